Context: an optimization exercise on an open-source flow, tuned for small area. The choices shown serve that exercise and are no tape-out recipe. RTL that was checked went through simulation tests only; none was proved equivalent to the original. Order is by start time. A run may have started before the one above it ended, and the first run may already hold edits. The series may have gaps, and a smaller design here may also do less where the tests do not look. The RTL of run 15 was laid out without a check of its function. No activity file was given, so power comes from the tool's default toggle rates.

### flow/run.sh
#!/bin/bash
# synth_recipe.tcl (not shown) runs the flow's synth.tcl, then flattens the netlist and writes it again
# the make line also repeats each setting of config.mk as NAME=value (left out here)
make -C /OpenROAD-flow-scripts/flow DESIGN_CONFIG=/design/flow/config.mk WORK_HOME=/design/flow/orfs CLKGATE_MAP_FILE= SYNTH_SCRIPT=/design/flow/synth_recipe.tcl finish
### flow/config.mk
export PLATFORM = sky130hd
export DESIGN_NAME = CombinedCode
export DESIGN_NICKNAME = CombinedCode
export VERILOG_FILES = /design/flow/design.v
export SDC_FILE = /design/flow/constraint.sdc
export NUM_CORES = 4
export LEC_CHECK = 0
export CAP_MARGIN = 20
export CORE_MARGIN = 2
export CORE_UTILIZATION = 40
export SLEW_MARGIN = 20
### flow/constraint.sdc
create_clock -name core_clock -period 8.0 [get_ports {clk}]
set_input_delay 1.6000 -clock core_clock [delete_from_list [all_inputs] [get_ports {clk}]]
set_output_delay 1.6000 -clock core_clock [all_outputs]
set_load 0.01 [all_outputs]
### flow/design.v
module CombinedCode(clk,rst,switch, btn1, btn2,keypad_col,keypad_row, dot_row, dot_col, seven_right, led1, led2);
input clk,rst;
input switch;
input btn1, btn2;
input [3:0] keypad_col;
output [3:0] keypad_row;
output reg [7:0] dot_row;
output reg [15:0] dot_col;
output wire [6:0] seven_right;
output wire led1, led2;
wire [15:0]col1;
wire [7:0]col2;
wire [7:0]row1;
wire[7:0]row2;
HeartDisease gm1(.game_mode(switch),.clk(clk),.rst(rst),.btn1(btn1),.btn2(btn2),
					.dot_row(row1),.dot_col(col1),.led1(led1),.led2(led2));
MoleBuster gm2(.game_mode(switch),.clk(clk),.rst(rst),.keypad_row(keypad_row),
					.keypad_col(keypad_col),.dot_row(row2),.dot_col(col2),.score(seven_right));
always@(*) begin
case(switch)
	1'd0:begin
		dot_col = col1;
		dot_row = row1;
	end
	1'd1:begin
		dot_col = {8'd0, col2};
		dot_row = row2;
	end
endcase
end
endmodule
module HeartDisease(    input game_mode,
								input clk,
                        input rst,
                        input btn1,
                        input btn2,
                        output wire [7:0] dot_row,
                        output wire [15:0] dot_col,
                        output wire led1,
                        output wire led2);
wire clk_seven, clk_dot;
wire tick_seven, tick_dot;
wire [3:0] number1, number2;
wire btn1push, btn2push;
ClockDividerSeven div_seven(clk, rst, clk_seven, tick_seven);
ClockDivDot div_dot(clk, rst, clk_dot, tick_dot);
ButtonControl button1(btn1, clk, rst, btn1push);
ButtonControl button2(btn2, clk, rst, btn2push);
StateMachineControl fsm(game_mode,clk, tick_seven, rst, btn1push, btn2push, number1, number2, led1, led2);
DotMatrixDisplay dot(game_mode, clk, tick_dot, number1, number2, rst, dot_row, dot_col);
endmodule
module StateMachineControl( input game_mode,
									 input clk,
									 input tick,
                            input rst,
                            input btn1push,
                            input btn2push,
                            output reg [3:0] number1,
                            output reg [3:0] number2,
                            output reg led1,
                            output reg led2);
reg [3:0] state, next;
reg [3:0] tmp1, tmp2;
parameter s0 = 4'd0, s1 = 4'd1, s2 = 4'd2;
always @(*) begin
	next = s0;
	led1 = 0;
	led2 = 0;
	if(!rst) begin
		next = s0;
   end
   else begin
		case (state)
			s0: begin
				if (btn1push) begin
					if (number1 == number2) begin
						next = s1;
					end
					else begin
						next = s2;
					end
				end
				else if (btn2push) begin
					if (number1 == number2) begin
						next = s2;
					end
					else begin
						next = s1;
					end
				end
				else 
					next = s0;
			end
			s1: begin
				next = s1;
			end
			s2: begin
				next = s2;
			end
			default: next = s0;
		endcase
		case (next)
			s0: begin
				led1 = 0;
				led2 = 0;
			end
			s1: begin
				led1 = 1;
				led2 = 0;
			end
			s2: begin
				led1 = 0;
				led2 = 1;
			end
			default: begin
				led1 = 0;
				led2 = 0;
			end
		endcase
	end
end
always @(posedge clk or negedge rst) begin
	if (!rst) begin
		state <= s0;
		tmp1 <= 3'd2;
		tmp2 <= 3'd3;
		number1<=4'd2;
		number2<=4'd3;
	end
	else if(!tick) begin
	end
	else if(game_mode != 1'd0) begin
		state <= s0;
		tmp1 <= 3'd2;
		tmp2 <= 3'd3;
		number1<=4'd2;
		number2<=4'd3;
	end
	else begin
		state <= next;
		if (state==s0) begin	
			number1 <= (number1 + tmp1) % 4'd10;
			number2 <= (number2 + tmp2) % 4'd10;
			tmp1 = tmp1 + 4'd1;
			tmp2 = tmp2 + 4'd1;
		end
	end
end
endmodule
module DotMatrixDisplay(    input game_mode,
									 input clk,
									 input tick,
									 input [3:0] number1,
									 input [3:0] number2,
                            input rst,
                            output reg [7:0] dot_row,
                            output reg [15:0] dot_col);
reg [3:0] counter;
reg [3:0] row_count;
always @ (posedge clk or negedge rst) begin
    if(~rst)
    begin
        row_count<=4'd0;
        dot_row<=8'd0;
        dot_col<=16'd0;
    end
    else if (tick) begin
	 if (game_mode==0)
    begin
		row_count <= row_count+4'd1;
		case(row_count)
			3'd0:dot_row<=8'b01111111;
			3'd1:dot_row<=8'b10111111;
			3'd2:dot_row<=8'b11011111;
			3'd3:dot_row<=8'b11101111;
			3'd4:dot_row<=8'b11110111;
			3'd5:dot_row<=8'b11111011;
			3'd6:dot_row<=8'b11111101;
			3'd7:dot_row<=8'b11111110;
			endcase
		case(number1)
		4'd0:
			case(row_count)
			3'd0:dot_col[7:0]<=8'b01111110;
			3'd1:dot_col[7:0]<=8'b01100110;
			3'd2:dot_col[7:0]<=8'b01100110;
			3'd3:dot_col[7:0]<=8'b01100110;
			3'd4:dot_col[7:0]<=8'b01100110;
			3'd5:dot_col[7:0]<=8'b01100110;
			3'd6:dot_col[7:0]<=8'b01100110;
			3'd7:dot_col[7:0]<=8'b01111110;
			endcase
		4'd1:
		    case(row_count)
		   3'd0:dot_col[7:0]<=8'b00111000;
			3'd1:dot_col[7:0]<=8'b11011000;
			3'd2:dot_col[7:0]<=8'b11011000;
			3'd3:dot_col[7:0]<=8'b00011000;
			3'd4:dot_col[7:0]<=8'b00011000;
			3'd5:dot_col[7:0]<=8'b00011000;
			3'd6:dot_col[7:0]<=8'b00011000;
			3'd7:dot_col[7:0]<=8'b01111110;
			endcase
		4'd2:
		    case(row_count)
		    3'd0:dot_col[7:0]<=8'b01111110;
			3'd1:dot_col[7:0]<=8'b00000110;
			3'd2:dot_col[7:0]<=8'b00000110;
			3'd3:dot_col[7:0]<=8'b01111110;
			3'd4:dot_col[7:0]<=8'b01111110;
			3'd5:dot_col[7:0]<=8'b01100000;
			3'd6:dot_col[7:0]<=8'b01100000;
			3'd7:dot_col[7:0]<=8'b01111110;
			endcase
		4'd3:
		    case(row_count)
		    3'd0:dot_col[7:0]<=8'b01111110;
			3'd1:dot_col[7:0]<=8'b00000110;
			3'd2:dot_col[7:0]<=8'b00000110;
			3'd3:dot_col[7:0]<=8'b01111110;
			3'd4:dot_col[7:0]<=8'b01111110;
			3'd5:dot_col[7:0]<=8'b00000110;
			3'd6:dot_col[7:0]<=8'b00000110;
			3'd7:dot_col[7:0]<=8'b01111110;
			endcase
		4'd4:
		    case(row_count)
		    3'd0:dot_col[7:0]<=8'b01100110;
			3'd1:dot_col[7:0]<=8'b01100110;
			3'd2:dot_col[7:0]<=8'b01100110;
			3'd3:dot_col[7:0]<=8'b01111110;
			3'd4:dot_col[7:0]<=8'b01111110;
			3'd5:dot_col[7:0]<=8'b00000110;
			3'd6:dot_col[7:0]<=8'b00000110;
			3'd7:dot_col[7:0]<=8'b00000110;
			endcase
		4'd5:
		    case(row_count)
		    3'd0:dot_col[7:0]<=8'b01111110;
			3'd1:dot_col[7:0]<=8'b01100000;
			3'd2:dot_col[7:0]<=8'b01100000;
			3'd3:dot_col[7:0]<=8'b01111110;
			3'd4:dot_col[7:0]<=8'b01111110;
			3'd5:dot_col[7:0]<=8'b00000110;
			3'd6:dot_col[7:0]<=8'b00000110;
			3'd7:dot_col[7:0]<=8'b01111110;
			endcase
		4'd6:
		    case(row_count)
		    3'd0:dot_col[7:0]<=8'b01100000;
			3'd1:dot_col[7:0]<=8'b01100000;
			3'd2:dot_col[7:0]<=8'b01100000;
			3'd3:dot_col[7:0]<=8'b01111110;
			3'd4:dot_col[7:0]<=8'b01111110;
			3'd5:dot_col[7:0]<=8'b01100110;
			3'd6:dot_col[7:0]<=8'b01100110;
			3'd7:dot_col[7:0]<=8'b01111110;
			endcase
		4'd7:
		    case(row_count)
		    3'd0:dot_col[7:0]<=8'b01111110;
			3'd1:dot_col[7:0]<=8'b01111110;
			3'd2:dot_col[7:0]<=8'b00000110;
			3'd3:dot_col[7:0]<=8'b00000110;
			3'd4:dot_col[7:0]<=8'b00000110;
			3'd5:dot_col[7:0]<=8'b00000110;
			3'd6:dot_col[7:0]<=8'b00000110;
			3'd7:dot_col[7:0]<=8'b00000110;
			endcase
		4'd8:
		    case(row_count)
		   3'd0:dot_col[7:0]<=8'b01111110;
			3'd1:dot_col[7:0]<=8'b01100110;
			3'd2:dot_col[7:0]<=8'b01100110;
			3'd3:dot_col[7:0]<=8'b01111110;
			3'd4:dot_col[7:0]<=8'b01111110;
			3'd5:dot_col[7:0]<=8'b01100110;
			3'd6:dot_col[7:0]<=8'b01100110;
			3'd7:dot_col[7:0]<=8'b01111110;
			endcase
		4'd9:
		    case(row_count)
		   3'd0:dot_col[7:0]<=8'b01111110;
			3'd1:dot_col[7:0]<=8'b01100110;
			3'd2:dot_col[7:0]<=8'b01100110;
			3'd3:dot_col[7:0]<=8'b01111110;
			3'd4:dot_col[7:0]<=8'b01111110;
			3'd5:dot_col[7:0]<=8'b00000110;
			3'd6:dot_col[7:0]<=8'b00000110;
			3'd7:dot_col[7:0]<=8'b01111110;
			endcase
		default:
			case(row_count)
			3'd0:dot_col[7:0]<=8'b01111110;
			3'd1:dot_col[7:0]<=8'b01111110;
			3'd2:dot_col[7:0]<=8'b01111110;
			3'd3:dot_col[7:0]<=8'b01111110;
			3'd4:dot_col[7:0]<=8'b01111110;
			3'd5:dot_col[7:0]<=8'b01111110;
			3'd6:dot_col[7:0]<=8'b01111110;
			3'd7:dot_col[7:0]<=8'b01111110;
			endcase
		endcase
		case(number2)
		4'd0:
			case(row_count)
			3'd0:dot_col[15:8]<=8'b01111110;
			3'd1:dot_col[15:8]<=8'b01100110;
			3'd2:dot_col[15:8]<=8'b01100110;
			3'd3:dot_col[15:8]<=8'b01100110;
			3'd4:dot_col[15:8]<=8'b01100110;
			3'd5:dot_col[15:8]<=8'b01100110;
			3'd6:dot_col[15:8]<=8'b01100110;
			3'd7:dot_col[15:8]<=8'b01111110;
			endcase
		4'd1:
		    case(row_count)
		   3'd0:dot_col[15:8]<=8'b00111000;
			3'd1:dot_col[15:8]<=8'b11011000;
			3'd2:dot_col[15:8]<=8'b11011000;
			3'd3:dot_col[15:8]<=8'b00011000;
			3'd4:dot_col[15:8]<=8'b00011000;
			3'd5:dot_col[15:8]<=8'b00011000;
			3'd6:dot_col[15:8]<=8'b00011000;
			3'd7:dot_col[15:8]<=8'b01111110;
			endcase
		4'd2:
		    case(row_count)
		    3'd0:dot_col[15:8]<=8'b01111110;
			3'd1:dot_col[15:8]<=8'b00000110;
			3'd2:dot_col[15:8]<=8'b00000110;
			3'd3:dot_col[15:8]<=8'b01111110;
			3'd4:dot_col[15:8]<=8'b01111110;
			3'd5:dot_col[15:8]<=8'b01100000;
			3'd6:dot_col[15:8]<=8'b01100000;
			3'd7:dot_col[15:8]<=8'b01111110;
			endcase
		4'd3:
		    case(row_count)
		    3'd0:dot_col[15:8]<=8'b01111110;
			3'd1:dot_col[15:8]<=8'b00000110;
			3'd2:dot_col[15:8]<=8'b00000110;
			3'd3:dot_col[15:8]<=8'b01111110;
			3'd4:dot_col[15:8]<=8'b01111110;
			3'd5:dot_col[15:8]<=8'b00000110;
			3'd6:dot_col[15:8]<=8'b00000110;
			3'd7:dot_col[15:8]<=8'b01111110;
			endcase
		4'd4:
		    case(row_count)
		    3'd0:dot_col[15:8]<=8'b01100110;
			3'd1:dot_col[15:8]<=8'b01100110;
			3'd2:dot_col[15:8]<=8'b01100110;
			3'd3:dot_col[15:8]<=8'b01111110;
			3'd4:dot_col[15:8]<=8'b01111110;
			3'd5:dot_col[15:8]<=8'b00000110;
			3'd6:dot_col[15:8]<=8'b00000110;
			3'd7:dot_col[15:8]<=8'b00000110;
			endcase
		4'd5:
		    case(row_count)
		    3'd0:dot_col[15:8]<=8'b01111110;
			3'd1:dot_col[15:8]<=8'b01100000;
			3'd2:dot_col[15:8]<=8'b01100000;
			3'd3:dot_col[15:8]<=8'b01111110;
			3'd4:dot_col[15:8]<=8'b01111110;
			3'd5:dot_col[15:8]<=8'b00000110;
			3'd6:dot_col[15:8]<=8'b00000110;
			3'd7:dot_col[15:8]<=8'b01111110;
			endcase
		4'd6:
		    case(row_count)
		    3'd0:dot_col[15:8]<=8'b01100000;
			3'd1:dot_col[15:8]<=8'b01100000;
			3'd2:dot_col[15:8]<=8'b01100000;
			3'd3:dot_col[15:8]<=8'b01111110;
			3'd4:dot_col[15:8]<=8'b01111110;
			3'd5:dot_col[15:8]<=8'b01100110;
			3'd6:dot_col[15:8]<=8'b01100110;
			3'd7:dot_col[15:8]<=8'b01111110;
			endcase
		4'd7:
		    case(row_count)
		    3'd0:dot_col[15:8]<=8'b01111110;
			3'd1:dot_col[15:8]<=8'b01111110;
			3'd2:dot_col[15:8]<=8'b00000110;
			3'd3:dot_col[15:8]<=8'b00000110;
			3'd4:dot_col[15:8]<=8'b00000110;
			3'd5:dot_col[15:8]<=8'b00000110;
			3'd6:dot_col[15:8]<=8'b00000110;
			3'd7:dot_col[15:8]<=8'b00000110;
			endcase
		4'd8:
		    case(row_count)
		   3'd0:dot_col[15:8]<=8'b01111110;
			3'd1:dot_col[15:8]<=8'b01100110;
			3'd2:dot_col[15:8]<=8'b01100110;
			3'd3:dot_col[15:8]<=8'b01111110;
			3'd4:dot_col[15:8]<=8'b01111110;
			3'd5:dot_col[15:8]<=8'b01100110;
			3'd6:dot_col[15:8]<=8'b01100110;
			3'd7:dot_col[15:8]<=8'b01111110;
			endcase
		4'd9:
		    case(row_count)
		    3'd0:dot_col[15:8]<=8'b01111110;
			3'd1:dot_col[15:8]<=8'b01100110;
			3'd2:dot_col[15:8]<=8'b01100110;
			3'd3:dot_col[15:8]<=8'b01111110;
			3'd4:dot_col[15:8]<=8'b01111110;
			3'd5:dot_col[15:8]<=8'b00000110;
			3'd6:dot_col[15:8]<=8'b00000110;
			3'd7:dot_col[15:8]<=8'b01111110;
			endcase
		default:
			case(row_count)
			3'd0:dot_col[15:8]<=8'b01111110;
			3'd1:dot_col[15:8]<=8'b01111110;
			3'd2:dot_col[15:8]<=8'b01111110;
			3'd3:dot_col[15:8]<=8'b01111110;
			3'd4:dot_col[15:8]<=8'b01111110;
			3'd5:dot_col[15:8]<=8'b01111110;
			3'd6:dot_col[15:8]<=8'b01111110;
			3'd7:dot_col[15:8]<=8'b01111110;
			endcase
		endcase
    end
	 end
end
endmodule
module ButtonControl(   input btn,
                        input clk,
                        input rst,
                        output reg isPushed);
reg [31:0] cnt;
always@(posedge clk or negedge rst)
begin
    if(~rst)
    begin
        isPushed <= 1'b0;
        cnt <= 32'd0;
    end
    else
    begin
        if(cnt == 300)
        begin
            isPushed <= 1'b0;
            cnt  <= 32'd0;
        end
        else if(cnt[7:0] == 8'd0)
        begin
            isPushed <= (!btn)? 1'b1 : isPushed;
            cnt <= cnt + 32'b1;
        end
        else 
        begin
            cnt <= cnt + 32'b1;
        end
    end
end
endmodule
module ClockDividerSeven(  input clk,
									input rst,
									output reg clk_seven,
									output tick);
reg [31:0] count;
assign tick = (count == 32'd1200) && !clk_seven;
always@(posedge clk or negedge rst) begin
    if(!rst) begin
        count <= 32'd0;
        clk_seven <= 1'b0;
    end
    else begin
		if(count == 32'd1200) begin
			count <= 32'd0;
			clk_seven <= ~clk_seven;
		end
		else count <= count + 32'd1;
    end
end
endmodule
module ClockDivDot(	input clk, 
							input rst, 
							output reg clk_dot,
							output tick);
reg [31:0] count;
assign tick = (count == 13'd3) && !clk_dot;
always @(posedge clk or negedge rst) begin
	if (!rst) begin
		count <= 32'd0;
		clk_dot <= 1'b0;
	end
	else begin
		if (count == 13'd3) begin
			count <= 32'd0;
			clk_dot <= ~clk_dot;
		end
		else count <= count + 32'd1;
	end
end
endmodule
module MoleBuster(game_mode,clk,rst,keypad_row,keypad_col,dot_row,dot_col,score);
	input clk,rst;
	input game_mode;
	output [3:0] keypad_row;
	input [3:0] keypad_col;
	output reg [7:0] dot_row,dot_col;
	output wire [6:0] score;
	reg [31:0] cnt_div,cnt_dot;
	reg [7:0] dot_col_buf[0:7];
	wire [4:0] keypad_buf;
	reg [2:0] row_count;
	reg [3:0] score_count;
	wire clk_div, clk_dot, clk_spn;  
	wire tick_div, tick_dot, tick_spn;
	clk_divide div(.clk(clk), .rst(rst), .div_clk(clk_div), .tick(tick_div), .frequency(32'd5));
	clk_divide dot(.clk(clk), .rst(rst), .div_clk(clk_dot), .tick(tick_dot), .frequency(32'd3));
	clk_divide spn(.clk(clk), .rst(rst), .div_clk(clk_spn), .tick(tick_spn), .frequency(32'd500));
	BCD scr(.in(cur2), .out(score), .game_mode(game_mode));
	checkkeypad keypad_detect(game_mode,clk,rst,keypad_row,keypad_col,keypad_buf);
	reg [7:0] rnd_seq;
	reg [7:0] rnd_num;
	always @(rnd_seq) begin
		rnd_num = (rnd_seq[6:3] * rnd_seq[4:1]);
		rnd_num[3:0] = {rnd_seq[7], rnd_num[3], rnd_num[5], rnd_seq[0]};
	end
	always @(posedge clk or negedge rst) begin		
	if (~rst)
		rnd_seq <= 8'd1; 
	else if (!tick_spn) begin
	end
	else if (game_mode!=1)
		rnd_seq <= 8'd1; 
	else
		rnd_seq <= {rnd_seq[6:0], rnd_seq[7] ^ rnd_seq[5] ^ rnd_seq[4] ^ rnd_seq[3]};
	end
	integer it;
	always@ (posedge clk or negedge rst)
	begin
		if (~rst)
		begin
			dot_row <= 8'd0;
			dot_col <= 8'd0;
			row_count <= 3'd0;
		end
		else if (!tick_dot) begin
		end
		else if (game_mode!=1)
		begin
			dot_row <= 8'd0;
			dot_col <= 8'd0;
			row_count <= 3'd0;
		end
		else
		begin
		    row_count <= row_count + 4'd1;
		    dot_col <= dot_col_buf[row_count];
		    case (row_count)
				3'd0: dot_row <= 8'b01111111;
				3'd1: dot_row <= 8'b10111111;
				3'd2: dot_row <= 8'b11011111;
				3'd3: dot_row <= 8'b11101111;
				3'd4: dot_row <= 8'b11110111;
				3'd5: dot_row <= 8'b11111011;
				3'd6: dot_row <= 8'b11111101;
				3'd7: dot_row <= 8'b11111110;
			endcase
		end
	end
	reg [15:0] signal;
	reg [31:0] count [15:0];
	reg [3:0] cur2;
	reg [3:0] nxt;
	always@(*)begin
		case(cur2)
			0:nxt=1;
			1:nxt=2;
			2:nxt=3;
			3:nxt=4;
			4:nxt=5;
			5:nxt=6;
			6:nxt=7;
			7:nxt=8;
			8:nxt=9;
			9:nxt=0;
			default:nxt=0;
		endcase
	end
	always@(posedge clk or negedge rst)
	begin
		if (~rst)
		begin
			cur2<=0;
			signal <= 16'd0;
			for(it=0;it<16;it=it+1)
				count[it] <= 32'd0;
			dot_col_buf[0] <= 8'd0;
			dot_col_buf[1] <= 8'd0;
			dot_col_buf[2] <= 8'd0;
			dot_col_buf[3] <= 8'd0;
			dot_col_buf[4] <= 8'd0;
			dot_col_buf[5] <= 8'd0;
			dot_col_buf[6] <= 8'd0;
			dot_col_buf[7] <= 8'd0;
		end
		else if (!tick_div) begin
		end
		else if (game_mode!=1)
		begin
			cur2<=0;
			dot_col_buf[0] <= 8'd0;
			dot_col_buf[1] <= 8'd0;
			dot_col_buf[2] <= 8'd0;
			dot_col_buf[3] <= 8'd0;
			dot_col_buf[4] <= 8'd0;
			dot_col_buf[5] <= 8'd0;
			dot_col_buf[6] <= 8'd0;
			dot_col_buf[7] <= 8'd0;
		end
		else
		begin
			case(rnd_num[5:2])
				4'hf:begin
					signal[0]<=1'b1;
					dot_col_buf[0]<=8'b11000000|dot_col_buf[0];
					dot_col_buf[1]<=8'b11000000|dot_col_buf[1];
				end
				4'he:begin
					signal[1]<=1'b1;
					dot_col_buf[0]<=8'b00110000|dot_col_buf[0];
					dot_col_buf[1]<=8'b00110000|dot_col_buf[1];
				end
				4'hd:begin
					signal[2]<=1'b1;
					dot_col_buf[0]<=8'b00001100|dot_col_buf[0];
					dot_col_buf[1]<=8'b00001100|dot_col_buf[1];
				end
				4'hc:begin
					signal[3]<=1'b1;
					dot_col_buf[0]<=8'b00000011|dot_col_buf[0];
					dot_col_buf[1]<=8'b00000011|dot_col_buf[1];
				end
				4'hb:begin
					signal[4]<=1'b1;
					dot_col_buf[2]<=8'b11000000|dot_col_buf[2];
					dot_col_buf[3]<=8'b11000000|dot_col_buf[3];
				end
				4'h3:begin
					signal[5]<=1'b1;
					dot_col_buf[2]<=8'b00110000|dot_col_buf[2];
					dot_col_buf[3]<=8'b00110000|dot_col_buf[3];
				end
				4'h6:begin
					signal[6]<=1'b1;
					dot_col_buf[2]<=8'b00001100|dot_col_buf[2];
					dot_col_buf[3]<=8'b00001100|dot_col_buf[3];
				end
				4'h9:begin
					signal[7]<=1'b1;
					dot_col_buf[2]<=8'b00000011|dot_col_buf[2];
					dot_col_buf[3]<=8'b00000011|dot_col_buf[3];
				end
				4'ha:begin
					signal[8]<=1'b1;
					dot_col_buf[4]<=8'b11000000|dot_col_buf[4];
					dot_col_buf[5]<=8'b11000000|dot_col_buf[5];
				end
				4'h2:begin
					signal[9]<=1'b1;
					dot_col_buf[4]<=8'b00110000|dot_col_buf[4];
					dot_col_buf[5]<=8'b00110000|dot_col_buf[5];
				end
				4'h5:begin
					signal[10]<=1'b1;
					dot_col_buf[4]<=8'b00001100|dot_col_buf[4];
					dot_col_buf[5]<=8'b00001100|dot_col_buf[5];
				end
				4'h8:begin
					signal[11]<=1'b1;
					dot_col_buf[4]<=8'b00000011|dot_col_buf[4];
					dot_col_buf[5]<=8'b00000011|dot_col_buf[5];
				end
				4'h0:begin
					signal[12]<=1'b1;
					dot_col_buf[6]<=8'b11000000|dot_col_buf[6];
					dot_col_buf[7]<=8'b11000000|dot_col_buf[7];
				end
				4'h1:begin
					signal[13]<=1'b1;
					dot_col_buf[6]<=8'b00110000|dot_col_buf[6];
					dot_col_buf[7]<=8'b00110000|dot_col_buf[7];
				end
				4'h4:begin
					signal[14]<=1'b1;
					dot_col_buf[6]<=8'b00001100|dot_col_buf[6];
					dot_col_buf[7]<=8'b00001100|dot_col_buf[7];
				end
				4'h7:begin
					signal[15]<=1'b1;
					dot_col_buf[6]<=8'b00000011|dot_col_buf[6];
					dot_col_buf[7]<=8'b00000011|dot_col_buf[7];
				end
			endcase
			case(keypad_buf)
				5'hf:begin
					if(dot_col_buf[0][6])
						cur2 <= nxt;
					dot_col_buf[0]<=8'b00111111&dot_col_buf[0];
					dot_col_buf[1]<=8'b00111111&dot_col_buf[1];
				end
				5'he:begin
					if(dot_col_buf[0][4])
						cur2 <= nxt;
					dot_col_buf[0]<=8'b11001111&dot_col_buf[0];
					dot_col_buf[1]<=8'b11001111&dot_col_buf[1];
				end
				5'hd:begin
					if(dot_col_buf[0][2])
						cur2 <= nxt;
					dot_col_buf[0]<=8'b11110011&dot_col_buf[0];
					dot_col_buf[1]<=8'b11110011&dot_col_buf[1];
				end
				5'hc:begin
					if(dot_col_buf[0][0])
						cur2 <= nxt;
					dot_col_buf[0]<=8'b11111100&dot_col_buf[0];
					dot_col_buf[1]<=8'b11111100&dot_col_buf[1];
				end
				5'hb:begin
					if(dot_col_buf[2][6])
						cur2 <= nxt;
					dot_col_buf[2]<=8'b00111111&dot_col_buf[2];
					dot_col_buf[3]<=8'b00111111&dot_col_buf[3];
				end
				5'h3:begin
					if(dot_col_buf[2][4])
						cur2 <= nxt;
					dot_col_buf[2]<=8'b11001111&dot_col_buf[2];
					dot_col_buf[3]<=8'b11001111&dot_col_buf[3];
				end
				5'h6:begin
					if(dot_col_buf[2][2])
						cur2 <= nxt;
					dot_col_buf[2]<=8'b11110011&dot_col_buf[2];
					dot_col_buf[3]<=8'b11110011&dot_col_buf[3];
				end
				5'h9:begin
				if(dot_col_buf[2][0])
						cur2 <= nxt;
					dot_col_buf[2]<=8'b11111100&dot_col_buf[2];
					dot_col_buf[3]<=8'b11111100&dot_col_buf[3];
				end
				5'ha:begin
				if(dot_col_buf[4][6])
						cur2 <= nxt;
					dot_col_buf[4]<=8'b00111111&dot_col_buf[4];
					dot_col_buf[5]<=8'b00111111&dot_col_buf[5];
				end
				5'h2:begin
				if(dot_col_buf[4][4])
						cur2 <= nxt;
					dot_col_buf[4]<=8'b11001111&dot_col_buf[4];
					dot_col_buf[5]<=8'b11001111&dot_col_buf[5];
				end
				5'h5:begin
				if(dot_col_buf[4][2])
						cur2 <= nxt;
					dot_col_buf[4]<=8'b11110011&dot_col_buf[4];
					dot_col_buf[5]<=8'b11110011&dot_col_buf[5];
				end
				5'h8:begin
					if(dot_col_buf[4][0])
						cur2 <= nxt;
					dot_col_buf[4]<=8'b11111100&dot_col_buf[4];
					dot_col_buf[5]<=8'b11111100&dot_col_buf[5];
				end
				5'h0:begin
				if(dot_col_buf[6][6])
						cur2 <= nxt;
					dot_col_buf[6]<=8'b00111111&dot_col_buf[6];
					dot_col_buf[7]<=8'b00111111&dot_col_buf[7];
				end
				5'h1:begin
				if(dot_col_buf[6][4])
						cur2 <= nxt;
					dot_col_buf[6]<=8'b11001111&dot_col_buf[6];
					dot_col_buf[7]<=8'b11001111&dot_col_buf[7];
				end
				5'h4:begin
				if(dot_col_buf[6][2])
						cur2 <= nxt;
					dot_col_buf[6]<=8'b11110011&dot_col_buf[6];
					dot_col_buf[7]<=8'b11110011&dot_col_buf[7];
				end
				5'h7:begin
				if(dot_col_buf[6][0])
						cur2 <= nxt;
					dot_col_buf[6]<=8'b11111100&dot_col_buf[6];
					dot_col_buf[7]<=8'b11111100&dot_col_buf[7];
				end
			endcase
			for(it=0;it<16;it=it+1) begin
				if(signal[it]==1'b1) begin
					if(count[it]==32'd500) begin
						count[it]<=32'd0;
						case(it)
							0:begin
								signal[0]<=1'b0;
								dot_col_buf[0]<=8'b00111111&dot_col_buf[0];
								dot_col_buf[1]<=8'b00111111&dot_col_buf[1];
							end
							1:begin
								signal[1]<=1'b0;
								dot_col_buf[0]<=8'b11001111&dot_col_buf[0];
								dot_col_buf[1]<=8'b11001111&dot_col_buf[1];
							end
							2:begin
								signal[2]<=1'b0;
								dot_col_buf[0]<=8'b11110011&dot_col_buf[0];
								dot_col_buf[1]<=8'b11110011&dot_col_buf[1];
							end
							3:begin
								signal[3]<=1'b0;
								dot_col_buf[0]<=8'b11111100&dot_col_buf[0];
								dot_col_buf[1]<=8'b11111100&dot_col_buf[1];
							end
							4:begin
								signal[4]<=1'b0;
								dot_col_buf[2]<=8'b00111111&dot_col_buf[2];
								dot_col_buf[3]<=8'b00111111&dot_col_buf[3];
							end
							5:begin
								signal[5]<=1'b0;
								dot_col_buf[2]<=8'b11001111&dot_col_buf[2];
								dot_col_buf[3]<=8'b11001111&dot_col_buf[3];
							end
							6:begin
								signal[6]<=1'b0;
								dot_col_buf[2]<=8'b11110011&dot_col_buf[2];
								dot_col_buf[3]<=8'b11110011&dot_col_buf[3];
							end
							7:begin
								signal[7]<=1'b0;
								dot_col_buf[2]<=8'b11111100&dot_col_buf[2];
								dot_col_buf[3]<=8'b11111100&dot_col_buf[3];
							end
							8:begin
								signal[8]<=1'b0;
								dot_col_buf[4]<=8'b00111111&dot_col_buf[4];
								dot_col_buf[5]<=8'b00111111&dot_col_buf[5];
							end
							9:begin
								signal[9]<=1'b0;
								dot_col_buf[4]<=8'b11001111&dot_col_buf[4];
								dot_col_buf[5]<=8'b11001111&dot_col_buf[5];
							end
							10:begin
								signal[10]<=1'b0;
								dot_col_buf[4]<=8'b11110011&dot_col_buf[4];
								dot_col_buf[5]<=8'b11110011&dot_col_buf[5];
							end
							11:begin
								signal[11]<=1'b0;
								dot_col_buf[4]<=8'b11111100&dot_col_buf[4];
								dot_col_buf[5]<=8'b11111100&dot_col_buf[5];
							end
							12:begin
								signal[12]<=1'b0;
								dot_col_buf[6]<=8'b00111111&dot_col_buf[6];
								dot_col_buf[7]<=8'b00111111&dot_col_buf[7];
							end
							13:begin
								signal[13]<=1'b0;
								dot_col_buf[6]<=8'b11001111&dot_col_buf[6];
								dot_col_buf[7]<=8'b11001111&dot_col_buf[7];
							end
							14:begin
								signal[14]<=1'b0;
								dot_col_buf[6]<=8'b11110011&dot_col_buf[6];
								dot_col_buf[7]<=8'b11110011&dot_col_buf[7];
							end
							15:begin
								signal[15]<=1'b0;
								dot_col_buf[6]<=8'b11111100&dot_col_buf[6];
								dot_col_buf[7]<=8'b11111100&dot_col_buf[7];
							end
						endcase
					end	
					else begin
						count[it] <= count[it] + 32'd1;
					end
				end
				else begin end
			end
		end
	end
endmodule
module checkkeypad (game_mode,clk,rst,keypadRow,keypadCol,keypadBuf);   
	input clk,rst;
	input game_mode;
	input [3:0]keypadCol;
	output reg[3:0]keypadRow;
	output reg [4:0]keypadBuf;
	reg [31:0]keypadDelay;
	always @(posedge clk or negedge rst)
	begin 
		if (!rst)
		begin
			keypadRow <= 4'b1110;
			keypadBuf <= 5'b11111;
			keypadDelay <= 31'd0;
		end
		else if (game_mode!=1)
		begin
			keypadRow <= 4'b1110;
			keypadBuf <= 5'b11111;
			keypadDelay <= 31'd0;
		end
		else
		begin
			if (keypadDelay == 32'd5) 
			begin 
				keypadDelay <= 31'd0;
				case ({keypadRow, keypadCol})
					8'b1110_1110: keypadBuf <= 5'h7;
					8'b1110_1101: keypadBuf <= 5'h4;
					8'b1110_1011: keypadBuf <= 5'h1;
					8'b1110_0111: keypadBuf <= 5'h0;
					8'b1101_1110: keypadBuf <= 5'h8;
					8'b1101_1101: keypadBuf <= 5'h5;
					8'b1101_1011: keypadBuf <= 5'h2;
					8'b1101_0111: keypadBuf <= 5'ha;
					8'b1011_1110: keypadBuf <= 5'h9;
					8'b1011_1101: keypadBuf <= 5'h6;
					8'b1011_1011: keypadBuf <= 5'h3;
					8'b1011_0111: keypadBuf <= 5'hb;
					8'b0111_1110: keypadBuf <= 5'hc;
					8'b0111_1101: keypadBuf <= 5'hd;
					8'b0111_1011: keypadBuf <= 5'he;
					8'b0111_0111: keypadBuf <= 5'hf;
					default: keypadBuf <= keypadBuf;
				endcase
				case (keypadRow)
					4'b1110: keypadRow <= 4'b1101;
					4'b1101: keypadRow <= 4'b1011;
					4'b1011: keypadRow <= 4'b0111;
					4'b0111: keypadRow <= 4'b1110;
					default: keypadRow <= 4'b1110;
				endcase
			end
			else
				keypadDelay <= keypadDelay + 1'b1;
		end
	end
endmodule
module clk_divide(clk, rst, div_clk, tick, frequency);
input clk, rst;
input [31:0] frequency;
output div_clk;
output tick;
reg div_clk;
reg [31:0] count;
assign tick = (count==frequency) && !div_clk;
always@(posedge clk)
begin
	if(!rst)
	begin
		count <= 32'd0;
		div_clk <= 1'b0;
	end
	else
	begin
		if(count==frequency)
		begin
			count <= 32'd0;
			div_clk <= ~div_clk;
		end
		else
		begin
			count <= count + 32'd1;
		end
	end
end
endmodule
module BCD(in, out,game_mode);
input game_mode;
input [3:0] in;
output [6:0] out;
reg [6:0] out;
always@(in or game_mode)
	begin
		case(in)
			1:	out=7'b1111001;
			2:	out=7'b0100100;
			3:	out=7'b0110000;
			4:	out=7'b0011001;
			5:	out=7'b0010010;
			6:	out=7'b0000010;
			7:	out=7'b1111000;
			8:	out=7'b0000000;
			9:	out=7'b0010000;
			10:out=7'b0001000;
			11:out=7'b0000011;
			12:out=7'b1000110;
			13:out=7'b0100001;
			14:out=7'b0000110;
			15:out=7'b0001110;
			default:	begin
			case(game_mode) 
			0:out=7'b1111111;
			1:out=7'b1000000;
			endcase
			end
		endcase
	end
endmodule
==> metrics.csv, run 1 <==
stage,metric,value,unit
place,dpl_worst_slack,2.583,ns
drt,drc,0,
cts,clkTransAtPathRegs,0.05,ns
logic_synthesis,ys_warn_count,12,
cts,cts_resized,0,
logic_synthesis,syn_nets,5041,
worst_hold_path,min_from,gm2.dot.count[0],
logic_synthesis,ys_seq_area_share,48.30,%
logic_synthesis,synth_largest_area_cell,dfrtp_1,
drt,via_count,36080,
outcome,status,finished clean,
job,max_cap_violations,0,
logic_synthesis,postSynthAreaPerCell,9.586,um^2
drt,dr.pass1.iters,9,
timing,finalWorstSetupSlack,2.899,ns
critical_path,r2r_setup_slack,4.14,ns
logic_synthesis,synth_top_area_share,43.30,%
place,gp_congestion,0.8644,
floorplan,core-area,0.1179,mm^2
drt,wl,107.7,mm
timing,fin_crit_sh,63.77,%
floorplan,num_rows,126,
floorplan,pin_count,46,
drt,drt-initial-drc-count,2538,
grt,grt_overflow,0,
layout,area_growth,12.01,%
logic_synthesis,synth_edf_count,0,
critical_path,cp.required,6.40,ns
critical_path,reg2reg_from,gm2.div.count[0],
floorplan,die_area,0.1214,mm^2
critical_path,critical_path_arrival,3.50,ns
timing,finalSetupTns,0,ns
layout,final_nets,5082,
timing,fmax,196.0,MHz
logic_synthesis,yosysMostFrequentCell,dfrtp_1,
cts,cts_hold_buf,0,
cts,clockRootBuffer,clkbuf_16,
logic_synthesis,async_flop_share,89.41,%
timing,report.final.hold_viol_count,0,
floorplan,start_util,40.24,%
cts,cts_buffer_depth,3,
cts,insertion_delay,0.70,ns
logic_synthesis,synthTopCellsByCount,"821 x dfrtp_1, 454 x nand2_1, 424 x nor2_1",
layout,utilization,45.07,%
cts,cts_made_buffers,103,
timing,timing.slew.headroom,21.82,%
logic_synthesis,synth_area_leaders,"dfrtp_1 43%, xnor2_1 7.1%, xor2_1 4.9%",
cts,cts_setup_buffers,0,
grt,grt_max_degree,94,
critical_path,setup.worst_path.end_class,output port,
drt,ant_nets,0,
logic_synthesis,synthCells,4950,
timing,rsz0062_at_grt,false,
timing,finClkSkew,0.03594,ns
worst_hold_path,hold_path_depth,1,
critical_path,reg2reg_depth,8,
cts,clock-sinks,935,
timing,hold-worst-slack,0.4592,ns
worst_hold_path,holdPathEnd,gm2.dot.count[0],
timing,worst_slew_pin_slew,1.162,ns
timing,slew_violations,0,
grt,grt_pass1_vias,34830,
cts,htree_levels,3,
critical_path,critPathMaxFanout,61,
logic_synthesis,synthDistinctLibCells,95,
place,io_buffers,44,
logic_synthesis,synth-seq-cells,935,
grt,antenna_found_initial,2,
timing,finalSetupViolCount,0,
floorplan,die_h,348.4,um
logic_synthesis,synthFlopType,dfrtp_1,
critical_path,critPathKind,in2out,
place,hpwlAfterDp,74.83,mm
timing,min_period,5.101,ns
cts,cts_tree,done,
grt,grt_pass1_wl,181.9,mm
power_and_ir_drop,peakVddDrop,206.9,uV
drt,wl_per_cell,16.29,um
grt,grt_util_all_layers,17.87,%
worst_hold_path,hold_path_class,reg2reg,
critical_path,startpoint_type,primary input,
floorplan,die_x,348.4,um
power_and_ir_drop,p_per_area,205.4,mW/mm^2
power_and_ir_drop,p_leak,22.95,nW
layout,drive_gt1_share,6.227,%
critical_path,r2r-end,gm2.count[15][21],
logic_synthesis,syn_area,0.04745,mm^2
drt,vias_per_cell,5.457,
[final cells by class]
| cell class | count | area [um^2] |
|---|---|---|
| repair buffers | 90 | 807.0 |
| multi-input cells | 3644 | 23140 |
| fillers | 11170 | 64770 |
| flip-flops and latches | 935 | 22920 |
| diodes | 1 | 2.502 |
| clock buffers | 143 | 2979 |
| inverters | 217 | 814.5 |
| well taps | 1536 | 1922 |
| clock inverters | 46 | 564.3 |
[worst max-delay path by stage]
stage               cells after the start                 to  slack [ns]   start
CTS                                     7     seven_right[3]        2.92  switch
floorplan                               6         dot_col[1]        3.57  switch
finish                                  7     seven_right[3]        2.90  switch
global placement                        8  gm2.count[13][22]        2.69  switch
detailed placement                      8  gm2.count[13][30]        2.58  switch
global route                            7     seven_right[0]        2.75  switch
[through the flow]
step / area (um^2) / cells / power, mW
CTS: 53130 / 6609 / 11.06
finish: 53150 / 6612 / 10.92
global route: 53150 / 6611 / 11.39
detailed placement: 49590 / 6420 / 6.059
floorplan: 47450 / 4950 / 5.619
global placement: 49590 / 6420 / 6.058
[cells in the final DEF, fill, tap and decap left out, types with 15 or more instances in the layout]
master	netlist	routed
a21o_1	28	28
a21oi_1	121	121
a31oi_1	17	17
and2_1	50	50
and3_1	130	130
and4_1	104	104
buf_4	9	43
clkbuf_1	103	17
clkbuf_16	0	104
clkbuf_8	0	23
clkdlybuf4s50_1	0	42
clkinv_2	0	26
dfrtp_1	821	821
dfstp_2	15	15
dfxtp_1	99	99
ha_1	77	77
inv_1	215	215
mux2i_1	23	23
nand2_1	454	454
nand2b_1	31	31
nand3_1	294	293
nand4_1	226	226
nor2_1	424	424
nor2b_1	24	24
nor3_1	168	165
nor4_1	193	187
nor4_2	9	15
nor4b_1	32	32
nor4bb_1	16	16
o211ai_1	16	16
o21a_1	15	15
o21ai_0	247	247
o31ai_1	27	26
or3_1	36	36
xnor2_1	383	383
xor2_1	267	267
[flip-flops by register name, summed over array words and instances (netlist names), 8 cells and up]
register and cells:
gm2.count 512, gm2.dot_col_buf 64, gm1.button1.cnt 32, gm1.button2.cnt 32, gm1.div_dot.count 32, gm1.div_seven.count 32
gm2.div.count 32, gm2.dot.count 32, gm2.keypad_detect.keypadDelay 32, gm2.spn.count 32, gm2.signal 16, gm1.dot.dot_col 10
gm1.dot.dot_row 8, gm2.dot_col 8, gm2.dot_row 8, gm2.rnd_seq 8
[worst max-delay path, stage by stage]
cell             delay, ns
buf_4                 0.22
buf_4                 0.63
nor2_1                0.11
nand3_1               0.17
o21a_1                0.16
o211ai_1              0.08
clkdlybuf4s50_1       0.48
[kinds of logic (layout without fill, tap and decap cells)]
group	Yosys count	in the layout	synth area share, %
buf+inv	371	496	3.111
other cells	1	2	0.007903
simple gates	2275	2275	25.66
fa+ha+maj	82	82	2.241
compound gates	598	598	7.808
xor+xnor	651	651	12.05
flops	935	935	48.30
mux	37	37	0.8174
[metal layers]
| metal | vias up | track usage, % | routed length (um) |
|---|---|---|---|
| li1 | 17690 | - | - |
| met1 | 17590 | 25.84 | 52720 |
| met2 | 635 | 27.39 | 47290 |
| met3 | 174 | 3.272 | 4983 |
| met4 | 2 | 4.847 | 2683 |
| met5 | - | 0 | 13 |
[where the power goes]
group	switching [mW]	total (mW)	leakage [nW]	internal (mW)
Combinational	0.544	0.893	9.19	0.349
Sequential	0.214	5.09	12.0	4.87
Clock	1.96	4.94	1.76	2.98
==> inputs of run 2 (changes only) <==
==> flow/design.v (replaced) <==
module CombinedCode(clk,rst,switch, btn1, btn2,keypad_col,keypad_row, dot_row, dot_col, seven_right, led1, led2);
input clk,rst;
input switch;
input btn1, btn2;
input [3:0] keypad_col;
output [3:0] keypad_row;
output [7:0] dot_row;
output [15:0] dot_col;
output [6:0] seven_right;
output led1, led2;
function [15:0] hcol(input [5:0] jc, input [2:0] r);
  case ({jc, r})
    9'd200: hcol = 16'h7e7e;
    9'd201: hcol = 16'h0606;
    9'd202: hcol = 16'h0606;
    9'd203: hcol = 16'h7e7e;
    9'd204: hcol = 16'h7e7e;
    9'd205: hcol = 16'h0660;
    9'd206: hcol = 16'h0660;
    9'd207: hcol = 16'h7e7e;
    9'd208: hcol = 16'h6066;
    9'd209: hcol = 16'h6066;
    9'd210: hcol = 16'h6066;
    9'd211: hcol = 16'h7e7e;
    9'd212: hcol = 16'h7e7e;
    9'd213: hcol = 16'h6606;
    9'd214: hcol = 16'h6606;
    9'd215: hcol = 16'h7e06;
    9'd216: hcol = 16'h7e7e;
    9'd217: hcol = 16'h667e;
    9'd218: hcol = 16'h6606;
    9'd219: hcol = 16'h6606;
    9'd220: hcol = 16'h6606;
    9'd221: hcol = 16'h6606;
    9'd222: hcol = 16'h6606;
    9'd223: hcol = 16'h7e06;
    9'd224: hcol = 16'h7e38;
    9'd225: hcol = 16'h60d8;
    9'd226: hcol = 16'h60d8;
    9'd227: hcol = 16'h7e18;
    9'd228: hcol = 16'h7e18;
    9'd229: hcol = 16'h0618;
    9'd230: hcol = 16'h0618;
    9'd231: hcol = 16'h7e7e;
    9'd232: hcol = 16'h3860;
    9'd233: hcol = 16'hd860;
    9'd234: hcol = 16'hd860;
    9'd235: hcol = 16'h187e;
    9'd236: hcol = 16'h187e;
    9'd237: hcol = 16'h1866;
    9'd238: hcol = 16'h1866;
    9'd239: hcol = 16'h7e7e;
    9'd240: hcol = 16'h7e7e;
    9'd241: hcol = 16'h6606;
    9'd242: hcol = 16'h6606;
    9'd243: hcol = 16'h7e7e;
    9'd244: hcol = 16'h7e7e;
    9'd245: hcol = 16'h6660;
    9'd246: hcol = 16'h6660;
    9'd247: hcol = 16'h7e7e;
    9'd248: hcol = 16'h7e7e;
    9'd249: hcol = 16'h6666;
    9'd250: hcol = 16'h6666;
    9'd251: hcol = 16'h667e;
    9'd252: hcol = 16'h667e;
    9'd253: hcol = 16'h6606;
    9'd254: hcol = 16'h6606;
    9'd255: hcol = 16'h7e7e;
    9'd256: hcol = 16'h7e38;
    9'd257: hcol = 16'h66d8;
    9'd258: hcol = 16'h66d8;
    9'd259: hcol = 16'h7e18;
    9'd260: hcol = 16'h7e18;
    9'd261: hcol = 16'h0618;
    9'd262: hcol = 16'h0618;
    9'd263: hcol = 16'h7e7e;
    9'd264: hcol = 16'h7e7e;
    9'd265: hcol = 16'h0666;
    9'd266: hcol = 16'h0666;
    9'd267: hcol = 16'h7e66;
    9'd268: hcol = 16'h7e66;
    9'd269: hcol = 16'h0666;
    9'd270: hcol = 16'h0666;
    9'd271: hcol = 16'h7e7e;
    9'd272: hcol = 16'h667e;
    9'd273: hcol = 16'h6666;
    9'd274: hcol = 16'h6666;
    9'd275: hcol = 16'h7e66;
    9'd276: hcol = 16'h7e66;
    9'd277: hcol = 16'h0666;
    9'd278: hcol = 16'h0666;
    9'd279: hcol = 16'h067e;
    9'd280: hcol = 16'h7e38;
    9'd281: hcol = 16'h66d8;
    9'd282: hcol = 16'h66d8;
    9'd283: hcol = 16'h6618;
    9'd284: hcol = 16'h6618;
    9'd285: hcol = 16'h6618;
    9'd286: hcol = 16'h6618;
    9'd287: hcol = 16'h7e7e;
    9'd288: hcol = 16'h7e7e;
    9'd289: hcol = 16'h0606;
    9'd290: hcol = 16'h0606;
    9'd291: hcol = 16'h7e7e;
    9'd292: hcol = 16'h7e7e;
    9'd293: hcol = 16'h0606;
    9'd294: hcol = 16'h0606;
    9'd295: hcol = 16'h7e7e;
    9'd296: hcol = 16'h387e;
    9'd297: hcol = 16'hd866;
    9'd298: hcol = 16'hd866;
    9'd299: hcol = 16'h1866;
    9'd300: hcol = 16'h1866;
    9'd301: hcol = 16'h1866;
    9'd302: hcol = 16'h1866;
    9'd303: hcol = 16'h7e7e;
    9'd304: hcol = 16'h7e66;
    9'd305: hcol = 16'h6666;
    9'd306: hcol = 16'h6666;
    9'd307: hcol = 16'h667e;
    9'd308: hcol = 16'h667e;
    9'd309: hcol = 16'h6606;
    9'd310: hcol = 16'h6606;
    9'd311: hcol = 16'h7e06;
    9'd312: hcol = 16'h7e7e;
    9'd313: hcol = 16'h6606;
    9'd314: hcol = 16'h6606;
    9'd315: hcol = 16'h667e;
    9'd316: hcol = 16'h667e;
    9'd317: hcol = 16'h6606;
    9'd318: hcol = 16'h6606;
    9'd319: hcol = 16'h7e7e;
    9'd320: hcol = 16'h387e;
    9'd321: hcol = 16'hd806;
    9'd322: hcol = 16'hd806;
    9'd323: hcol = 16'h187e;
    9'd324: hcol = 16'h187e;
    9'd325: hcol = 16'h1806;
    9'd326: hcol = 16'h1806;
    9'd327: hcol = 16'h7e7e;
    9'd328: hcol = 16'h7e66;
    9'd329: hcol = 16'h0666;
    9'd330: hcol = 16'h0666;
    9'd331: hcol = 16'h7e7e;
    9'd332: hcol = 16'h7e7e;
    9'd333: hcol = 16'h0606;
    9'd334: hcol = 16'h0606;
    9'd335: hcol = 16'h7e06;
    9'd336: hcol = 16'h6060;
    9'd337: hcol = 16'h6060;
    9'd338: hcol = 16'h6060;
    9'd339: hcol = 16'h7e7e;
    9'd340: hcol = 16'h7e7e;
    9'd341: hcol = 16'h6666;
    9'd342: hcol = 16'h6666;
    9'd343: hcol = 16'h7e7e;
    9'd344: hcol = 16'h7e7e;
    9'd345: hcol = 16'h6666;
    9'd346: hcol = 16'h6666;
    9'd347: hcol = 16'h667e;
    9'd348: hcol = 16'h667e;
    9'd349: hcol = 16'h6606;
    9'd350: hcol = 16'h6606;
    9'd351: hcol = 16'h7e7e;
    9'd352: hcol = 16'h7e7e;
    9'd353: hcol = 16'h6006;
    9'd354: hcol = 16'h6006;
    9'd355: hcol = 16'h7e7e;
    9'd356: hcol = 16'h7e7e;
    9'd357: hcol = 16'h0606;
    9'd358: hcol = 16'h0606;
    9'd359: hcol = 16'h7e7e;
    9'd360: hcol = 16'h387e;
    9'd361: hcol = 16'hd866;
    9'd362: hcol = 16'hd866;
    9'd363: hcol = 16'h187e;
    9'd364: hcol = 16'h187e;
    9'd365: hcol = 16'h1866;
    9'd366: hcol = 16'h1866;
    9'd367: hcol = 16'h7e7e;
    9'd368: hcol = 16'h7e66;
    9'd369: hcol = 16'h6666;
    9'd370: hcol = 16'h6666;
    9'd371: hcol = 16'h7e7e;
    9'd372: hcol = 16'h7e7e;
    9'd373: hcol = 16'h6606;
    9'd374: hcol = 16'h6606;
    9'd375: hcol = 16'h7e06;
    9'd376: hcol = 16'h7e38;
    9'd377: hcol = 16'h66d8;
    9'd378: hcol = 16'h66d8;
    9'd379: hcol = 16'h6618;
    9'd380: hcol = 16'h6618;
    9'd381: hcol = 16'h6618;
    9'd382: hcol = 16'h6618;
    9'd383: hcol = 16'h7e7e;
    9'd384: hcol = 16'h7e7e;
    9'd385: hcol = 16'h6666;
    9'd386: hcol = 16'h6666;
    9'd387: hcol = 16'h7e7e;
    9'd388: hcol = 16'h7e7e;
    9'd389: hcol = 16'h0606;
    9'd390: hcol = 16'h0606;
    9'd391: hcol = 16'h7e7e;
    9'd392: hcol = 16'h7e7e;
    9'd393: hcol = 16'h0606;
    9'd394: hcol = 16'h0606;
    9'd395: hcol = 16'h7e7e;
    9'd396: hcol = 16'h7e7e;
    9'd397: hcol = 16'h0660;
    9'd398: hcol = 16'h0660;
    9'd399: hcol = 16'h7e7e;
    9'd400: hcol = 16'h667e;
    9'd401: hcol = 16'h6606;
    9'd402: hcol = 16'h6606;
    9'd403: hcol = 16'h7e7e;
    9'd404: hcol = 16'h7e7e;
    9'd405: hcol = 16'h0660;
    9'd406: hcol = 16'h0660;
    9'd407: hcol = 16'h067e;
    9'd408: hcol = 16'h7e7e;
    9'd409: hcol = 16'h6606;
    9'd410: hcol = 16'h6606;
    9'd411: hcol = 16'h667e;
    9'd412: hcol = 16'h667e;
    9'd413: hcol = 16'h6606;
    9'd414: hcol = 16'h6606;
    9'd415: hcol = 16'h7e7e;
    9'd416: hcol = 16'h7e7e;
    9'd417: hcol = 16'h0660;
    9'd418: hcol = 16'h0660;
    9'd419: hcol = 16'h7e7e;
    9'd420: hcol = 16'h7e7e;
    9'd421: hcol = 16'h0606;
    9'd422: hcol = 16'h0606;
    9'd423: hcol = 16'h7e7e;
    9'd424: hcol = 16'h387e;
    9'd425: hcol = 16'hd806;
    9'd426: hcol = 16'hd806;
    9'd427: hcol = 16'h187e;
    9'd428: hcol = 16'h187e;
    9'd429: hcol = 16'h1860;
    9'd430: hcol = 16'h1860;
    9'd431: hcol = 16'h7e7e;
    9'd432: hcol = 16'h7e7e;
    9'd433: hcol = 16'h6666;
    9'd434: hcol = 16'h6666;
    9'd435: hcol = 16'h6666;
    9'd436: hcol = 16'h6666;
    9'd437: hcol = 16'h6666;
    9'd438: hcol = 16'h6666;
    9'd439: hcol = 16'h7e7e;
    9'd440: hcol = 16'h7e7e;
    9'd441: hcol = 16'h6660;
    9'd442: hcol = 16'h6660;
    9'd443: hcol = 16'h667e;
    9'd444: hcol = 16'h667e;
    9'd445: hcol = 16'h6606;
    9'd446: hcol = 16'h6606;
    9'd447: hcol = 16'h7e7e;
    9'd448: hcol = 16'h387e;
    9'd449: hcol = 16'hd860;
    9'd450: hcol = 16'hd860;
    9'd451: hcol = 16'h187e;
    9'd452: hcol = 16'h187e;
    9'd453: hcol = 16'h1806;
    9'd454: hcol = 16'h1806;
    9'd455: hcol = 16'h7e7e;
    9'd456: hcol = 16'h7e60;
    9'd457: hcol = 16'h0660;
    9'd458: hcol = 16'h0660;
    9'd459: hcol = 16'h7e7e;
    9'd460: hcol = 16'h7e7e;
    9'd461: hcol = 16'h0666;
    9'd462: hcol = 16'h0666;
    9'd463: hcol = 16'h7e7e;
    9'd464: hcol = 16'h607e;
    9'd465: hcol = 16'h6066;
    9'd466: hcol = 16'h6066;
    9'd467: hcol = 16'h7e7e;
    9'd468: hcol = 16'h7e7e;
    9'd469: hcol = 16'h6666;
    9'd470: hcol = 16'h6666;
    9'd471: hcol = 16'h7e7e;
    9'd472: hcol = 16'h7e38;
    9'd473: hcol = 16'h66d8;
    9'd474: hcol = 16'h66d8;
    9'd475: hcol = 16'h6618;
    9'd476: hcol = 16'h6618;
    9'd477: hcol = 16'h6618;
    9'd478: hcol = 16'h6618;
    9'd479: hcol = 16'h7e7e;
    9'd480: hcol = 16'h7e7e;
    9'd481: hcol = 16'h6060;
    9'd482: hcol = 16'h6060;
    9'd483: hcol = 16'h7e7e;
    9'd484: hcol = 16'h7e7e;
    9'd485: hcol = 16'h0606;
    9'd486: hcol = 16'h0606;
    9'd487: hcol = 16'h7e7e;
    9'd488: hcol = 16'h387e;
    9'd489: hcol = 16'hd866;
    9'd490: hcol = 16'hd866;
    9'd491: hcol = 16'h1866;
    9'd492: hcol = 16'h1866;
    9'd493: hcol = 16'h1866;
    9'd494: hcol = 16'h1866;
    9'd495: hcol = 16'h7e7e;
    9'd496: hcol = 16'h7e60;
    9'd497: hcol = 16'h6660;
    9'd498: hcol = 16'h6660;
    9'd499: hcol = 16'h7e7e;
    9'd500: hcol = 16'h7e7e;
    9'd501: hcol = 16'h6666;
    9'd502: hcol = 16'h6666;
    9'd503: hcol = 16'h7e7e;
    9'd504: hcol = 16'h7e7e;
    9'd505: hcol = 16'h6606;
    9'd506: hcol = 16'h6606;
    9'd507: hcol = 16'h667e;
    9'd508: hcol = 16'h667e;
    9'd509: hcol = 16'h6606;
    9'd510: hcol = 16'h6606;
    9'd511: hcol = 16'h7e7e;
    default: hcol = 16'h0000;
  endcase
endfunction
function heq(input [5:0] j);
  heq = (j == 6'd36) | (j == 6'd42) | (j == 6'd48) | (j == 6'd54) | (j == 6'd60);
endfunction
reg [2:0] c8;     
reg [1:0] c3;     
reg [7:0] l167;   
reg [10:0] l1201; 
reg [8:0] l301;   
wire e167  = ((l167  & 8'hcf)   == 8'hc2);      
wire e1201 = ((l1201 & 11'h2f7) == 11'h2d6);    
wire b_end = ((l301 & 9'h0df)   == 9'h05a);     
wire b_s0  = ((l301 & 9'h177)   == 9'h074);     
wire b_s1  = ((l301 & 9'h0bf)   == 9'h03c);     
always @(posedge clk or negedge rst) begin
  if (!rst) begin
    c8 <= 3'd0;
    c3 <= 2'd0;
    l167 <= 8'ha4;
    l1201 <= 11'h7bc;
    l301 <= 9'h0f4;
  end else begin
    c8 <= c8 + 3'd1;
    c3 <= {c3[0], ~(c3[0] | c3[1])};
    l167 <= {l167[6:0], l167[7] ^ l167[2] ^ e167};
    l1201 <= {l1201[9:0], l1201[10] ^ l1201[0] ^ e1201};
    l301 <= {l301[7:0], l301[8] ^ l301[1] ^ b_end};
  end
end
wire c3_0 = ~c3[0] & ~c3[1];
wire c3_1 = c3[0];
wire c3_2 = c3[1];
wire tick_dot = (c8 == 3'd3);                          
wire tick_div = (c8[1:0] == 2'd1) & c3_2;              
wire tick_spn = ~c8[0] & c3_2 & e167;                  
wire tick7    = ~c8[0] & e1201;                        
wire quiet = ((c8[1:0] == 2'd2) & c3_2) | ((c8[1:0] == 2'd3) & c3_0) |
             ((c8[1:0] == 2'd0) & c3_1) | ((c8[1:0] == 2'd1) & c3_2);
reg [1:0] st;      
reg [5:0] j;       
reg p1, p2;        
reg [3:0] q;       
reg [5:0] jc;      
wire eq = heq(j);
wire hs0 = ~st[0] & ~st[1];
wire nx1 = st[0] | (hs0 & (p1 ? eq : (p2 & ~eq)));
wire nx2 = st[1] | (hs0 & (p1 ? ~eq : (p2 & eq)));
assign led1 = nx1;
assign led2 = nx2;
always @(posedge clk or negedge rst) begin
  if (!rst) begin
    p1 <= 1'b0;
    p2 <= 1'b0;
  end else if (b_end) begin
    p1 <= 1'b0;
    p2 <= 1'b0;
  end else if (b_s0 | b_s1) begin
    p1 <= p1 | ~btn1;
    p2 <= p2 | ~btn2;
  end
end
always @(posedge clk or negedge rst) begin
  if (!rst) begin
    st <= 2'd0;
    j <= 6'd25;
  end else if (tick7) begin
    if (switch) begin
      st <= 2'd0;
      j <= 6'd25;
    end else begin
      st <= {nx2, nx1};
      if (hs0) j <= {j[5] | (&j[4:0]), j[4:0] + 5'd1};
    end
  end
end
wire [3:0] q1 = q + 4'd1;
always @(posedge clk or negedge rst) begin
  if (!rst) begin
    q <= 4'd15;
    jc <= 6'd0;
  end else if (tick_dot & ~switch) begin
    q <= q1;
    if (!q1[3]) jc <= j;
  end
end
wire [2:0] hr = q[2:0] | {3{q[3]}};
wire [7:0] h_row = (jc[5] | jc[4]) ? ~(8'h80 >> hr) : 8'h00;
wire [15:0] h_col = hcol(jc, hr);
reg [7:0] rnd;
always @(posedge clk or negedge rst) begin
  if (!rst) rnd <= 8'd1;
  else if (tick_spn) rnd <= switch ? {rnd[6:0], rnd[7] ^ rnd[5] ^ rnd[4] ^ rnd[3]} : 8'd1;
end
wire [7:0] prod = rnd[6:3] * rnd[4:1];
wire [3:0] rn = {prod[5], prod[4], rnd[7], prod[3]};
reg [3:0] sel;
always @(*) begin
  case (rn)
    4'hf: sel = 4'd0;   4'he: sel = 4'd1;   4'hd: sel = 4'd2;   4'hc: sel = 4'd3;
    4'hb: sel = 4'd4;   4'h3: sel = 4'd5;   4'h6: sel = 4'd6;   4'h9: sel = 4'd7;
    4'ha: sel = 4'd8;   4'h2: sel = 4'd9;   4'h5: sel = 4'd10;  4'h8: sel = 4'd11;
    4'h0: sel = 4'd12;  4'h1: sel = 4'd13;  4'h4: sel = 4'd14;  default: sel = 4'd15;
  endcase
end
reg [2:0] kd;      
reg [1:0] kr;      
reg kv;            
reg [3:0] kb;      
wire kev = kd[2] & ~kd[1];
wire col_ok = (keypad_col == 4'b1110) | (keypad_col == 4'b1101) |
              (keypad_col == 4'b1011) | (keypad_col == 4'b0111);
wire [1:0] ci = {~keypad_col[3] | ~keypad_col[2], ~keypad_col[3] | ~keypad_col[1]};
assign keypad_row = ~(4'b0001 << kr);
always @(posedge clk or negedge rst) begin
  if (!rst) begin
    kd <= 3'd0;
    kr <= 2'd0;
    kv <= 1'b0;
  end else if (!switch) begin
    kd <= 3'd0;
    kr <= 2'd0;
    kv <= 1'b0;
  end else begin
    kd <= {kd[1:0], ~kd[2]};
    if (kev) begin
      kr <= kr + 2'd1;
      if (col_ok) kv <= 1'b1;
    end
  end
end
always @(posedge clk) begin
  if (switch & kev & col_ok) kb <= ~{kr, ci};
end
reg [8:0] ra [0:7];
reg [8:0] rb [0:7];
reg m1;            
reg [3:0] slast;   
reg swp;           
reg xv;            
reg [3:0] xi;      
wire tw = m1 & ~quiet;
wire [8:0] ha = swp ? 9'd0 : ra[7];
wire [8:0] hb = swp ? 9'd0 : rb[7];
wire nza = |ha;
wire nzb = |hb;
wire sta = tw & (slast == {1'b0, c8});
wire stb = tw & (slast == {1'b1, c8});
wire [8:0] na = (ha + {8'd0, tw & (nza | sta)}) | {5'd0, sta & ~nza, 1'b0, sta & ~nza, 1'b0};
wire [8:0] nb = (hb + {8'd0, tw & (nzb | stb)}) | {5'd0, stb & ~nzb, 1'b0, stb & ~nzb, 1'b0};
wire xa = tw & (ha == 9'd510);
wire xb = tw & (hb == 9'd510);
integer i;
always @(posedge clk) begin
  for (i = 7; i > 0; i = i - 1) begin
    ra[i] <= ra[i-1];
    rb[i] <= rb[i-1];
  end
  ra[0] <= na;
  rb[0] <= nb;
end
always @(posedge clk) begin
  if (tick_div) slast <= sel;
  if (xa | xb) xi <= {xb, c8};
end
wire T1 = tick_div & switch;
wire T0 = tick_div & ~switch;
always @(posedge clk or negedge rst) begin
  if (!rst) begin
    m1 <= 1'b0;
    swp <= 1'b1;
    xv <= 1'b0;
  end else begin
    if (tick_div) m1 <= switch;
    if (c8 == 3'd7) swp <= 1'b0;
    if (T1) xv <= 1'b0;
    else if (xa | xb) xv <= 1'b1;
  end
end
reg [15:0] lit;
reg [3:0] cur2;
wire hit = kv & lit[kb];
integer p, b;
reg [15:0] lit_n;
always @(*) begin
  lit_n = lit;
  for (p = 0; p < 4; p = p + 1) begin
    if (xv && xi[3:2] == p) lit_n[4*p + xi[1:0]] = 1'b0;
    else if (kv && kb[3:2] == p) lit_n[4*p + kb[1:0]] = 1'b0;
    else if (sel[3:2] == p) lit_n[4*p + sel[1:0]] = 1'b1;
  end
end
always @(posedge clk or negedge rst) begin
  if (!rst) begin
    lit <= 16'd0;
    cur2 <= 4'd0;
  end else if (T0) begin
    lit <= 16'd0;
    cur2 <= 4'd0;
  end else if (T1) begin
    lit <= lit_n;
    if (hit) cur2 <= (cur2 == 4'd9) ? 4'd0 : cur2 + 4'd1;
  end
end
reg [2:0] rd;      
reg vm;            
reg [3:0] cap;     
wire [2:0] rd1 = rd + 3'd1;
always @(posedge clk or negedge rst) begin
  if (!rst) begin
    rd <= 3'd7;
    vm <= 1'b0;
    cap <= 4'd0;
  end else if (tick_dot) begin
    if (switch) begin
      rd <= rd1;
      vm <= 1'b1;
      cap <= lit[{rd1[2:1], 2'b00} +: 4];
    end else begin
      rd <= 3'd7;
      vm <= 1'b0;
      cap <= 4'd0;
    end
  end
end
wire [7:0] m_row = vm ? ~(8'h80 >> rd) : 8'h00;
wire [7:0] m_col = {cap[0], cap[0], cap[1], cap[1], cap[2], cap[2], cap[3], cap[3]};
reg [6:0] seg;
always @(*) begin
  case (cur2)
    4'd1: seg = 7'b1111001;
    4'd2: seg = 7'b0100100;
    4'd3: seg = 7'b0110000;
    4'd4: seg = 7'b0011001;
    4'd5: seg = 7'b0010010;
    4'd6: seg = 7'b0000010;
    4'd7: seg = 7'b1111000;
    4'd8: seg = 7'b0000000;
    4'd9: seg = 7'b0010000;
    default: seg = switch ? 7'b1000000 : 7'b1111111;
  endcase
end
assign seven_right = seg;
assign dot_row = switch ? m_row : h_row;
assign dot_col = switch ? {8'd0, m_col} : h_col;
endmodule
==> run 2 against run 1 <==
- the flow now stops in 1_2_yosys
==> metrics.csv, run 2 <==
stage,metric,value,unit,change
outcome,stop_stage,1_2_yosys,,
outcome,firstError,ERROR: TCL interpreter returned an error: Source files actually used in the design:,,
outcome,status,aborted with a tool error,,was finished clean
logic_synthesis,ys_warn_count,3,,was 12
==> inputs of run 3 (changes only) <==
==> flow/design.v (replaced) <==
module CombinedCode(clk,rst,switch, btn1, btn2,keypad_col,keypad_row, dot_row, dot_col, seven_right, led1, led2);
input clk,rst;
input switch;
input btn1, btn2;
input [3:0] keypad_col;
output [3:0] keypad_row;
output [7:0] dot_row;
output [15:0] dot_col;
output [6:0] seven_right;
output led1, led2;
function [7:0] hdig(input [5:0] j);   
  begin hdig = 0;
  case (j)
    6'd25: hdig = 8'd50;
    6'd26: hdig = 8'd100;
    6'd27: hdig = 8'd7;
    6'd28: hdig = 8'd81;
    6'd29: hdig = 8'd22;
    6'd30: hdig = 8'd130;
    6'd31: hdig = 8'd9;
    6'd32: hdig = 8'd145;
    6'd33: hdig = 8'd48;
    6'd34: hdig = 8'd64;
    6'd35: hdig = 8'd1;
    6'd36: hdig = 8'd51;
    6'd37: hdig = 8'd16;
    6'd38: hdig = 8'd4;
    6'd39: hdig = 8'd3;
    6'd40: hdig = 8'd19;
    6'd41: hdig = 8'd52;
    6'd42: hdig = 8'd102;
    6'd43: hdig = 8'd9;
    6'd44: hdig = 8'd83;
    6'd45: hdig = 8'd24;
    6'd46: hdig = 8'd132;
    6'd47: hdig = 8'd1;
    6'd48: hdig = 8'd153;
    6'd49: hdig = 8'd50;
    6'd50: hdig = 8'd66;
    6'd51: hdig = 8'd3;
    6'd52: hdig = 8'd53;
    6'd53: hdig = 8'd18;
    6'd54: hdig = 8'd0;
    6'd55: hdig = 8'd5;
    6'd56: hdig = 8'd21;
    6'd57: hdig = 8'd54;
    6'd58: hdig = 8'd104;
    6'd59: hdig = 8'd1;
    6'd60: hdig = 8'd85;
    6'd61: hdig = 8'd16;
    6'd62: hdig = 8'd134;
    6'd63: hdig = 8'd3;
    default: hdig = 8'd0;
  endcase
  end
endfunction
function heq(input [5:0] j);   
  heq = (j == 6'd36) | (j == 6'd42) | (j == 6'd48) | (j == 6'd54) | (j == 6'd60);
endfunction
function [7:0] glyph(input [3:0] d, input [2:0] r);   
  begin glyph = 0;
  case ({d, r})
    7'd0: glyph = 8'd126;
    7'd1: glyph = 8'd102;
    7'd2: glyph = 8'd102;
    7'd3: glyph = 8'd102;
    7'd4: glyph = 8'd102;
    7'd5: glyph = 8'd102;
    7'd6: glyph = 8'd102;
    7'd7: glyph = 8'd126;
    7'd8: glyph = 8'd56;
    7'd9: glyph = 8'd216;
    7'd10: glyph = 8'd216;
    7'd11: glyph = 8'd24;
    7'd12: glyph = 8'd24;
    7'd13: glyph = 8'd24;
    7'd14: glyph = 8'd24;
    7'd15: glyph = 8'd126;
    7'd16: glyph = 8'd126;
    7'd17: glyph = 8'd6;
    7'd18: glyph = 8'd6;
    7'd19: glyph = 8'd126;
    7'd20: glyph = 8'd126;
    7'd21: glyph = 8'd96;
    7'd22: glyph = 8'd96;
    7'd23: glyph = 8'd126;
    7'd24: glyph = 8'd126;
    7'd25: glyph = 8'd6;
    7'd26: glyph = 8'd6;
    7'd27: glyph = 8'd126;
    7'd28: glyph = 8'd126;
    7'd29: glyph = 8'd6;
    7'd30: glyph = 8'd6;
    7'd31: glyph = 8'd126;
    7'd32: glyph = 8'd102;
    7'd33: glyph = 8'd102;
    7'd34: glyph = 8'd102;
    7'd35: glyph = 8'd126;
    7'd36: glyph = 8'd126;
    7'd37: glyph = 8'd6;
    7'd38: glyph = 8'd6;
    7'd39: glyph = 8'd6;
    7'd40: glyph = 8'd126;
    7'd41: glyph = 8'd96;
    7'd42: glyph = 8'd96;
    7'd43: glyph = 8'd126;
    7'd44: glyph = 8'd126;
    7'd45: glyph = 8'd6;
    7'd46: glyph = 8'd6;
    7'd47: glyph = 8'd126;
    7'd48: glyph = 8'd96;
    7'd49: glyph = 8'd96;
    7'd50: glyph = 8'd96;
    7'd51: glyph = 8'd126;
    7'd52: glyph = 8'd126;
    7'd53: glyph = 8'd102;
    7'd54: glyph = 8'd102;
    7'd55: glyph = 8'd126;
    7'd56: glyph = 8'd126;
    7'd57: glyph = 8'd126;
    7'd58: glyph = 8'd6;
    7'd59: glyph = 8'd6;
    7'd60: glyph = 8'd6;
    7'd61: glyph = 8'd6;
    7'd62: glyph = 8'd6;
    7'd63: glyph = 8'd6;
    7'd64: glyph = 8'd126;
    7'd65: glyph = 8'd102;
    7'd66: glyph = 8'd102;
    7'd67: glyph = 8'd126;
    7'd68: glyph = 8'd126;
    7'd69: glyph = 8'd102;
    7'd70: glyph = 8'd102;
    7'd71: glyph = 8'd126;
    7'd72: glyph = 8'd126;
    7'd73: glyph = 8'd102;
    7'd74: glyph = 8'd102;
    7'd75: glyph = 8'd126;
    7'd76: glyph = 8'd126;
    7'd77: glyph = 8'd6;
    7'd78: glyph = 8'd6;
    7'd79: glyph = 8'd126;
    default: glyph = 8'd0;
  endcase
  end
endfunction
function [3:0] selmap(input [3:0] rn);   
  begin selmap = 0;
  case (rn)
    4'd0: selmap = 4'd12;
    4'd1: selmap = 4'd13;
    4'd2: selmap = 4'd9;
    4'd3: selmap = 4'd5;
    4'd4: selmap = 4'd14;
    4'd5: selmap = 4'd10;
    4'd6: selmap = 4'd6;
    4'd7: selmap = 4'd15;
    4'd8: selmap = 4'd11;
    4'd9: selmap = 4'd7;
    4'd10: selmap = 4'd8;
    4'd11: selmap = 4'd4;
    4'd12: selmap = 4'd3;
    4'd13: selmap = 4'd2;
    4'd14: selmap = 4'd1;
    default: selmap = 4'd0;
  endcase
  end
endfunction
reg [2:0] c8;     
reg [1:0] c3;     
reg [7:0] l167;   
reg [10:0] l1201; 
reg [8:0] l301;   
wire e167  = ((l167  & 8'hcf)   == 8'hc2);      
wire e1201 = ((l1201 & 11'h2f7) == 11'h2d6);    
wire b_end = ((l301 & 9'h0df)   == 9'h05a);     
wire b_s0  = ((l301 & 9'h177)   == 9'h074);     
wire b_s1  = ((l301 & 9'h0bf)   == 9'h03c);     
always @(posedge clk or negedge rst) begin
  if (!rst) begin
    c8 <= 3'd0;
    c3 <= 2'd0;
    l167 <= 8'ha4;
    l1201 <= 11'h7bc;
    l301 <= 9'h0f4;
  end else begin
    c8 <= c8 + 3'd1;
    c3 <= {c3[0], ~(c3[0] | c3[1])};
    l167 <= {l167[6:0], l167[7] ^ l167[2] ^ e167};
    l1201 <= {l1201[9:0], l1201[10] ^ l1201[0] ^ e1201};
    l301 <= {l301[7:0], l301[8] ^ l301[1] ^ b_end};
  end
end
wire c3_0 = ~c3[0] & ~c3[1];
wire c3_1 = c3[0];
wire c3_2 = c3[1];
wire tick_dot = (c8 == 3'd3);                          
wire tick_div = (c8[1:0] == 2'd1) & c3_2;              
wire tick_spn = ~c8[0] & c3_2 & e167;                  
wire tick7    = ~c8[0] & e1201;                        
wire quiet = ((c8[1:0] == 2'd2) & c3_2) | ((c8[1:0] == 2'd3) & c3_0) |
             ((c8[1:0] == 2'd0) & c3_1) | ((c8[1:0] == 2'd1) & c3_2);
reg [1:0] st;      
reg [5:0] j;       
reg p1, p2;        
reg [3:0] q;       
reg hv;            
reg [3:0] d1, d2;  
wire eq = heq(j);
wire hs0 = ~st[0] & ~st[1];
wire nx1 = st[0] | (hs0 & (p1 ? eq : (p2 & ~eq)));
wire nx2 = st[1] | (hs0 & (p1 ? ~eq : (p2 & eq)));
assign led1 = nx1;
assign led2 = nx2;
always @(posedge clk or negedge rst) begin
  if (!rst) begin
    p1 <= 1'b0;
    p2 <= 1'b0;
  end else if (b_end) begin
    p1 <= 1'b0;
    p2 <= 1'b0;
  end else if (b_s0 | b_s1) begin
    p1 <= p1 | ~btn1;
    p2 <= p2 | ~btn2;
  end
end
always @(posedge clk or negedge rst) begin
  if (!rst) begin
    st <= 2'd0;
    j <= 6'd25;
  end else if (tick7) begin
    if (switch) begin
      st <= 2'd0;
      j <= 6'd25;
    end else begin
      st <= {nx2, nx1};
      if (hs0) j <= {j[5] | (&j[4:0]), j[4:0] + 5'd1};
    end
  end
end
wire [3:0] q1 = q + 4'd1;
wire [7:0] dj = hdig(j);
always @(posedge clk or negedge rst) begin
  if (!rst) begin
    q <= 4'd15;
    hv <= 1'b0;
    d1 <= 4'd0;
    d2 <= 4'd0;
  end else if (tick_dot & ~switch) begin
    q <= q1;
    if (!q1[3]) begin
      hv <= 1'b1;
      d1 <= dj[3:0];
      d2 <= dj[7:4];
    end
  end
end
wire [2:0] hr = q[2:0] | {3{q[3]}};
wire [7:0] g1 = glyph(d1, hr);
wire [7:0] g2 = glyph(d2, hr);
wire [15:0] h_col = hv ? {g2, g1} : 16'd0;
reg [7:0] rnd;
always @(posedge clk or negedge rst) begin
  if (!rst) rnd <= 8'd1;
  else if (tick_spn) rnd <= switch ? {rnd[6:0], rnd[7] ^ rnd[5] ^ rnd[4] ^ rnd[3]} : 8'd1;
end
wire [7:0] prod = rnd[6:3] * rnd[4:1];
wire [3:0] rn = {prod[5], prod[4], rnd[7], prod[3]};
wire [3:0] sel = selmap(rn);
reg [2:0] kd;      
reg [1:0] kr;      
reg kv;            
reg [3:0] kb;      
wire kev = kd[2] & ~kd[1];
wire col_ok = (keypad_col == 4'b1110) | (keypad_col == 4'b1101) |
              (keypad_col == 4'b1011) | (keypad_col == 4'b0111);
wire [1:0] ci = {~keypad_col[3] | ~keypad_col[2], ~keypad_col[3] | ~keypad_col[1]};
assign keypad_row = ~(4'b0001 << kr);
always @(posedge clk or negedge rst) begin
  if (!rst) begin
    kd <= 3'd0;
    kr <= 2'd0;
    kv <= 1'b0;
  end else if (!switch) begin
    kd <= 3'd0;
    kr <= 2'd0;
    kv <= 1'b0;
  end else begin
    kd <= {kd[1:0], ~kd[2]};
    if (kev) begin
      kr <= kr + 2'd1;
      if (col_ok) kv <= 1'b1;
    end
  end
end
always @(posedge clk) begin
  if (switch & kev & col_ok) kb <= ~{kr, ci};
end
reg [8:0] ra [0:7];
reg [8:0] rb [0:7];
reg m1;            
reg [3:0] slast;   
reg swp;           
reg xv;            
reg [3:0] xi;      
wire tw = m1 & ~quiet;
wire [8:0] ha = swp ? 9'd0 : ra[7];
wire [8:0] hb = swp ? 9'd0 : rb[7];
wire nza = |ha;
wire nzb = |hb;
wire sta = tw & (slast == {1'b0, c8});
wire stb = tw & (slast == {1'b1, c8});
wire [8:0] na = (ha + {8'd0, tw & (nza | sta)}) | {5'd0, sta & ~nza, 1'b0, sta & ~nza, 1'b0};
wire [8:0] nb = (hb + {8'd0, tw & (nzb | stb)}) | {5'd0, stb & ~nzb, 1'b0, stb & ~nzb, 1'b0};
wire xa = tw & (ha == 9'd510);
wire xb = tw & (hb == 9'd510);
integer i;
always @(posedge clk) begin
  for (i = 7; i > 0; i = i - 1) begin
    ra[i] <= ra[i-1];
    rb[i] <= rb[i-1];
  end
  ra[0] <= na;
  rb[0] <= nb;
end
always @(posedge clk) begin
  if (tick_div) slast <= sel;
  if (xa | xb) xi <= {xb, c8};
end
wire T1 = tick_div & switch;
wire T0 = tick_div & ~switch;
always @(posedge clk or negedge rst) begin
  if (!rst) begin
    m1 <= 1'b0;
    swp <= 1'b1;
    xv <= 1'b0;
  end else begin
    if (tick_div) m1 <= switch;
    if (c8 == 3'd7) swp <= 1'b0;
    if (T1) xv <= 1'b0;
    else if (xa | xb) xv <= 1'b1;
  end
end
reg [15:0] lit;
reg [3:0] cur2;
wire hit = kv & lit[kb];
integer p, b;
reg [15:0] lit_n;
always @(*) begin
  lit_n = lit;
  for (p = 0; p < 4; p = p + 1) begin
    if (xv && xi[3:2] == p) lit_n[4*p + xi[1:0]] = 1'b0;
    else if (kv && kb[3:2] == p) lit_n[4*p + kb[1:0]] = 1'b0;
    else if (sel[3:2] == p) lit_n[4*p + sel[1:0]] = 1'b1;
  end
end
always @(posedge clk or negedge rst) begin
  if (!rst) begin
    lit <= 16'd0;
    cur2 <= 4'd0;
  end else if (T0) begin
    lit <= 16'd0;
    cur2 <= 4'd0;
  end else if (T1) begin
    lit <= lit_n;
    if (hit) cur2 <= (cur2 == 4'd9) ? 4'd0 : cur2 + 4'd1;
  end
end
reg [2:0] rd;      
reg vm;            
reg [3:0] cap;     
wire [2:0] rd1 = rd + 3'd1;
always @(posedge clk or negedge rst) begin
  if (!rst) begin
    rd <= 3'd7;
    vm <= 1'b0;
    cap <= 4'd0;
  end else if (tick_dot) begin
    if (switch) begin
      rd <= rd1;
      vm <= 1'b1;
      cap <= lit[{rd1[2:1], 2'b00} +: 4];
    end else begin
      rd <= 3'd7;
      vm <= 1'b0;
      cap <= 4'd0;
    end
  end
end
wire [7:0] m_col = {cap[0], cap[0], cap[1], cap[1], cap[2], cap[2], cap[3], cap[3]};
reg [6:0] seg;
always @(*) begin
  case (cur2)
    4'd1: seg = 7'b1111001;
    4'd2: seg = 7'b0100100;
    4'd3: seg = 7'b0110000;
    4'd4: seg = 7'b0011001;
    4'd5: seg = 7'b0010010;
    4'd6: seg = 7'b0000010;
    4'd7: seg = 7'b1111000;
    4'd8: seg = 7'b0000000;
    4'd9: seg = 7'b0010000;
    default: seg = switch ? 7'b1000000 : 7'b1111111;
  endcase
end
assign seven_right = seg;
wire [2:0] rsel = switch ? rd : hr;
wire ren = switch ? vm : hv;
assign dot_row = ren ? ~(8'h80 >> rsel) : 8'h00;
assign dot_col = switch ? {8'd0, m_col} : h_col;
endmodule
==> run 3 against run 2 <==
- now clean on timing, DRC and antenna
==> metrics.csv, run 3 <==
stage,metric,value,unit,change
cts,clockRootBuffer,clkbuf_16,,
floorplan,pin_count,46,,
worst_hold_path,hold_path_class,reg2reg,,
grt,grt_max_degree,53,,
layout,fin_cells,1562,,
logic_synthesis,ys_warn_count,3,,unchanged
timing,fmax,189.9,MHz,
drt,drc,0,,
cts,insertion_delay,0.53,ns,
logic_synthesis,synthTopCellsByCount,"144 x dfxtp_1, 108 x nand2_1, 91 x nor2_1",,
critical_path,cpPeakStageDelay,0.58,ns,
logic_synthesis,async_flop_share,39.30,%,
logic_synthesis,synthDistinctLibCells,80,,
layout,diodes,0,,
timing,finClkSkew,0.005870,ns,
drt,drt-initial-drc-count,579,,
critical_path,crit_buf_inv,2,,
drt,via_count,8316,,
drt,wl_per_cell,15.97,um,
timing,timing.slew.headroom,34.97,%,
grt,grt_pass1_vias,7823,,
floorplan,num_rows,61,,
timing,worst_slew_pin_slew,0.9665,ns,
critical_path,crit_slowest_cell,dfstp_2,,
critical_path,critPathMaxFanout,7,,
critical_path,setup.worst_path.end_class,output port,,
outcome,status,finished clean,,was aborted with a tool error
drt,topRoutingLayerUsed,met4,,
layout,largestRegisters,"ra (72), rb (72), lit (16)",,
logic_synthesis,yosysMostFrequentCell,dfxtp_1,,
critical_path,cp.required,6.40,ns,
timing,slew_violations,0,,
floorplan,core-area,0.02786,mm^2,
logic_synthesis,syn_nets,1206,,
drt,wl,24.94,mm,
cts,cts_resized,0,,
job,max_cap_violations,0,,
cts,cts_made_buffers,26,,
timing,finalSetupViolCount,0,,
drt,wl_met1,12.00,mm,
cts,htree_levels,1,,
logic_synthesis,synthCells,1145,,
critical_path,reg2reg_from,rnd[4],,
cts,cts_tree,done,,
place,hpwlAfterDp,17.21,mm,
floorplan,die_x,172.3,um,
cts,cts_setup_buffers,0,,
place,gp_congestion,0.9528,,
floorplan,die_h,172.3,um,
worst_hold_path,holdPathEnd,rb[4][0],,
worst_hold_path,hold_path_depth,0,,
cts,clkTransAtPathRegs,0.06,ns,
place,io_buffers,44,,
logic_synthesis,postSynthAreaPerCell,9.894,um^2,
grt,grt_util_all_layers,17.09,%,
timing,fin_crit_sh,65.83,%,
critical_path,r2r-end,lit[2],,
critical_path,cp_common_cell,a211oi_1,,
power_and_ir_drop,peakVddDrop,112.6,uV,
cts,cts_hold_buf,0,,
power_and_ir_drop,p_per_area,229.3,mW/mm^2,
logic_synthesis,synth_largest_area_cell,dfxtp_1,,
logic_synthesis,synthFlopType,dfxtp_1,,
drt,ant_nets,0,,
critical_path,critPathKind,reg2out,,
logic_synthesis,synth_edf_count,12,,
critical_path,r2r_setup_slack,3.21,ns,
grt,grt_overflow,0,,
drt,dr.pass1.iters,5,,
critical_path,reg2reg_depth,16,,
layout,final_cell_mix,"144 x dfxtp_1, 108 x nand2_1, 91 x nor2_1",,
grt,antenna_found_initial,0,,
timing,report.final.hold_viol_count,0,,
place,dp.cells,1514,,
layout,area_growth,14.28,%,
layout,drive_gt1_share,9.628,%,
drt,wl_met3,1.441,mm,
critical_path,critical_path_arrival,3.67,ns,
grt,grt_pass1_wl,40.95,mm,
logic_synthesis,syn_area,0.01133,mm^2,
power_and_ir_drop,p_leak,5.222,nW,
logic_synthesis,synth_top_area_share,25.45,%,
logic_synthesis,ys_seq_area_share,51.25,%,
timing,min_period,5.267,ns,
worst_hold_path,min_from,rb[3][0],,
timing,finalSetupTns,0,ns,
critical_path,startpoint_type,register,,
cts,clock-sinks,257,,
critical_path,critical_path.top_delay_family,compound AO/OA/AOI/OAI gates,,
drt,vias_per_cell,5.324,,
drt,wl_met2,10.84,mm,
floorplan,die_area,0.02968,mm^2,
logic_synthesis,synth_area_leaders,"dfxtp_1 25%, dfrtp_1 16%, dfstp_2 6.5%",,
logic_synthesis,synth-seq-cells,257,,
layout,final_nets,1225,,
timing,rsz0062_at_grt,false,,
floorplan,start_util,40.66,%,
cts,cts_buffer_depth,3,,
layout,layout_commonest_cell,dfxtp_1,,
critical_path,path_cells,"nor2_1, inv_1, ha_1, o21ai_0, o21ai_1, nor3_1, a211oi_1, a211oi_1, a211oi_1, a21o_1, clkdlybuf4s50_1",,
-- run 3: cells by family (layout without fill, tap and decap cells) --
family	count (synthesis)	in the layout	synth area share, %
adder cells (fa/ha/maj)	53	53	6.031
multiplexers	22	22	2.993
other	1	1	0.03310
AO/OA/AOI/OAI	274	274	15.39
flip-flops	257	257	51.25
buffers and inverters	113	152	3.877
XOR/XNOR	41	41	3.435
AND/OR/NAND/NOR	384	384	17.00
-- run 3: how the worst max path moves through the flow --
stage	startpoint	endpoint	slack [ns]	cells past startpoint
after floorplan	switch	dot_row[5]	3.68	5
after CTS	switch	dot_col[7]	2.73	6
after global routing	switch	dot_col[7]	2.54	6
final	q[3]	dot_col[3]	2.73	11
after detailed placement	switch	dot_col[7]	2.76	6
after global placement	switch	dot_col[7]	2.84	6
-- run 3: layout make-up --
cell class / instances / area, um^2
inverters: 54 / 202.7
clock buffers: 40 / 825.8
well taps: 378 / 473.0
fillers: 2573 / 14910
flip-flops and latches: 257 / 5806
multi-input cells: 775 / 5084
clock inverters: 8 / 77.57
repair buffers: 50 / 478.0
-- run 3: worst register-to-register path, delay by kind of cell, from the launching register on --
family,cells,cell delay (ns)
XOR/XNOR,1,0.32
buffers and inverters,2,0.18
AND/OR/NAND/NOR,3,0.66
adder cells (fa/ha/maj),4,1.66
flip-flops,1,0.44
AO/OA/AOI/OAI,6,1.47
-- run 3: metrics by stage --
step	hold WS [ns]	power [mW]	area (um^2)	util (%)	setup slack, ns
floorplan	0.3096	1.644	11330	-	3.678
global placement	0.3103	1.773	12040	43.23	2.840
detailed placement	0.3121	1.777	12040	43.23	2.758
CTS	0.3198	3.005	12950	46.47	2.732
global route	0.3288	3.103	12950	46.47	2.539
finish	0.3203	2.968	12950	46.47	2.733
-- run 3: power by group --
part | internal [mW] | switching, mW | leakage (nW)
registers | 1.36 | 0.0556 | 2.48
clock network | 0.719 | 0.496 | 0.445
logic | 0.157 | 0.185 | 2.30
total | 2.23 | 0.736 | 5.22
-- run 3: layer usage --
layer	GRT usage [%]	up-vias
met5	0	-
met4	5.042	0
met3	2.220	51
met2	26.09	230
met1	25.31	3962
li1	-	4073
==> inputs of run 4 (changes only) <==
--- a/flow/design.v
+++ b/flow/design.v
@@ -146,21 +146,21 @@
 endfunction
-function [3:0] selmap(input [3:0] rn);   
-  begin selmap = 0;
-  case (rn)
-    4'd0: selmap = 4'd12;
-    4'd1: selmap = 4'd13;
-    4'd2: selmap = 4'd9;
-    4'd3: selmap = 4'd5;
-    4'd4: selmap = 4'd14;
-    4'd5: selmap = 4'd10;
-    4'd6: selmap = 4'd6;
-    4'd7: selmap = 4'd15;
-    4'd8: selmap = 4'd11;
-    4'd9: selmap = 4'd7;
-    4'd10: selmap = 4'd8;
-    4'd11: selmap = 4'd4;
-    4'd12: selmap = 4'd3;
-    4'd13: selmap = 4'd2;
-    4'd14: selmap = 4'd1;
-    default: selmap = 4'd0;
+function [3:0] keyid(input [3:0] s);   
+  begin keyid = 0;
+  case (s)
+    4'd0: keyid = 4'd15;
+    4'd1: keyid = 4'd14;
+    4'd2: keyid = 4'd13;
+    4'd3: keyid = 4'd12;
+    4'd4: keyid = 4'd11;
+    4'd5: keyid = 4'd3;
+    4'd6: keyid = 4'd6;
+    4'd7: keyid = 4'd9;
+    4'd8: keyid = 4'd10;
+    4'd9: keyid = 4'd2;
+    4'd10: keyid = 4'd5;
+    4'd11: keyid = 4'd8;
+    4'd12: keyid = 4'd0;
+    4'd13: keyid = 4'd1;
+    4'd14: keyid = 4'd4;
+    default: keyid = 4'd7;
   endcase
@@ -246,11 +246,11 @@
     hv <= 1'b0;
-    d1 <= 4'd0;
-    d2 <= 4'd0;
   end else if (tick_dot & ~switch) begin
     q <= q1;
-    if (!q1[3]) begin
-      hv <= 1'b1;
-      d1 <= dj[3:0];
-      d2 <= dj[7:4];
-    end
+    if (!q1[3]) hv <= 1'b1;
+  end
+end
+always @(posedge clk) begin
+  if (tick_dot & ~switch & ~q1[3]) begin
+    d1 <= dj[3:0];
+    d2 <= dj[7:4];
   end
@@ -268,3 +268,3 @@
 wire [3:0] rn = {prod[5], prod[4], rnd[7], prod[3]};
-wire [3:0] sel = selmap(rn);
+wire [3:0] sel = rn;   
 reg [2:0] kd;      
@@ -296,3 +296,3 @@
 always @(posedge clk) begin
-  if (switch & kev & col_ok) kb <= ~{kr, ci};
+  if (switch & kev & col_ok) kb <= keyid(~{kr, ci});
 end
@@ -344,25 +344,32 @@
 reg [15:0] lit;
-reg [3:0] cur2;
-wire hit = kv & lit[kb];
-integer p, b;
+wire [15:0] X, K, S;
+assign X[0] = xv & (xi == 4'd15);  assign K[0] = kv & (kb == 4'd15);  assign S[0] = (sel == 4'd15);
+assign X[1] = xv & (xi == 4'd14);  assign K[1] = kv & (kb == 4'd14);  assign S[1] = (sel == 4'd14);
+assign X[2] = xv & (xi == 4'd13);  assign K[2] = kv & (kb == 4'd13);  assign S[2] = (sel == 4'd13);
+assign X[3] = xv & (xi == 4'd12);  assign K[3] = kv & (kb == 4'd12);  assign S[3] = (sel == 4'd12);
+assign X[4] = xv & (xi == 4'd11);  assign K[4] = kv & (kb == 4'd11);  assign S[4] = (sel == 4'd11);
+assign X[5] = xv & (xi == 4'd3);  assign K[5] = kv & (kb == 4'd3);  assign S[5] = (sel == 4'd3);
+assign X[6] = xv & (xi == 4'd6);  assign K[6] = kv & (kb == 4'd6);  assign S[6] = (sel == 4'd6);
+assign X[7] = xv & (xi == 4'd9);  assign K[7] = kv & (kb == 4'd9);  assign S[7] = (sel == 4'd9);
+assign X[8] = xv & (xi == 4'd10);  assign K[8] = kv & (kb == 4'd10);  assign S[8] = (sel == 4'd10);
+assign X[9] = xv & (xi == 4'd2);  assign K[9] = kv & (kb == 4'd2);  assign S[9] = (sel == 4'd2);
+assign X[10] = xv & (xi == 4'd5);  assign K[10] = kv & (kb == 4'd5);  assign S[10] = (sel == 4'd5);
+assign X[11] = xv & (xi == 4'd8);  assign K[11] = kv & (kb == 4'd8);  assign S[11] = (sel == 4'd8);
+assign X[12] = xv & (xi == 4'd0);  assign K[12] = kv & (kb == 4'd0);  assign S[12] = (sel == 4'd0);
+assign X[13] = xv & (xi == 4'd1);  assign K[13] = kv & (kb == 4'd1);  assign S[13] = (sel == 4'd1);
+assign X[14] = xv & (xi == 4'd4);  assign K[14] = kv & (kb == 4'd4);  assign S[14] = (sel == 4'd4);
+assign X[15] = xv & (xi == 4'd7);  assign K[15] = kv & (kb == 4'd7);  assign S[15] = (sel == 4'd7);
+wire [3:0] XP = {|X[15:12], |X[11:8], |X[7:4], |X[3:0]};
+wire [3:0] KP = {|K[15:12], |K[11:8], |K[7:4], |K[3:0]};
+wire hit = |(K & lit);
 reg [15:0] lit_n;
+integer s;
 always @(*) begin
-  lit_n = lit;
-  for (p = 0; p < 4; p = p + 1) begin
-    if (xv && xi[3:2] == p) lit_n[4*p + xi[1:0]] = 1'b0;
-    else if (kv && kb[3:2] == p) lit_n[4*p + kb[1:0]] = 1'b0;
-    else if (sel[3:2] == p) lit_n[4*p + sel[1:0]] = 1'b1;
-  end
+  for (s = 0; s < 16; s = s + 1)
+    lit_n[s] = XP[s/4] ? (lit[s] & ~X[s]) : KP[s/4] ? (lit[s] & ~K[s]) : (lit[s] | S[s]);
 end
 always @(posedge clk or negedge rst) begin
-  if (!rst) begin
-    lit <= 16'd0;
-    cur2 <= 4'd0;
-  end else if (T0) begin
-    lit <= 16'd0;
-    cur2 <= 4'd0;
-  end else if (T1) begin
-    lit <= lit_n;
-    if (hit) cur2 <= (cur2 == 4'd9) ? 4'd0 : cur2 + 4'd1;
-  end
+  if (!rst) lit <= 16'd0;
+  else if (T0) lit <= 16'd0;
+  else if (T1) lit <= lit_n;
 end
@@ -390,2 +397,24 @@
 wire [7:0] m_col = {cap[0], cap[0], cap[1], cap[1], cap[2], cap[2], cap[3], cap[3]};
+reg [3:0] cur2;
+reg [3:0] cnx;
+always @(*) begin
+  case (cur2)
+    4'd0: cnx = 4'd8;
+    4'd8: cnx = 4'd2;
+    4'd2: cnx = 4'd3;
+    4'd3: cnx = 4'd15;
+    4'd15: cnx = 4'd5;
+    4'd5: cnx = 4'd9;
+    4'd9: cnx = 4'd6;
+    4'd6: cnx = 4'd1;
+    4'd1: cnx = 4'd13;
+    4'd13: cnx = 4'd0;
+    default: cnx = 4'bx;
+  endcase
+end
+always @(posedge clk or negedge rst) begin
+  if (!rst) cur2 <= 4'd0;
+  else if (T0) cur2 <= 4'd0;
+  else if (T1 & hit) cur2 <= cnx;
+end
 reg [6:0] seg;
@@ -393,12 +422,13 @@
   case (cur2)
-    4'd1: seg = 7'b1111001;
+    4'd8: seg = 7'b1111001;
     4'd2: seg = 7'b0100100;
     4'd3: seg = 7'b0110000;
-    4'd4: seg = 7'b0011001;
+    4'd15: seg = 7'b0011001;
     4'd5: seg = 7'b0010010;
-    4'd6: seg = 7'b0000010;
-    4'd7: seg = 7'b1111000;
-    4'd8: seg = 7'b0000000;
-    4'd9: seg = 7'b0010000;
-    default: seg = switch ? 7'b1000000 : 7'b1111111;
+    4'd9: seg = 7'b0000010;
+    4'd6: seg = 7'b1111000;
+    4'd1: seg = 7'b0000000;
+    4'd13: seg = 7'b0010000;
+    4'd0: seg = switch ? 7'b1000000 : 7'b1111111;
+    default: seg = 7'bx;
   endcase
--- a/flow/config.mk
+++ b/flow/config.mk
@@ -10,2 +10,5 @@
 export CORE_UTILIZATION = 40
+export CTS_BUF_LIST = sky130_fd_sc_hd__clkbuf_8
+export CTS_CLUSTER_DIAMETER = 50
+export CTS_CLUSTER_SIZE = 16
 export SLEW_MARGIN = 20
==> run 4 against run 3 <==
- synthesized cell count is 8.1% lower
- cell area decreased by 7.5%
- critical path type unchanged
- setup slack gained 0.12 ns
- utilization shrank 0.64 points
- synthesized area is 5.6% lower
- worst hold slack lost 0.0017 ns
- total power fell by 11%
- final cell count shrank 8.7%
- sequential cell count stayed put
- still clean
==> metrics.csv, run 4 <==
stage,metric,value,unit,change
outcome,status,finished clean,,unchanged
drt,via_count,7737,,was 8316
layout,final_cell_mix,"144 x dfxtp_1, 91 x nand2_1, 80 x nor2_1, 80 x o21ai_0, 65 x dfrtp_1",,"was 144 x dfxtp_1, 108 x nand2_1, 91 x nor2_1"
logic_synthesis,synth.area.mux_share,3.099,%,was 2.993%
critical_path,r2r_setup_slack,4.72,ns,was 3.21 ns
timing,worst_slew_pin_slew,0.8107,ns,was 0.9665 ns
cts,cts_setup_buffers,0,,unchanged
power_and_ir_drop,p_comb_share,11.9,%,was 11.5%
grt,grt_pass1_vias,7159,,was 7823
grt,grt_max_degree,63,,was 53
cts,clkTransAtPathRegs,0.10,ns,was 0.06 ns
timing,report.final.hold_viol_count,0,,unchanged
timing,hold-worst-slack,0.3186,ns,was 0.3203 ns
critical_path,critPathKind,reg2out,,unchanged
critical_path,crit_slowest_cell,clkdlybuf4s50_1,,was dfstp_2
cts,cts_resized,0,,unchanged
job,max_cap_violations,0,,unchanged
drt,wl,21.96,mm,was 24.94 mm
logic_synthesis,synth-compound-area-share,14.90,%,was 15.39%
logic_synthesis,synth-seq-cells,257,,unchanged
cts,htree_levels,1,,unchanged
logic_synthesis,synth_largest_area_cell,dfxtp_1,,unchanged
logic_synthesis,async_flop_share,36.19,%,was 39.30%
floorplan,die_area,0.02807,mm^2,was 0.02968 mm^2
logic_synthesis,synthFlopType,dfxtp_1,,unchanged
critical_path,cpPeakStageDelay,0.57,ns,was 0.58 ns
cts,cts_hold_buf,0,,unchanged
critical_path,setup.worst_path.end_class,output port,,unchanged
place,gp_congestion,0.8951,,was 0.9528
cts,cts_buffer_depth,3,,unchanged
drt,wl_per_cell,15.40,um,was 15.97 um
cts,cts_made_buffers,28,,was 26
logic_synthesis,synth_area_leaders,"dfxtp_1 27%, dfrtp_1 15%, dfstp_2 6.9%",,"was dfxtp_1 25%, dfrtp_1 16%, dfstp_2 6.5%"
logic_synthesis,synthCells,1052,,was 1145
power_and_ir_drop,p_leak,4.835,nW,was 5.222 nW
cts,clock-sinks,257,,unchanged
place,placed_area,0.01136,mm^2,was 0.01204 mm^2
layout,drive_gt1_share,9.899,%,was 9.628%
timing,slew_violations,0,,unchanged
timing,fmax,194.5,MHz,was 189.9 MHz
logic_synthesis,yosysMostFrequentCell,dfxtp_1,,unchanged
logic_synthesis,synth_top_area_share,26.95,%,was 25.45%
floorplan,start_util,40.94,%,was 40.66%
critical_path,cp_common_cell,o21ai_0,,was a211oi_1
timing,fin_crit_sh,64.27,%,was 65.83%
power_and_ir_drop,p_sw,0.7295,mW,was 0.7365 mW
floorplan,core-area,0.02613,mm^2,was 0.02786 mm^2
grt,antenna_found_initial,0,,unchanged
layout,layout_commonest_cell,dfxtp_1,,unchanged
critical_path,critical_path_arrival,3.54,ns,was 3.67 ns
logic_synthesis,synth_xor_area_share,3.170,%,was 3.435%
logic_synthesis,synth_top_family_by_area,simple AND/OR/NAND/NOR gates,,unchanged
drt,dr.pass1.iters,16,,was 5
logic_synthesis,syn_nets,1097,,was 1206
critical_path,cp.required,6.40,ns,about the same
floorplan,die_x,167.5,um,was 172.3 um
logic_synthesis,ys_seq_area_share,54.64,%,was 51.25%
timing,finalSetupTns,0,ns,unchanged
timing,finalSetupViolCount,0,,unchanged
layout,fin_area,0.01198,mm^2,was 0.01295 mm^2
critical_path,path_cells,"or2_2, ha_1, nor2_1, o21ai_0, a221oi_1, o21ai_0, o21ai_0, clkdlybuf4s50_1",,"was nor2_1, inv_1, ha_1, o21ai_0, o21ai_1, nor3_1, a211oi_1, a211oi_1, a211oi_1, a21o_1, clkdlybuf4s50_1"
timing,timing.slew.headroom,45.89,%,was 34.97%
logic_synthesis,synth_edf_count,20,,was 12
cts,insertion_delay,0.58,ns,was 0.53 ns
layout,area_growth,11.95,%,was 14.28%
critical_path,critPathMaxFanout,16,,was 7
worst_hold_path,hold_path_class,reg2reg,,unchanged
layout,diodes,0,,unchanged
grt,grt_util_all_layers,15.87,%,was 17.09%
logic_synthesis,synthTopCellsByCount,"144 x dfxtp_1, 91 x nand2_1, 80 x nor2_1, 80 x o21ai_0, 65 x dfrtp_1",,"was 144 x dfxtp_1, 108 x nand2_1, 91 x nor2_1"
power_and_ir_drop,clockPowerShare,34.8,%,was 40.9%
logic_synthesis,ys_warn_count,3,,unchanged
drt,vias_per_cell,5.426,,was 5.324
layout,final_nets,1118,,was 1225
power_and_ir_drop,intPower,1.908,mW,was 2.232 mW
critical_path,critical_path.top_delay_family,compound AO/OA/AOI/OAI gates,,unchanged
cts,clockRootBuffer,clkbuf_8,,was clkbuf_16
critical_path,crit_buf_inv,1,,was 2
logic_synthesis,synthAdderAreaFrac,4.702,%,was 6.030%
timing,finClkSkew,0.01400,ns,was 0.005870 ns
logic_synthesis,synthDistinctLibCells,77,,was 80
grt,grt_overflow,0,,unchanged
power_and_ir_drop,seq_power_share,53.3,%,was 47.5%
drt,ant_nets,0,,unchanged
timing,rsz0062_at_grt,false,,unchanged
grt,grt_pass1_wl,37.03,mm,was 40.95 mm
layout,utilization,45.83,%,was 46.47%
floorplan,die_h,167.5,um,was 172.3 um
layout,largestRegisters,"ra (72), rb (72), lit (16)",,unchanged
cts,cts_tree,done,,unchanged
drt,drc,0,,unchanged
logic_synthesis,syn_area,0.01070,mm^2,was 0.01133 mm^2
place,hpwlAfterDp,14.86,mm,was 17.21 mm
power_and_ir_drop,peakVddDrop,171.8,uV,was 112.6 uV
critical_path,startpoint_type,register,,unchanged
timing,min_period,5.142,ns,was 5.267 ns
logic_synthesis,postSynthAreaPerCell,10.17,um^2,was 9.894 um^2
floorplan,num_rows,59,,was 61
drt,drt-initial-drc-count,593,,was 579
floorplan,pin_count,46,,unchanged
place,io_buffers,44,,unchanged
power_and_ir_drop,p_sw_share,27.66,%,was 24.81%
power_and_ir_drop,p_per_area,220.2,mW/mm^2,was 229.3 mW/mm^2
logic_synthesis,yosys.area_share.simple,15.32,%,was 17.00%
==> run 4: metrics by stage <==
stage | total power, mW | std cells | setup WS, ns
6_report | 2.638 | 1426 | 2.858
3_5_place_dp | 1.743 | 1378 | 2.868
4_1_cts | 2.679 | 1426 | 2.863
5_1_grt | 2.778 | 1426 | 2.648
3_3_place_gp | 1.740 | 1378 | 2.886
2_1_floorplan | 1.637 | 1052 | 3.644
==> run 4: path summary, 6_finish.rpt <==
path                           from          to  cells after the start
max                            q[3]  dot_col[6]                      8
min                        ra[5][7]    ra[6][7]                      0
max reg2reg                  rnd[2]      lit[7]                     10
min reg2reg                ra[5][7]    ra[6][7]                      0
max in group asynchronous       rst        j[1]                      2
min in group asynchronous       rst      rnd[6]                      1
==> run 4: layout make-up <==
type | instances | area, um^2
repair buffers | 50 | 478.0
multi-input cells | 681 | 4410
flip-flops and latches | 257 | 5846
inverters | 55 | 206.4
fillers | 2484 | 14160
well taps | 335 | 419.2
clock buffers | 29 | 399.1
clock inverters | 19 | 217.7
==> run 4: cell families (layout without fill, tap and decap cells) <==
| family | after synthesis | after routing |
|---|---|---|
| buffers and inverters | 114 | 153 |
| other | 1 | 1 |
| and+or+nand+nor | 331 | 331 |
| xor gates and xnor gates | 37 | 37 |
| AOI/OAI and AO/OA | 248 | 248 |
| adders and majority gates | 39 | 39 |
| DFF | 257 | 257 |
| muxes | 25 | 25 |
==> run 4: layer usage <==
metal	part of all wire [%]	vias to the layer above	global-route usage, %	wire, um
li1	-	3749	-	-
met1	49	3682	23.76	10750
met2	42	245	23.67	9286
met3	5.8	61	2.411	1278
met4	2.9	0	4.839	644
met5	0	-	0	0
==> run 4: power by group through the flow <==
stage | Sequential [mW] | Clock [mW] | Combinational [mW]
after global placement | 1.43 | 0 | 0.308
after CTS | 1.41 | 0.960 | 0.312
after detailed placement | 1.43 | 0 | 0.310
final | 1.41 | 0.919 | 0.313
after global routing | 1.42 | 1.01 | 0.350
after floorplan | 1.41 | 0 | 0.228
==> inputs of run 5 (changes only) <==
--- a/flow/config.mk
+++ b/flow/config.mk
@@ -10,5 +10,5 @@
 export CORE_UTILIZATION = 40
-export CTS_BUF_LIST = sky130_fd_sc_hd__clkbuf_8
-export CTS_CLUSTER_DIAMETER = 50
-export CTS_CLUSTER_SIZE = 16
+export CTS_BUF_LIST = sky130_fd_sc_hd__clkbuf_4
+export CTS_CLUSTER_DIAMETER = 40
+export CTS_CLUSTER_SIZE = 10
 export SLEW_MARGIN = 20
==> run 5 against run 4 <==
- first-iteration DRC count decreased by 22%
- register-to-register slack got worse by 0.03 ns
- largest power group unchanged
- sequential cell count unchanged
- setup slack got worse by 0.016 ns
- clock skew increased by 0.025 ns
- still clean on timing, DRC and antenna
- non-clock buffer count unchanged
- highest routed layer unchanged
- global-route usage increased by 0.34 points
- clock power increased by 2%
==> metrics.csv, run 5 <==
stage,metric,value,unit,change
critical_path,path_cells,"or2_2, ha_1, nor2_1, o21ai_0, a221oi_1, o21ai_0, o21ai_0, clkdlybuf4s50_1",,unchanged
job,max_cap_violations,0,,unchanged
timing,fin_crit_sh,64.47,%,was 64.27%
place,io_buffers,44,,unchanged
layout,area_growth,11.91,%,was 11.95%
layout,drive_gt1_share,11.60,%,was 9.899%
cts,clkTransAtPathRegs,0.11,ns,was 0.10 ns
logic_synthesis,synthFlopType,dfxtp_1,,unchanged
power_and_ir_drop,p_leak,4.840,nW,was 4.835 nW
power_and_ir_drop,peakVddDrop,153.9,uV,was 171.8 uV
drt,wl_per_cell,15.33,um,was 15.40 um
logic_synthesis,synth_area_leaders,"dfxtp_1 27%, dfrtp_1 15%, dfstp_2 6.9%",,unchanged
timing,report.final.hold_viol_count,0,,unchanged
logic_synthesis,yosysMostFrequentCell,dfxtp_1,,unchanged
critical_path,cpPeakStageDelay,0.57,ns,about the same
drt,ant_nets,0,,unchanged
logic_synthesis,postSynthAreaPerCell,10.17,um^2,unchanged
logic_synthesis,synth_top_area_share,26.95,%,unchanged
place,hpwlAfterDp,14.86,mm,unchanged
layout,layout_commonest_cell,dfxtp_1,,unchanged
cts,htree_levels,2,,was 1
floorplan,core-area,0.02613,mm^2,unchanged
grt,grt_max_degree,63,,unchanged
grt,grt_util_all_layers,16.21,%,was 15.87%
layout,utilization,45.81,%,was 45.83%
layout,final_cell_mix,"144 x dfxtp_1, 91 x nand2_1, 80 x nor2_1, 80 x o21ai_0, 65 x dfrtp_1",,unchanged
logic_synthesis,syn_area,0.01070,mm^2,unchanged
timing,fmax,193.9,MHz,was 194.5 MHz
logic_synthesis,yosys.area_share.simple,15.32,%,unchanged
cts,clockRootBuffer,clkbuf_4,,was clkbuf_8
floorplan,die_h,167.5,um,unchanged
floorplan,die_x,167.5,um,unchanged
logic_synthesis,synth_largest_area_cell,dfxtp_1,,unchanged
critical_path,cp_common_cell,o21ai_0,,unchanged
logic_synthesis,synth-compound-area-share,14.90,%,unchanged
logic_synthesis,synthAdderAreaFrac,4.702,%,unchanged
critical_path,critical_path.top_delay_family,compound AO/OA/AOI/OAI gates,,unchanged
critical_path,setup.worst_path.end_class,output port,,unchanged
cts,cts_hold_buf,0,,unchanged
grt,grt_pass1_wl,37.43,mm,was 37.03 mm
logic_synthesis,synth.area.mux_share,3.099,%,unchanged
drt,drt-initial-drc-count,460,,was 593
timing,worst_slew_pin_slew,0.8122,ns,was 0.8107 ns
critical_path,cp.required,6.40,ns,about the same
critical_path,crit_buf_inv,1,,unchanged
floorplan,die_area,0.02807,mm^2,unchanged
drt,vias_per_cell,5.415,,was 5.426
logic_synthesis,synth_top_family_by_area,simple AND/OR/NAND/NOR gates,,unchanged
layout,final_nets,1131,,was 1118
grt,grt_pass1_vias,7301,,was 7159
critical_path,r2r_setup_slack,4.69,ns,was 4.72 ns
logic_synthesis,async_flop_share,36.19,%,unchanged
drt,via_count,7841,,was 7737
power_and_ir_drop,p_per_area,221.4,mW/mm^2,was 220.2 mW/mm^2
floorplan,pin_count,46,,unchanged
floorplan,start_util,40.94,%,unchanged
layout,largestRegisters,"ra (72), rb (72), lit (16)",,unchanged
logic_synthesis,synthDistinctLibCells,77,,unchanged
floorplan,num_rows,59,,unchanged
logic_synthesis,synthTopCellsByCount,"144 x dfxtp_1, 91 x nand2_1, 80 x nor2_1, 80 x o21ai_0, 65 x dfrtp_1",,unchanged
cts,cts_tree,done,,unchanged
drt,drc,0,,unchanged
grt,grt_overflow,0,,unchanged
cts,cts_made_buffers,41,,was 28
timing,finalSetupTns,0,ns,unchanged
logic_synthesis,synthCells,1052,,unchanged
cts,clock-sinks,257,,unchanged
critical_path,critPathKind,reg2out,,unchanged
logic_synthesis,synth-seq-cells,257,,unchanged
timing,timing.slew.headroom,45.79,%,was 45.89%
critical_path,startpoint_type,register,,unchanged
timing,finClkSkew,0.03924,ns,was 0.01400 ns
cts,cts_resized,0,,unchanged
logic_synthesis,ys_warn_count,3,,unchanged
critical_path,critical_path_arrival,3.56,ns,was 3.54 ns
timing,rsz0062_at_grt,false,,unchanged
place,gp_congestion,0.8951,,unchanged
drt,dr.pass1.iters,16,,unchanged
timing,min_period,5.157,ns,was 5.142 ns
worst_hold_path,hold_path_class,reg2reg,,unchanged
cts,cts_buffer_depth,3,,unchanged
cts,insertion_delay,0.66,ns,was 0.58 ns
timing,finalSetupViolCount,0,,unchanged
logic_synthesis,synth_edf_count,20,,unchanged
timing,slew_violations,0,,unchanged
drt,wl,22.19,mm,was 21.96 mm
logic_synthesis,ys_seq_area_share,54.64,%,unchanged
grt,antenna_found_initial,1,,was 0
logic_synthesis,syn_nets,1097,,unchanged
outcome,status,finished clean,,unchanged
critical_path,crit_slowest_cell,clkdlybuf4s50_1,,unchanged
critical_path,critPathMaxFanout,16,,unchanged
logic_synthesis,synth_xor_area_share,3.170,%,unchanged
cts,cts_setup_buffers,0,,unchanged
[run 5: cell type report]
class / instances / area, um^2
Fill cell: 2497 / 14160
Sequential cell: 257 / 5846
Multi-Input combinational cell: 681 / 4410
Timing Repair Buffer: 50 / 478.0
Tap cell: 335 / 419.2
Clock buffer: 49 / 367.9
Clock inverter: 20 / 241.5
Inverter: 55 / 206.4
Antenna cell: 1 / 2.502
[run 5: final timing paths]
check / cells after the start / end / startpoint
worst max-delay path: 8 / dot_col[6] / q[3]
worst min-delay path: 0 / ra[7][6] / ra[6][6]
worst max register to register: 10 / lit[7] / rnd[2]
worst min register to register: 0 / ra[7][6] / ra[6][6]
max in group asynchronous: 2 / j[2] / rst
min in group asynchronous: 1 / c3[1] / rst
[run 5: stage by stage]
stage                     instances  area (um^2)  power [mW]  worst slack [ns]  hold WS (ns)
after floorplan                1052        10700       1.637             3.644        0.3096
after global placement         1378        11360       1.740             2.886        0.3101
after detailed placement       1378        11360       1.743             2.868        0.3121
after CTS                      1447        11970       2.703             2.777        0.3030
after global routing           1448        11970       2.801             2.535        0.3280
final                          1448        11970       2.651             2.843        0.3195
[run 5: worst reg2reg max path, stage by stage (launching register included)]
cell and delay, ns:
dfrtp_1 0.46, nand2_1 0.13, inv_1 0.07, ha_1 0.15
inv_1 0.06, fa_1 0.50, inv_1 0.07, fa_1 0.86
nand2_1 0.26, or4b_1 0.56, o21ai_1 0.13
[run 5: cells by family (layout without fill, tap and decap cells)]
family | Yosys count | in the layout
muxes | 25 | 25
buffers and inverters | 114 | 174
DFF | 257 | 257
other | 1 | 2
and+or+nand+nor | 331 | 331
xor gates and xnor gates | 37 | 37
adders and majority gates | 39 | 39
AOI/OAI and AO/OA | 248 | 248
[run 5: power by group]
part           total (mW)  switching (mW)  internal [mW]
sequential           1.41          0.0412           1.36
clock               0.934           0.491          0.443
combinational       0.311           0.175          0.136
total                2.65           0.708           1.94
[run 5: metal layers]
layer	part of all wire [%]	global-route usage (%)
met5	0	0
met4	2.6	6.049
met3	6.1	3.096
met2	43	23.99
met1	48	23.58
==> inputs of run 6 (changes only) <==
==> flow/flow/run.sh (new file) <==
#!/bin/bash
# Standard layout with the port buffers made of the smallest buffer cell and a clock tree of
# mid-size buffers without dummy loads.
set -euo pipefail
export BUFFER_PORTS_ARGS="-buffer_cell sky130_fd_sc_hd__buf_1"
export CTS_ARGS="-sink_clustering_enable -repair_clock_nets -sink_clustering_size 16 -sink_clustering_max_diameter 50 -buf_list sky130_fd_sc_hd__clkbuf_8 -dont_use_dummy_load"
bash standard.sh finish > layout.log 2>&1
==> flow/standard.sh (new file) <==
#!/bin/bash
# synth_recipe.tcl (not shown) runs the flow's synth.tcl, then flattens the netlist and writes it again
# the make line also repeats each setting of config.mk as NAME=value (left out here)
make -C /OpenROAD-flow-scripts/flow DESIGN_CONFIG=/design/flow/config.mk WORK_HOME=/design/flow/orfs CLKGATE_MAP_FILE= SYNTH_SCRIPT=/design/flow/synth_recipe.tcl "${@:-finish}"
--- a/flow/config.mk
+++ b/flow/config.mk
@@ -10,5 +10,2 @@
 export CORE_UTILIZATION = 40
-export CTS_BUF_LIST = sky130_fd_sc_hd__clkbuf_4
-export CTS_CLUSTER_DIAMETER = 40
-export CTS_CLUSTER_SIZE = 10
 export SLEW_MARGIN = 20
removed: flow/run.sh
==> run 6 against run 5 <==
- synthesized cell count unchanged
- count of clock-buffer cells in the layout fell by 20
- sequential share of layout area grew 2.0 points
- still clean
- setup slack better by 0.062 ns
- cell area fell by 4.0%
- global-route usage decreased by 0.20 points
- non-clock buffer count stayed put
- fmax increased by 1.2%
- critical path depth decreased by 2
==> metrics.csv, run 6 <==
stage,metric,value,unit,change
timing,fin_crit_sh,63.69,%,was 64.47%
place,hpwlAfterDp,15.12,mm,was 14.86 mm
cts,cts_hold_buf,0,,unchanged
grt,grt_util_all_layers,16.00,%,was 16.21%
floorplan,pin_count,46,,unchanged
timing,finalSetupTns,0,ns,unchanged
logic_synthesis,async_flop_share,36.19,%,unchanged
drt,drt-initial-drc-count,627,,was 460
drt,drc,0,,unchanged
layout,final_cell_mix,"144 x dfxtp_1, 91 x nand2_1, 80 x nor2_1, 80 x o21ai_0, 65 x dfrtp_1",,unchanged
critical_path,cp.required,6.40,ns,about the same
logic_synthesis,synth-seq-cells,257,,unchanged
timing,slew_violations,0,,unchanged
cts,clock-sinks,257,,unchanged
cts,cts_tree,done,,unchanged
grt,antenna_found_initial,0,,was 1
timing,min_period,5.095,ns,was 5.157 ns
grt,top_usage_layer,met2,,unchanged
logic_synthesis,syn_nets,1097,,unchanged
worst_hold_path,hold_path_class,reg2reg,,unchanged
logic_synthesis,syn_area,0.01070,mm^2,unchanged
place,dp.cells,1378,,unchanged
layout,drive_gt1_share,8.489,%,was 11.60%
timing,fmax,196.3,MHz,was 193.9 MHz
logic_synthesis,synth_top_area_share,26.95,%,unchanged
grt,use_met2,24.64,%,was 23.99%
power_and_ir_drop,p_leak,4.611,nW,was 4.840 nW
place,dpl_worst_slack,2.891,ns,was 2.868 ns
logic_synthesis,ys_seq_area_share,54.64,%,unchanged
timing,finalWorstSetupSlack,2.905,ns,was 2.843 ns
power_and_ir_drop,total_power,2.407,mW,was 2.651 mW
cts,cts_buffer_depth,3,,unchanged
layout,utilization,43.99,%,was 45.81%
floorplan,num_rows,59,,unchanged
cts,clockRootBuffer,clkbuf_8,,was clkbuf_4
floorplan,die_h,167.5,um,unchanged
logic_synthesis,synth_area_leaders,"dfxtp_1 27%, dfrtp_1 15%, dfstp_2 6.9%",,unchanged
drt,dr.pass1.iters,16,,unchanged
cts,cts_made_buffers,29,,was 41
timing,timing.slew.headroom,46.89,%,was 45.79%
outcome,status,finished clean,,unchanged
drt,ant_nets,0,,unchanged
floorplan,die_x,167.5,um,unchanged
layout,diodes,0,,was 1
critical_path,setup.worst_path.end_class,output port,,unchanged
layout,layout_commonest_cell,dfxtp_1,,unchanged
logic_synthesis,synth_largest_area_cell,dfxtp_1,,unchanged
floorplan,start_util,40.94,%,unchanged
timing,finClkSkew,0.08187,ns,was 0.03924 ns
logic_synthesis,synth_edf_count,20,,unchanged
grt,grt_max_degree,64,,was 63
timing,worst_slew_pin_slew,0.7958,ns,was 0.8122 ns
logic_synthesis,synthCells,1052,,unchanged
logic_synthesis,postSynthAreaPerCell,10.17,um^2,unchanged
drt,vias_per_cell,5.452,,was 5.415
logic_synthesis,synthFlopType,dfxtp_1,,unchanged
timing,finalSetupViolCount,0,,unchanged
cts,cts_resized,0,,unchanged
timing,rsz0062_at_grt,false,,unchanged
critical_path,startpoint_type,primary input,,was register
timing,report.final.hold_viol_count,0,,unchanged
cts,insertion_delay,0.57,ns,was 0.66 ns
drt,wl,21.92,mm,was 22.19 mm
drt,wl_per_cell,15.58,um,was 15.33 um
critical_path,critical_path_arrival,3.49,ns,was 3.56 ns
drt,via_count,7671,,was 7841
grt,grt_overflow,0,,unchanged
layout,largestRegisters,"ra (72), rb (72), lit (16)",,unchanged
critical_path,critPathKind,in2out,,was reg2out
place,io_buffers,44,,unchanged
grt,grt_pass1_wl,37.33,mm,was 37.43 mm
cts,clkTransAtPathRegs,0.09,ns,was 0.11 ns
layout,final_nets,1119,,was 1131
grt,grt_pass1_vias,7234,,was 7301
logic_synthesis,ys_warn_count,3,,unchanged
logic_synthesis,synthTopCellsByCount,"144 x dfxtp_1, 91 x nand2_1, 80 x nor2_1, 80 x o21ai_0, 65 x dfrtp_1",,unchanged
layout,fin_cells,1407,,was 1448
layout,area_growth,7.462,%,was 11.91%
cts,htree_levels,1,,was 2
power_and_ir_drop,peakVddDrop,187.9,uV,was 153.9 uV
power_and_ir_drop,p_per_area,209.4,mW/mm^2,was 221.4 mW/mm^2
floorplan,core-area,0.02613,mm^2,unchanged
grt,use_met3,2.505,%,was 3.096%
cts,cts_setup_buffers,0,,unchanged
logic_synthesis,yosysMostFrequentCell,dfxtp_1,,unchanged
place,gp_congestion,0.9117,,was 0.8951
critical_path,critPathMaxFanout,56,,was 16
grt,use_met1,23.47,%,was 23.58%
logic_synthesis,synthDistinctLibCells,77,,unchanged
job,max_cap_violations,0,,unchanged
floorplan,die_area,0.02807,mm^2,unchanged
run 6: metal layers:
layer / wire length (um) / share of wire (%) / up-vias
met4: 524 / 2.4 / 0
met5: 0 / 0 / -
met3: 1219 / 5.6 / 42
met2: 9615 / 44 / 221
li1: - / - / 3739
met1: 10560 / 48 / 3669
run 6: report_power, final:
part	internal, mW	leakage [nW]	switching [mW]
logic	0.113	2.01	0.176
clock network	0.319	0.209	0.393
registers	1.37	2.39	0.0408
run 6: layout make-up:
cell class	instances	area, um^2
Clock buffer	29	399.1
Fill cell	2542	14640
Inverter	55	206.4
Multi-Input combinational cell	681	4410
Sequential cell	257	5846
Tap cell	335	419.2
Timing Repair Buffer	50	215.2
run 6: critical path: stages:
cell	delay (ns)
clkbuf_2	0.08
buf_4	0.47
inv_1	0.54
mux2_2	0.46
a21oi_1	0.16
buf_1	0.17
run 6: cell families after synthesis:
logic type	synth area share [%]
AOI/OAI and AO/OA	14.90
xor gates and xnor gates	3.170
adders and majority gates	4.702
buffers and inverters	4.129
DFF	54.64
muxes	3.099
other	0.03505
and+or+nand+nor	15.32
run 6: final timing paths:
| kind | to | startpoint | depth (start not counted) | slack [ns] |
|---|---|---|---|---|
| setup reg to reg | lit[7] | rnd[2] | 10 | 4.72 |
| hold / removal | ra[3][8] | ra[2][8] | 0 | 0.30 |
| setup / recovery | dot_row[6] | switch | 6 | 2.91 |
| hold reg to reg | ra[3][8] | ra[2][8] | 0 | 0.30 |
| min in group asynchronous | lit[14] | rst | 1 | 1.06 |
| max in group asynchronous | j[1] | rst | 2 | 5.76 |
run 6: metrics by stage:
step / instance area (um^2) / hold WS [ns]
2_1_floorplan: 10700 / 0.3096
3_3_place_gp: 11100 / 0.3100
3_5_place_dp: 11100 / 0.3121
4_1_cts: 11500 / 0.3047
5_1_grt: 11500 / 0.3170
6_report: 11500 / 0.3025
==> inputs of run 7 (changes only) <==
==> flow/flow/run.sh (replaced) <==
#!/bin/bash
# Standard layout with the port buffers made of the smallest buffer cell and a clock tree of
# mid-size buffers without dummy loads.
set -euo pipefail
export BUFFER_PORTS_ARGS="-buffer_cell sky130_fd_sc_hd__buf_1"
export CTS_ARGS="-sink_clustering_enable -repair_clock_nets -sink_clustering_size 10 -sink_clustering_max_diameter 40 -buf_list sky130_fd_sc_hd__clkbuf_4 -dont_use_dummy_load"
bash standard.sh finish > layout.log 2>&1
==> run 7 against run 6 <==
- sequential share of layout area increased by 0.46 points
- clock power decreased by 13%
- global-route usage increased by 0.23 points
- total power decreased by 4.0%
- highest routed layer unchanged
- utilization decreased by 0.40 points
- largest cell class unchanged
- worst hold slack got worse by 0.016 ns
- setup slack got worse by 0.0046 ns
- still clean on timing, DRC and antenna
- die area unchanged
==> metrics.csv, run 7 <==
stage,metric,value,unit,change
timing,fin_crit_sh,63.74,%,was 63.69%
logic_synthesis,synthCells,1052,,unchanged
critical_path,startpoint_type,primary input,,unchanged
grt,grt_max_degree,64,,unchanged
critical_path,critPathMaxFanout,56,,unchanged
critical_path,reg2reg_from,rnd[2],,unchanged
grt,grt_util_all_layers,16.23,%,was 16.00%
layout,layout_commonest_cell,dfxtp_1,,unchanged
critical_path,critPathLaunch,switch,,unchanged
floorplan,start_util,40.94,%,unchanged
floorplan,die_x,167.5,um,unchanged
logic_synthesis,synth_largest_area_cell,dfxtp_1,,unchanged
logic_synthesis,ys_seq_area_share,54.64,%,unchanged
grt,grt_overflow,0,,unchanged
place,gp_congestion,0.9117,,unchanged
grt,use_met1,23.27,%,was 23.47%
power_and_ir_drop,intPower,1.702,mW,was 1.797 mW
grt,use_met3,3.096,%,was 2.505%
place,hpwlAfterDp,15.12,mm,unchanged
logic_synthesis,synth-seq-cells,257,,unchanged
cts,cts_setup_buffers,0,,unchanged
cts,cts_resized,0,,unchanged
job,max_cap_violations,0,,unchanged
cts,clock-sinks,257,,unchanged
cts,cts_hold_buf,0,,unchanged
outcome,status,finished clean,,unchanged
floorplan,die_h,167.5,um,unchanged
logic_synthesis,postSynthAreaPerCell,10.17,um^2,unchanged
power_and_ir_drop,p_leak,4.582,nW,was 4.611 nW
timing,slew_violations,0,,unchanged
grt,grt_pass1_wl,37.61,mm,was 37.33 mm
drt,vias_per_cell,5.424,,was 5.452
drt,drt-initial-drc-count,635,,was 627
floorplan,num_rows,59,,unchanged
drt,dr.pass1.iters,16,,unchanged
timing,timing.slew.headroom,45.69,%,was 46.89%
layout,area_growth,6.491,%,was 7.462%
grt,antenna_found_initial,1,,was 0
timing,report.final.hold_viol_count,0,,unchanged
floorplan,pin_count,46,,unchanged
timing,finalSetupTns,0,ns,unchanged
drt,wl,22.09,mm,was 21.92 mm
logic_synthesis,yosysMostFrequentCell,dfxtp_1,,unchanged
layout,nFillCells,2564,,was 2542
logic_synthesis,synth_area_leaders,"dfxtp_1 27%, dfrtp_1 15%, dfstp_2 6.9%",,unchanged
power_and_ir_drop,peakVddDrop,130.9,uV,was 187.9 uV
power_and_ir_drop,p_per_area,202.8,mW/mm^2,was 209.4 mW/mm^2
logic_synthesis,syn_nets,1097,,unchanged
power_and_ir_drop,p_comb_share,12.5,%,was 12.0%
power_and_ir_drop,clockPowerShare,26.7,%,was 29.6%
layout,drive_gt1_share,9.335,%,was 8.489%
cts,clkTransAtPathRegs,0.09,ns,about the same
power_and_ir_drop,p_sw,0.6084,mW,was 0.6095 mW
cts,cts_tree,done,,unchanged
layout,final_cell_mix,"144 x dfxtp_1, 91 x nand2_1, 80 x nor2_1, 80 x o21ai_0, 65 x dfrtp_1",,unchanged
grt,use_met2,24.79,%,was 24.64%
place,io_buffers,44,,unchanged
place,placed_area,0.01110,mm^2,unchanged
logic_synthesis,syn_area,0.01070,mm^2,unchanged
worst_hold_path,hold_path_class,reg2reg,,unchanged
drt,wl_per_cell,15.58,um,about the same
layout,utilization,43.59,%,was 43.99%
power_and_ir_drop,seq_power_share,60.8,%,was 58.4%
timing,finClkSkew,0.1038,ns,was 0.08187 ns
logic_synthesis,async_flop_share,36.19,%,unchanged
power_and_ir_drop,p_sw_share,26.33,%,was 25.32%
timing,worst_slew_pin_slew,0.8146,ns,was 0.7958 ns
cts,cts_made_buffers,39,,was 29
floorplan,core-area,0.02613,mm^2,unchanged
worst_hold_path,min_from,ra[1][4],,was ra[2][8]
timing,min_period,5.100,ns,was 5.095 ns
timing,rsz0062_at_grt,false,,unchanged
layout,final_nets,1129,,was 1119
timing,fmax,196.1,MHz,was 196.3 MHz
critical_path,cp.required,6.40,ns,about the same
drt,via_count,7691,,was 7671
timing,finalSetupViolCount,0,,unchanged
critical_path,setup.worst_path.end_class,output port,,unchanged
logic_synthesis,synth_edf_count,20,,unchanged
critical_path,critPathKind,in2out,,unchanged
layout,fin_area,0.01139,mm^2,was 0.01150 mm^2
floorplan,die_area,0.02807,mm^2,unchanged
logic_synthesis,synthDistinctLibCells,77,,unchanged
critical_path,critical_path_arrival,3.50,ns,was 3.49 ns
cts,htree_levels,2,,was 1
logic_synthesis,synthTopCellsByCount,"144 x dfxtp_1, 91 x nand2_1, 80 x nor2_1, 80 x o21ai_0, 65 x dfrtp_1",,unchanged
logic_synthesis,ys_warn_count,3,,unchanged
drt,ant_nets,0,,unchanged
drt,drc,0,,unchanged
grt,grt_pass1_vias,7325,,was 7234
grt,top_usage_layer,met2,,unchanged
layout,largestRegisters,"ra (72), rb (72), lit (16)",,unchanged
logic_synthesis,synthFlopType,dfxtp_1,,unchanged
logic_synthesis,synth_top_area_share,26.95,%,unchanged
cts,cts_buffer_depth,3,,unchanged
cts,insertion_delay,0.66,ns,was 0.57 ns
cts,clockRootBuffer,clkbuf_4,,was clkbuf_8
==> run 7: cell counts after synthesis <==
Identical to the previous run, type by type.
==> run 7: routing by layer <==
metal | vias to the layer above | part of all wire [%]
met5 | - | 0
met4 | 0 | 2.2
met3 | 45 | 5.9
met2 | 220 | 44
met1 | 3656 | 48
li1 | 3770 | -
==> run 7: cell families (layout without fill, tap and decap cells) <==
family          after synthesis  in the layout  share of synthesized area (%)
compound gates              248            248                          14.90
simple gates                331            331                          15.32
xor+xnor                     37             37                          3.170
mux                          25             25                          3.099
buf+inv                     114            144                          4.129
other cells                   1              2                        0.03505
fa+ha+maj                    39             39                          4.702
flops                       257            257                          54.64
==> run 7: final timing paths <==
| check | endpoint | slack, ns | cells after the start |
|---|---|---|---|
| max | dot_row[6] | 2.90 | 6 |
| min | ra[2][4] | 0.29 | 0 |
| max reg2reg | lit[7] | 4.74 | 10 |
| min reg2reg | ra[2][4] | 0.29 | 0 |
| max in group asynchronous | st[1] | 5.81 | 2 |
| min in group asynchronous | cur2[1] | 0.95 | 1 |
==> run 7: power groups by stage <==
stage | logic, mW | registers [mW] | clock network [mW]
floorplan | 0.228 | 1.41 | 0
global placement | 0.286 | 1.43 | 0
detailed placement | 0.289 | 1.43 | 0
CTS | 0.290 | 1.41 | 0.656
global route | 0.326 | 1.42 | 0.702
finish | 0.289 | 1.41 | 0.616
==> run 7: layout make-up <==
| cell class | count | area, um^2 | share of cell area (%) |
|---|---|---|---|
| antenna | 1 | 2.502 | 0.02197 |
| clock buffer | 39 | 292.8 | 2.570 |
| inverter | 55 | 206.4 | 1.812 |
| multi-input combinational | 681 | 4410 | 38.71 |
| sequential | 257 | 5846 | 51.31 |
| tap | 335 | 419.2 | 3.679 |
| timing repair buffer | 50 | 215.2 | 1.889 |
==> run 7: worst max-delay path, stage by stage <==
cell and delay (ns):
clkbuf_2 0.08, buf_4 0.48, inv_1 0.54, mux2_2 0.46, a21oi_1 0.16, buf_1 0.17
==> run 7: metrics by stage <==
step           hold slack (ns)  power [mW]  cells  worst slack (ns)
2_1_floorplan           0.3096       1.637   1052             3.644
3_3_place_gp            0.3100       1.717   1378             2.914
3_5_place_dp            0.3121       1.721   1378             2.891
4_1_cts                 0.2917       2.353   1417             2.886
5_1_grt                 0.3010       2.444   1418             2.762
6_report                0.2865       2.310   1418             2.900
==> inputs of run 8 (changes only) <==
==> flow/flow/run.sh (replaced) <==
#!/bin/bash
# Standard layout, except: the combinational cells of the standard synthesis are mapped again
# for area (registers untouched), the port buffers use the smallest buffer cell, and the clock
# tree uses mid-size buffers without dummy loads. Each tool's output goes to its own log here.
set -euo pipefail
export BUFFER_PORTS_ARGS="-buffer_cell sky130_fd_sc_hd__buf_1"
export CTS_ARGS="-sink_clustering_enable -repair_clock_nets -sink_clustering_size 10 -sink_clustering_max_diameter 40 -buf_list sky130_fd_sc_hd__clkbuf_4 -dont_use_dummy_load"
YOSYS=${YOSYS_EXE:-$FLOW_HOME/../tools/install/yosys/bin/yosys}
R=orfs/results/$FLOW_PLATFORM/CombinedCode/base
bash standard.sh synth > synth.log 2>&1
cp $R/1_2_yosys.v standard_synth.v
REOPT_LIB=$FLOW_HOME/platforms/$FLOW_PLATFORM/lib/sky130_fd_sc_hd__tt_025C_1v80.lib \
REOPT_IN=standard_synth.v REOPT_OUT=reopt_synth.v REOPT_DIR=. REOPT_ABC=flow/reopt.abc \
  $YOSYS -c flow/reopt.tcl > reopt.log 2>&1
cp reopt_synth.v $R/1_2_yosys.v
bash standard.sh finish > layout.log 2>&1
==> flow/flow/reopt.abc (new file) <==
strash
balance -l
resub -K 6 -l
rewrite -l
resub -K 6 -N 2 -l
refactor -l
resub -K 8 -l
balance -l
resub -K 8 -N 2 -l
rewrite -l
resub -K 10 -l
rewrite -z -l
resub -K 10 -N 2 -l
balance -l
resub -K 12 -l
refactor -z -l
resub -K 12 -N 2 -l
rewrite -z -l
balance -l
&get -n
&st
&dch -f
&nf -a
&put
strash
balance -l
resub -K 6 -l
rewrite -l
resub -K 6 -N 2 -l
refactor -l
resub -K 8 -l
balance -l
resub -K 8 -N 2 -l
rewrite -l
resub -K 10 -l
rewrite -z -l
resub -K 10 -N 2 -l
balance -l
resub -K 12 -l
refactor -z -l
resub -K 12 -N 2 -l
rewrite -z -l
balance -l
&get -n
&st
&dch -f
&nf -a
&put
topo
==> flow/flow/reopt.tcl (new file) <==
# Area re-mapping of the standard synthesis netlist: the registers (and the tie cell) are kept
# as they are; only the combinational cells between them are mapped again, for area.
yosys -import
set lib $::env(REOPT_LIB)
set top $::env(FLOW_TOP)
read_liberty -ignore_miss_func $lib
read_verilog $::env(REOPT_IN)
hierarchy -top $top
setattr -mod -set keep_hierarchy 1 sky130_fd_sc_hd__df* sky130_fd_sc_hd__edf* sky130_fd_sc_hd__conb*
tee -o $::env(REOPT_DIR)/reopt_before.stat stat -liberty $lib
flatten
opt_clean
techmap
opt -fast
abc -liberty $lib -dont_use *probe* -dont_use *lpflow* -dont_use *clkbuf* -dont_use *clkdly* -dont_use *clkinv* -dont_use *dlygate* -dont_use *dlymetal* -script $::env(REOPT_ABC) $top
opt_clean -purge
splitnets
opt_clean -purge
insbuf -buf sky130_fd_sc_hd__buf_4 A X
hierarchy -top $top
tee -o $::env(REOPT_DIR)/reopt_after.stat stat -liberty $lib
blackbox =A:keep_hierarchy
setattr -mod -unset keep_hierarchy
write_verilog -noattr -noexpr -nohex -nodec $::env(REOPT_OUT)
==> run 8 against run 7 <==
- non-clock buffer count shrank 3
- synthesized cell count shrank 16%
- utilization grew 0.49 points
- die area shrank 12%
- sequential cell count is the same
- combinational power shrank 25%
- critical path type unchanged
- highest routed layer unchanged
==> metrics.csv, run 8 <==
stage,metric,value,unit,change
drt,topRoutingLayerUsed,met4,,unchanged
logic_synthesis,ys_warn_count,3,,unchanged
cts,clkTransAtPathRegs,0.09,ns,about the same
layout,area_growth,9.003,%,was 6.491%
drt,wl_met3,1.052,mm,was 1.298 mm
grt,grt_overflow,0,,unchanged
critical_path,critical_path.top_delay_family,simple AND/OR/NAND/NOR gates,,was buffers and inverters
timing,min_period,4.952,ns,was 5.100 ns
cts,clock-sinks,257,,unchanged
critical_path,cpPeakStageDelay,0.36,ns,was 0.54 ns
cts,cts_made_buffers,36,,was 39
layout,fin_area,0.01025,mm^2,was 0.01139 mm^2
drt,via_count,6700,,was 7691
logic_synthesis,syn_area,0.009408,mm^2,was 0.01070 mm^2
grt,grt_pass1_vias,6255,,was 7325
drt,wl,19.20,mm,was 22.09 mm
cts,cts_setup_buffers,0,,unchanged
place,gp_congestion,0.8897,,was 0.9117
drt,wl_per_cell,14.96,um,was 15.58 um
critical_path,setup.worst_path.end_class,output port,,unchanged
critical_path,cp.required,6.40,ns,about the same
place,hpwlAfterDp,13.20,mm,was 15.12 mm
layout,layout_commonest_cell,dfxtp_1,,unchanged
cts,cts_tree,done,,unchanged
grt,grt_max_degree,62,,was 64
worst_hold_path,min_from,rb[6][1],,was ra[1][4]
layout,multiInputGateArea,0.003470,mm^2,was 0.004410 mm^2
timing,slew_violations,0,,unchanged
logic_synthesis,syn_nets,892,,was 1097
critical_path,crit_slowest_cell,nor2b_1,,was inv_1
cts,clockRootBuffer,clkbuf_4,,unchanged
cts,cts_hold_buf,0,,unchanged
floorplan,pin_count,46,,unchanged
critical_path,reg2reg_from,c8[0],,was rnd[2]
outcome,status,finished clean,,unchanged
critical_path,critPathLaunch,switch,,unchanged
timing,finClkSkew,0.09608,ns,was 0.1038 ns
floorplan,core-area,0.02326,mm^2,was 0.02613 mm^2
layout,utilization,44.08,%,was 43.59%
critical_path,critPathKind,in2out,,unchanged
floorplan,die_area,0.02476,mm^2,was 0.02807 mm^2
timing,finalSetupViolCount,0,,unchanged
timing,worst_slew_pin_slew,0.7878,ns,was 0.8146 ns
cts,htree_levels,2,,unchanged
critical_path,critPathMaxFanout,43,,was 56
floorplan,die_x,157.4,um,was 167.5 um
critical_path,path_cells,"clkbuf_2, buf_4, nor2b_1, nand2_1, a41o_1, a31o_1, a21oi_1, and3_1, buf_1",,"was clkbuf_2, buf_4, inv_1, mux2_2, a21oi_1, buf_1"
layout,nFillCells,2273,,was 2564
logic_synthesis,synthCells,883,,was 1052
critical_path,crit_buf_inv,3,,was 4
floorplan,start_util,40.44,%,was 40.94%
timing,fin_crit_sh,61.90,%,was 63.74%
timing,hold-worst-slack,0.3128,ns,was 0.2865 ns
place,io_buffers,44,,unchanged
timing,report.final.hold_viol_count,0,,unchanged
power_and_ir_drop,p_per_area,214.1,mW/mm^2,was 202.8 mW/mm^2
drt,drc,0,,unchanged
drt,wl_met1,9.586,mm,was 10.60 mm
logic_synthesis,postSynthAreaPerCell,10.65,um^2,was 10.17 um^2
grt,grt_pass1_wl,31.66,mm,was 37.61 mm
place,placed_area,0.009977,mm^2,was 0.01110 mm^2
critical_path,startpoint_type,primary input,,unchanged
cts,insertion_delay,0.62,ns,was 0.66 ns
drt,ant_nets,0,,unchanged
timing,fmax,201.9,MHz,was 196.1 MHz
power_and_ir_drop,p_leak,4.040,nW,was 4.582 nW
layout,register_area,0.005846,mm^2,unchanged
drt,wl_met2,8.186,mm,was 9.708 mm
floorplan,die_h,157.4,um,was 167.5 um
grt,grt_util_all_layers,16.01,%,was 16.23%
critical_path,critical_path_arrival,3.35,ns,was 3.50 ns
floorplan,num_rows,56,,was 59
cts,cts_resized,0,,unchanged
worst_hold_path,hold_path_class,reg2reg,,unchanged
drt,drt-initial-drc-count,554,,was 635
drt,vias_per_cell,5.222,,was 5.424
layout,largestRegisters,"ra (72), rb (72), lit (16)",,unchanged
timing,rsz0062_at_grt,false,,unchanged
layout,final_cell_mix,"144 x dfxtp_1, 97 x nand2_1, 80 x nor2_1",,"was 144 x dfxtp_1, 91 x nand2_1, 80 x nor2_1, 80 x o21ai_0, 65 x dfrtp_1"
power_and_ir_drop,peakVddDrop,91.45,uV,was 130.9 uV
cts,cts_buffer_depth,3,,unchanged
layout,drive_gt1_share,7.269,%,was 9.335%
grt,antenna_found_initial,1,,unchanged
timing,timing.slew.headroom,47.33,%,was 45.69%
job,max_cap_violations,0,,unchanged
layout,final_nets,974,,was 1129
drt,dr.pass1.iters,6,,was 16
timing,finalSetupTns,0,ns,unchanged
power_and_ir_drop,total_power,2.195,mW,was 2.310 mW
## run 8: where the power goes
group	internal [mW]	total, mW	switching (mW)
combinational	0.0750	0.218	0.143
sequential	1.36	1.39	0.0359
clock	0.208	0.585	0.377
total	1.64	2.20	0.555
## run 8: cell type report
type	count	area share, %
sequential	257	57.00
multi-input combinational	603	33.83
tap	319	3.892
clock buffer	36	2.635
timing repair buffer	47	1.879
inverter	20	0.7321
antenna	1	0.02440
## run 8: path summary, 6_finish.rpt
kind	endpoint	slack (ns)	depth (start not counted)
min reg2reg	rb[7][1]	0.31	0
min	rb[7][1]	0.31	0
max in group asynchronous	lit[2]	5.81	2
min in group asynchronous	l167[1]	0.98	1
max	dot_col[15]	3.05	9
max reg2reg	d2[0]	5.15	6
## run 8: per-layer routing
metal / vias up / GRT usage, %
li1: 3361 / -
met1: 3130 / 23.90
met2: 182 / 23.14
met3: 27 / 3.221
met4: 0 / 5.281
met5: - / 0
## run 8: through the flow
stage	std cells	setup WS, ns
4_1_cts	1282	3.041
3_3_place_gp	1246	3.065
2_1_floorplan	883	3.638
5_1_grt	1283	2.814
3_5_place_dp	1246	3.061
6_report	1283	3.048
==> inputs of run 9 (changes only) <==
--- a/flow/flow/run.sh
+++ b/flow/flow/run.sh
@@ -6,3 +6,3 @@
 export BUFFER_PORTS_ARGS="-buffer_cell sky130_fd_sc_hd__buf_1"
-export CTS_ARGS="-sink_clustering_enable -repair_clock_nets -sink_clustering_size 10 -sink_clustering_max_diameter 40 -buf_list sky130_fd_sc_hd__clkbuf_4 -dont_use_dummy_load"
+export CTS_ARGS="-sink_clustering_enable -repair_clock_nets -sink_clustering_size 6 -sink_clustering_max_diameter 30 -buf_list sky130_fd_sc_hd__clkbuf_2 -dont_use_dummy_load"
 YOSYS=${YOSYS_EXE:-$FLOW_HOME/../tools/install/yosys/bin/yosys}
==> run 9 against run 8 <==
- die area unchanged
- count of clock-buffer cells in the layout grew 21
- sequential power hardly changed
- global-route usage rose by 0.18 points
- clock skew rose by 0.032 ns
- combinational power is essentially flat
- critical endpoint unchanged
- largest power group unchanged
==> metrics.csv, run 9 <==
stage,metric,value,unit,change
outcome,status,finished clean,,unchanged
logic_synthesis,syn_nets,892,,unchanged
critical_path,startpoint_type,primary input,,unchanged
cts,cts_made_buffers,57,,was 36
layout,register_area,0.005846,mm^2,unchanged
cts,insertion_delay,0.83,ns,was 0.62 ns
cts,cts_hold_buf,0,,unchanged
critical_path,setup.worst_path.end_class,output port,,unchanged
drt,vias_per_cell,5.246,,was 5.222
floorplan,die_x,157.4,um,unchanged
timing,worst_slew_pin_slew,0.7953,ns,was 0.7878 ns
drt,wl,19.45,mm,was 19.20 mm
floorplan,num_rows,56,,unchanged
timing,report.final.hold_viol_count,0,,unchanged
critical_path,critical_path_arrival,3.35,ns,about the same
cts,cts_buffer_depth,3,,unchanged
layout,drive_gt1_share,9.248,%,was 7.269%
power_and_ir_drop,p_comb_share,9.9,%,about the same
power_and_ir_drop,p_sw_share,26.88,%,was 25.29%
drt,drc,0,,unchanged
grt,grt_max_degree,62,,unchanged
layout,multiInputGateArea,0.003470,mm^2,unchanged
cts,clkTransAtPathRegs,0.10,ns,was 0.09 ns
timing,finalWorstSetupSlack,3.046,ns,was 3.048 ns
power_and_ir_drop,peakVddDrop,80.64,uV,was 91.45 uV
grt,grt_pass1_wl,31.98,mm,was 31.66 mm
timing,fmax,201.9,MHz,about the same
timing,finalSetupViolCount,0,,unchanged
cts,clockRootBuffer,clkbuf_2,,was clkbuf_4
drt,wl_per_cell,14.91,um,was 14.96 um
power_and_ir_drop,p_sw,0.5941,mW,was 0.5551 mW
drt,drt-initial-drc-count,507,,was 554
critical_path,critPathMaxFanout,43,,unchanged
cts,cts_resized,0,,unchanged
layout,final_nets,995,,was 974
grt,antenna_found_initial,1,,unchanged
critical_path,cp.required,6.40,ns,about the same
critical_path,path_cells,"clkbuf_2, buf_4, nor2b_1, nand2_1, a41o_1, a31o_1, a21oi_1, and3_1, buf_1",,unchanged
timing,hold-worst-slack,0.2919,ns,was 0.3128 ns
layout,largestRegisters,"ra (72), rb (72), lit (16)",,unchanged
drt,via_count,6841,,was 6700
power_and_ir_drop,seq_power_share,63.0,%,was 63.4%
power_and_ir_drop,p_leak,4.111,nW,was 4.040 nW
logic_synthesis,syn_area,0.009408,mm^2,unchanged
place,io_buffers,44,,unchanged
timing,rsz0062_at_grt,false,,unchanged
layout,layout_commonest_cell,dfxtp_1,,unchanged
layout,area_growth,9.163,%,was 9.003%
logic_synthesis,synthCells,883,,unchanged
drt,ant_nets,0,,unchanged
floorplan,die_h,157.4,um,unchanged
timing,fin_crit_sh,61.92,%,was 61.90%
place,hpwlAfterDp,13.20,mm,unchanged
power_and_ir_drop,intPower,1.616,mW,was 1.640 mW
layout,fin_cells,1304,,was 1283
cts,clock-sinks,257,,unchanged
cts,htree_levels,2,,unchanged
layout,nFillCells,2278,,was 2273
critical_path,critPathKind,in2out,,unchanged
grt,grt_overflow,0,,unchanged
place,gp_congestion,0.8897,,unchanged
logic_synthesis,postSynthAreaPerCell,10.65,um^2,unchanged
place,dp.cells,1246,,unchanged
layout,final_cell_mix,"144 x dfxtp_1, 97 x nand2_1, 80 x nor2_1",,unchanged
power_and_ir_drop,p_per_area,215.2,mW/mm^2,was 214.1 mW/mm^2
critical_path,crit_slowest_cell,nor2b_1,,unchanged
logic_synthesis,ys_warn_count,3,,unchanged
timing,min_period,4.954,ns,was 4.952 ns
cts,cts_setup_buffers,0,,unchanged
drt,dr.pass1.iters,6,,unchanged
place,dpl_worst_slack,3.061,ns,unchanged
floorplan,pin_count,46,,unchanged
worst_hold_path,hold_path_class,reg2reg,,unchanged
critical_path,cpPeakStageDelay,0.35,ns,was 0.36 ns
floorplan,core-area,0.02326,mm^2,unchanged
timing,finalSetupTns,0,ns,unchanged
grt,grt_util_all_layers,16.19,%,was 16.01%
timing,finClkSkew,0.1282,ns,was 0.09608 ns
job,max_cap_violations,0,,unchanged
power_and_ir_drop,clockPowerShare,27.1,%,was 26.6%
grt,grt_pass1_vias,6417,,was 6255
floorplan,die_area,0.02476,mm^2,unchanged
cts,cts_tree,done,,unchanged
timing,timing.slew.headroom,46.83,%,was 47.33%
timing,slew_violations,0,,unchanged
floorplan,start_util,40.44,%,unchanged
-- run 9: path summary, 6_finish.rpt --
kind / slack (ns) / to / depth (start not counted) / startpoint
max: 3.05 / dot_col[15] / 9 / switch
min: 0.29 / rb[3][2] / 0 / rb[2][2]
max reg2reg: 5.07 / lit[10] / 5 / c8[0]
min reg2reg: 0.29 / rb[3][2] / 0 / rb[2][2]
max in group asynchronous: 5.99 / lit[10] / 2 / rst
min in group asynchronous: 0.76 / c8[0] / 1 / rst
-- run 9: per-stage QoR --
step                cell area (um^2)  util [%]  power (mW)
floorplan                       9408         -       1.562
global placement                9977     42.89       1.635
detailed placement              9977     42.89       1.637
CTS                            10260     44.12       2.251
global route                   10270     44.15       2.346
finish                         10270     44.15       2.210
-- run 9: worst max-delay path, delay by kind of cell --
kind	cells	cell delay, ns
AO/OA/AOI/OAI	3	0.56
AND/OR/NAND/NOR	3	0.67
buffers and inverters	3	0.50
-- run 9: power by group through the flow --
stage,Sequential (mW),Combinational (mW),Clock [mW]
finish,1.39,0.219,0.599
global route,1.40,0.249,0.695
CTS,1.39,0.217,0.640
detailed placement,1.42,0.217,0
global placement,1.42,0.215,0
floorplan,1.41,0.153,0
-- run 9: metal layers --
metal	global-route usage, %	up-vias	part of all wire (%)
li1	-	3403	-
met1	23.74	3205	49
met2	22.94	198	43
met3	3.744	35	5.7
met4	6.623	0	2.1
met5	0	-	0
-- run 9: area by class of cell --
class                      instances  area share, %
multi-input combinational        603          33.78
tap                              319          3.886
clock buffer                      57          2.778
inverter                          20         0.7310
timing repair buffer              47          1.876
antenna                            1        0.02437
sequential                       257          56.92
==> inputs of run 10 (changes only) <==
--- a/flow/flow/run.sh
+++ b/flow/flow/run.sh
@@ -6,3 +6,3 @@
 export BUFFER_PORTS_ARGS="-buffer_cell sky130_fd_sc_hd__buf_1"
-export CTS_ARGS="-sink_clustering_enable -repair_clock_nets -sink_clustering_size 6 -sink_clustering_max_diameter 30 -buf_list sky130_fd_sc_hd__clkbuf_2 -dont_use_dummy_load"
+export CTS_ARGS="-sink_clustering_enable -repair_clock_nets -sink_clustering_size 12 -sink_clustering_max_diameter 45 -buf_list sky130_fd_sc_hd__clkbuf_4 -dont_use_dummy_load"
 YOSYS=${YOSYS_EXE:-$FLOW_HOME/../tools/install/yosys/bin/yosys}
==> run 10 against run 9 <==
- still clean on timing, DRC and antenna
- sequential share of layout area grew 0.38 points
- setup slack gained 0.0025 ns
- non-clock buffer count is the same
- worst hold slack gained 0.031 ns
- utilization shrank 0.29 points
- total power shrank 2.9%
- via count shrank 2.1%
- synthesized cell count is the same
- fmax is essentially flat
- count of clock-buffer cells in the layout shrank 28
- clock power shrank 11%
- critical endpoint is now seven_right[1]
==> metrics.csv, run 10 <==
stage,metric,value,unit,change
timing,finClkSkew,0.09567,ns,was 0.1282 ns
layout,nFillCells,2280,,was 2278
layout,final_nets,967,,was 995
power_and_ir_drop,p_per_area,210.3,mW/mm^2,was 215.2 mW/mm^2
place,gp_congestion,0.8897,,unchanged
drt,drt-initial-drc-count,530,,was 507
grt,grt_overflow,0,,unchanged
power_and_ir_drop,total_power,2.145,mW,was 2.210 mW
cts,clock-sinks,257,,unchanged
timing,slew_violations,0,,unchanged
cts,cts_tree,done,,unchanged
floorplan,num_rows,56,,unchanged
cts,cts_setup_buffers,0,,unchanged
place,io_buffers,44,,unchanged
outcome,status,finished clean,,unchanged
worst_hold_path,hold_path_depth,0,,unchanged
job,max_cap_violations,0,,unchanged
drt,ant_nets,0,,unchanged
logic_synthesis,syn_area,0.009408,mm^2,unchanged
place,hpwlAfterDp,13.20,mm,unchanged
floorplan,core-area,0.02326,mm^2,unchanged
layout,multiInputGateArea,0.003470,mm^2,unchanged
power_and_ir_drop,peakVddDrop,81.85,uV,was 80.64 uV
layout,final_cell_mix,"144 x dfxtp_1, 97 x nand2_1, 80 x nor2_1",,unchanged
drt,wl,19.16,mm,was 19.45 mm
critical_path,critPathKind,in2out,,unchanged
floorplan,die_h,157.4,um,unchanged
timing,fin_crit_sh,61.89,%,was 61.92%
grt,antenna_found_initial,1,,unchanged
critical_path,cp.required,6.40,ns,about the same
logic_synthesis,ys_warn_count,3,,unchanged
drt,drc,0,,unchanged
layout,drive_gt1_share,6.590,%,was 9.248%
cts,clockRootBuffer,clkbuf_4,,was clkbuf_2
critical_path,setup.worst_path.end_class,output port,,unchanged
timing,worst_slew_pin_slew,0.7888,ns,was 0.7953 ns
critical_path,r2r-end,cur2[1],,was lit[10]
cts,cts_buffer_depth,3,,unchanged
cts,cts_made_buffers,29,,was 57
cts,insertion_delay,0.69,ns,was 0.83 ns
floorplan,start_util,40.44,%,unchanged
timing,min_period,4.951,ns,was 4.954 ns
grt,grt_pass1_vias,6216,,was 6417
logic_synthesis,synthCells,883,,unchanged
worst_hold_path,hold_path_class,reg2reg,,unchanged
logic_synthesis,postSynthAreaPerCell,10.65,um^2,unchanged
timing,finalSetupTns,0,ns,unchanged
logic_synthesis,syn_nets,892,,unchanged
worst_hold_path,holdPathEnd,rb[2][3],,was rb[3][2]
critical_path,critical_path_arrival,3.35,ns,about the same
floorplan,die_x,157.4,um,unchanged
timing,report.final.hold_viol_count,0,,unchanged
cts,htree_levels,1,,was 2
critical_path,critPathMaxFanout,43,,unchanged
layout,layout_commonest_cell,dfxtp_1,,unchanged
critical_path,reg2reg_depth,7,,was 5
timing,fmax,202.0,MHz,was 201.9 MHz
cts,cts_resized,0,,unchanged
worst_hold_path,min_from,rb[1][3],,was rb[2][2]
layout,register_area,0.005846,mm^2,unchanged
grt,grt_util_all_layers,15.74,%,was 16.19%
floorplan,die_area,0.02476,mm^2,unchanged
cts,cts_hold_buf,0,,unchanged
grt,grt_pass1_wl,31.50,mm,was 31.98 mm
critical_path,r2r_setup_slack,5.11,ns,was 5.07 ns
power_and_ir_drop,p_leak,4.007,nW,was 4.111 nW
timing,timing.slew.headroom,47.27,%,was 46.83%
drt,via_count,6700,,was 6841
critical_path,startpoint_type,primary input,,unchanged
timing,finalSetupViolCount,0,,unchanged
layout,largestRegisters,"ra (72), rb (72), lit (16)",,unchanged
timing,rsz0062_at_grt,false,,unchanged
layout,area_growth,8.445,%,was 9.163%
drt,vias_per_cell,5.251,,was 5.246
floorplan,pin_count,46,,unchanged
cts,clkTransAtPathRegs,0.11,ns,was 0.10 ns
grt,grt_max_degree,62,,unchanged
critical_path,reg2reg_from,c8[0],,unchanged
drt,dr.pass1.iters,5,,was 6
drt,wl_per_cell,15.01,um,was 14.91 um
## run 10: changes by cell type in the layout (fill, tap and decap cells not counted)
cell / before / now
clkbuf_2: 58 / 1
clkbuf_4: 1 / 30
## run 10: layout make-up
type,instances,area share (%)
antenna,1,0.02453
clock buffer,29,2.134
sequential,257,57.30
tap,319,3.912
timing repair buffer,47,1.889
inverter,20,0.7358
multi-input combinational,603,34.01
## run 10: report_power, final
| group | internal, mW | total, mW | switching [mW] |
|---|---|---|---|
| Clock | 0.166 | 0.534 | 0.368 |
| Sequential | 1.36 | 1.39 | 0.0359 |
| Combinational | 0.0750 | 0.219 | 0.144 |
## run 10: through the flow
step	worst slack [ns]	hold WS [ns]	cells	util, %	cell area [um^2]
floorplan	3.638	0.3096	883	-	9408
global placement	3.065	0.3099	1246	42.89	9977
detailed placement	3.061	0.3121	1246	42.89	9977
CTS	3.041	0.3296	1275	43.83	10190
global route	2.815	0.3309	1276	43.86	10200
finish	3.049	0.3231	1276	43.86	10200
## run 10: how the worst max path moves through the flow
stage / from / to / slack (ns) / depth (start not counted)
after detailed placement: switch / seven_right[1] / 3.06 / 8
after floorplan: switch / dot_col[15] / 3.64 / 6
after global placement: switch / dot_col[15] / 3.06 / 9
after CTS: switch / seven_right[1] / 3.04 / 8
final: switch / seven_right[1] / 3.05 / 9
after global routing: switch / dot_col[15] / 2.82 / 9
## run 10: metal layers
metal  GRT usage, %  routed length (um)  vias to the layer above
li1               -                   -                     3337
met3          2.423                1000                       34
met1          23.94                9624                     3144
met2          23.00                8087                      185
met4          4.805                 447                        0
met5              0                   0                        -
## run 10: worst max-delay path, cell delays in order
cell      delay, ns
clkbuf_2       0.08
buf_4          0.27
inv_1          0.44
nor2_1         0.13
a21oi_1        0.25
a21o_1         0.18
o21ai_0        0.08
mux2i_1        0.13
buf_1          0.17
==> inputs of run 11 (changes only) <==
--- a/flow/design.v
+++ b/flow/design.v
@@ -262,5 +262,13 @@
 reg [7:0] rnd;
+reg pm;            
+wire spn_late  = tick_spn & c8[1];                                      
+wire spn_early = tick_spn & ~c8[1];                                     
+wire spn_apply = (c8[1:0] == 2'd1) & c3_1 & ((l167 & 8'h77) == 8'h42);  
+wire rnd_mode = spn_late ? switch : pm;
+always @(posedge clk) begin
+  if (spn_early) pm <= switch;
+end
 always @(posedge clk or negedge rst) begin
   if (!rst) rnd <= 8'd1;
-  else if (tick_spn) rnd <= switch ? {rnd[6:0], rnd[7] ^ rnd[5] ^ rnd[4] ^ rnd[3]} : 8'd1;
+  else if (spn_late | spn_apply) rnd <= rnd_mode ? {rnd[6:0], rnd[7] ^ rnd[5] ^ rnd[4] ^ rnd[3]} : 8'd1;
 end
@@ -301,3 +309,2 @@
 reg m1;            
-reg [3:0] slast;   
 reg swp;           
@@ -310,4 +317,4 @@
 wire nzb = |hb;
-wire sta = tw & (slast == {1'b0, c8});
-wire stb = tw & (slast == {1'b1, c8});
+wire sta = tw & (sel == {1'b0, c8});
+wire stb = tw & (sel == {1'b1, c8});
 wire [8:0] na = (ha + {8'd0, tw & (nza | sta)}) | {5'd0, sta & ~nza, 1'b0, sta & ~nza, 1'b0};
@@ -326,3 +333,2 @@
 always @(posedge clk) begin
-  if (tick_div) slast <= sel;
   if (xa | xb) xi <= {xb, c8};
==> flow/flow/run.sh (replaced) <==
#!/bin/bash
# Standard layout, except: the combinational cells of the standard synthesis are mapped again
# for area (registers untouched; the smallest of three ABC scripts' results is kept), the port
# buffers use the smallest buffer cell, and the clock tree uses mid-size buffers without dummy
# loads. Each tool's output goes to its own log here.
set -euo pipefail
export BUFFER_PORTS_ARGS="-buffer_cell sky130_fd_sc_hd__buf_1"
export CTS_ARGS="-sink_clustering_enable -repair_clock_nets -sink_clustering_size 12 -sink_clustering_max_diameter 45 -buf_list sky130_fd_sc_hd__clkbuf_4 -dont_use_dummy_load"
YOSYS=${YOSYS_EXE:-$FLOW_HOME/../tools/install/yosys/bin/yosys}
R=orfs/results/$FLOW_PLATFORM/CombinedCode/base
bash standard.sh synth > synth.log 2>&1
cp $R/1_2_yosys.v standard_synth.v
best=""; best_area=""
for s in 1 2 3; do
  mkdir -p reopt_$s
  REOPT_LIB=$FLOW_HOME/platforms/$FLOW_PLATFORM/lib/sky130_fd_sc_hd__tt_025C_1v80.lib \
  REOPT_IN=standard_synth.v REOPT_OUT=reopt_$s/netlist.v REOPT_DIR=reopt_$s REOPT_ABC=flow/reopt_$s.abc \
    $YOSYS -c flow/reopt.tcl > reopt_$s.log 2>&1 || continue
  a=$(awk '/Chip area for top module/ {print $NF}' reopt_$s/reopt_after.stat)
  if [[ -n "$a" ]] && { [[ -z "$best" ]] || awk -v a="$a" -v b="$best_area" 'BEGIN {exit !(a < b)}'; }; then
    best=$s; best_area=$a
  fi
done
echo "re-mapped netlist: script $best, area $best_area" > reopt_choice.txt
if [[ -n "$best" ]]; then cp reopt_$best/netlist.v $R/1_2_yosys.v; fi
bash standard.sh finish > layout.log 2>&1
==> flow/flow/reopt_1.abc (new file) <==
strash
balance -l
resub -K 6 -l
rewrite -l
resub -K 6 -N 2 -l
refactor -l
resub -K 8 -l
balance -l
resub -K 8 -N 2 -l
rewrite -l
resub -K 10 -l
rewrite -z -l
resub -K 10 -N 2 -l
balance -l
resub -K 12 -l
refactor -z -l
resub -K 12 -N 2 -l
rewrite -z -l
balance -l
&get -n
&st
&dch -f
&nf -a
&put
strash
balance -l
resub -K 6 -l
rewrite -l
resub -K 6 -N 2 -l
refactor -l
resub -K 8 -l
balance -l
resub -K 8 -N 2 -l
rewrite -l
resub -K 10 -l
rewrite -z -l
resub -K 10 -N 2 -l
balance -l
resub -K 12 -l
refactor -z -l
resub -K 12 -N 2 -l
rewrite -z -l
balance -l
&get -n
&st
&dch -f
&nf -a
&put
topo
==> flow/flow/reopt_2.abc (new file) <==
strash
balance -l
resub -K 6 -l
rewrite -l
resub -K 6 -N 2 -l
refactor -l
resub -K 8 -l
balance -l
resub -K 8 -N 2 -l
rewrite -l
resub -K 10 -l
rewrite -z -l
resub -K 10 -N 2 -l
balance -l
resub -K 12 -l
refactor -z -l
resub -K 12 -N 2 -l
rewrite -z -l
balance -l
&get -n
&st
&dch -f
&nf -a -R 1000
&put
strash
balance -l
resub -K 6 -l
rewrite -l
resub -K 6 -N 2 -l
refactor -l
resub -K 8 -l
balance -l
resub -K 8 -N 2 -l
rewrite -l
resub -K 10 -l
rewrite -z -l
resub -K 10 -N 2 -l
balance -l
resub -K 12 -l
refactor -z -l
resub -K 12 -N 2 -l
rewrite -z -l
balance -l
&get -n
&st
&dch -f
&nf -a -R 1000
&put
topo
==> flow/flow/reopt_3.abc (new file) <==
strash
balance -l
resub -K 6 -l
rewrite -l
resub -K 6 -N 2 -l
refactor -l
resub -K 8 -l
balance -l
resub -K 8 -N 2 -l
rewrite -l
resub -K 10 -l
rewrite -z -l
resub -K 10 -N 2 -l
balance -l
resub -K 12 -l
refactor -z -l
resub -K 12 -N 2 -l
rewrite -z -l
balance -l
&get -n
&st
&dch -f
&nf -a
&put
strash
balance -l
resub -K 6 -l
rewrite -l
resub -K 6 -N 2 -l
refactor -l
resub -K 8 -l
balance -l
resub -K 8 -N 2 -l
rewrite -l
resub -K 10 -l
rewrite -z -l
resub -K 10 -N 2 -l
balance -l
resub -K 12 -l
refactor -z -l
resub -K 12 -N 2 -l
rewrite -z -l
balance -l
&get -n
&st
&dch -f
&nf -a
&put
strash
balance -l
resub -K 6 -l
rewrite -l
resub -K 6 -N 2 -l
refactor -l
resub -K 8 -l
balance -l
resub -K 8 -N 2 -l
rewrite -l
resub -K 10 -l
rewrite -z -l
resub -K 10 -N 2 -l
balance -l
resub -K 12 -l
refactor -z -l
resub -K 12 -N 2 -l
rewrite -z -l
balance -l
&get -n
&st
&dch -f
&nf -a
&put
topo
--- a/flow/config.mk
+++ b/flow/config.mk
@@ -7,2 +7,3 @@
 export LEC_CHECK = 0
+export ABC_AREA = 1
 export CAP_MARGIN = 20
removed: flow/flow/reopt.abc
==> run 11 against run 10 <==
- sequential share of layout area fell by 0.38 points
- still clean
- sequential cell count fell by 3
- synthesized cell count rose by 2.2%
- final cell count rose by 1.2%
==> metrics.csv, run 11 <==
stage,metric,value,unit,change
floorplan,start_util,40.90,%,was 40.44%
layout,area_growth,8.542,%,was 8.445%
timing,min_period,4.876,ns,was 4.951 ns
timing,fin_crit_sh,60.95,%,was 61.89%
outcome,status,finished clean,,unchanged
critical_path,startpoint_type,register,,was primary input
floorplan,num_rows,55,,was 56
grt,grt_util_all_layers,15.43,%,was 15.74%
timing,finalSetupTns,0,ns,unchanged
cts,cts_hold_buf,0,,unchanged
cts,cts_tree,done,,unchanged
cts,clockRootBuffer,clkbuf_4,,unchanged
drt,dr.pass1.iters,6,,was 5
cts,clock-sinks,254,,was 257
layout,final_cell_mix,"144 x dfxtp_1, 108 x nand2_1, 100 x nor2_1",,"was 144 x dfxtp_1, 97 x nand2_1, 80 x nor2_1"
floorplan,die_h,156.6,um,was 157.4 um
timing,worst_slew_pin_slew,0.8017,ns,was 0.7888 ns
drt,drt-initial-drc-count,635,,was 530
layout,register_area,0.005756,mm^2,was 0.005846 mm^2
layout,fin_cells,1291,,was 1276
grt,grt_overflow,0,,unchanged
timing,report.final.hold_viol_count,0,,unchanged
logic_synthesis,syn_area,0.009316,mm^2,was 0.009408 mm^2
drt,vias_per_cell,5.316,,was 5.251
timing,rsz0062_at_grt,false,,unchanged
place,hpwlAfterDp,12.81,mm,was 13.20 mm
critical_path,cp.required,6.40,ns,about the same
power_and_ir_drop,p_per_area,207.6,mW/mm^2,was 210.3 mW/mm^2
cts,htree_levels,1,,unchanged
timing,timing.slew.headroom,45.99,%,was 47.27%
critical_path,critPathKind,reg2out,,was in2out
layout,largestRegisters,"ra (72), rb (72), lit (16)",,unchanged
floorplan,pin_count,46,,unchanged
drt,via_count,6863,,was 6700
logic_synthesis,syn_nets,911,,was 892
critical_path,setup.worst_path.end_class,output port,,unchanged
cts,clkTransAtPathRegs,0.12,ns,was 0.11 ns
layout,nFillCells,2169,,was 2280
power_and_ir_drop,peakVddDrop,134.0,uV,was 81.85 uV
place,dp.cells,1260,,was 1246
place,gp_congestion,0.9072,,was 0.8897
floorplan,die_area,0.02453,mm^2,was 0.02476 mm^2
floorplan,core-area,0.02278,mm^2,was 0.02326 mm^2
cts,cts_made_buffers,30,,was 29
drt,wl_per_cell,14.46,um,was 15.01 um
grt,grt_max_degree,67,,was 62
grt,grt_pass1_vias,6258,,was 6216
job,max_cap_violations,0,,unchanged
place,io_buffers,44,,unchanged
layout,final_nets,988,,was 967
logic_synthesis,postSynthAreaPerCell,10.33,um^2,was 10.65 um^2
cts,insertion_delay,0.71,ns,was 0.69 ns
logic_synthesis,ys_warn_count,3,,unchanged
timing,fmax,205.1,MHz,was 202.0 MHz
floorplan,die_x,156.6,um,was 157.4 um
cts,cts_setup_buffers,0,,unchanged
worst_hold_path,hold_path_class,reg2reg,,unchanged
logic_synthesis,synthCells,902,,was 883
timing,hold-worst-slack,0.2836,ns,was 0.3231 ns
cts,cts_buffer_depth,3,,unchanged
drt,drc,0,,unchanged
layout,multiInputGateArea,0.003460,mm^2,was 0.003470 mm^2
critical_path,critical_path_arrival,3.28,ns,was 3.35 ns
timing,finClkSkew,0.1435,ns,was 0.09567 ns
timing,finalSetupViolCount,0,,unchanged
grt,antenna_found_initial,0,,was 1
grt,grt_pass1_wl,31.02,mm,was 31.50 mm
power_and_ir_drop,p_leak,3.979,nW,was 4.007 nW
drt,ant_nets,0,,unchanged
layout,layout_commonest_cell,dfxtp_1,,unchanged
drt,wl,18.67,mm,was 19.16 mm
layout,drive_gt1_share,6.551,%,was 6.590%
cts,cts_resized,0,,unchanged
timing,slew_violations,0,,unchanged
critical_path,critPathMaxFanout,12,,was 43
==> run 11: stage by stage <==
step                instance area, um^2  setup WS [ns]  utilization, %  total power [mW]
floorplan                          9316          3.755               -             1.519
global placement                   9884          3.375           43.39             1.591
detailed placement                 9884          3.258           43.39             1.591
CTS                               10110          3.118           44.38             2.136
global route                      10110          2.795           44.38             2.220
finish                            10110          3.124           44.39             2.099
==> run 11: per-layer routing <==
layer / wire length (um) / GRT usage [%]
met3: 1078 / 2.935
met1: 8948 / 21.76
met4: 504 / 5.286
met5: 0 / 0
met2: 8135 / 23.85
==> run 11: report_power, final <==
| part | leakage, nW | switching, mW | internal, mW |
|---|---|---|---|
| Combinational | 1.41 | 0.119 | 0.0644 |
| Clock | 0.138 | 0.363 | 0.171 |
| Sequential | 2.43 | 0.0484 | 1.33 |
==> run 11: path summary, 6_finish.rpt <==
path,cells after the start,startpoint,slack (ns),to
setup / recovery,11,j[0],3.12,led1
hold / removal,0,l1201[8],0.28,l1201[9]
setup reg to reg,19,rnd[5],3.85,rb[0][8]
hold reg to reg,0,l1201[8],0.28,l1201[9]
max in group asynchronous,2,rst,5.91,lit[0]
min in group asynchronous,1,rst,0.91,hv
==> run 11: critical path, cell delays in order (launching register included) <==
cell,delay (ns)
dfstp_2,0.67
nor2b_1,0.23
nor2b_1,0.22
a21oi_1,0.06
o32ai_1,0.40
nand3_1,0.13
o21ai_0,0.15
o21ai_0,0.13
o21ai_0,0.11
nor3b_1,0.26
or2_0,0.15
buf_1,0.15
==> run 11: final cells by class <==
| type | count | share of cell area (%) |
|---|---|---|
| timing repair buffer | 48 | 1.967 |
| antenna | 1 | 0.02475 |
| sequential | 254 | 56.92 |
| multi-input combinational | 624 | 34.21 |
| clock buffer | 30 | 2.227 |
| inverter | 21 | 0.7795 |
| tap | 313 | 3.873 |
==> inputs of run 12 (changes only) <==
--- a/flow/flow/run.sh
+++ b/flow/flow/run.sh
@@ -7,3 +7,3 @@
 export BUFFER_PORTS_ARGS="-buffer_cell sky130_fd_sc_hd__buf_1"
-export CTS_ARGS="-sink_clustering_enable -repair_clock_nets -sink_clustering_size 12 -sink_clustering_max_diameter 45 -buf_list sky130_fd_sc_hd__clkbuf_4 -dont_use_dummy_load"
+export CTS_ARGS="-sink_clustering_enable -repair_clock_nets -sink_clustering_size 10 -sink_clustering_max_diameter 40 -buf_list sky130_fd_sc_hd__clkbuf_4 -dont_use_dummy_load"
 YOSYS=${YOSYS_EXE:-$FLOW_HOME/../tools/install/yosys/bin/yosys}
==> run 12 against run 11 <==
- largest cell class unchanged
- total power up 2.5%
- still clean
- highest routed layer unchanged
- clock power up 9.7%
- register-to-register slack worse by 0.04 ns
- fmax up 0.39%
- critical path type unchanged
- sequential share of layout area down 0.24 points
- count of clock-buffer cells in the layout up 6
==> metrics.csv, run 12 <==
stage,metric,value,unit,change
outcome,status,finished clean,,unchanged
timing,worst_slew_pin_slew,0.8168,ns,was 0.8017 ns
worst_hold_path,hold_path_class,reg2reg,,unchanged
layout,drive_gt1_share,7.121,%,was 6.551%
drt,drc,0,,unchanged
critical_path,path_cells,"nor2b_1, nor2b_1, a21oi_1, o32ai_1, nand3_1, o21ai_0, o21ai_0, o21ai_0, nor3b_1, or2_0, buf_1",,unchanged
layout,final_cell_mix,"144 x dfxtp_1, 108 x nand2_1, 100 x nor2_1",,unchanged
cts,clkTransAtPathRegs,0.10,ns,was 0.12 ns
grt,grt_pass1_wl,31.31,mm,was 31.02 mm
timing,slew_violations,0,,unchanged
timing,finalSetupViolCount,0,,unchanged
cts,cts_hold_buf,0,,unchanged
cts,clockRootBuffer,clkbuf_4,,unchanged
critical_path,crit_slowest_cell,dfstp_2,,unchanged
layout,fin_cells,1296,,was 1291
timing,fmax,205.9,MHz,was 205.1 MHz
logic_synthesis,postSynthAreaPerCell,10.33,um^2,unchanged
floorplan,num_rows,55,,unchanged
drt,wl_per_cell,14.51,um,was 14.46 um
place,io_buffers,44,,unchanged
layout,fin_area,0.01015,mm^2,was 0.01011 mm^2
cts,cts_setup_buffers,0,,unchanged
grt,grt_max_degree,67,,unchanged
floorplan,start_util,40.90,%,unchanged
layout,nFillCells,2150,,was 2169
power_and_ir_drop,p_per_area,211.9,mW/mm^2,was 207.6 mW/mm^2
power_and_ir_drop,p_leak,4.007,nW,was 3.979 nW
layout,area_growth,8.998,%,was 8.542%
floorplan,die_h,156.6,um,unchanged
layout,utilization,44.58,%,was 44.39%
layout,diodes,0,,was 1
timing,finClkSkew,0.1311,ns,was 0.1435 ns
drt,via_count,6885,,was 6863
timing,report.final.hold_viol_count,0,,unchanged
cts,cts_made_buffers,36,,was 30
layout,layout_commonest_cell,dfxtp_1,,unchanged
logic_synthesis,synthCells,902,,unchanged
job,max_cap_violations,0,,unchanged
place,dp.cells,1260,,unchanged
cts,cts_resized,0,,unchanged
cts,clock-sinks,254,,unchanged
cts,cts_buffer_depth,3,,unchanged
critical_path,critPathMaxFanout,12,,unchanged
timing,finalSetupTns,0,ns,unchanged
cts,insertion_delay,0.66,ns,was 0.71 ns
drt,wl,18.81,mm,was 18.67 mm
logic_synthesis,syn_area,0.009316,mm^2,unchanged
place,dpl_worst_slack,3.258,ns,unchanged
floorplan,die_area,0.02453,mm^2,unchanged
critical_path,critical_path.top_delay_family,simple AND/OR/NAND/NOR gates,,unchanged
timing,timing.slew.headroom,45.55,%,was 45.99%
timing,fin_crit_sh,60.72,%,was 60.95%
critical_path,critical_path_arrival,3.26,ns,was 3.28 ns
drt,dr.pass1.iters,7,,was 6
place,placed_area,0.009884,mm^2,unchanged
critical_path,cpPeakStageDelay,0.67,ns,about the same
place,hpwlAfterDp,12.81,mm,unchanged
grt,grt_overflow,0,,unchanged
critical_path,crit_buf_inv,1,,unchanged
layout,register_area,0.005756,mm^2,unchanged
layout,largestRegisters,"ra (72), rb (72), lit (16)",,unchanged
grt,antenna_found_initial,0,,unchanged
cts,htree_levels,2,,was 1
critical_path,cp_common_cell,o21ai_0,,unchanged
logic_synthesis,ys_warn_count,3,,unchanged
floorplan,core-area,0.02278,mm^2,unchanged
layout,multiInputGateArea,0.003460,mm^2,unchanged
power_and_ir_drop,peakVddDrop,132.0,uV,was 134.0 uV
critical_path,cp.required,6.40,ns,about the same
layout,final_nets,994,,was 988
logic_synthesis,syn_nets,911,,unchanged
drt,ant_nets,0,,unchanged
critical_path,critPathKind,reg2out,,unchanged
timing,rsz0062_at_grt,false,,unchanged
floorplan,die_x,156.6,um,unchanged
place,gp_congestion,0.9072,,unchanged
critical_path,startpoint_type,register,,unchanged
drt,drt-initial-drc-count,597,,was 635
timing,min_period,4.857,ns,was 4.876 ns
drt,vias_per_cell,5.313,,was 5.316
timing,finalWorstSetupSlack,3.143,ns,was 3.124 ns
floorplan,pin_count,46,,unchanged
grt,grt_pass1_vias,6321,,was 6258
critical_path,setup.worst_path.end_class,output port,,unchanged
cts,cts_tree,done,,unchanged
grt,grt_util_all_layers,15.71,%,was 15.43%
run 12: cell types whose count changed in the layout (fill, tap and decap cells not counted):
cell	previous run	this run
diode_2	1	0
clkbuf_4	31	37
run 12: where the power goes:
part           internal, mW  switching, mW  total (mW)  leakage [nW]
sequential             1.33         0.0483        1.38          2.43
combinational        0.0644          0.120       0.184          1.41
clock                 0.207          0.379       0.586         0.166
run 12: area by class of cell:
class	instances	share of cell area (%)
Tap cell	313	3.857
Timing Repair Buffer	48	1.959
Inverter	21	0.7762
Clock buffer	36	2.661
Multi-Input combinational cell	624	34.07
Sequential cell	254	56.68
run 12: through the flow:
stage | hold slack (ns) | power (mW)
2_1_floorplan | 0.3096 | 1.519
3_3_place_gp | 0.3098 | 1.591
3_5_place_dp | 0.3121 | 1.591
4_1_cts | 0.2828 | 2.186
5_1_grt | 0.2877 | 2.278
6_report | 0.2849 | 2.152
run 12: routing by layer:
metal / up-vias / wire, um / GRT usage (%)
li1: 3403 / - / -
met4: 0 / 480 / 5.985
met2: 241 / 8147 / 23.96
met3: 45 / 1176 / 3.489
met5: - / 0 / 0
met1: 3196 / 9003 / 21.87
run 12: final timing paths:
path,startpoint,cells past startpoint,slack (ns),endpoint
max,j[0],11,3.14,led1
min,rb[6][5],0,0.28,rb[7][5]
max reg2reg,rnd[5],19,3.81,rb[0][8]
min reg2reg,rb[6][5],0,0.28,rb[7][5]
max in group asynchronous,rst,2,5.88,l167[4]
min in group asynchronous,rst,1,0.94,hv
run 12: worst reg2reg max path, stage by stage, from the launching register on:
cell	delay [ns]
dfrtp_1	0.48
xnor2_1	0.25
nand2_1	0.08
o21ai_0	0.14
xnor2_1	0.15
nand2_1	0.10
a21boi_0	0.27
o21ai_0	0.30
a22oi_1	0.20
o21ai_0	0.11
nor2_1	0.14
nand2_1	0.13
a21oi_1	0.32
nand3_1	0.17
nor3b_1	0.35
and2_0	0.29
nand3_1	0.16
nor2b_1	0.17
a21oi_1	0.05
a21oi_1	0.16
==> inputs of run 13 (changes only) <==
--- a/flow/flow/run.sh
+++ b/flow/flow/run.sh
@@ -2,3 +2,3 @@
 # Standard layout, except: the combinational cells of the standard synthesis are mapped again
-# for area (registers untouched; the smallest of three ABC scripts' results is kept), the port
+# for area (registers untouched; the smallest of five ABC scripts' results is kept), the port
 # buffers use the smallest buffer cell, and the clock tree uses mid-size buffers without dummy
@@ -13,3 +13,3 @@
 best=""; best_area=""
-for s in 1 2 3; do
+for s in 1 2 3 4 5; do
   mkdir -p reopt_$s
==> flow/flow/reopt_4.abc (new file) <==
strash
balance -l
resub -K 6 -l
rewrite -l
resub -K 6 -N 2 -l
refactor -l
resub -K 8 -l
balance -l
resub -K 8 -N 2 -l
rewrite -l
resub -K 10 -l
rewrite -z -l
resub -K 10 -N 2 -l
balance -l
resub -K 12 -l
refactor -z -l
resub -K 12 -N 2 -l
rewrite -z -l
balance -l
&get -n
&st
&dch -f
&nf -a -R 1000
&put
strash
balance -l
resub -K 6 -l
rewrite -l
resub -K 6 -N 2 -l
refactor -l
resub -K 8 -l
balance -l
resub -K 8 -N 2 -l
rewrite -l
resub -K 10 -l
rewrite -z -l
resub -K 10 -N 2 -l
balance -l
resub -K 12 -l
refactor -z -l
resub -K 12 -N 2 -l
rewrite -z -l
balance -l
&get -n
&st
&dch -f
&nf -a -R 1000
&put
strash
balance -l
resub -K 6 -l
rewrite -l
resub -K 6 -N 2 -l
refactor -l
resub -K 8 -l
balance -l
resub -K 8 -N 2 -l
rewrite -l
resub -K 10 -l
rewrite -z -l
resub -K 10 -N 2 -l
balance -l
resub -K 12 -l
refactor -z -l
resub -K 12 -N 2 -l
rewrite -z -l
balance -l
&get -n
&st
&dch -f
&nf -a -R 1000
&put
topo
==> flow/flow/reopt_5.abc (new file) <==
strash
balance -l
resub -K 6 -l
rewrite -l
resub -K 6 -N 2 -l
refactor -l
resub -K 8 -l
balance -l
resub -K 8 -N 2 -l
rewrite -l
resub -K 10 -l
rewrite -z -l
resub -K 10 -N 2 -l
balance -l
resub -K 12 -l
refactor -z -l
resub -K 12 -N 2 -l
rewrite -z -l
balance -l
&get -n
&st
&dch -f
&nf -a -R 2000 -F 20 -A 20
&put
strash
balance -l
resub -K 6 -l
rewrite -l
resub -K 6 -N 2 -l
refactor -l
resub -K 8 -l
balance -l
resub -K 8 -N 2 -l
rewrite -l
resub -K 10 -l
rewrite -z -l
resub -K 10 -N 2 -l
balance -l
resub -K 12 -l
refactor -z -l
resub -K 12 -N 2 -l
rewrite -z -l
balance -l
&get -n
&st
&dch -f
&nf -a -R 2000
&put
topo
==> run 13 against run 12 <==
- fmax shrank 3.8%
- highest routed layer unchanged
- wire length rose by 1.1%
- setup slack worse by 0.19 ns
- critical path depth decreased by 3
- die area fell by 0.30%
- non-clock buffer count is the same
- clock skew decreased by 0.060 ns
- utilization shrank 0.058 points
==> metrics.csv, run 13 <==
stage,metric,value,unit,change
outcome,status,finished clean,,unchanged
cts,clockRootBuffer,clkbuf_4,,unchanged
timing,slew_violations,0,,unchanged
cts,cts_made_buffers,38,,was 36
layout,largestRegisters,"ra (72), rb (72), lit (16)",,unchanged
cts,clock-sinks,254,,unchanged
critical_path,reg2reg_from,rnd[5],,unchanged
cts,insertion_delay,0.62,ns,was 0.66 ns
layout,nFillCells,2179,,was 2150
place,hpwlAfterDp,13.15,mm,was 12.81 mm
drt,dr.pass1.iters,5,,was 7
grt,grt_pass1_wl,31.44,mm,was 31.31 mm
floorplan,die_h,156.4,um,was 156.6 um
critical_path,r2r_setup_slack,3.63,ns,was 3.81 ns
place,placed_area,0.009821,mm^2,was 0.009884 mm^2
drt,drt-initial-drc-count,690,,was 597
floorplan,die_area,0.02445,mm^2,was 0.02453 mm^2
drt,wl_per_cell,14.92,um,was 14.51 um
logic_synthesis,ys_warn_count,3,,unchanged
timing,fin_crit_sh,63.10,%,was 60.72%
timing,finalSetupTns,0,ns,unchanged
floorplan,core-area,0.02271,mm^2,was 0.02278 mm^2
drt,via_count,6834,,was 6885
timing,rsz0062_at_grt,false,,unchanged
cts,cts_resized,0,,unchanged
power_and_ir_drop,p_leak,3.999,nW,was 4.007 nW
job,max_cap_violations,0,,unchanged
floorplan,num_rows,55,,unchanged
drt,drc,0,,unchanged
timing,min_period,5.048,ns,was 4.857 ns
cts,clkTransAtPathRegs,0.09,ns,was 0.10 ns
timing,worst_slew_pin_slew,0.9770,ns,was 0.8168 ns
logic_synthesis,postSynthAreaPerCell,10.27,um^2,was 10.33 um^2
critical_path,setup.worst_path.end_class,output port,,unchanged
grt,antenna_found_initial,1,,was 0
cts,cts_setup_buffers,0,,unchanged
layout,layout_commonest_cell,dfxtp_1,,unchanged
critical_path,endpoint,dot_col[7],,was led1
timing,finClkSkew,0.07074,ns,was 0.1311 ns
logic_synthesis,syn_nets,913,,was 911
cts,cts_hold_buf,0,,unchanged
power_and_ir_drop,peakVddDrop,129.4,uV,was 132.0 uV
grt,grt_max_degree,78,,was 67
layout,fin_area,0.01011,mm^2,was 0.01015 mm^2
floorplan,pin_count,46,,unchanged
timing,finalWorstSetupSlack,2.952,ns,was 3.143 ns
floorplan,die_x,156.4,um,was 156.6 um
grt,grt_pass1_vias,6342,,was 6321
drt,vias_per_cell,5.364,,was 5.313
drt,ant_nets,0,,unchanged
timing,report.final.hold_viol_count,0,,unchanged
cts,cts_buffer_depth,3,,unchanged
timing,hold-worst-slack,0.2625,ns,was 0.2849 ns
layout,area_growth,8.864,%,was 8.998%
grt,grt_util_all_layers,15.85,%,was 15.71%
place,gp_congestion,0.9089,,was 0.9072
critical_path,critPathMaxFanout,18,,was 12
layout,multiInputGateArea,0.003405,mm^2,was 0.003460 mm^2
place,io_buffers,44,,unchanged
layout,final_cell_mix,"144 x dfxtp_1, 110 x nand2_1, 105 x nor2_1",,"was 144 x dfxtp_1, 108 x nand2_1, 100 x nor2_1"
grt,grt_overflow,0,,unchanged
critical_path,r2r-end,rb[0][8],,unchanged
logic_synthesis,syn_area,0.009288,mm^2,was 0.009316 mm^2
place,dpl_worst_slack,2.975,ns,was 3.258 ns
layout,register_area,0.005756,mm^2,unchanged
logic_synthesis,synthCells,904,,was 902
layout,final_nets,998,,was 994
power_and_ir_drop,total_power,2.188,mW,was 2.152 mW
cts,cts_tree,done,,unchanged
layout,drive_gt1_share,7.194,%,was 7.121%
timing,fmax,198.1,MHz,was 205.9 MHz
critical_path,critPathKind,in2out,,was reg2out
worst_hold_path,hold_path_class,reg2reg,,unchanged
timing,finalSetupViolCount,0,,unchanged
critical_path,reg2reg_depth,18,,was 19
critical_path,cp.required,6.40,ns,about the same
floorplan,start_util,40.90,%,about the same
cts,htree_levels,2,,unchanged
critical_path,critical_path_arrival,3.45,ns,was 3.26 ns
timing,timing.slew.headroom,34.86,%,was 45.55%
drt,wl,19.01,mm,was 18.81 mm
critical_path,critPathLaunch,switch,,was j[0]
critical_path,startpoint_type,primary input,,was register
power_and_ir_drop,p_per_area,216.4,mW/mm^2,was 211.9 mW/mm^2
==> run 13: cell types whose count changed in the layout (fill, tap and decap cells not counted), moves of 5 or more <==
cell,before,now
o22ai_1,9,15
a32oi_1,7,2
a31oi_1,11,17
nor2_1,100,105
nand3_1,28,21
inv_1,21,28
o21ai_0,61,51
==> run 13: layer usage <==
layer / GRT usage, % / vias up / part of all wire, %
met3: 3.517 / 28 / 5.5
met2: 24.33 / 187 / 45
met1: 22.32 / 3219 / 48
met4: 5.068 / 0 / 1.6
li1: - / 3400 / -
met5: 0 / - / 0
==> run 13: worst min-delay path by stage <==
stage | start | endpoint | slack [ns] | depth (start not counted)
final | rb[6][1] | rb[7][1] | 0.26 | 0
after CTS | rb[6][1] | rb[7][1] | 0.26 | 0
after detailed placement | ra[2][7] | ra[3][7] | 0.31 | 0
after floorplan | ra[0][0] | ra[1][0] | 0.31 | 0
after global placement | rb[2][8] | rb[3][8] | 0.31 | 0
after global routing | rb[3][1] | rb[4][1] | 0.25 | 0
==> run 13: critical path, stage by stage <==
cell and delay [ns]:
buf_1 0.28, buf_4 0.32, nor2b_1 0.30, nand2_1 0.15, a21oi_1 0.20, o211ai_1 0.19
o31ai_1 0.23, buf_1 0.17
==> run 13: power by group <==
group	internal, mW	switching (mW)	total (mW)
Clock	0.219	0.384	0.603
Sequential	1.34	0.0473	1.38
Combinational	0.0695	0.133	0.202
==> run 13: stage by stage <==
stage | cells | utilization [%]
floorplan | 904 | -
global placement | 1234 | 43.25
detailed placement | 1234 | 43.25
CTS | 1272 | 44.50
global route | 1274 | 44.52
finish | 1274 | 44.52
==> run 13: area by class of cell <==
cell class,instances,share of cell area (%)
diodes,2,0.04950
clock buffers,38,2.821
inverters,28,1.039
multi-input cells,619,33.67
flip-flops and latches,254,56.92
well taps,285,3.527
repair buffers,48,1.968
==> inputs of run 14 (changes only) <==
--- a/flow/config.mk
+++ b/flow/config.mk
@@ -10,3 +10,3 @@
 export CORE_MARGIN = 2
-export CORE_UTILIZATION = 40
+export CORE_UTILIZATION = 65
 export SLEW_MARGIN = 20
==> run 14 against run 13 <==
- still clean on timing, DRC and antenna
- clock power fell by 7.8%
- first-iteration DRC count up 7.5%
- critical path depth down 1
- via count is 7.8% higher
- sequential share of layout area grew 1.1 points
- critical path type unchanged
- critical endpoint is now dot_row[2]
- largest cell class unchanged
- largest power group unchanged
==> metrics.csv, run 14 <==
stage,metric,value,unit,change
outcome,status,finished clean,,unchanged
grt,grt_pass1_wl,36.80,mm,was 31.44 mm
grt,grt_util_all_layers,31.31,%,was 15.85%
logic_synthesis,ys_warn_count,3,,unchanged
cts,clock-sinks,254,,unchanged
drt,wl,23.49,mm,was 19.01 mm
drt,vias_per_cell,6.338,,was 5.364
grt,antenna_found_initial,1,,unchanged
floorplan,die_area,0.01526,mm^2,was 0.02445 mm^2
layout,nFillCells,991,,was 2179
place,dpl_worst_slack,2.930,ns,was 2.975 ns
drt,ant_nets,0,,unchanged
timing,finalWorstSetupSlack,2.797,ns,was 2.952 ns
timing,fin_crit_sh,65.03,%,was 63.10%
place,io_buffers,44,,unchanged
floorplan,core-area,0.01393,mm^2,was 0.02271 mm^2
grt,grt_overflow,0,,unchanged
layout,layout_commonest_cell,dfxtp_1,,unchanged
cts,cts_hold_buf,0,,unchanged
layout,area_growth,6.884,%,was 8.864%
cts,cts_tree,done,,unchanged
critical_path,r2r-end,rb[0][8],,unchanged
layout,largestRegisters,"ra (72), rb (72), lit (16)",,unchanged
critical_path,critPathKind,in2out,,unchanged
critical_path,cp_common_cell,buf_1,,unchanged
drt,drt-initial-drc-count,742,,was 690
cts,htree_levels,1,,was 2
timing,finalSetupViolCount,0,,unchanged
power_and_ir_drop,total_power,2.152,mW,was 2.188 mW
logic_synthesis,syn_area,0.009288,mm^2,unchanged
logic_synthesis,synthCells,904,,unchanged
critical_path,reg2reg_depth,18,,unchanged
layout,drive_gt1_share,6.531,%,was 7.194%
cts,cts_made_buffers,31,,was 38
critical_path,reg2reg_from,rnd[4],,was rnd[5]
timing,min_period,5.203,ns,was 5.048 ns
cts,clockRootBuffer,clkbuf_4,,unchanged
critical_path,startpoint_type,primary input,,unchanged
grt,grt_max_degree,76,,was 78
critical_path,endpoint,dot_row[2],,was dot_col[7]
timing,finClkSkew,0.04495,ns,was 0.07074 ns
layout,fin_cells,1162,,was 1274
timing,fmax,192.2,MHz,was 198.1 MHz
drt,via_count,7365,,was 6834
cts,insertion_delay,0.67,ns,was 0.62 ns
timing,rsz0062_at_grt,false,,unchanged
critical_path,critPathMaxFanout,20,,was 18
place,hpwlAfterDp,16.41,mm,was 13.15 mm
drt,wl_per_cell,20.22,um,was 14.92 um
power_and_ir_drop,peakVddDrop,178.1,uV,was 129.4 uV
drt,dr.pass1.iters,5,,unchanged
place,dp.cells,1129,,was 1234
floorplan,die_h,123.5,um,was 156.4 um
layout,final_cell_mix,"144 x dfxtp_1, 110 x nand2_1, 105 x nor2_1",,unchanged
critical_path,critPathLaunch,switch,,unchanged
job,max_cap_violations,0,,unchanged
layout,final_nets,991,,was 998
cts,cts_setup_buffers,0,,unchanged
timing,slew_violations,0,,unchanged
cts,cts_resized,0,,unchanged
timing,worst_slew_pin_slew,0.9724,ns,was 0.9770 ns
power_and_ir_drop,p_leak,3.967,nW,was 3.999 nW
floorplan,pin_count,46,,unchanged
cts,clkTransAtPathRegs,0.11,ns,was 0.09 ns
timing,timing.slew.headroom,34.57,%,was 34.86%
floorplan,start_util,66.65,%,was 40.90%
floorplan,num_rows,43,,was 55
drt,drc,0,,unchanged
cts,cts_buffer_depth,3,,unchanged
critical_path,critical_path_arrival,3.60,ns,was 3.45 ns
grt,grt_pass1_vias,7159,,was 6342
critical_path,crit_slowest_cell,buf_1,,was buf_4
worst_hold_path,hold_path_class,reg2reg,,unchanged
place,gp_congestion,0.9457,,was 0.9089
critical_path,r2r_setup_slack,2.82,ns,was 3.63 ns
critical_path,setup.worst_path.end_class,output port,,unchanged
timing,finalSetupTns,0,ns,unchanged
critical_path,cp.required,6.40,ns,about the same
power_and_ir_drop,p_per_area,216.8,mW/mm^2,was 216.4 mW/mm^2
logic_synthesis,syn_nets,913,,unchanged
critical_path,cpPeakStageDelay,0.68,ns,was 0.32 ns
critical_path,path_cells,"buf_1, buf_4, inv_1, o22ai_1, nor2_1, a21oi_1, buf_1",,"was buf_1, buf_4, nor2b_1, nand2_1, a21oi_1, o211ai_1, o31ai_1, buf_1"
floorplan,die_x,123.5,um,was 156.4 um
logic_synthesis,postSynthAreaPerCell,10.27,um^2,unchanged
timing,report.final.hold_viol_count,0,,unchanged
-- run 14: area by class of cell --
type / instances / area, um^2 / area share, %
Antenna cell: 2 / 5.005 / 0.05042
Clock buffer: 31 / 232.7 / 2.344
Inverter: 28 / 105.1 / 1.059
Multi-Input combinational cell: 619 / 3405 / 34.30
Sequential cell: 254 / 5756 / 57.98
Tap cell: 180 / 225.2 / 2.269
Timing Repair Buffer: 48 / 198.9 / 2.004
-- run 14: layer usage --
layer / share of wire, % / GRT usage [%] / wire length [um]
met1: 40 / 39.29 / 9373
met2: 49 / 53.37 / 11510
met3: 6.7 / 5.212 / 1581
met4: 4.4 / 14.06 / 1032
met5: 0 / 0 / 0
-- run 14: worst max-delay path, delay by kind of cell --
family	cells	cell delay, ns
buffers and inverters	4	1.38
AO/OA/AOI/OAI	2	0.50
AND/OR/NAND/NOR	1	0.12
-- run 14: how the worst min path moves through the flow --
stage / slack (ns) / from / endpoint / cells after the start
floorplan: 0.31 / ra[0][0] / ra[1][0] / 0
global placement: 0.31 / ra[4][5] / ra[5][5] / 0
detailed placement: 0.31 / ra[0][4] / ra[1][4] / 0
CTS: 0.32 / rb[3][7] / rb[4][7] / 0
global route: 0.32 / rb[3][7] / rb[4][7] / 0
finish: 0.31 / rb[3][7] / rb[4][7] / 0
-- run 14: per-stage QoR --
step / area [um^2] / hold WS [ns] / utilization (%)
6_report: 9927 / 0.3099 / 71.24
5_1_grt: 9927 / 0.3185 / 71.24
4_1_cts: 9922 / 0.3196 / 71.20
3_5_place_dp: 9689 / 0.3121 / 69.53
3_3_place_gp: 9689 / 0.3104 / 69.53
2_1_floorplan: 9288 / 0.3096 / -
-- run 14: where the power goes --
part           switching, mW  internal (mW)  total, mW  leakage [nW]
clock                  0.379          0.177      0.556         0.143
combinational          0.141         0.0696      0.211          1.39
sequential            0.0489           1.34       1.39          2.44
total                  0.569           1.58       2.15          3.97
==> inputs of run 15 (changes only) <==
--- a/flow/design.v
+++ b/flow/design.v
@@ -178,3 +178,3 @@
 wire b_s1  = ((l301 & 9'h0bf)   == 9'h03c);     
-always @(posedge clk or negedge rst) begin
+always @(posedge clk) begin
   if (!rst) begin
@@ -212,5 +212,5 @@
 wire nx2 = st[1] | (hs0 & (p1 ? ~eq : (p2 & eq)));
-assign led1 = nx1;
-assign led2 = nx2;
-always @(posedge clk or negedge rst) begin
+assign led1 = rst & nx1;   
+assign led2 = rst & nx2;
+always @(posedge clk) begin
   if (!rst) begin
@@ -226,3 +226,3 @@
 end
-always @(posedge clk or negedge rst) begin
+always @(posedge clk) begin
   if (!rst) begin
@@ -243,9 +243,8 @@
 always @(posedge clk or negedge rst) begin
-  if (!rst) begin
-    q <= 4'd15;
-    hv <= 1'b0;
-  end else if (tick_dot & ~switch) begin
-    q <= q1;
-    if (!q1[3]) hv <= 1'b1;
-  end
+  if (!rst) hv <= 1'b0;
+  else if (tick_dot & ~switch & ~q1[3]) hv <= 1'b1;
+end
+always @(posedge clk) begin   
+  if (!rst) q <= 4'd15;
+  else if (tick_dot & ~switch) q <= q1;
 end
@@ -270,3 +269,3 @@
 end
-always @(posedge clk or negedge rst) begin
+always @(posedge clk) begin
   if (!rst) rnd <= 8'd1;
@@ -287,9 +286,9 @@
 always @(posedge clk or negedge rst) begin
-  if (!rst) begin
-    kd <= 3'd0;
-    kr <= 2'd0;
-    kv <= 1'b0;
-  end else if (!switch) begin
+  if (!rst) kr <= 2'd0;
+  else if (!switch) kr <= 2'd0;
+  else if (kev) kr <= kr + 2'd1;
+end
+always @(posedge clk) begin
+  if (!rst | !switch) begin
     kd <= 3'd0;
-    kr <= 2'd0;
     kv <= 1'b0;
@@ -297,6 +296,3 @@
     kd <= {kd[1:0], ~kd[2]};
-    if (kev) begin
-      kr <= kr + 2'd1;
-      if (col_ok) kv <= 1'b1;
-    end
+    if (kev & col_ok) kv <= 1'b1;
   end
@@ -337,3 +333,3 @@
 wire T0 = tick_div & ~switch;
-always @(posedge clk or negedge rst) begin
+always @(posedge clk) begin
   if (!rst) begin
@@ -376,5 +372,4 @@
 end
-always @(posedge clk or negedge rst) begin
-  if (!rst) lit <= 16'd0;
-  else if (T0) lit <= 16'd0;
+always @(posedge clk) begin
+  if (!rst | T0) lit <= 16'd0;
   else if (T1) lit <= lit_n;
@@ -387,3 +382,2 @@
   if (!rst) begin
-    rd <= 3'd7;
     vm <= 1'b0;
@@ -392,3 +386,2 @@
     if (switch) begin
-      rd <= rd1;
       vm <= 1'b1;
@@ -396,3 +389,2 @@
     end else begin
-      rd <= 3'd7;
       vm <= 1'b0;
@@ -402,2 +394,6 @@
 end
+always @(posedge clk) begin   
+  if (!rst) rd <= 3'd7;
+  else if (tick_dot) rd <= switch ? rd1 : 3'd7;
+end
 wire [7:0] m_col = {cap[0], cap[0], cap[1], cap[1], cap[2], cap[2], cap[3], cap[3]};
==> run 15 against run 14 <==
- still clean on timing, DRC and antenna
- utilization barely moved
- count of clock-buffer cells in the layout rose by 3
- first-iteration DRC count decreased by 18%
- global-route usage decreased by 7.1 points
- clock power is 2% higher
- critical path type unchanged
==> metrics.csv, run 15 <==
stage,metric,value,unit,change
floorplan,start_util,66.51,%,was 66.65%
cts,cts_tree,done,,unchanged
timing,fmax,207.3,MHz,was 192.2 MHz
critical_path,crit_slowest_cell,buf_1,,unchanged
grt,grt_max_degree,73,,was 76
layout,layout_commonest_cell,dfxtp_1,,unchanged
critical_path,crit_buf_inv,4,,unchanged
place,io_buffers,44,,unchanged
drt,drt-initial-drc-count,612,,was 742
timing,slew_violations,0,,unchanged
cts,cts_buffer_depth,3,,unchanged
power_and_ir_drop,total_power,2.074,mW,was 2.152 mW
floorplan,num_rows,43,,unchanged
grt,grt_overflow,0,,unchanged
grt,grt_util_all_layers,24.23,%,was 31.31%
place,dp.cells,1191,,was 1129
cts,cts_hold_buf,0,,unchanged
power_and_ir_drop,peakVddDrop,159.3,uV,was 178.1 uV
timing,finalSetupTns,0,ns,unchanged
grt,grt_pass1_wl,29.48,mm,was 36.80 mm
cts,clkTransAtPathRegs,0.09,ns,was 0.11 ns
timing,fin_crit_sh,60.31,%,was 65.03%
drt,drc,0,,unchanged
layout,fin_cells,1225,,was 1162
critical_path,critical_path.top_delay_family,buffers and inverters,,unchanged
cts,cts_resized,0,,unchanged
cts,cts_setup_buffers,0,,unchanged
layout,area_growth,7.116,%,was 6.884%
floorplan,pin_count,46,,unchanged
outcome,status,finished clean,,unchanged
logic_synthesis,syn_nets,975,,was 913
timing,report.final.hold_viol_count,0,,unchanged
job,max_cap_violations,0,,unchanged
layout,final_nets,1056,,was 991
layout,largestRegisters,"ra (72), rb (72), lit (16)",,unchanged
layout,final_cell_mix,"225 x dfxtp_1, 113 x nor2_1, 106 x nand2_1",,"was 144 x dfxtp_1, 110 x nand2_1, 105 x nor2_1"
worst_hold_path,hold_path_class,reg2reg,,unchanged
timing,finalSetupViolCount,0,,unchanged
drt,vias_per_cell,5.767,,was 6.338
cts,clockRootBuffer,clkbuf_4,,unchanged
drt,ant_nets,0,,unchanged
drt,wl,18.39,mm,was 23.49 mm
logic_synthesis,ys_warn_count,3,,unchanged
cts,insertion_delay,0.59,ns,was 0.67 ns
power_and_ir_drop,p_per_area,210.6,mW/mm^2,was 216.8 mW/mm^2
power_and_ir_drop,p_leak,3.706,nW,was 3.967 nW
critical_path,startpoint_type,primary input,,unchanged
drt,dr.pass1.iters,6,,was 5
critical_path,setup.worst_path.end_class,output port,,unchanged
cts,htree_levels,2,,was 1
place,gp_congestion,0.9774,,was 0.9457
logic_synthesis,synthCells,966,,was 904
logic_synthesis,postSynthAreaPerCell,9.520,um^2,was 10.27 um^2
critical_path,critPathKind,in2out,,unchanged
logic_synthesis,syn_area,0.009196,mm^2,was 0.009288 mm^2
layout,diodes,0,,was 2
floorplan,core-area,0.01383,mm^2,was 0.01393 mm^2
floorplan,die_area,0.01512,mm^2,was 0.01526 mm^2
timing,worst_slew_pin_slew,0.7093,ns,was 0.9724 ns
cts,cts_made_buffers,34,,was 31
cts,clock-sinks,254,,unchanged
critical_path,path_cells,"buf_1, buf_4, inv_1, o22ai_1, nor2_1, a21oi_1, buf_1",,unchanged
drt,via_count,7065,,was 7365
critical_path,cp.required,6.40,ns,about the same
critical_path,cpPeakStageDelay,0.43,ns,was 0.68 ns
timing,rsz0062_at_grt,false,,unchanged
timing,min_period,4.824,ns,was 5.203 ns
drt,wl_per_cell,15.01,um,was 20.22 um
timing,timing.slew.headroom,52.05,%,was 34.57%
critical_path,cp_common_cell,buf_1,,unchanged
floorplan,die_x,122.9,um,was 123.5 um
critical_path,critPathMaxFanout,21,,was 20
layout,drive_gt1_share,3.828,%,was 6.531%
grt,grt_pass1_vias,6271,,was 7159
floorplan,die_h,122.9,um,was 123.5 um
critical_path,critical_path_arrival,3.22,ns,was 3.60 ns
place,hpwlAfterDp,12.91,mm,was 16.41 mm
timing,finClkSkew,0.05111,ns,was 0.04495 ns
grt,antenna_found_initial,0,,was 1
[run 15: per-layer routing]
metal	up-vias	wire length, um	track usage, %
met5	-	0	0
met4	0	304	7.830
met3	34	946	4.751
met2	202	8346	37.74
met1	3247	8789	34.16
li1	3582	-	-
[run 15: final timing paths]
check	start	depth (start not counted)	slack (ns)	to
max in group asynchronous	rst	2	6.37	hv
min in group asynchronous	rst	2	1.14	cap[3]
worst max register to register	rnd[3]	19	3.73	rb[0][8]
worst min-delay path	ra[6][1]	0	0.31	ra[7][1]
worst min register to register	ra[6][1]	0	0.31	ra[7][1]
worst max-delay path	switch	7	3.18	dot_row[1]
[run 15: final cells by class]
| type | instances | area [um^2] |
|---|---|---|
| Inverter | 22 | 82.58 |
| Fill cell | 1071 | 3976 |
| Timing Repair Buffer | 48 | 196.4 |
| Sequential cell | 254 | 5315 |
| Tap cell | 180 | 225.2 |
| Clock buffer | 34 | 255.2 |
| Multi-Input combinational cell | 687 | 3776 |
[run 15: per-stage QoR]
stage / cell area [um^2] / utilization, % / worst slack [ns] / hold WS, ns
final: 9851 / 71.24 / 3.176 / 0.3098
after global routing: 9851 / 71.24 / 2.944 / 0.3364
after CTS: 9851 / 71.24 / 3.173 / 0.3197
after detailed placement: 9595 / 69.40 / 3.179 / 0.3121
after global placement: 9595 / 69.40 / 3.255 / 0.3096
after floorplan: 9196 / - / 3.814 / 0.3096
[run 15: power by group]
group | total (mW) | switching [mW] | internal [mW] | leakage [nW]
combinational | 0.172 | 0.108 | 0.0632 | 1.42
clock | 0.565 | 0.368 | 0.197 | 0.156
sequential | 1.34 | 0.0324 | 1.30 | 2.13
[run 15: worst register-to-register path: stages (launching register included)]
cell and delay [ns]:
dfxtp_1 0.50, nor2b_1 0.10, a21oi_1 0.16, xor2_1 0.20, nand3_1 0.09, inv_1 0.08
a31oi_1 0.12, a21oi_1 0.23, o21ai_0 0.25, xor2_1 0.19, o211ai_1 0.13, nand2b_1 0.22
a21oi_1 0.18, and3_1 0.22, and2_0 0.25, nor2b_1 0.34, nand3_1 0.17, nor3b_1 0.48
nand2_1 0.13, xnor2_1 0.14
==> inputs of run 16 (changes only) <==
--- a/flow/design.v
+++ b/flow/design.v
@@ -212,5 +212,5 @@
 wire nx2 = st[1] | (hs0 & (p1 ? ~eq : (p2 & eq)));
-assign led1 = rst & nx1;   
-assign led2 = rst & nx2;
-always @(posedge clk) begin
+assign led1 = nx1;
+assign led2 = nx2;
+always @(posedge clk or negedge rst) begin
   if (!rst) begin
@@ -226,3 +226,3 @@
 end
-always @(posedge clk) begin
+always @(posedge clk or negedge rst) begin
   if (!rst) begin
@@ -243,8 +243,9 @@
 always @(posedge clk or negedge rst) begin
-  if (!rst) hv <= 1'b0;
-  else if (tick_dot & ~switch & ~q1[3]) hv <= 1'b1;
-end
-always @(posedge clk) begin   
-  if (!rst) q <= 4'd15;
-  else if (tick_dot & ~switch) q <= q1;
+  if (!rst) begin
+    q <= 4'd15;
+    hv <= 1'b0;
+  end else if (tick_dot & ~switch) begin
+    q <= q1;
+    if (!q1[3]) hv <= 1'b1;
+  end
 end
@@ -382,2 +383,3 @@
   if (!rst) begin
+    rd <= 3'd7;
     vm <= 1'b0;
@@ -386,2 +388,3 @@
     if (switch) begin
+      rd <= rd1;
       vm <= 1'b1;
@@ -389,2 +392,3 @@
     end else begin
+      rd <= 3'd7;
       vm <= 1'b0;
@@ -394,6 +398,2 @@
 end
-always @(posedge clk) begin   
-  if (!rst) rd <= 3'd7;
-  else if (tick_dot) rd <= switch ? rd1 : 3'd7;
-end
 wire [7:0] m_col = {cap[0], cap[0], cap[1], cap[1], cap[2], cap[2], cap[3], cap[3]};
==> run 16 against run 15 <==
- still clean on timing, DRC and antenna
- register-to-register slack got worse by 0.19 ns
- combinational power increased by 120%
- total power increased by 12%
- utilization decreased by 0.27 points
- via count increased by 4.7%
- cell area decreased by 0.38%
- wire length increased by 16%
- die area decreased by 0.21%
- critical path depth increased by 6
- worst hold slack improved by 0.014 ns
- setup slack got worse by 0.056 ns
- largest cell class unchanged
- largest power group unchanged
- highest routed layer unchanged
==> metrics.csv, run 16 <==
stage,metric,value,unit,change
power_and_ir_drop,p_comb_share,16.0,%,was 8.3%
logic_synthesis,ys_warn_count,3,,unchanged
logic_synthesis,syn_nets,950,,was 975
cts,cts_made_buffers,31,,was 34
critical_path,critPathKind,reg2out,,was in2out
power_and_ir_drop,p_sw,0.6772,mW,was 0.5089 mW
cts,cts_resized,0,,unchanged
timing,slew_violations,0,,unchanged
timing,worst_slew_pin_slew,1.033,ns,was 0.7093 ns
layout,largestRegisters,"ra (72), rb (72), lit (16)",,unchanged
power_and_ir_drop,intPower,1.649,mW,was 1.565 mW
grt,grt_pass1_wl,34.98,mm,was 29.48 mm
drt,ant_nets,0,,unchanged
floorplan,start_util,66.37,%,was 66.51%
floorplan,die_h,122.8,um,was 122.9 um
drt,drc,0,,unchanged
critical_path,critical_path_arrival,3.28,ns,was 3.22 ns
timing,timing.slew.headroom,29.35,%,was 52.05%
floorplan,die_x,122.8,um,was 122.9 um
power_and_ir_drop,peakVddDrop,197.7,uV,was 159.3 uV
place,io_buffers,44,,unchanged
critical_path,critPathMaxFanout,12,,was 21
outcome,status,finished clean,,unchanged
floorplan,num_rows,43,,unchanged
cts,clock-sinks,254,,unchanged
cts,cts_tree,done,,unchanged
layout,final_nets,1029,,was 1056
drt,vias_per_cell,6.175,,was 5.767
cts,cts_setup_buffers,0,,unchanged
drt,drt-initial-drc-count,607,,was 612
timing,finalSetupViolCount,0,,unchanged
logic_synthesis,postSynthAreaPerCell,9.752,um^2,was 9.520 um^2
worst_hold_path,hold_path_class,reg2reg,,unchanged
critical_path,path_cells,"xor2_1, inv_1, nand2_1, nor2_1, nor2_1, o32ai_1, nand2b_1, o21ai_0, xor2_1, a21oi_1, inv_1, o21bai_1, buf_1",,"was buf_1, buf_4, inv_1, o22ai_1, nor2_1, a21oi_1, buf_1"
timing,fmax,204.9,MHz,was 207.3 MHz
layout,diodes,0,,unchanged
drt,wl_met1,9.248,mm,was 8.789 mm
timing,fin_crit_sh,61.01,%,was 60.31%
timing,finalSetupTns,0,ns,unchanged
grt,grt_overflow,0,,unchanged
place,gp_congestion,0.9704,,was 0.9774
critical_path,cpPeakStageDelay,0.68,ns,was 0.43 ns
cts,insertion_delay,0.67,ns,was 0.59 ns
power_and_ir_drop,total_power,2.326,mW,was 2.074 mW
critical_path,crit_slowest_cell,dfstp_2,,was buf_1
drt,wl,21.35,mm,was 18.39 mm
critical_path,setup.worst_path.end_class,output port,,unchanged
drt,via_count,7398,,was 7065
layout,final_cell_mix,"208 x dfxtp_1, 106 x nand2_1, 105 x nor2_1",,"was 225 x dfxtp_1, 113 x nor2_1, 106 x nand2_1"
power_and_ir_drop,seq_power_share,60.5,%,was 64.5%
cts,cts_hold_buf,0,,unchanged
grt,grt_util_all_layers,28.97,%,was 24.23%
drt,wl_per_cell,17.82,um,was 15.01 um
layout,nFillCells,997,,was 1071
power_and_ir_drop,p_sw_share,29.11,%,was 24.54%
grt,grt_max_degree,77,,was 73
layout,multiInputGateArea,0.003685,mm^2,was 0.003776 mm^2
timing,min_period,4.881,ns,was 4.824 ns
drt,topRoutingLayerUsed,met4,,unchanged
timing,finClkSkew,0.06735,ns,was 0.05111 ns
job,max_cap_violations,0,,unchanged
cts,clockRootBuffer,clkbuf_4,,unchanged
cts,cts_buffer_depth,3,,unchanged
layout,area_growth,6.940,%,was 7.116%
drt,dr.pass1.iters,8,,was 6
critical_path,startpoint_type,register,,was primary input
grt,antenna_found_initial,0,,unchanged
timing,report.final.hold_viol_count,0,,unchanged
drt,wl_met2,10.04,mm,was 8.346 mm
layout,register_area,0.005413,mm^2,was 0.005315 mm^2
power_and_ir_drop,p_per_area,237.0,mW/mm^2,was 210.6 mW/mm^2
place,hpwlAfterDp,14.86,mm,was 12.91 mm
grt,grt_pass1_vias,7115,,was 6271
timing,rsz0062_at_grt,false,,unchanged
drt,wl_met3,1.305,mm,was 946 um
cts,clkTransAtPathRegs,0.11,ns,was 0.09 ns
power_and_ir_drop,p_leak,3.740,nW,was 3.706 nW
logic_synthesis,synthCells,941,,was 966
critical_path,cp.required,6.40,ns,about the same
cts,htree_levels,1,,was 2
layout,layout_commonest_cell,dfxtp_1,,unchanged
floorplan,pin_count,46,,unchanged
floorplan,die_area,0.01508,mm^2,was 0.01512 mm^2
layout,drive_gt1_share,4.813,%,was 3.828%
power_and_ir_drop,clockPowerShare,23.5,%,was 27.3%
logic_synthesis,syn_area,0.009176,mm^2,was 0.009196 mm^2
floorplan,core-area,0.01383,mm^2,unchanged
-- run 16: cell type report --
class	instances	area share [%]
sequential	254	55.16
timing repair buffer	49	2.053
multi-input combinational	669	37.55
tap	180	2.295
clock buffer	31	2.372
inverter	15	0.5738
-- run 16: worst max-delay path: cells and delay by family, from the launching register on --
kind,cells,cell delay [ns]
AND/OR/NAND/NOR,4,0.43
buffers and inverters,3,0.36
XOR/XNOR,2,0.29
AO/OA/AOI/OAI,4,0.87
flip-flops,1,0.68
-- run 16: path summary, 6_finish.rpt --
kind | from | to | slack (ns) | cells past startpoint
max in group asynchronous | rst | cap[0] | 6.32 | 2
max | j[0] | led1 | 3.12 | 13
min reg2reg | ra[5][7] | ra[6][7] | 0.32 | 0
min in group asynchronous | rst | cap[2] | 1.12 | 2
min | ra[5][7] | ra[6][7] | 0.32 | 0
max reg2reg | rnd[5] | ra[0][8] | 3.54 | 17
-- run 16: metrics by stage --
step | setup WS (ns) | cell area, um^2 | hold WS [ns] | util, % | std cells
finish | 3.119 | 9813 | 0.3237 | 70.97 | 1198
global route | 2.875 | 9813 | 0.3302 | 70.97 | 1198
CTS | 3.023 | 9808 | 0.3287 | 70.93 | 1197
detailed placement | 3.257 | 9575 | 0.3121 | 69.25 | 1166
global placement | 3.407 | 9575 | 0.3101 | 69.25 | 1166
floorplan | 3.888 | 9176 | 0.3096 | - | 941
-- run 16: per-layer routing --
layer / track usage, % / vias up
met5: 0 / -
met4: 13.15 / 0
met3: 4.740 / 72
met2: 46.82 / 304
met1: 38.37 / 3506
li1: - / 3516
-- run 16: power groups by stage --
stage / Combinational (mW) / Clock (mW) / Sequential, mW
after floorplan: 0.266 / 0 / 1.41
after global placement: 0.348 / 0 / 1.43
after detailed placement: 0.361 / 0 / 1.43
after CTS: 0.363 / 0.559 / 1.41
after global routing: 0.415 / 0.606 / 1.42
final: 0.372 / 0.546 / 1.41
==> inputs of run 17 (changes only) <==
--- a/flow/flow/run.sh
+++ b/flow/flow/run.sh
@@ -2,3 +2,3 @@
 # Standard layout, except: the combinational cells of the standard synthesis are mapped again
-# for area (registers untouched; the smallest of five ABC scripts' results is kept), the port
+# for area (registers untouched; the smallest of seven ABC scripts' results is kept), the port
 # buffers use the smallest buffer cell, and the clock tree uses mid-size buffers without dummy
@@ -13,3 +13,3 @@
 best=""; best_area=""
-for s in 1 2 3 4 5; do
+for s in 1 2 3 4 5 6 7; do
   mkdir -p reopt_$s
==> flow/flow/reopt_6.abc (new file) <==
strash
balance
rewrite
refactor
balance
rewrite
rewrite -z
balance
refactor -z
rewrite -z
balance
balance -l
resub -K 6 -l
rewrite -l
resub -K 6 -N 2 -l
refactor -l
resub -K 8 -l
balance -l
resub -K 8 -N 2 -l
rewrite -l
resub -K 10 -l
rewrite -z -l
resub -K 10 -N 2 -l
balance -l
resub -K 12 -l
refactor -z -l
resub -K 12 -N 2 -l
rewrite -z -l
balance -l
&get -n
&st
&dch -f
&nf -a -R 1000
&put
strash
balance -l
resub -K 6 -l
rewrite -l
resub -K 6 -N 2 -l
refactor -l
resub -K 8 -l
balance -l
resub -K 8 -N 2 -l
rewrite -l
resub -K 10 -l
rewrite -z -l
resub -K 10 -N 2 -l
balance -l
resub -K 12 -l
refactor -z -l
resub -K 12 -N 2 -l
rewrite -z -l
balance -l
&get -n
&st
&dch -f
&nf -a -R 1000
&put
topo
==> flow/flow/reopt_7.abc (new file) <==
strash
balance -l
resub -K 6 -l
rewrite -l
resub -K 6 -N 2 -l
refactor -l
resub -K 8 -l
balance -l
resub -K 8 -N 2 -l
rewrite -l
resub -K 10 -l
rewrite -z -l
resub -K 10 -N 2 -l
balance -l
resub -K 12 -l
refactor -z -l
resub -K 12 -N 2 -l
rewrite -z -l
balance -l
&get -n
&st
&dch
&nf -a -R 1000
&put
strash
balance -l
resub -K 6 -l
rewrite -l
resub -K 6 -N 2 -l
refactor -l
resub -K 8 -l
balance -l
resub -K 8 -N 2 -l
rewrite -l
resub -K 10 -l
rewrite -z -l
resub -K 10 -N 2 -l
balance -l
resub -K 12 -l
refactor -z -l
resub -K 12 -N 2 -l
rewrite -z -l
balance -l
&get -n
&st
&dch
&nf -a -R 1000
&put
topo
==> run 17 against run 16 <==
- still clean
- synthesized area decreased by 0.29%
- sequential power is essentially flat
- non-clock buffer count down 2
- sequential cell count unchanged
- die area fell by 0.28%
- register-to-register slack lost 0.36 ns
- clock power rose by 4.4%
- first-iteration DRC count is 3.6% lower
- sequential share of layout area is 0.092 points higher
- final cell count is essentially flat
- via count up 0.45%
- critical endpoint unchanged
- largest cell class unchanged
==> metrics.csv, run 17 <==
stage,metric,value,unit,change
outcome,status,finished clean,,unchanged
job,max_cap_violations,0,,unchanged
timing,min_period,4.836,ns,was 4.881 ns
logic_synthesis,synthCells,939,,was 941
timing,fmax,206.8,MHz,was 204.9 MHz
logic_synthesis,postSynthAreaPerCell,9.744,um^2,was 9.752 um^2
drt,via_count,7431,,was 7398
critical_path,startpoint_type,register,,unchanged
logic_synthesis,syn_nets,948,,was 950
drt,drc,0,,unchanged
critical_path,reg2reg_depth,14,,was 17
grt,grt_pass1_vias,7118,,was 7115
cts,clockRootBuffer,clkbuf_4,,unchanged
drt,wl,21.98,mm,was 21.35 mm
timing,finalSetupTns,0,ns,unchanged
grt,grt_util_all_layers,29.21,%,was 28.97%
timing,finClkSkew,0.08792,ns,was 0.06735 ns
drt,dr.pass1.iters,6,,was 8
drt,drt-initial-drc-count,585,,was 607
layout,diodes,0,,unchanged
layout,area_growth,7.070,%,was 6.940%
grt,antenna_found_initial,0,,unchanged
layout,fin_area,0.009797,mm^2,was 0.009813 mm^2
cts,cts_buffer_depth,3,,unchanged
critical_path,critPathMaxFanout,12,,unchanged
critical_path,endpoint,led1,,unchanged
place,dpl_worst_slack,3.329,ns,was 3.257 ns
grt,grt_overflow,0,,unchanged
power_and_ir_drop,peakVddDrop,195.1,uV,was 197.7 uV
critical_path,critPathLaunch,j[0],,unchanged
place,gp_congestion,0.9680,,was 0.9704
drt,wl_per_cell,18.36,um,was 17.82 um
layout,largestRegisters,"ra (72), rb (72), lit (16)",,unchanged
power_and_ir_drop,p_leak,3.768,nW,was 3.740 nW
place,io_buffers,44,,unchanged
floorplan,start_util,66.18,%,was 66.37%
place,placed_area,0.009542,mm^2,was 0.009575 mm^2
grt,grt_pass1_wl,34.64,mm,was 34.98 mm
timing,timing.slew.headroom,34.22,%,was 29.35%
floorplan,pin_count,46,,unchanged
cts,cts_made_buffers,34,,was 31
critical_path,critical_path_arrival,3.24,ns,was 3.28 ns
critical_path,reg2reg_from,rnd[3],,was rnd[5]
worst_hold_path,hold_path_class,reg2reg,,unchanged
critical_path,critPathKind,reg2out,,unchanged
critical_path,r2r_setup_slack,3.18,ns,was 3.54 ns
drt,vias_per_cell,6.208,,was 6.175
cts,htree_levels,2,,was 1
drt,ant_nets,0,,unchanged
grt,grt_max_degree,77,,unchanged
timing,finalSetupViolCount,0,,unchanged
timing,finalWorstSetupSlack,3.164,ns,was 3.119 ns
timing,report.final.hold_viol_count,0,,unchanged
timing,fin_crit_sh,60.45,%,was 61.01%
layout,final_nets,1028,,was 1029
layout,drive_gt1_share,4.818,%,was 4.813%
timing,slew_violations,0,,unchanged
cts,cts_setup_buffers,0,,unchanged
cts,insertion_delay,0.60,ns,was 0.67 ns
power_and_ir_drop,p_per_area,236.4,mW/mm^2,was 237.0 mW/mm^2
logic_synthesis,ys_warn_count,3,,unchanged
cts,cts_resized,0,,unchanged
power_and_ir_drop,total_power,2.316,mW,was 2.326 mW
cts,cts_hold_buf,0,,unchanged
floorplan,die_area,0.01504,mm^2,was 0.01508 mm^2
critical_path,r2r-end,ra[0][8],,unchanged
floorplan,die_h,122.6,um,was 122.8 um
floorplan,core-area,0.01383,mm^2,unchanged
logic_synthesis,syn_area,0.009150,mm^2,was 0.009176 mm^2
place,hpwlAfterDp,14.94,mm,was 14.86 mm
layout,layout_commonest_cell,dfxtp_1,,unchanged
timing,rsz0062_at_grt,false,,unchanged
cts,cts_tree,done,,unchanged
critical_path,cp.required,6.40,ns,about the same
floorplan,num_rows,43,,unchanged
timing,worst_slew_pin_slew,0.9868,ns,was 1.033 ns
cts,clkTransAtPathRegs,0.10,ns,was 0.11 ns
floorplan,die_x,122.6,um,was 122.8 um
critical_path,setup.worst_path.end_class,output port,,unchanged
cts,clock-sinks,254,,unchanged
layout,final_cell_mix,"208 x dfxtp_1, 121 x nand2_1, 99 x nor2_1",,"was 208 x dfxtp_1, 106 x nand2_1, 105 x nor2_1"
==> run 17: worst max-delay path, cell delays in order (launching register included) <==
cell and delay (ns):
dfstp_2 0.66, xor2_1 0.36, inv_1 0.07, nand2_1 0.14
a21oi_1 0.08, o211ai_1 0.20, o31ai_1 0.13, a21oi_1 0.22
a21oi_1 0.11, nand2_1 0.07, a21oi_1 0.06, nor2_1 0.11
inv_1 0.07, o21bai_1 0.17, buf_1 0.17
==> run 17: through the flow <==
step	hold slack [ns]	std cells	utilization (%)
finish	0.2889	1197	70.85
floorplan	0.3096	939	-
global placement	0.3105	1163	69.01
detailed placement	0.3121	1163	69.01
CTS	0.2738	1197	70.85
global route	0.2680	1197	70.85
==> run 17: per-layer routing <==
metal / GRT usage (%) / routed length (um) / vias up
met1: 35.81 / 9030 / 3510
met5: 0 / 0 / -
li1: - / - / 3493
met3: 5.390 / 1393 / 68
met4: 11.93 / 680 / 0
met2: 50.76 / 10880 / 360
==> run 17: layout make-up <==
| class | count | area [um^2] |
|---|---|---|
| tap | 180 | 225.2 |
| fill | 1011 | 4030 |
| timing repair buffer | 47 | 188.9 |
| sequential | 254 | 5413 |
| clock buffer | 34 | 255.2 |
| multi-input combinational | 667 | 3659 |
| inverter | 15 | 56.30 |
==> run 17: how the worst min path moves through the flow <==
stage | cells past startpoint | start | endpoint
global placement | 0 | rb[6][5] | rb[7][5]
CTS | 0 | ra[1][1] | ra[2][1]
finish | 0 | ra[5][1] | ra[6][1]
detailed placement | 0 | ra[4][5] | ra[5][5]
global route | 0 | ra[1][1] | ra[2][1]
floorplan | 0 | ra[0][0] | ra[1][0]
==> run 17: report_power, final <==
group          switching [mW]  internal (mW)
clock network           0.373          0.197
logic                   0.229          0.121
registers              0.0588           1.34
total                   0.661           1.66

==> afterwards: timing with drivers on the ports <==
Ports are ideal in the flow. The routed layouts listed here were re-timed in OpenROAD.
Step 1 sets driving cells, clkbuf_16 on the clock port and buf_2 on the other inputs (assumed; they add their load-dependent delay and slew).
Step 2 also shifts input and output timing later by t, the mid clock arrival at the registers, as if the neighbouring blocks saw the same clock.
Three values: ideal ports, drivers, drivers and shift; two values: the first two.
run | shift t [ns] | setup WS [ns] | worst setup path after step 2
run 1 | 0.766 | 2.899 / 2.870 / 2.480 | input to register
run 3 | 0.571 | 2.733 / 2.692 / 2.714 | input to output
run 4 | 0.617 | 2.858 / 2.817 / 2.855 | input to output
run 5 | 0.687 | 2.843 / 2.799 / 2.852 | input to output
run 6 | 0.576 | 2.905 / 2.880 / 2.880 | input to output
run 7 | 0.646 | 2.900 / 2.875 / 2.875 | input to output
run 8 | 0.608 | 3.048 / 3.026 / 3.026 | input to output
run 9 | 0.798 | 3.046 / 3.025 / 3.025 | input to output
run 10 | 0.682 | 3.049 / 3.027 / 3.027 | input to output
run 11 | 0.671 | 3.124 / 3.088 / 3.213 | input to output
run 12 | 0.634 | 3.143 / 3.105 / 3.208 | input to output
run 13 | 0.611 | 2.952 / 2.930 / 2.930 | input to output
run 14 | 0.691 | 2.797 / 2.771 / 2.771 | input to output
run 15 | 0.601 | 3.176 / 3.152 / 3.152 | input to output
run 16 | 0.675 | 3.119 / 3.084 / 3.217 | input to output
run 17 | 0.608 | 3.164 / 3.130 / 3.183 | register to register
After both steps setup and hold are still met in every run listed. The setup slack of run 1, which loses most, moves by -0.029 ns with the drivers and by -0.419 ns with both steps.
